Context: an optimization exercise on an open-source flow, tuned for small area and a short achievable clock period. The choices shown serve that exercise and are no tape-out recipe.
The runs stand in the order in which they began. Some may have run side by side, so a run need not build on the results above it, and the first need not be the original design.
The series may have gaps, and a smaller design here may also do less where the tests do not look.
Function was not checked in any run shown here: the RTL went through the layout flow alone.
Power figures rest on the tool's default switching activity, not on a simulated workload.

===== flow/config.mk =====
export PLATFORM = sky130hd
export DESIGN_NAME = VKSA_256_top
export DESIGN_NICKNAME = VKSA_256_top
export VERILOG_FILES = /design/flow/design.v
export SDC_FILE = /design/flow/constraint.sdc
export NUM_CORES = 4
export LEC_CHECK = 0
export CAP_MARGIN = 20
export CORE_AREA = 17 17 227 227
export CTS_CLUSTER_DIAMETER = 120
export CTS_CLUSTER_SIZE = 24
export DIE_AREA = 0 0 244 244
export PLACE_DENSITY = 0.5
export SETUP_SLACK_MARGIN = 3.2
export SLEW_MARGIN = 20
export SYNTH_HIERARCHICAL = 1
export TNS_END_PERCENT = 5

===== flow/constraint.sdc =====
create_clock -name core_clock -period 5.5 [get_ports {in_clk}]
set_input_delay 1.1000 -clock core_clock [delete_from_list [all_inputs] [get_ports {in_clk}]]
set_output_delay 1.1000 -clock core_clock [all_outputs]
set_load 0.01 [all_outputs]

===== flow/design.v =====
module ksa_inv (a, y);
  input a;
  output y;
  assign y = ~a;
endmodule
module ksa_nand2 (a, b, y);
  input a, b;
  output y;
  assign y = ~(a & b);
endmodule
module ksa_nor2 (a, b, y);
  input a, b;
  output y;
  assign y = ~(a | b);
endmodule
module ksa_nand3 (a, b, c, y);
  input a, b, c;
  output y;
  assign y = ~(a & b & c);
endmodule
module ksa_nand4 (a, b, c, d, y);
  input a, b, c, d;
  output y;
  assign y = ~(a & b & c & d);
endmodule
module ksa_and2 (a, b, y);
  input a, b;
  output y;
  assign y = a & b;
endmodule
module ksa_and3 (a, b, c, y);
  input a, b, c;
  output y;
  assign y = a & b & c;
endmodule
module ksa_and4 (a, b, c, d, y);
  input a, b, c, d;
  output y;
  assign y = a & b & c & d;
endmodule
module ksa_xor2 (a, b, y);
  input a, b;
  output y;
  assign y = a ^ b;
endmodule
module ksa_xnor2 (a, b, y);
  input a, b;
  output y;
  assign y = ~(a ^ b);
endmodule
module ksa_aoi21 (p, c, g, y);
  input p, c, g;
  output y;
  assign y = ~((p & c) | g);
endmodule
module ksa_a21boi (p, c, ng, y);
  input p, c, ng;
  output y;
  assign y = ~((p & c) | ~ng);
endmodule
module ksa_oai21 (np, nc, ng, y);
  input np, nc, ng;
  output y;
  assign y = ~((np | nc) & ng);
endmodule
module ksa_fa (a, b, ci, s, co);
  input a, b, ci;
  output s, co;
  wire na = ~a, nb = ~b, nc = ~ci;
  assign s = ~(na ^ nb ^ nc);
  assign co = ~((na & nb) | (na & nc) | (nb & nc));
endmodule
module ksa_ha (a, b, s, co);
  input a, b;
  output s, co;
  assign s = a ^ b;
  assign co = a & b;
endmodule
module VKSA_blocks (in_A, in_B, in_CI, out_BS, out_BG);
  input [255:0] in_A, in_B;
  input in_CI;
  output [255:0] out_BS;
  output [64:0] out_BG;
  wire [256:0] c;
  ksa_fa u_0 (.a(in_A[0]), .b(in_B[0]), .ci(in_CI), .s(out_BS[0]), .co(c[1]));
  ksa_fa u_1 (.a(in_A[1]), .b(in_B[1]), .ci(c[1]), .s(out_BS[1]), .co(c[2]));
  ksa_fa u_2 (.a(in_A[2]), .b(in_B[2]), .ci(c[2]), .s(out_BS[2]), .co(out_BG[0]));
  ksa_ha u_3 (.a(in_A[3]), .b(in_B[3]), .s(out_BS[3]), .co(c[4]));
  ksa_fa u_4 (.a(in_A[4]), .b(in_B[4]), .ci(c[4]), .s(out_BS[4]), .co(c[5]));
  ksa_fa u_5 (.a(in_A[5]), .b(in_B[5]), .ci(c[5]), .s(out_BS[5]), .co(c[6]));
  ksa_fa u_6 (.a(in_A[6]), .b(in_B[6]), .ci(c[6]), .s(out_BS[6]), .co(out_BG[1]));
  ksa_ha u_7 (.a(in_A[7]), .b(in_B[7]), .s(out_BS[7]), .co(c[8]));
  ksa_fa u_8 (.a(in_A[8]), .b(in_B[8]), .ci(c[8]), .s(out_BS[8]), .co(c[9]));
  ksa_fa u_9 (.a(in_A[9]), .b(in_B[9]), .ci(c[9]), .s(out_BS[9]), .co(c[10]));
  ksa_fa u_10 (.a(in_A[10]), .b(in_B[10]), .ci(c[10]), .s(out_BS[10]), .co(out_BG[2]));
  ksa_ha u_11 (.a(in_A[11]), .b(in_B[11]), .s(out_BS[11]), .co(c[12]));
  ksa_fa u_12 (.a(in_A[12]), .b(in_B[12]), .ci(c[12]), .s(out_BS[12]), .co(c[13]));
  ksa_fa u_13 (.a(in_A[13]), .b(in_B[13]), .ci(c[13]), .s(out_BS[13]), .co(c[14]));
  ksa_fa u_14 (.a(in_A[14]), .b(in_B[14]), .ci(c[14]), .s(out_BS[14]), .co(out_BG[3]));
  ksa_ha u_15 (.a(in_A[15]), .b(in_B[15]), .s(out_BS[15]), .co(c[16]));
  ksa_fa u_16 (.a(in_A[16]), .b(in_B[16]), .ci(c[16]), .s(out_BS[16]), .co(c[17]));
  ksa_fa u_17 (.a(in_A[17]), .b(in_B[17]), .ci(c[17]), .s(out_BS[17]), .co(c[18]));
  ksa_fa u_18 (.a(in_A[18]), .b(in_B[18]), .ci(c[18]), .s(out_BS[18]), .co(out_BG[4]));
  ksa_ha u_19 (.a(in_A[19]), .b(in_B[19]), .s(out_BS[19]), .co(c[20]));
  ksa_fa u_20 (.a(in_A[20]), .b(in_B[20]), .ci(c[20]), .s(out_BS[20]), .co(c[21]));
  ksa_fa u_21 (.a(in_A[21]), .b(in_B[21]), .ci(c[21]), .s(out_BS[21]), .co(c[22]));
  ksa_fa u_22 (.a(in_A[22]), .b(in_B[22]), .ci(c[22]), .s(out_BS[22]), .co(out_BG[5]));
  ksa_ha u_23 (.a(in_A[23]), .b(in_B[23]), .s(out_BS[23]), .co(c[24]));
  ksa_fa u_24 (.a(in_A[24]), .b(in_B[24]), .ci(c[24]), .s(out_BS[24]), .co(c[25]));
  ksa_fa u_25 (.a(in_A[25]), .b(in_B[25]), .ci(c[25]), .s(out_BS[25]), .co(c[26]));
  ksa_fa u_26 (.a(in_A[26]), .b(in_B[26]), .ci(c[26]), .s(out_BS[26]), .co(out_BG[6]));
  ksa_ha u_27 (.a(in_A[27]), .b(in_B[27]), .s(out_BS[27]), .co(c[28]));
  ksa_fa u_28 (.a(in_A[28]), .b(in_B[28]), .ci(c[28]), .s(out_BS[28]), .co(c[29]));
  ksa_fa u_29 (.a(in_A[29]), .b(in_B[29]), .ci(c[29]), .s(out_BS[29]), .co(c[30]));
  ksa_fa u_30 (.a(in_A[30]), .b(in_B[30]), .ci(c[30]), .s(out_BS[30]), .co(out_BG[7]));
  ksa_ha u_31 (.a(in_A[31]), .b(in_B[31]), .s(out_BS[31]), .co(c[32]));
  ksa_fa u_32 (.a(in_A[32]), .b(in_B[32]), .ci(c[32]), .s(out_BS[32]), .co(c[33]));
  ksa_fa u_33 (.a(in_A[33]), .b(in_B[33]), .ci(c[33]), .s(out_BS[33]), .co(c[34]));
  ksa_fa u_34 (.a(in_A[34]), .b(in_B[34]), .ci(c[34]), .s(out_BS[34]), .co(out_BG[8]));
  ksa_ha u_35 (.a(in_A[35]), .b(in_B[35]), .s(out_BS[35]), .co(c[36]));
  ksa_fa u_36 (.a(in_A[36]), .b(in_B[36]), .ci(c[36]), .s(out_BS[36]), .co(c[37]));
  ksa_fa u_37 (.a(in_A[37]), .b(in_B[37]), .ci(c[37]), .s(out_BS[37]), .co(c[38]));
  ksa_fa u_38 (.a(in_A[38]), .b(in_B[38]), .ci(c[38]), .s(out_BS[38]), .co(out_BG[9]));
  ksa_ha u_39 (.a(in_A[39]), .b(in_B[39]), .s(out_BS[39]), .co(c[40]));
  ksa_fa u_40 (.a(in_A[40]), .b(in_B[40]), .ci(c[40]), .s(out_BS[40]), .co(c[41]));
  ksa_fa u_41 (.a(in_A[41]), .b(in_B[41]), .ci(c[41]), .s(out_BS[41]), .co(c[42]));
  ksa_fa u_42 (.a(in_A[42]), .b(in_B[42]), .ci(c[42]), .s(out_BS[42]), .co(out_BG[10]));
  ksa_ha u_43 (.a(in_A[43]), .b(in_B[43]), .s(out_BS[43]), .co(c[44]));
  ksa_fa u_44 (.a(in_A[44]), .b(in_B[44]), .ci(c[44]), .s(out_BS[44]), .co(c[45]));
  ksa_fa u_45 (.a(in_A[45]), .b(in_B[45]), .ci(c[45]), .s(out_BS[45]), .co(c[46]));
  ksa_fa u_46 (.a(in_A[46]), .b(in_B[46]), .ci(c[46]), .s(out_BS[46]), .co(out_BG[11]));
  ksa_ha u_47 (.a(in_A[47]), .b(in_B[47]), .s(out_BS[47]), .co(c[48]));
  ksa_fa u_48 (.a(in_A[48]), .b(in_B[48]), .ci(c[48]), .s(out_BS[48]), .co(c[49]));
  ksa_fa u_49 (.a(in_A[49]), .b(in_B[49]), .ci(c[49]), .s(out_BS[49]), .co(c[50]));
  ksa_fa u_50 (.a(in_A[50]), .b(in_B[50]), .ci(c[50]), .s(out_BS[50]), .co(out_BG[12]));
  ksa_ha u_51 (.a(in_A[51]), .b(in_B[51]), .s(out_BS[51]), .co(c[52]));
  ksa_fa u_52 (.a(in_A[52]), .b(in_B[52]), .ci(c[52]), .s(out_BS[52]), .co(c[53]));
  ksa_fa u_53 (.a(in_A[53]), .b(in_B[53]), .ci(c[53]), .s(out_BS[53]), .co(c[54]));
  ksa_fa u_54 (.a(in_A[54]), .b(in_B[54]), .ci(c[54]), .s(out_BS[54]), .co(out_BG[13]));
  ksa_ha u_55 (.a(in_A[55]), .b(in_B[55]), .s(out_BS[55]), .co(c[56]));
  ksa_fa u_56 (.a(in_A[56]), .b(in_B[56]), .ci(c[56]), .s(out_BS[56]), .co(c[57]));
  ksa_fa u_57 (.a(in_A[57]), .b(in_B[57]), .ci(c[57]), .s(out_BS[57]), .co(c[58]));
  ksa_fa u_58 (.a(in_A[58]), .b(in_B[58]), .ci(c[58]), .s(out_BS[58]), .co(out_BG[14]));
  ksa_ha u_59 (.a(in_A[59]), .b(in_B[59]), .s(out_BS[59]), .co(c[60]));
  ksa_fa u_60 (.a(in_A[60]), .b(in_B[60]), .ci(c[60]), .s(out_BS[60]), .co(c[61]));
  ksa_fa u_61 (.a(in_A[61]), .b(in_B[61]), .ci(c[61]), .s(out_BS[61]), .co(c[62]));
  ksa_fa u_62 (.a(in_A[62]), .b(in_B[62]), .ci(c[62]), .s(out_BS[62]), .co(out_BG[15]));
  ksa_ha u_63 (.a(in_A[63]), .b(in_B[63]), .s(out_BS[63]), .co(c[64]));
  ksa_fa u_64 (.a(in_A[64]), .b(in_B[64]), .ci(c[64]), .s(out_BS[64]), .co(c[65]));
  ksa_fa u_65 (.a(in_A[65]), .b(in_B[65]), .ci(c[65]), .s(out_BS[65]), .co(c[66]));
  ksa_fa u_66 (.a(in_A[66]), .b(in_B[66]), .ci(c[66]), .s(out_BS[66]), .co(out_BG[16]));
  ksa_ha u_67 (.a(in_A[67]), .b(in_B[67]), .s(out_BS[67]), .co(c[68]));
  ksa_fa u_68 (.a(in_A[68]), .b(in_B[68]), .ci(c[68]), .s(out_BS[68]), .co(c[69]));
  ksa_fa u_69 (.a(in_A[69]), .b(in_B[69]), .ci(c[69]), .s(out_BS[69]), .co(c[70]));
  ksa_fa u_70 (.a(in_A[70]), .b(in_B[70]), .ci(c[70]), .s(out_BS[70]), .co(out_BG[17]));
  ksa_ha u_71 (.a(in_A[71]), .b(in_B[71]), .s(out_BS[71]), .co(c[72]));
  ksa_fa u_72 (.a(in_A[72]), .b(in_B[72]), .ci(c[72]), .s(out_BS[72]), .co(c[73]));
  ksa_fa u_73 (.a(in_A[73]), .b(in_B[73]), .ci(c[73]), .s(out_BS[73]), .co(c[74]));
  ksa_fa u_74 (.a(in_A[74]), .b(in_B[74]), .ci(c[74]), .s(out_BS[74]), .co(out_BG[18]));
  ksa_ha u_75 (.a(in_A[75]), .b(in_B[75]), .s(out_BS[75]), .co(c[76]));
  ksa_fa u_76 (.a(in_A[76]), .b(in_B[76]), .ci(c[76]), .s(out_BS[76]), .co(c[77]));
  ksa_fa u_77 (.a(in_A[77]), .b(in_B[77]), .ci(c[77]), .s(out_BS[77]), .co(c[78]));
  ksa_fa u_78 (.a(in_A[78]), .b(in_B[78]), .ci(c[78]), .s(out_BS[78]), .co(out_BG[19]));
  ksa_ha u_79 (.a(in_A[79]), .b(in_B[79]), .s(out_BS[79]), .co(c[80]));
  ksa_fa u_80 (.a(in_A[80]), .b(in_B[80]), .ci(c[80]), .s(out_BS[80]), .co(c[81]));
  ksa_fa u_81 (.a(in_A[81]), .b(in_B[81]), .ci(c[81]), .s(out_BS[81]), .co(c[82]));
  ksa_fa u_82 (.a(in_A[82]), .b(in_B[82]), .ci(c[82]), .s(out_BS[82]), .co(out_BG[20]));
  ksa_ha u_83 (.a(in_A[83]), .b(in_B[83]), .s(out_BS[83]), .co(c[84]));
  ksa_fa u_84 (.a(in_A[84]), .b(in_B[84]), .ci(c[84]), .s(out_BS[84]), .co(c[85]));
  ksa_fa u_85 (.a(in_A[85]), .b(in_B[85]), .ci(c[85]), .s(out_BS[85]), .co(c[86]));
  ksa_fa u_86 (.a(in_A[86]), .b(in_B[86]), .ci(c[86]), .s(out_BS[86]), .co(out_BG[21]));
  ksa_ha u_87 (.a(in_A[87]), .b(in_B[87]), .s(out_BS[87]), .co(c[88]));
  ksa_fa u_88 (.a(in_A[88]), .b(in_B[88]), .ci(c[88]), .s(out_BS[88]), .co(c[89]));
  ksa_fa u_89 (.a(in_A[89]), .b(in_B[89]), .ci(c[89]), .s(out_BS[89]), .co(c[90]));
  ksa_fa u_90 (.a(in_A[90]), .b(in_B[90]), .ci(c[90]), .s(out_BS[90]), .co(out_BG[22]));
  ksa_ha u_91 (.a(in_A[91]), .b(in_B[91]), .s(out_BS[91]), .co(c[92]));
  ksa_fa u_92 (.a(in_A[92]), .b(in_B[92]), .ci(c[92]), .s(out_BS[92]), .co(c[93]));
  ksa_fa u_93 (.a(in_A[93]), .b(in_B[93]), .ci(c[93]), .s(out_BS[93]), .co(c[94]));
  ksa_fa u_94 (.a(in_A[94]), .b(in_B[94]), .ci(c[94]), .s(out_BS[94]), .co(out_BG[23]));
  ksa_ha u_95 (.a(in_A[95]), .b(in_B[95]), .s(out_BS[95]), .co(c[96]));
  ksa_fa u_96 (.a(in_A[96]), .b(in_B[96]), .ci(c[96]), .s(out_BS[96]), .co(c[97]));
  ksa_fa u_97 (.a(in_A[97]), .b(in_B[97]), .ci(c[97]), .s(out_BS[97]), .co(c[98]));
  ksa_fa u_98 (.a(in_A[98]), .b(in_B[98]), .ci(c[98]), .s(out_BS[98]), .co(out_BG[24]));
  ksa_ha u_99 (.a(in_A[99]), .b(in_B[99]), .s(out_BS[99]), .co(c[100]));
  ksa_fa u_100 (.a(in_A[100]), .b(in_B[100]), .ci(c[100]), .s(out_BS[100]), .co(c[101]));
  ksa_fa u_101 (.a(in_A[101]), .b(in_B[101]), .ci(c[101]), .s(out_BS[101]), .co(c[102]));
  ksa_fa u_102 (.a(in_A[102]), .b(in_B[102]), .ci(c[102]), .s(out_BS[102]), .co(out_BG[25]));
  ksa_ha u_103 (.a(in_A[103]), .b(in_B[103]), .s(out_BS[103]), .co(c[104]));
  ksa_fa u_104 (.a(in_A[104]), .b(in_B[104]), .ci(c[104]), .s(out_BS[104]), .co(c[105]));
  ksa_fa u_105 (.a(in_A[105]), .b(in_B[105]), .ci(c[105]), .s(out_BS[105]), .co(c[106]));
  ksa_fa u_106 (.a(in_A[106]), .b(in_B[106]), .ci(c[106]), .s(out_BS[106]), .co(out_BG[26]));
  ksa_ha u_107 (.a(in_A[107]), .b(in_B[107]), .s(out_BS[107]), .co(c[108]));
  ksa_fa u_108 (.a(in_A[108]), .b(in_B[108]), .ci(c[108]), .s(out_BS[108]), .co(c[109]));
  ksa_fa u_109 (.a(in_A[109]), .b(in_B[109]), .ci(c[109]), .s(out_BS[109]), .co(c[110]));
  ksa_fa u_110 (.a(in_A[110]), .b(in_B[110]), .ci(c[110]), .s(out_BS[110]), .co(out_BG[27]));
  ksa_ha u_111 (.a(in_A[111]), .b(in_B[111]), .s(out_BS[111]), .co(c[112]));
  ksa_fa u_112 (.a(in_A[112]), .b(in_B[112]), .ci(c[112]), .s(out_BS[112]), .co(c[113]));
  ksa_fa u_113 (.a(in_A[113]), .b(in_B[113]), .ci(c[113]), .s(out_BS[113]), .co(c[114]));
  ksa_fa u_114 (.a(in_A[114]), .b(in_B[114]), .ci(c[114]), .s(out_BS[114]), .co(out_BG[28]));
  ksa_ha u_115 (.a(in_A[115]), .b(in_B[115]), .s(out_BS[115]), .co(c[116]));
  ksa_fa u_116 (.a(in_A[116]), .b(in_B[116]), .ci(c[116]), .s(out_BS[116]), .co(c[117]));
  ksa_fa u_117 (.a(in_A[117]), .b(in_B[117]), .ci(c[117]), .s(out_BS[117]), .co(c[118]));
  ksa_fa u_118 (.a(in_A[118]), .b(in_B[118]), .ci(c[118]), .s(out_BS[118]), .co(out_BG[29]));
  ksa_ha u_119 (.a(in_A[119]), .b(in_B[119]), .s(out_BS[119]), .co(c[120]));
  ksa_fa u_120 (.a(in_A[120]), .b(in_B[120]), .ci(c[120]), .s(out_BS[120]), .co(c[121]));
  ksa_fa u_121 (.a(in_A[121]), .b(in_B[121]), .ci(c[121]), .s(out_BS[121]), .co(c[122]));
  ksa_fa u_122 (.a(in_A[122]), .b(in_B[122]), .ci(c[122]), .s(out_BS[122]), .co(out_BG[30]));
  ksa_ha u_123 (.a(in_A[123]), .b(in_B[123]), .s(out_BS[123]), .co(c[124]));
  ksa_fa u_124 (.a(in_A[124]), .b(in_B[124]), .ci(c[124]), .s(out_BS[124]), .co(c[125]));
  ksa_fa u_125 (.a(in_A[125]), .b(in_B[125]), .ci(c[125]), .s(out_BS[125]), .co(c[126]));
  ksa_fa u_126 (.a(in_A[126]), .b(in_B[126]), .ci(c[126]), .s(out_BS[126]), .co(out_BG[31]));
  ksa_ha u_127 (.a(in_A[127]), .b(in_B[127]), .s(out_BS[127]), .co(c[128]));
  ksa_fa u_128 (.a(in_A[128]), .b(in_B[128]), .ci(c[128]), .s(out_BS[128]), .co(c[129]));
  ksa_fa u_129 (.a(in_A[129]), .b(in_B[129]), .ci(c[129]), .s(out_BS[129]), .co(c[130]));
  ksa_fa u_130 (.a(in_A[130]), .b(in_B[130]), .ci(c[130]), .s(out_BS[130]), .co(out_BG[32]));
  ksa_ha u_131 (.a(in_A[131]), .b(in_B[131]), .s(out_BS[131]), .co(c[132]));
  ksa_fa u_132 (.a(in_A[132]), .b(in_B[132]), .ci(c[132]), .s(out_BS[132]), .co(c[133]));
  ksa_fa u_133 (.a(in_A[133]), .b(in_B[133]), .ci(c[133]), .s(out_BS[133]), .co(c[134]));
  ksa_fa u_134 (.a(in_A[134]), .b(in_B[134]), .ci(c[134]), .s(out_BS[134]), .co(out_BG[33]));
  ksa_ha u_135 (.a(in_A[135]), .b(in_B[135]), .s(out_BS[135]), .co(c[136]));
  ksa_fa u_136 (.a(in_A[136]), .b(in_B[136]), .ci(c[136]), .s(out_BS[136]), .co(c[137]));
  ksa_fa u_137 (.a(in_A[137]), .b(in_B[137]), .ci(c[137]), .s(out_BS[137]), .co(c[138]));
  ksa_fa u_138 (.a(in_A[138]), .b(in_B[138]), .ci(c[138]), .s(out_BS[138]), .co(out_BG[34]));
  ksa_ha u_139 (.a(in_A[139]), .b(in_B[139]), .s(out_BS[139]), .co(c[140]));
  ksa_fa u_140 (.a(in_A[140]), .b(in_B[140]), .ci(c[140]), .s(out_BS[140]), .co(c[141]));
  ksa_fa u_141 (.a(in_A[141]), .b(in_B[141]), .ci(c[141]), .s(out_BS[141]), .co(c[142]));
  ksa_fa u_142 (.a(in_A[142]), .b(in_B[142]), .ci(c[142]), .s(out_BS[142]), .co(out_BG[35]));
  ksa_ha u_143 (.a(in_A[143]), .b(in_B[143]), .s(out_BS[143]), .co(c[144]));
  ksa_fa u_144 (.a(in_A[144]), .b(in_B[144]), .ci(c[144]), .s(out_BS[144]), .co(c[145]));
  ksa_fa u_145 (.a(in_A[145]), .b(in_B[145]), .ci(c[145]), .s(out_BS[145]), .co(c[146]));
  ksa_fa u_146 (.a(in_A[146]), .b(in_B[146]), .ci(c[146]), .s(out_BS[146]), .co(out_BG[36]));
  ksa_ha u_147 (.a(in_A[147]), .b(in_B[147]), .s(out_BS[147]), .co(c[148]));
  ksa_fa u_148 (.a(in_A[148]), .b(in_B[148]), .ci(c[148]), .s(out_BS[148]), .co(c[149]));
  ksa_fa u_149 (.a(in_A[149]), .b(in_B[149]), .ci(c[149]), .s(out_BS[149]), .co(c[150]));
  ksa_fa u_150 (.a(in_A[150]), .b(in_B[150]), .ci(c[150]), .s(out_BS[150]), .co(out_BG[37]));
  ksa_ha u_151 (.a(in_A[151]), .b(in_B[151]), .s(out_BS[151]), .co(c[152]));
  ksa_fa u_152 (.a(in_A[152]), .b(in_B[152]), .ci(c[152]), .s(out_BS[152]), .co(c[153]));
  ksa_fa u_153 (.a(in_A[153]), .b(in_B[153]), .ci(c[153]), .s(out_BS[153]), .co(c[154]));
  ksa_fa u_154 (.a(in_A[154]), .b(in_B[154]), .ci(c[154]), .s(out_BS[154]), .co(out_BG[38]));
  ksa_ha u_155 (.a(in_A[155]), .b(in_B[155]), .s(out_BS[155]), .co(c[156]));
  ksa_fa u_156 (.a(in_A[156]), .b(in_B[156]), .ci(c[156]), .s(out_BS[156]), .co(c[157]));
  ksa_fa u_157 (.a(in_A[157]), .b(in_B[157]), .ci(c[157]), .s(out_BS[157]), .co(c[158]));
  ksa_fa u_158 (.a(in_A[158]), .b(in_B[158]), .ci(c[158]), .s(out_BS[158]), .co(out_BG[39]));
  ksa_ha u_159 (.a(in_A[159]), .b(in_B[159]), .s(out_BS[159]), .co(c[160]));
  ksa_fa u_160 (.a(in_A[160]), .b(in_B[160]), .ci(c[160]), .s(out_BS[160]), .co(c[161]));
  ksa_fa u_161 (.a(in_A[161]), .b(in_B[161]), .ci(c[161]), .s(out_BS[161]), .co(c[162]));
  ksa_fa u_162 (.a(in_A[162]), .b(in_B[162]), .ci(c[162]), .s(out_BS[162]), .co(out_BG[40]));
  ksa_ha u_163 (.a(in_A[163]), .b(in_B[163]), .s(out_BS[163]), .co(c[164]));
  ksa_fa u_164 (.a(in_A[164]), .b(in_B[164]), .ci(c[164]), .s(out_BS[164]), .co(c[165]));
  ksa_fa u_165 (.a(in_A[165]), .b(in_B[165]), .ci(c[165]), .s(out_BS[165]), .co(c[166]));
  ksa_fa u_166 (.a(in_A[166]), .b(in_B[166]), .ci(c[166]), .s(out_BS[166]), .co(out_BG[41]));
  ksa_ha u_167 (.a(in_A[167]), .b(in_B[167]), .s(out_BS[167]), .co(c[168]));
  ksa_fa u_168 (.a(in_A[168]), .b(in_B[168]), .ci(c[168]), .s(out_BS[168]), .co(c[169]));
  ksa_fa u_169 (.a(in_A[169]), .b(in_B[169]), .ci(c[169]), .s(out_BS[169]), .co(c[170]));
  ksa_fa u_170 (.a(in_A[170]), .b(in_B[170]), .ci(c[170]), .s(out_BS[170]), .co(out_BG[42]));
  ksa_ha u_171 (.a(in_A[171]), .b(in_B[171]), .s(out_BS[171]), .co(c[172]));
  ksa_fa u_172 (.a(in_A[172]), .b(in_B[172]), .ci(c[172]), .s(out_BS[172]), .co(c[173]));
  ksa_fa u_173 (.a(in_A[173]), .b(in_B[173]), .ci(c[173]), .s(out_BS[173]), .co(c[174]));
  ksa_fa u_174 (.a(in_A[174]), .b(in_B[174]), .ci(c[174]), .s(out_BS[174]), .co(out_BG[43]));
  ksa_ha u_175 (.a(in_A[175]), .b(in_B[175]), .s(out_BS[175]), .co(c[176]));
  ksa_fa u_176 (.a(in_A[176]), .b(in_B[176]), .ci(c[176]), .s(out_BS[176]), .co(c[177]));
  ksa_fa u_177 (.a(in_A[177]), .b(in_B[177]), .ci(c[177]), .s(out_BS[177]), .co(c[178]));
  ksa_fa u_178 (.a(in_A[178]), .b(in_B[178]), .ci(c[178]), .s(out_BS[178]), .co(out_BG[44]));
  ksa_ha u_179 (.a(in_A[179]), .b(in_B[179]), .s(out_BS[179]), .co(c[180]));
  ksa_fa u_180 (.a(in_A[180]), .b(in_B[180]), .ci(c[180]), .s(out_BS[180]), .co(c[181]));
  ksa_fa u_181 (.a(in_A[181]), .b(in_B[181]), .ci(c[181]), .s(out_BS[181]), .co(c[182]));
  ksa_fa u_182 (.a(in_A[182]), .b(in_B[182]), .ci(c[182]), .s(out_BS[182]), .co(out_BG[45]));
  ksa_ha u_183 (.a(in_A[183]), .b(in_B[183]), .s(out_BS[183]), .co(c[184]));
  ksa_fa u_184 (.a(in_A[184]), .b(in_B[184]), .ci(c[184]), .s(out_BS[184]), .co(c[185]));
  ksa_fa u_185 (.a(in_A[185]), .b(in_B[185]), .ci(c[185]), .s(out_BS[185]), .co(c[186]));
  ksa_fa u_186 (.a(in_A[186]), .b(in_B[186]), .ci(c[186]), .s(out_BS[186]), .co(out_BG[46]));
  ksa_ha u_187 (.a(in_A[187]), .b(in_B[187]), .s(out_BS[187]), .co(c[188]));
  ksa_fa u_188 (.a(in_A[188]), .b(in_B[188]), .ci(c[188]), .s(out_BS[188]), .co(c[189]));
  ksa_fa u_189 (.a(in_A[189]), .b(in_B[189]), .ci(c[189]), .s(out_BS[189]), .co(c[190]));
  ksa_fa u_190 (.a(in_A[190]), .b(in_B[190]), .ci(c[190]), .s(out_BS[190]), .co(out_BG[47]));
  ksa_ha u_191 (.a(in_A[191]), .b(in_B[191]), .s(out_BS[191]), .co(c[192]));
  ksa_fa u_192 (.a(in_A[192]), .b(in_B[192]), .ci(c[192]), .s(out_BS[192]), .co(c[193]));
  ksa_fa u_193 (.a(in_A[193]), .b(in_B[193]), .ci(c[193]), .s(out_BS[193]), .co(c[194]));
  ksa_fa u_194 (.a(in_A[194]), .b(in_B[194]), .ci(c[194]), .s(out_BS[194]), .co(out_BG[48]));
  ksa_ha u_195 (.a(in_A[195]), .b(in_B[195]), .s(out_BS[195]), .co(c[196]));
  ksa_fa u_196 (.a(in_A[196]), .b(in_B[196]), .ci(c[196]), .s(out_BS[196]), .co(c[197]));
  ksa_fa u_197 (.a(in_A[197]), .b(in_B[197]), .ci(c[197]), .s(out_BS[197]), .co(c[198]));
  ksa_fa u_198 (.a(in_A[198]), .b(in_B[198]), .ci(c[198]), .s(out_BS[198]), .co(out_BG[49]));
  ksa_ha u_199 (.a(in_A[199]), .b(in_B[199]), .s(out_BS[199]), .co(c[200]));
  ksa_fa u_200 (.a(in_A[200]), .b(in_B[200]), .ci(c[200]), .s(out_BS[200]), .co(c[201]));
  ksa_fa u_201 (.a(in_A[201]), .b(in_B[201]), .ci(c[201]), .s(out_BS[201]), .co(c[202]));
  ksa_fa u_202 (.a(in_A[202]), .b(in_B[202]), .ci(c[202]), .s(out_BS[202]), .co(out_BG[50]));
  ksa_ha u_203 (.a(in_A[203]), .b(in_B[203]), .s(out_BS[203]), .co(c[204]));
  ksa_fa u_204 (.a(in_A[204]), .b(in_B[204]), .ci(c[204]), .s(out_BS[204]), .co(c[205]));
  ksa_fa u_205 (.a(in_A[205]), .b(in_B[205]), .ci(c[205]), .s(out_BS[205]), .co(c[206]));
  ksa_fa u_206 (.a(in_A[206]), .b(in_B[206]), .ci(c[206]), .s(out_BS[206]), .co(out_BG[51]));
  ksa_ha u_207 (.a(in_A[207]), .b(in_B[207]), .s(out_BS[207]), .co(c[208]));
  ksa_fa u_208 (.a(in_A[208]), .b(in_B[208]), .ci(c[208]), .s(out_BS[208]), .co(c[209]));
  ksa_fa u_209 (.a(in_A[209]), .b(in_B[209]), .ci(c[209]), .s(out_BS[209]), .co(c[210]));
  ksa_fa u_210 (.a(in_A[210]), .b(in_B[210]), .ci(c[210]), .s(out_BS[210]), .co(out_BG[52]));
  ksa_ha u_211 (.a(in_A[211]), .b(in_B[211]), .s(out_BS[211]), .co(c[212]));
  ksa_fa u_212 (.a(in_A[212]), .b(in_B[212]), .ci(c[212]), .s(out_BS[212]), .co(c[213]));
  ksa_fa u_213 (.a(in_A[213]), .b(in_B[213]), .ci(c[213]), .s(out_BS[213]), .co(c[214]));
  ksa_fa u_214 (.a(in_A[214]), .b(in_B[214]), .ci(c[214]), .s(out_BS[214]), .co(out_BG[53]));
  ksa_ha u_215 (.a(in_A[215]), .b(in_B[215]), .s(out_BS[215]), .co(c[216]));
  ksa_fa u_216 (.a(in_A[216]), .b(in_B[216]), .ci(c[216]), .s(out_BS[216]), .co(c[217]));
  ksa_fa u_217 (.a(in_A[217]), .b(in_B[217]), .ci(c[217]), .s(out_BS[217]), .co(c[218]));
  ksa_fa u_218 (.a(in_A[218]), .b(in_B[218]), .ci(c[218]), .s(out_BS[218]), .co(out_BG[54]));
  ksa_ha u_219 (.a(in_A[219]), .b(in_B[219]), .s(out_BS[219]), .co(c[220]));
  ksa_fa u_220 (.a(in_A[220]), .b(in_B[220]), .ci(c[220]), .s(out_BS[220]), .co(c[221]));
  ksa_fa u_221 (.a(in_A[221]), .b(in_B[221]), .ci(c[221]), .s(out_BS[221]), .co(c[222]));
  ksa_fa u_222 (.a(in_A[222]), .b(in_B[222]), .ci(c[222]), .s(out_BS[222]), .co(out_BG[55]));
  ksa_ha u_223 (.a(in_A[223]), .b(in_B[223]), .s(out_BS[223]), .co(c[224]));
  ksa_fa u_224 (.a(in_A[224]), .b(in_B[224]), .ci(c[224]), .s(out_BS[224]), .co(c[225]));
  ksa_fa u_225 (.a(in_A[225]), .b(in_B[225]), .ci(c[225]), .s(out_BS[225]), .co(c[226]));
  ksa_fa u_226 (.a(in_A[226]), .b(in_B[226]), .ci(c[226]), .s(out_BS[226]), .co(out_BG[56]));
  ksa_ha u_227 (.a(in_A[227]), .b(in_B[227]), .s(out_BS[227]), .co(c[228]));
  ksa_fa u_228 (.a(in_A[228]), .b(in_B[228]), .ci(c[228]), .s(out_BS[228]), .co(c[229]));
  ksa_fa u_229 (.a(in_A[229]), .b(in_B[229]), .ci(c[229]), .s(out_BS[229]), .co(c[230]));
  ksa_fa u_230 (.a(in_A[230]), .b(in_B[230]), .ci(c[230]), .s(out_BS[230]), .co(out_BG[57]));
  ksa_ha u_231 (.a(in_A[231]), .b(in_B[231]), .s(out_BS[231]), .co(c[232]));
  ksa_fa u_232 (.a(in_A[232]), .b(in_B[232]), .ci(c[232]), .s(out_BS[232]), .co(c[233]));
  ksa_fa u_233 (.a(in_A[233]), .b(in_B[233]), .ci(c[233]), .s(out_BS[233]), .co(c[234]));
  ksa_fa u_234 (.a(in_A[234]), .b(in_B[234]), .ci(c[234]), .s(out_BS[234]), .co(out_BG[58]));
  ksa_ha u_235 (.a(in_A[235]), .b(in_B[235]), .s(out_BS[235]), .co(c[236]));
  ksa_fa u_236 (.a(in_A[236]), .b(in_B[236]), .ci(c[236]), .s(out_BS[236]), .co(c[237]));
  ksa_fa u_237 (.a(in_A[237]), .b(in_B[237]), .ci(c[237]), .s(out_BS[237]), .co(c[238]));
  ksa_fa u_238 (.a(in_A[238]), .b(in_B[238]), .ci(c[238]), .s(out_BS[238]), .co(out_BG[59]));
  ksa_ha u_239 (.a(in_A[239]), .b(in_B[239]), .s(out_BS[239]), .co(c[240]));
  ksa_fa u_240 (.a(in_A[240]), .b(in_B[240]), .ci(c[240]), .s(out_BS[240]), .co(c[241]));
  ksa_fa u_241 (.a(in_A[241]), .b(in_B[241]), .ci(c[241]), .s(out_BS[241]), .co(c[242]));
  ksa_fa u_242 (.a(in_A[242]), .b(in_B[242]), .ci(c[242]), .s(out_BS[242]), .co(out_BG[60]));
  ksa_ha u_243 (.a(in_A[243]), .b(in_B[243]), .s(out_BS[243]), .co(c[244]));
  ksa_fa u_244 (.a(in_A[244]), .b(in_B[244]), .ci(c[244]), .s(out_BS[244]), .co(c[245]));
  ksa_fa u_245 (.a(in_A[245]), .b(in_B[245]), .ci(c[245]), .s(out_BS[245]), .co(c[246]));
  ksa_fa u_246 (.a(in_A[246]), .b(in_B[246]), .ci(c[246]), .s(out_BS[246]), .co(out_BG[61]));
  ksa_ha u_247 (.a(in_A[247]), .b(in_B[247]), .s(out_BS[247]), .co(c[248]));
  ksa_fa u_248 (.a(in_A[248]), .b(in_B[248]), .ci(c[248]), .s(out_BS[248]), .co(c[249]));
  ksa_fa u_249 (.a(in_A[249]), .b(in_B[249]), .ci(c[249]), .s(out_BS[249]), .co(c[250]));
  ksa_fa u_250 (.a(in_A[250]), .b(in_B[250]), .ci(c[250]), .s(out_BS[250]), .co(out_BG[62]));
  ksa_ha u_251 (.a(in_A[251]), .b(in_B[251]), .s(out_BS[251]), .co(c[252]));
  ksa_fa u_252 (.a(in_A[252]), .b(in_B[252]), .ci(c[252]), .s(out_BS[252]), .co(c[253]));
  ksa_fa u_253 (.a(in_A[253]), .b(in_B[253]), .ci(c[253]), .s(out_BS[253]), .co(c[254]));
  ksa_fa u_254 (.a(in_A[254]), .b(in_B[254]), .ci(c[254]), .s(out_BS[254]), .co(out_BG[63]));
  ksa_ha u_255 (.a(in_A[255]), .b(in_B[255]), .s(out_BS[255]), .co(out_BG[64]));
endmodule
module VKSA_256 (in_BS, in_BG, out_S, out_CO);
  input [255:0] in_BS;
  input [64:0] in_BG;
  output [255:0] out_S;
  output out_CO;
  wire bp1;
  ksa_nand3 i2 (.a(in_BS[0]), .b(in_BS[1]), .c(in_BS[2]), .y(bp1));
  wire bp3;
  ksa_nand4 i4 (.a(in_BS[3]), .b(in_BS[4]), .c(in_BS[5]), .d(in_BS[6]), .y(bp3));
  wire bp5;
  ksa_nand4 i6 (.a(in_BS[7]), .b(in_BS[8]), .c(in_BS[9]), .d(in_BS[10]), .y(bp5));
  wire bp7;
  ksa_nand4 i8 (.a(in_BS[11]), .b(in_BS[12]), .c(in_BS[13]), .d(in_BS[14]), .y(bp7));
  wire bp9;
  ksa_nand4 i10 (.a(in_BS[15]), .b(in_BS[16]), .c(in_BS[17]), .d(in_BS[18]), .y(bp9));
  wire bp11;
  ksa_nand4 i12 (.a(in_BS[19]), .b(in_BS[20]), .c(in_BS[21]), .d(in_BS[22]), .y(bp11));
  wire bp13;
  ksa_nand4 i14 (.a(in_BS[23]), .b(in_BS[24]), .c(in_BS[25]), .d(in_BS[26]), .y(bp13));
  wire bp15;
  ksa_nand4 i16 (.a(in_BS[27]), .b(in_BS[28]), .c(in_BS[29]), .d(in_BS[30]), .y(bp15));
  wire bp17;
  ksa_nand4 i18 (.a(in_BS[31]), .b(in_BS[32]), .c(in_BS[33]), .d(in_BS[34]), .y(bp17));
  wire bp19;
  ksa_nand4 i20 (.a(in_BS[35]), .b(in_BS[36]), .c(in_BS[37]), .d(in_BS[38]), .y(bp19));
  wire bp21;
  ksa_nand4 i22 (.a(in_BS[39]), .b(in_BS[40]), .c(in_BS[41]), .d(in_BS[42]), .y(bp21));
  wire bp23;
  ksa_nand4 i24 (.a(in_BS[43]), .b(in_BS[44]), .c(in_BS[45]), .d(in_BS[46]), .y(bp23));
  wire bp25;
  ksa_nand4 i26 (.a(in_BS[47]), .b(in_BS[48]), .c(in_BS[49]), .d(in_BS[50]), .y(bp25));
  wire bp27;
  ksa_nand4 i28 (.a(in_BS[51]), .b(in_BS[52]), .c(in_BS[53]), .d(in_BS[54]), .y(bp27));
  wire bp29;
  ksa_nand4 i30 (.a(in_BS[55]), .b(in_BS[56]), .c(in_BS[57]), .d(in_BS[58]), .y(bp29));
  wire bp31;
  ksa_nand4 i32 (.a(in_BS[59]), .b(in_BS[60]), .c(in_BS[61]), .d(in_BS[62]), .y(bp31));
  wire bp33;
  ksa_nand4 i34 (.a(in_BS[63]), .b(in_BS[64]), .c(in_BS[65]), .d(in_BS[66]), .y(bp33));
  wire bp35;
  ksa_nand4 i36 (.a(in_BS[67]), .b(in_BS[68]), .c(in_BS[69]), .d(in_BS[70]), .y(bp35));
  wire bp37;
  ksa_nand4 i38 (.a(in_BS[71]), .b(in_BS[72]), .c(in_BS[73]), .d(in_BS[74]), .y(bp37));
  wire bp39;
  ksa_nand4 i40 (.a(in_BS[75]), .b(in_BS[76]), .c(in_BS[77]), .d(in_BS[78]), .y(bp39));
  wire bp41;
  ksa_nand4 i42 (.a(in_BS[79]), .b(in_BS[80]), .c(in_BS[81]), .d(in_BS[82]), .y(bp41));
  wire bp43;
  ksa_nand4 i44 (.a(in_BS[83]), .b(in_BS[84]), .c(in_BS[85]), .d(in_BS[86]), .y(bp43));
  wire bp45;
  ksa_nand4 i46 (.a(in_BS[87]), .b(in_BS[88]), .c(in_BS[89]), .d(in_BS[90]), .y(bp45));
  wire bp47;
  ksa_nand4 i48 (.a(in_BS[91]), .b(in_BS[92]), .c(in_BS[93]), .d(in_BS[94]), .y(bp47));
  wire bp49;
  ksa_nand4 i50 (.a(in_BS[95]), .b(in_BS[96]), .c(in_BS[97]), .d(in_BS[98]), .y(bp49));
  wire bp51;
  ksa_nand4 i52 (.a(in_BS[99]), .b(in_BS[100]), .c(in_BS[101]), .d(in_BS[102]), .y(bp51));
  wire bp53;
  ksa_nand4 i54 (.a(in_BS[103]), .b(in_BS[104]), .c(in_BS[105]), .d(in_BS[106]), .y(bp53));
  wire bp55;
  ksa_nand4 i56 (.a(in_BS[107]), .b(in_BS[108]), .c(in_BS[109]), .d(in_BS[110]), .y(bp55));
  wire bp57;
  ksa_nand4 i58 (.a(in_BS[111]), .b(in_BS[112]), .c(in_BS[113]), .d(in_BS[114]), .y(bp57));
  wire bp59;
  ksa_nand4 i60 (.a(in_BS[115]), .b(in_BS[116]), .c(in_BS[117]), .d(in_BS[118]), .y(bp59));
  wire bp61;
  ksa_nand4 i62 (.a(in_BS[119]), .b(in_BS[120]), .c(in_BS[121]), .d(in_BS[122]), .y(bp61));
  wire bp63;
  ksa_nand4 i64 (.a(in_BS[123]), .b(in_BS[124]), .c(in_BS[125]), .d(in_BS[126]), .y(bp63));
  wire bp65;
  ksa_nand4 i66 (.a(in_BS[127]), .b(in_BS[128]), .c(in_BS[129]), .d(in_BS[130]), .y(bp65));
  wire bp67;
  ksa_nand4 i68 (.a(in_BS[131]), .b(in_BS[132]), .c(in_BS[133]), .d(in_BS[134]), .y(bp67));
  wire bp69;
  ksa_nand4 i70 (.a(in_BS[135]), .b(in_BS[136]), .c(in_BS[137]), .d(in_BS[138]), .y(bp69));
  wire bp71;
  ksa_nand4 i72 (.a(in_BS[139]), .b(in_BS[140]), .c(in_BS[141]), .d(in_BS[142]), .y(bp71));
  wire bp73;
  ksa_nand4 i74 (.a(in_BS[143]), .b(in_BS[144]), .c(in_BS[145]), .d(in_BS[146]), .y(bp73));
  wire bp75;
  ksa_nand4 i76 (.a(in_BS[147]), .b(in_BS[148]), .c(in_BS[149]), .d(in_BS[150]), .y(bp75));
  wire bp77;
  ksa_nand4 i78 (.a(in_BS[151]), .b(in_BS[152]), .c(in_BS[153]), .d(in_BS[154]), .y(bp77));
  wire bp79;
  ksa_nand4 i80 (.a(in_BS[155]), .b(in_BS[156]), .c(in_BS[157]), .d(in_BS[158]), .y(bp79));
  wire bp81;
  ksa_nand4 i82 (.a(in_BS[159]), .b(in_BS[160]), .c(in_BS[161]), .d(in_BS[162]), .y(bp81));
  wire bp83;
  ksa_nand4 i84 (.a(in_BS[163]), .b(in_BS[164]), .c(in_BS[165]), .d(in_BS[166]), .y(bp83));
  wire bp85;
  ksa_nand4 i86 (.a(in_BS[167]), .b(in_BS[168]), .c(in_BS[169]), .d(in_BS[170]), .y(bp85));
  wire bp87;
  ksa_nand4 i88 (.a(in_BS[171]), .b(in_BS[172]), .c(in_BS[173]), .d(in_BS[174]), .y(bp87));
  wire bp89;
  ksa_nand4 i90 (.a(in_BS[175]), .b(in_BS[176]), .c(in_BS[177]), .d(in_BS[178]), .y(bp89));
  wire bp91;
  ksa_nand4 i92 (.a(in_BS[179]), .b(in_BS[180]), .c(in_BS[181]), .d(in_BS[182]), .y(bp91));
  wire bp93;
  ksa_nand4 i94 (.a(in_BS[183]), .b(in_BS[184]), .c(in_BS[185]), .d(in_BS[186]), .y(bp93));
  wire bp95;
  ksa_nand4 i96 (.a(in_BS[187]), .b(in_BS[188]), .c(in_BS[189]), .d(in_BS[190]), .y(bp95));
  wire bp97;
  ksa_nand4 i98 (.a(in_BS[191]), .b(in_BS[192]), .c(in_BS[193]), .d(in_BS[194]), .y(bp97));
  wire bp99;
  ksa_nand4 i100 (.a(in_BS[195]), .b(in_BS[196]), .c(in_BS[197]), .d(in_BS[198]), .y(bp99));
  wire bp101;
  ksa_nand4 i102 (.a(in_BS[199]), .b(in_BS[200]), .c(in_BS[201]), .d(in_BS[202]), .y(bp101));
  wire bp103;
  ksa_nand4 i104 (.a(in_BS[203]), .b(in_BS[204]), .c(in_BS[205]), .d(in_BS[206]), .y(bp103));
  wire bp105;
  ksa_nand4 i106 (.a(in_BS[207]), .b(in_BS[208]), .c(in_BS[209]), .d(in_BS[210]), .y(bp105));
  wire bp107;
  ksa_nand4 i108 (.a(in_BS[211]), .b(in_BS[212]), .c(in_BS[213]), .d(in_BS[214]), .y(bp107));
  wire bp109;
  ksa_nand4 i110 (.a(in_BS[215]), .b(in_BS[216]), .c(in_BS[217]), .d(in_BS[218]), .y(bp109));
  wire bp111;
  ksa_nand4 i112 (.a(in_BS[219]), .b(in_BS[220]), .c(in_BS[221]), .d(in_BS[222]), .y(bp111));
  wire bp113;
  ksa_nand4 i114 (.a(in_BS[223]), .b(in_BS[224]), .c(in_BS[225]), .d(in_BS[226]), .y(bp113));
  wire bp115;
  ksa_nand4 i116 (.a(in_BS[227]), .b(in_BS[228]), .c(in_BS[229]), .d(in_BS[230]), .y(bp115));
  wire bp117;
  ksa_nand4 i118 (.a(in_BS[231]), .b(in_BS[232]), .c(in_BS[233]), .d(in_BS[234]), .y(bp117));
  wire bp119;
  ksa_nand4 i120 (.a(in_BS[235]), .b(in_BS[236]), .c(in_BS[237]), .d(in_BS[238]), .y(bp119));
  wire bp121;
  ksa_nand4 i122 (.a(in_BS[239]), .b(in_BS[240]), .c(in_BS[241]), .d(in_BS[242]), .y(bp121));
  wire bp123;
  ksa_nand4 i124 (.a(in_BS[243]), .b(in_BS[244]), .c(in_BS[245]), .d(in_BS[246]), .y(bp123));
  wire bp125;
  ksa_nand4 i126 (.a(in_BS[247]), .b(in_BS[248]), .c(in_BS[249]), .d(in_BS[250]), .y(bp125));
  wire bp127;
  ksa_nand4 i128 (.a(in_BS[251]), .b(in_BS[252]), .c(in_BS[253]), .d(in_BS[254]), .y(bp127));
  wire bp129;
  ksa_inv i130 (.a(in_BS[255]), .y(bp129));
  wire g131;
  wire iv132;
  ksa_inv i133 (.a(bp3), .y(iv132));
  ksa_aoi21 i134 (.p(iv132), .c(in_BG[0]), .g(in_BG[1]), .y(g131));
  wire g135;
  wire iv136;
  ksa_inv i137 (.a(bp7), .y(iv136));
  ksa_aoi21 i138 (.p(iv136), .c(in_BG[2]), .g(in_BG[3]), .y(g135));
  wire p139;
  wire iv140;
  ksa_inv i141 (.a(bp5), .y(iv140));
  ksa_nand2 i142 (.a(iv136), .b(iv140), .y(p139));
  wire g143;
  wire iv144;
  ksa_inv i145 (.a(bp11), .y(iv144));
  ksa_aoi21 i146 (.p(iv144), .c(in_BG[4]), .g(in_BG[5]), .y(g143));
  wire p147;
  wire iv148;
  ksa_inv i149 (.a(bp9), .y(iv148));
  ksa_nand2 i150 (.a(iv144), .b(iv148), .y(p147));
  wire g151;
  wire iv152;
  ksa_inv i153 (.a(bp15), .y(iv152));
  ksa_aoi21 i154 (.p(iv152), .c(in_BG[6]), .g(in_BG[7]), .y(g151));
  wire p155;
  wire iv156;
  ksa_inv i157 (.a(bp13), .y(iv156));
  ksa_nand2 i158 (.a(iv152), .b(iv156), .y(p155));
  wire g159;
  wire iv160;
  ksa_inv i161 (.a(bp19), .y(iv160));
  ksa_aoi21 i162 (.p(iv160), .c(in_BG[8]), .g(in_BG[9]), .y(g159));
  wire p163;
  wire iv164;
  ksa_inv i165 (.a(bp17), .y(iv164));
  ksa_nand2 i166 (.a(iv160), .b(iv164), .y(p163));
  wire g167;
  wire iv168;
  ksa_inv i169 (.a(bp23), .y(iv168));
  ksa_aoi21 i170 (.p(iv168), .c(in_BG[10]), .g(in_BG[11]), .y(g167));
  wire p171;
  wire iv172;
  ksa_inv i173 (.a(bp21), .y(iv172));
  ksa_nand2 i174 (.a(iv168), .b(iv172), .y(p171));
  wire g175;
  wire iv176;
  ksa_inv i177 (.a(bp27), .y(iv176));
  ksa_aoi21 i178 (.p(iv176), .c(in_BG[12]), .g(in_BG[13]), .y(g175));
  wire p179;
  wire iv180;
  ksa_inv i181 (.a(bp25), .y(iv180));
  ksa_nand2 i182 (.a(iv176), .b(iv180), .y(p179));
  wire g183;
  wire iv184;
  ksa_inv i185 (.a(bp31), .y(iv184));
  ksa_aoi21 i186 (.p(iv184), .c(in_BG[14]), .g(in_BG[15]), .y(g183));
  wire p187;
  wire iv188;
  ksa_inv i189 (.a(bp29), .y(iv188));
  ksa_nand2 i190 (.a(iv184), .b(iv188), .y(p187));
  wire g191;
  wire iv192;
  ksa_inv i193 (.a(bp35), .y(iv192));
  ksa_aoi21 i194 (.p(iv192), .c(in_BG[16]), .g(in_BG[17]), .y(g191));
  wire p195;
  wire iv196;
  ksa_inv i197 (.a(bp33), .y(iv196));
  ksa_nand2 i198 (.a(iv192), .b(iv196), .y(p195));
  wire g199;
  wire iv200;
  ksa_inv i201 (.a(bp39), .y(iv200));
  ksa_aoi21 i202 (.p(iv200), .c(in_BG[18]), .g(in_BG[19]), .y(g199));
  wire p203;
  wire iv204;
  ksa_inv i205 (.a(bp37), .y(iv204));
  ksa_nand2 i206 (.a(iv200), .b(iv204), .y(p203));
  wire g207;
  wire iv208;
  ksa_inv i209 (.a(bp43), .y(iv208));
  ksa_aoi21 i210 (.p(iv208), .c(in_BG[20]), .g(in_BG[21]), .y(g207));
  wire p211;
  wire iv212;
  ksa_inv i213 (.a(bp41), .y(iv212));
  ksa_nand2 i214 (.a(iv208), .b(iv212), .y(p211));
  wire g215;
  wire iv216;
  ksa_inv i217 (.a(bp47), .y(iv216));
  ksa_aoi21 i218 (.p(iv216), .c(in_BG[22]), .g(in_BG[23]), .y(g215));
  wire p219;
  wire iv220;
  ksa_inv i221 (.a(bp45), .y(iv220));
  ksa_nand2 i222 (.a(iv216), .b(iv220), .y(p219));
  wire g223;
  wire iv224;
  ksa_inv i225 (.a(bp51), .y(iv224));
  ksa_aoi21 i226 (.p(iv224), .c(in_BG[24]), .g(in_BG[25]), .y(g223));
  wire p227;
  wire iv228;
  ksa_inv i229 (.a(bp49), .y(iv228));
  ksa_nand2 i230 (.a(iv224), .b(iv228), .y(p227));
  wire g231;
  wire iv232;
  ksa_inv i233 (.a(bp55), .y(iv232));
  ksa_aoi21 i234 (.p(iv232), .c(in_BG[26]), .g(in_BG[27]), .y(g231));
  wire p235;
  wire iv236;
  ksa_inv i237 (.a(bp53), .y(iv236));
  ksa_nand2 i238 (.a(iv232), .b(iv236), .y(p235));
  wire g239;
  wire iv240;
  ksa_inv i241 (.a(bp59), .y(iv240));
  ksa_aoi21 i242 (.p(iv240), .c(in_BG[28]), .g(in_BG[29]), .y(g239));
  wire p243;
  wire iv244;
  ksa_inv i245 (.a(bp57), .y(iv244));
  ksa_nand2 i246 (.a(iv240), .b(iv244), .y(p243));
  wire g247;
  wire iv248;
  ksa_inv i249 (.a(bp63), .y(iv248));
  ksa_aoi21 i250 (.p(iv248), .c(in_BG[30]), .g(in_BG[31]), .y(g247));
  wire p251;
  wire iv252;
  ksa_inv i253 (.a(bp61), .y(iv252));
  ksa_nand2 i254 (.a(iv248), .b(iv252), .y(p251));
  wire g255;
  wire iv256;
  ksa_inv i257 (.a(bp67), .y(iv256));
  ksa_aoi21 i258 (.p(iv256), .c(in_BG[32]), .g(in_BG[33]), .y(g255));
  wire p259;
  wire iv260;
  ksa_inv i261 (.a(bp65), .y(iv260));
  ksa_nand2 i262 (.a(iv256), .b(iv260), .y(p259));
  wire g263;
  wire iv264;
  ksa_inv i265 (.a(bp71), .y(iv264));
  ksa_aoi21 i266 (.p(iv264), .c(in_BG[34]), .g(in_BG[35]), .y(g263));
  wire p267;
  wire iv268;
  ksa_inv i269 (.a(bp69), .y(iv268));
  ksa_nand2 i270 (.a(iv264), .b(iv268), .y(p267));
  wire g271;
  wire iv272;
  ksa_inv i273 (.a(bp75), .y(iv272));
  ksa_aoi21 i274 (.p(iv272), .c(in_BG[36]), .g(in_BG[37]), .y(g271));
  wire p275;
  wire iv276;
  ksa_inv i277 (.a(bp73), .y(iv276));
  ksa_nand2 i278 (.a(iv272), .b(iv276), .y(p275));
  wire g279;
  wire iv280;
  ksa_inv i281 (.a(bp79), .y(iv280));
  ksa_aoi21 i282 (.p(iv280), .c(in_BG[38]), .g(in_BG[39]), .y(g279));
  wire p283;
  wire iv284;
  ksa_inv i285 (.a(bp77), .y(iv284));
  ksa_nand2 i286 (.a(iv280), .b(iv284), .y(p283));
  wire g287;
  wire iv288;
  ksa_inv i289 (.a(bp83), .y(iv288));
  ksa_aoi21 i290 (.p(iv288), .c(in_BG[40]), .g(in_BG[41]), .y(g287));
  wire p291;
  wire iv292;
  ksa_inv i293 (.a(bp81), .y(iv292));
  ksa_nand2 i294 (.a(iv288), .b(iv292), .y(p291));
  wire g295;
  wire iv296;
  ksa_inv i297 (.a(bp87), .y(iv296));
  ksa_aoi21 i298 (.p(iv296), .c(in_BG[42]), .g(in_BG[43]), .y(g295));
  wire p299;
  wire iv300;
  ksa_inv i301 (.a(bp85), .y(iv300));
  ksa_nand2 i302 (.a(iv296), .b(iv300), .y(p299));
  wire g303;
  wire iv304;
  ksa_inv i305 (.a(bp91), .y(iv304));
  ksa_aoi21 i306 (.p(iv304), .c(in_BG[44]), .g(in_BG[45]), .y(g303));
  wire p307;
  wire iv308;
  ksa_inv i309 (.a(bp89), .y(iv308));
  ksa_nand2 i310 (.a(iv304), .b(iv308), .y(p307));
  wire g311;
  wire iv312;
  ksa_inv i313 (.a(bp95), .y(iv312));
  ksa_aoi21 i314 (.p(iv312), .c(in_BG[46]), .g(in_BG[47]), .y(g311));
  wire p315;
  wire iv316;
  ksa_inv i317 (.a(bp93), .y(iv316));
  ksa_nand2 i318 (.a(iv312), .b(iv316), .y(p315));
  wire g319;
  wire iv320;
  ksa_inv i321 (.a(bp99), .y(iv320));
  ksa_aoi21 i322 (.p(iv320), .c(in_BG[48]), .g(in_BG[49]), .y(g319));
  wire p323;
  wire iv324;
  ksa_inv i325 (.a(bp97), .y(iv324));
  ksa_nand2 i326 (.a(iv320), .b(iv324), .y(p323));
  wire g327;
  wire iv328;
  ksa_inv i329 (.a(bp103), .y(iv328));
  ksa_aoi21 i330 (.p(iv328), .c(in_BG[50]), .g(in_BG[51]), .y(g327));
  wire p331;
  wire iv332;
  ksa_inv i333 (.a(bp101), .y(iv332));
  ksa_nand2 i334 (.a(iv328), .b(iv332), .y(p331));
  wire g335;
  wire iv336;
  ksa_inv i337 (.a(bp107), .y(iv336));
  ksa_aoi21 i338 (.p(iv336), .c(in_BG[52]), .g(in_BG[53]), .y(g335));
  wire p339;
  wire iv340;
  ksa_inv i341 (.a(bp105), .y(iv340));
  ksa_nand2 i342 (.a(iv336), .b(iv340), .y(p339));
  wire g343;
  wire iv344;
  ksa_inv i345 (.a(bp111), .y(iv344));
  ksa_aoi21 i346 (.p(iv344), .c(in_BG[54]), .g(in_BG[55]), .y(g343));
  wire p347;
  wire iv348;
  ksa_inv i349 (.a(bp109), .y(iv348));
  ksa_nand2 i350 (.a(iv344), .b(iv348), .y(p347));
  wire g351;
  wire iv352;
  ksa_inv i353 (.a(bp115), .y(iv352));
  ksa_aoi21 i354 (.p(iv352), .c(in_BG[56]), .g(in_BG[57]), .y(g351));
  wire p355;
  wire iv356;
  ksa_inv i357 (.a(bp113), .y(iv356));
  ksa_nand2 i358 (.a(iv352), .b(iv356), .y(p355));
  wire g359;
  wire iv360;
  ksa_inv i361 (.a(bp119), .y(iv360));
  ksa_aoi21 i362 (.p(iv360), .c(in_BG[58]), .g(in_BG[59]), .y(g359));
  wire p363;
  wire iv364;
  ksa_inv i365 (.a(bp117), .y(iv364));
  ksa_nand2 i366 (.a(iv360), .b(iv364), .y(p363));
  wire g367;
  wire iv368;
  ksa_inv i369 (.a(bp123), .y(iv368));
  ksa_aoi21 i370 (.p(iv368), .c(in_BG[60]), .g(in_BG[61]), .y(g367));
  wire p371;
  wire iv372;
  ksa_inv i373 (.a(bp121), .y(iv372));
  ksa_nand2 i374 (.a(iv368), .b(iv372), .y(p371));
  wire g375;
  wire iv376;
  ksa_inv i377 (.a(bp127), .y(iv376));
  ksa_aoi21 i378 (.p(iv376), .c(in_BG[62]), .g(in_BG[63]), .y(g375));
  wire p379;
  wire iv380;
  ksa_inv i381 (.a(bp125), .y(iv380));
  ksa_nand2 i382 (.a(iv376), .b(iv380), .y(p379));
  wire g383;
  ksa_oai21 i384 (.np(p139), .nc(g131), .ng(g135), .y(g383));
  wire g385;
  ksa_oai21 i386 (.np(p155), .nc(g143), .ng(g151), .y(g385));
  wire p387;
  ksa_nor2 i388 (.a(p155), .b(p147), .y(p387));
  wire g389;
  ksa_oai21 i390 (.np(p171), .nc(g159), .ng(g167), .y(g389));
  wire p391;
  ksa_nor2 i392 (.a(p171), .b(p163), .y(p391));
  wire g393;
  ksa_oai21 i394 (.np(p187), .nc(g175), .ng(g183), .y(g393));
  wire p395;
  ksa_nor2 i396 (.a(p187), .b(p179), .y(p395));
  wire g397;
  ksa_oai21 i398 (.np(p203), .nc(g191), .ng(g199), .y(g397));
  wire p399;
  ksa_nor2 i400 (.a(p203), .b(p195), .y(p399));
  wire g401;
  ksa_oai21 i402 (.np(p219), .nc(g207), .ng(g215), .y(g401));
  wire p403;
  ksa_nor2 i404 (.a(p219), .b(p211), .y(p403));
  wire g405;
  ksa_oai21 i406 (.np(p235), .nc(g223), .ng(g231), .y(g405));
  wire p407;
  ksa_nor2 i408 (.a(p235), .b(p227), .y(p407));
  wire g409;
  ksa_oai21 i410 (.np(p251), .nc(g239), .ng(g247), .y(g409));
  wire p411;
  ksa_nor2 i412 (.a(p251), .b(p243), .y(p411));
  wire g413;
  ksa_oai21 i414 (.np(p267), .nc(g255), .ng(g263), .y(g413));
  wire p415;
  ksa_nor2 i416 (.a(p267), .b(p259), .y(p415));
  wire g417;
  ksa_oai21 i418 (.np(p283), .nc(g271), .ng(g279), .y(g417));
  wire p419;
  ksa_nor2 i420 (.a(p283), .b(p275), .y(p419));
  wire g421;
  ksa_oai21 i422 (.np(p299), .nc(g287), .ng(g295), .y(g421));
  wire p423;
  ksa_nor2 i424 (.a(p299), .b(p291), .y(p423));
  wire g425;
  ksa_oai21 i426 (.np(p315), .nc(g303), .ng(g311), .y(g425));
  wire p427;
  ksa_nor2 i428 (.a(p315), .b(p307), .y(p427));
  wire g429;
  ksa_oai21 i430 (.np(p331), .nc(g319), .ng(g327), .y(g429));
  wire p431;
  ksa_nor2 i432 (.a(p331), .b(p323), .y(p431));
  wire g433;
  ksa_oai21 i434 (.np(p347), .nc(g335), .ng(g343), .y(g433));
  wire p435;
  ksa_nor2 i436 (.a(p347), .b(p339), .y(p435));
  wire g437;
  ksa_oai21 i438 (.np(p363), .nc(g351), .ng(g359), .y(g437));
  wire p439;
  ksa_nor2 i440 (.a(p363), .b(p355), .y(p439));
  wire g441;
  ksa_oai21 i442 (.np(p379), .nc(g367), .ng(g375), .y(g441));
  wire p443;
  ksa_nor2 i444 (.a(p379), .b(p371), .y(p443));
  wire g445;
  wire iv446;
  ksa_inv i447 (.a(g383), .y(iv446));
  ksa_oai21 i448 (.np(p147), .nc(iv446), .ng(g143), .y(g445));
  wire g449;
  ksa_aoi21 i450 (.p(p387), .c(g383), .g(g385), .y(g449));
  wire g451;
  wire iv452;
  ksa_inv i453 (.a(g389), .y(iv452));
  ksa_oai21 i454 (.np(p179), .nc(iv452), .ng(g175), .y(g451));
  wire p455;
  wire iv456;
  ksa_inv i457 (.a(p391), .y(iv456));
  ksa_nor2 i458 (.a(p179), .b(iv456), .y(p455));
  wire g459;
  ksa_aoi21 i460 (.p(p395), .c(g389), .g(g393), .y(g459));
  wire p461;
  ksa_nand2 i462 (.a(p395), .b(p391), .y(p461));
  wire g463;
  wire iv464;
  ksa_inv i465 (.a(g397), .y(iv464));
  ksa_oai21 i466 (.np(p211), .nc(iv464), .ng(g207), .y(g463));
  wire p467;
  wire iv468;
  ksa_inv i469 (.a(p399), .y(iv468));
  ksa_nor2 i470 (.a(p211), .b(iv468), .y(p467));
  wire g471;
  ksa_aoi21 i472 (.p(p403), .c(g397), .g(g401), .y(g471));
  wire p473;
  ksa_nand2 i474 (.a(p403), .b(p399), .y(p473));
  wire g475;
  wire iv476;
  ksa_inv i477 (.a(g405), .y(iv476));
  ksa_oai21 i478 (.np(p243), .nc(iv476), .ng(g239), .y(g475));
  wire p479;
  wire iv480;
  ksa_inv i481 (.a(p407), .y(iv480));
  ksa_nor2 i482 (.a(p243), .b(iv480), .y(p479));
  wire g483;
  ksa_aoi21 i484 (.p(p411), .c(g405), .g(g409), .y(g483));
  wire p485;
  ksa_nand2 i486 (.a(p411), .b(p407), .y(p485));
  wire g487;
  wire iv488;
  ksa_inv i489 (.a(g413), .y(iv488));
  ksa_oai21 i490 (.np(p275), .nc(iv488), .ng(g271), .y(g487));
  wire p491;
  wire iv492;
  ksa_inv i493 (.a(p415), .y(iv492));
  ksa_nor2 i494 (.a(p275), .b(iv492), .y(p491));
  wire g495;
  ksa_aoi21 i496 (.p(p419), .c(g413), .g(g417), .y(g495));
  wire p497;
  ksa_nand2 i498 (.a(p419), .b(p415), .y(p497));
  wire g499;
  wire iv500;
  ksa_inv i501 (.a(g421), .y(iv500));
  ksa_oai21 i502 (.np(p307), .nc(iv500), .ng(g303), .y(g499));
  wire p503;
  wire iv504;
  ksa_inv i505 (.a(p423), .y(iv504));
  ksa_nor2 i506 (.a(p307), .b(iv504), .y(p503));
  wire g507;
  ksa_aoi21 i508 (.p(p427), .c(g421), .g(g425), .y(g507));
  wire p509;
  ksa_nand2 i510 (.a(p427), .b(p423), .y(p509));
  wire g511;
  wire iv512;
  ksa_inv i513 (.a(g429), .y(iv512));
  ksa_oai21 i514 (.np(p339), .nc(iv512), .ng(g335), .y(g511));
  wire p515;
  wire iv516;
  ksa_inv i517 (.a(p431), .y(iv516));
  ksa_nor2 i518 (.a(p339), .b(iv516), .y(p515));
  wire g519;
  ksa_aoi21 i520 (.p(p435), .c(g429), .g(g433), .y(g519));
  wire p521;
  ksa_nand2 i522 (.a(p435), .b(p431), .y(p521));
  wire g523;
  wire iv524;
  ksa_inv i525 (.a(g437), .y(iv524));
  ksa_oai21 i526 (.np(p371), .nc(iv524), .ng(g367), .y(g523));
  wire p527;
  wire iv528;
  ksa_inv i529 (.a(p439), .y(iv528));
  ksa_nor2 i530 (.a(p371), .b(iv528), .y(p527));
  wire g531;
  ksa_aoi21 i532 (.p(p443), .c(g437), .g(g441), .y(g531));
  wire p533;
  ksa_nand2 i534 (.a(p443), .b(p439), .y(p533));
  wire g535;
  ksa_oai21 i536 (.np(p163), .nc(g449), .ng(g159), .y(g535));
  wire g537;
  wire iv538;
  ksa_inv i539 (.a(g449), .y(iv538));
  ksa_aoi21 i540 (.p(p391), .c(iv538), .g(g389), .y(g537));
  wire g541;
  ksa_aoi21 i542 (.p(p455), .c(iv538), .g(g451), .y(g541));
  wire g543;
  ksa_oai21 i544 (.np(p461), .nc(g449), .ng(g459), .y(g543));
  wire g545;
  ksa_oai21 i546 (.np(p227), .nc(g471), .ng(g223), .y(g545));
  wire p547;
  ksa_nor2 i548 (.a(p227), .b(p473), .y(p547));
  wire g549;
  wire iv550;
  ksa_inv i551 (.a(g471), .y(iv550));
  ksa_aoi21 i552 (.p(p407), .c(iv550), .g(g405), .y(g549));
  wire p553;
  wire iv554;
  ksa_inv i555 (.a(p473), .y(iv554));
  ksa_nand2 i556 (.a(p407), .b(iv554), .y(p553));
  wire g557;
  ksa_aoi21 i558 (.p(p479), .c(iv550), .g(g475), .y(g557));
  wire p559;
  ksa_nand2 i560 (.a(p479), .b(iv554), .y(p559));
  wire g561;
  ksa_oai21 i562 (.np(p485), .nc(g471), .ng(g483), .y(g561));
  wire p563;
  ksa_nor2 i564 (.a(p485), .b(p473), .y(p563));
  wire g565;
  ksa_oai21 i566 (.np(p291), .nc(g495), .ng(g287), .y(g565));
  wire p567;
  ksa_nor2 i568 (.a(p291), .b(p497), .y(p567));
  wire g569;
  wire iv570;
  ksa_inv i571 (.a(g495), .y(iv570));
  ksa_aoi21 i572 (.p(p423), .c(iv570), .g(g421), .y(g569));
  wire p573;
  wire iv574;
  ksa_inv i575 (.a(p497), .y(iv574));
  ksa_nand2 i576 (.a(p423), .b(iv574), .y(p573));
  wire g577;
  ksa_aoi21 i578 (.p(p503), .c(iv570), .g(g499), .y(g577));
  wire p579;
  ksa_nand2 i580 (.a(p503), .b(iv574), .y(p579));
  wire g581;
  ksa_oai21 i582 (.np(p509), .nc(g495), .ng(g507), .y(g581));
  wire p583;
  ksa_nor2 i584 (.a(p509), .b(p497), .y(p583));
  wire g585;
  ksa_oai21 i586 (.np(p355), .nc(g519), .ng(g351), .y(g585));
  wire p587;
  ksa_nor2 i588 (.a(p355), .b(p521), .y(p587));
  wire g589;
  wire iv590;
  ksa_inv i591 (.a(g519), .y(iv590));
  ksa_aoi21 i592 (.p(p439), .c(iv590), .g(g437), .y(g589));
  wire p593;
  wire iv594;
  ksa_inv i595 (.a(p521), .y(iv594));
  ksa_nand2 i596 (.a(p439), .b(iv594), .y(p593));
  wire g597;
  ksa_aoi21 i598 (.p(p527), .c(iv590), .g(g523), .y(g597));
  wire p599;
  ksa_nand2 i600 (.a(p527), .b(iv594), .y(p599));
  wire g601;
  ksa_oai21 i602 (.np(p533), .nc(g519), .ng(g531), .y(g601));
  wire p603;
  ksa_nor2 i604 (.a(p533), .b(p521), .y(p603));
  wire g605;
  wire iv606;
  ksa_inv i607 (.a(g543), .y(iv606));
  ksa_oai21 i608 (.np(p195), .nc(iv606), .ng(g191), .y(g605));
  wire g609;
  ksa_aoi21 i610 (.p(p399), .c(g543), .g(g397), .y(g609));
  wire g611;
  ksa_aoi21 i612 (.p(p467), .c(g543), .g(g463), .y(g611));
  wire g613;
  ksa_oai21 i614 (.np(p473), .nc(iv606), .ng(g471), .y(g613));
  wire g615;
  ksa_aoi21 i616 (.p(p547), .c(g543), .g(g545), .y(g615));
  wire g617;
  ksa_oai21 i618 (.np(p553), .nc(iv606), .ng(g549), .y(g617));
  wire g619;
  ksa_oai21 i620 (.np(p559), .nc(iv606), .ng(g557), .y(g619));
  wire g621;
  ksa_aoi21 i622 (.p(p563), .c(g543), .g(g561), .y(g621));
  wire g623;
  wire iv624;
  ksa_inv i625 (.a(g581), .y(iv624));
  ksa_oai21 i626 (.np(p323), .nc(iv624), .ng(g319), .y(g623));
  wire p627;
  wire iv628;
  ksa_inv i629 (.a(p583), .y(iv628));
  ksa_nor2 i630 (.a(p323), .b(iv628), .y(p627));
  wire g631;
  ksa_aoi21 i632 (.p(p431), .c(g581), .g(g429), .y(g631));
  wire p633;
  ksa_nand2 i634 (.a(p431), .b(p583), .y(p633));
  wire g635;
  ksa_aoi21 i636 (.p(p515), .c(g581), .g(g511), .y(g635));
  wire p637;
  ksa_nand2 i638 (.a(p515), .b(p583), .y(p637));
  wire g639;
  ksa_oai21 i640 (.np(p521), .nc(iv624), .ng(g519), .y(g639));
  wire p641;
  ksa_nor2 i642 (.a(p521), .b(iv628), .y(p641));
  wire g643;
  ksa_aoi21 i644 (.p(p587), .c(g581), .g(g585), .y(g643));
  wire p645;
  ksa_nand2 i646 (.a(p587), .b(p583), .y(p645));
  wire g647;
  ksa_oai21 i648 (.np(p593), .nc(iv624), .ng(g589), .y(g647));
  wire p649;
  ksa_nor2 i650 (.a(p593), .b(iv628), .y(p649));
  wire g651;
  ksa_oai21 i652 (.np(p599), .nc(iv624), .ng(g597), .y(g651));
  wire p653;
  ksa_nor2 i654 (.a(p599), .b(iv628), .y(p653));
  wire g655;
  ksa_aoi21 i656 (.p(p603), .c(g581), .g(g601), .y(g655));
  wire p657;
  ksa_nand2 i658 (.a(p603), .b(p583), .y(p657));
  wire g659;
  ksa_oai21 i660 (.np(p259), .nc(g621), .ng(g255), .y(g659));
  wire g661;
  wire iv662;
  ksa_inv i663 (.a(g621), .y(iv662));
  ksa_aoi21 i664 (.p(p415), .c(iv662), .g(g413), .y(g661));
  wire g665;
  ksa_aoi21 i666 (.p(p491), .c(iv662), .g(g487), .y(g665));
  wire g667;
  ksa_oai21 i668 (.np(p497), .nc(g621), .ng(g495), .y(g667));
  wire g669;
  ksa_aoi21 i670 (.p(p567), .c(iv662), .g(g565), .y(g669));
  wire g671;
  ksa_oai21 i672 (.np(p573), .nc(g621), .ng(g569), .y(g671));
  wire g673;
  ksa_oai21 i674 (.np(p579), .nc(g621), .ng(g577), .y(g673));
  wire g675;
  ksa_aoi21 i676 (.p(p583), .c(iv662), .g(g581), .y(g675));
  wire g677;
  ksa_aoi21 i678 (.p(p627), .c(iv662), .g(g623), .y(g677));
  wire g679;
  ksa_oai21 i680 (.np(p633), .nc(g621), .ng(g631), .y(g679));
  wire g681;
  ksa_oai21 i682 (.np(p637), .nc(g621), .ng(g635), .y(g681));
  wire g683;
  ksa_aoi21 i684 (.p(p641), .c(iv662), .g(g639), .y(g683));
  wire g685;
  ksa_oai21 i686 (.np(p645), .nc(g621), .ng(g643), .y(g685));
  wire g687;
  ksa_aoi21 i688 (.p(p649), .c(iv662), .g(g647), .y(g687));
  wire g689;
  ksa_aoi21 i690 (.p(p653), .c(iv662), .g(g651), .y(g689));
  wire g691;
  ksa_oai21 i692 (.np(p657), .nc(g621), .ng(g655), .y(g691));
  wire g693;
  wire iv694;
  ksa_inv i695 (.a(g131), .y(iv694));
  ksa_aoi21 i696 (.p(iv140), .c(iv694), .g(in_BG[2]), .y(g693));
  wire g697;
  ksa_aoi21 i698 (.p(iv148), .c(g383), .g(in_BG[4]), .y(g697));
  wire g699;
  ksa_aoi21 i700 (.p(iv156), .c(g445), .g(in_BG[6]), .y(g699));
  wire g701;
  ksa_aoi21 i702 (.p(iv164), .c(iv538), .g(in_BG[8]), .y(g701));
  wire g703;
  ksa_aoi21 i704 (.p(iv172), .c(g535), .g(in_BG[10]), .y(g703));
  wire g705;
  wire iv706;
  ksa_inv i707 (.a(g537), .y(iv706));
  ksa_aoi21 i708 (.p(iv180), .c(iv706), .g(in_BG[12]), .y(g705));
  wire g709;
  wire iv710;
  ksa_inv i711 (.a(g541), .y(iv710));
  ksa_aoi21 i712 (.p(iv188), .c(iv710), .g(in_BG[14]), .y(g709));
  wire g713;
  ksa_aoi21 i714 (.p(iv196), .c(g543), .g(in_BG[16]), .y(g713));
  wire g715;
  ksa_aoi21 i716 (.p(iv204), .c(g605), .g(in_BG[18]), .y(g715));
  wire g717;
  wire iv718;
  ksa_inv i719 (.a(g609), .y(iv718));
  ksa_aoi21 i720 (.p(iv212), .c(iv718), .g(in_BG[20]), .y(g717));
  wire g721;
  wire iv722;
  ksa_inv i723 (.a(g611), .y(iv722));
  ksa_aoi21 i724 (.p(iv220), .c(iv722), .g(in_BG[22]), .y(g721));
  wire g725;
  ksa_aoi21 i726 (.p(iv228), .c(g613), .g(in_BG[24]), .y(g725));
  wire g727;
  wire iv728;
  ksa_inv i729 (.a(g615), .y(iv728));
  ksa_aoi21 i730 (.p(iv236), .c(iv728), .g(in_BG[26]), .y(g727));
  wire g731;
  ksa_aoi21 i732 (.p(iv244), .c(g617), .g(in_BG[28]), .y(g731));
  wire g733;
  ksa_aoi21 i734 (.p(iv252), .c(g619), .g(in_BG[30]), .y(g733));
  wire g735;
  ksa_aoi21 i736 (.p(iv260), .c(iv662), .g(in_BG[32]), .y(g735));
  wire g737;
  ksa_aoi21 i738 (.p(iv268), .c(g659), .g(in_BG[34]), .y(g737));
  wire g739;
  wire iv740;
  ksa_inv i741 (.a(g661), .y(iv740));
  ksa_aoi21 i742 (.p(iv276), .c(iv740), .g(in_BG[36]), .y(g739));
  wire g743;
  wire iv744;
  ksa_inv i745 (.a(g665), .y(iv744));
  ksa_aoi21 i746 (.p(iv284), .c(iv744), .g(in_BG[38]), .y(g743));
  wire g747;
  ksa_aoi21 i748 (.p(iv292), .c(g667), .g(in_BG[40]), .y(g747));
  wire g749;
  wire iv750;
  ksa_inv i751 (.a(g669), .y(iv750));
  ksa_aoi21 i752 (.p(iv300), .c(iv750), .g(in_BG[42]), .y(g749));
  wire g753;
  ksa_aoi21 i754 (.p(iv308), .c(g671), .g(in_BG[44]), .y(g753));
  wire g755;
  ksa_aoi21 i756 (.p(iv316), .c(g673), .g(in_BG[46]), .y(g755));
  wire g757;
  wire iv758;
  ksa_inv i759 (.a(g675), .y(iv758));
  ksa_aoi21 i760 (.p(iv324), .c(iv758), .g(in_BG[48]), .y(g757));
  wire g761;
  wire iv762;
  ksa_inv i763 (.a(g677), .y(iv762));
  ksa_aoi21 i764 (.p(iv332), .c(iv762), .g(in_BG[50]), .y(g761));
  wire g765;
  ksa_aoi21 i766 (.p(iv340), .c(g679), .g(in_BG[52]), .y(g765));
  wire g767;
  ksa_aoi21 i768 (.p(iv348), .c(g681), .g(in_BG[54]), .y(g767));
  wire g769;
  wire iv770;
  ksa_inv i771 (.a(g683), .y(iv770));
  ksa_aoi21 i772 (.p(iv356), .c(iv770), .g(in_BG[56]), .y(g769));
  wire g773;
  ksa_aoi21 i774 (.p(iv364), .c(g685), .g(in_BG[58]), .y(g773));
  wire g775;
  wire iv776;
  ksa_inv i777 (.a(g687), .y(iv776));
  ksa_aoi21 i778 (.p(iv372), .c(iv776), .g(in_BG[60]), .y(g775));
  wire g779;
  wire iv780;
  ksa_inv i781 (.a(g689), .y(iv780));
  ksa_aoi21 i782 (.p(iv380), .c(iv780), .g(in_BG[62]), .y(g779));
  wire g783;
  wire iv784;
  ksa_inv i785 (.a(bp129), .y(iv784));
  ksa_aoi21 i786 (.p(iv784), .c(g691), .g(in_BG[64]), .y(g783));
  assign out_S[0] = in_BS[0];
  assign out_S[1] = in_BS[1];
  assign out_S[2] = in_BS[2];
  ksa_xor2 i787 (.a(in_BS[3]), .b(in_BG[0]), .y(out_S[3]));
  wire t788;
  ksa_nand2 i789 (.a(in_BG[0]), .b(in_BS[3]), .y(t788));
  ksa_xnor2 i790 (.a(in_BS[4]), .b(t788), .y(out_S[4]));
  wire t791;
  ksa_nand3 i792 (.a(in_BG[0]), .b(in_BS[3]), .c(in_BS[4]), .y(t791));
  ksa_xnor2 i793 (.a(in_BS[5]), .b(t791), .y(out_S[5]));
  wire t794;
  ksa_nand4 i795 (.a(in_BG[0]), .b(in_BS[3]), .c(in_BS[4]), .d(in_BS[5]), .y(t794));
  ksa_xnor2 i796 (.a(in_BS[6]), .b(t794), .y(out_S[6]));
  ksa_xnor2 i797 (.a(in_BS[7]), .b(g131), .y(out_S[7]));
  wire nq798;
  ksa_inv i799 (.a(in_BS[7]), .y(nq798));
  wire t800;
  ksa_nor2 i801 (.a(g131), .b(nq798), .y(t800));
  ksa_xor2 i802 (.a(in_BS[8]), .b(t800), .y(out_S[8]));
  wire nq803;
  ksa_nand2 i804 (.a(in_BS[7]), .b(in_BS[8]), .y(nq803));
  wire t805;
  ksa_nor2 i806 (.a(g131), .b(nq803), .y(t805));
  ksa_xor2 i807 (.a(in_BS[9]), .b(t805), .y(out_S[9]));
  wire nq808;
  ksa_nand3 i809 (.a(in_BS[7]), .b(in_BS[8]), .c(in_BS[9]), .y(nq808));
  wire t810;
  ksa_nor2 i811 (.a(g131), .b(nq808), .y(t810));
  ksa_xor2 i812 (.a(in_BS[10]), .b(t810), .y(out_S[10]));
  ksa_xnor2 i813 (.a(in_BS[11]), .b(g693), .y(out_S[11]));
  wire nq814;
  ksa_inv i815 (.a(in_BS[11]), .y(nq814));
  wire t816;
  ksa_nor2 i817 (.a(g693), .b(nq814), .y(t816));
  ksa_xor2 i818 (.a(in_BS[12]), .b(t816), .y(out_S[12]));
  wire nq819;
  ksa_nand2 i820 (.a(in_BS[11]), .b(in_BS[12]), .y(nq819));
  wire t821;
  ksa_nor2 i822 (.a(g693), .b(nq819), .y(t821));
  ksa_xor2 i823 (.a(in_BS[13]), .b(t821), .y(out_S[13]));
  wire nq824;
  ksa_nand3 i825 (.a(in_BS[11]), .b(in_BS[12]), .c(in_BS[13]), .y(nq824));
  wire t826;
  ksa_nor2 i827 (.a(g693), .b(nq824), .y(t826));
  ksa_xor2 i828 (.a(in_BS[14]), .b(t826), .y(out_S[14]));
  ksa_xor2 i829 (.a(in_BS[15]), .b(g383), .y(out_S[15]));
  wire t830;
  ksa_nand2 i831 (.a(g383), .b(in_BS[15]), .y(t830));
  ksa_xnor2 i832 (.a(in_BS[16]), .b(t830), .y(out_S[16]));
  wire t833;
  ksa_nand3 i834 (.a(g383), .b(in_BS[15]), .c(in_BS[16]), .y(t833));
  ksa_xnor2 i835 (.a(in_BS[17]), .b(t833), .y(out_S[17]));
  wire t836;
  ksa_nand4 i837 (.a(g383), .b(in_BS[15]), .c(in_BS[16]), .d(in_BS[17]), .y(t836));
  ksa_xnor2 i838 (.a(in_BS[18]), .b(t836), .y(out_S[18]));
  ksa_xnor2 i839 (.a(in_BS[19]), .b(g697), .y(out_S[19]));
  wire nq840;
  ksa_inv i841 (.a(in_BS[19]), .y(nq840));
  wire t842;
  ksa_nor2 i843 (.a(g697), .b(nq840), .y(t842));
  ksa_xor2 i844 (.a(in_BS[20]), .b(t842), .y(out_S[20]));
  wire nq845;
  ksa_nand2 i846 (.a(in_BS[19]), .b(in_BS[20]), .y(nq845));
  wire t847;
  ksa_nor2 i848 (.a(g697), .b(nq845), .y(t847));
  ksa_xor2 i849 (.a(in_BS[21]), .b(t847), .y(out_S[21]));
  wire nq850;
  ksa_nand3 i851 (.a(in_BS[19]), .b(in_BS[20]), .c(in_BS[21]), .y(nq850));
  wire t852;
  ksa_nor2 i853 (.a(g697), .b(nq850), .y(t852));
  ksa_xor2 i854 (.a(in_BS[22]), .b(t852), .y(out_S[22]));
  ksa_xor2 i855 (.a(in_BS[23]), .b(g445), .y(out_S[23]));
  wire t856;
  ksa_nand2 i857 (.a(g445), .b(in_BS[23]), .y(t856));
  ksa_xnor2 i858 (.a(in_BS[24]), .b(t856), .y(out_S[24]));
  wire t859;
  ksa_nand3 i860 (.a(g445), .b(in_BS[23]), .c(in_BS[24]), .y(t859));
  ksa_xnor2 i861 (.a(in_BS[25]), .b(t859), .y(out_S[25]));
  wire t862;
  ksa_nand4 i863 (.a(g445), .b(in_BS[23]), .c(in_BS[24]), .d(in_BS[25]), .y(t862));
  ksa_xnor2 i864 (.a(in_BS[26]), .b(t862), .y(out_S[26]));
  ksa_xnor2 i865 (.a(in_BS[27]), .b(g699), .y(out_S[27]));
  wire nq866;
  ksa_inv i867 (.a(in_BS[27]), .y(nq866));
  wire t868;
  ksa_nor2 i869 (.a(g699), .b(nq866), .y(t868));
  ksa_xor2 i870 (.a(in_BS[28]), .b(t868), .y(out_S[28]));
  wire nq871;
  ksa_nand2 i872 (.a(in_BS[27]), .b(in_BS[28]), .y(nq871));
  wire t873;
  ksa_nor2 i874 (.a(g699), .b(nq871), .y(t873));
  ksa_xor2 i875 (.a(in_BS[29]), .b(t873), .y(out_S[29]));
  wire nq876;
  ksa_nand3 i877 (.a(in_BS[27]), .b(in_BS[28]), .c(in_BS[29]), .y(nq876));
  wire t878;
  ksa_nor2 i879 (.a(g699), .b(nq876), .y(t878));
  ksa_xor2 i880 (.a(in_BS[30]), .b(t878), .y(out_S[30]));
  ksa_xnor2 i881 (.a(in_BS[31]), .b(g449), .y(out_S[31]));
  wire nq882;
  ksa_inv i883 (.a(in_BS[31]), .y(nq882));
  wire t884;
  ksa_nor2 i885 (.a(g449), .b(nq882), .y(t884));
  ksa_xor2 i886 (.a(in_BS[32]), .b(t884), .y(out_S[32]));
  wire nq887;
  ksa_nand2 i888 (.a(in_BS[31]), .b(in_BS[32]), .y(nq887));
  wire t889;
  ksa_nor2 i890 (.a(g449), .b(nq887), .y(t889));
  ksa_xor2 i891 (.a(in_BS[33]), .b(t889), .y(out_S[33]));
  wire nq892;
  ksa_nand3 i893 (.a(in_BS[31]), .b(in_BS[32]), .c(in_BS[33]), .y(nq892));
  wire t894;
  ksa_nor2 i895 (.a(g449), .b(nq892), .y(t894));
  ksa_xor2 i896 (.a(in_BS[34]), .b(t894), .y(out_S[34]));
  ksa_xnor2 i897 (.a(in_BS[35]), .b(g701), .y(out_S[35]));
  wire nq898;
  ksa_inv i899 (.a(in_BS[35]), .y(nq898));
  wire t900;
  ksa_nor2 i901 (.a(g701), .b(nq898), .y(t900));
  ksa_xor2 i902 (.a(in_BS[36]), .b(t900), .y(out_S[36]));
  wire nq903;
  ksa_nand2 i904 (.a(in_BS[35]), .b(in_BS[36]), .y(nq903));
  wire t905;
  ksa_nor2 i906 (.a(g701), .b(nq903), .y(t905));
  ksa_xor2 i907 (.a(in_BS[37]), .b(t905), .y(out_S[37]));
  wire nq908;
  ksa_nand3 i909 (.a(in_BS[35]), .b(in_BS[36]), .c(in_BS[37]), .y(nq908));
  wire t910;
  ksa_nor2 i911 (.a(g701), .b(nq908), .y(t910));
  ksa_xor2 i912 (.a(in_BS[38]), .b(t910), .y(out_S[38]));
  ksa_xor2 i913 (.a(in_BS[39]), .b(g535), .y(out_S[39]));
  wire t914;
  ksa_nand2 i915 (.a(g535), .b(in_BS[39]), .y(t914));
  ksa_xnor2 i916 (.a(in_BS[40]), .b(t914), .y(out_S[40]));
  wire t917;
  ksa_nand3 i918 (.a(g535), .b(in_BS[39]), .c(in_BS[40]), .y(t917));
  ksa_xnor2 i919 (.a(in_BS[41]), .b(t917), .y(out_S[41]));
  wire t920;
  ksa_nand4 i921 (.a(g535), .b(in_BS[39]), .c(in_BS[40]), .d(in_BS[41]), .y(t920));
  ksa_xnor2 i922 (.a(in_BS[42]), .b(t920), .y(out_S[42]));
  ksa_xnor2 i923 (.a(in_BS[43]), .b(g703), .y(out_S[43]));
  wire nq924;
  ksa_inv i925 (.a(in_BS[43]), .y(nq924));
  wire t926;
  ksa_nor2 i927 (.a(g703), .b(nq924), .y(t926));
  ksa_xor2 i928 (.a(in_BS[44]), .b(t926), .y(out_S[44]));
  wire nq929;
  ksa_nand2 i930 (.a(in_BS[43]), .b(in_BS[44]), .y(nq929));
  wire t931;
  ksa_nor2 i932 (.a(g703), .b(nq929), .y(t931));
  ksa_xor2 i933 (.a(in_BS[45]), .b(t931), .y(out_S[45]));
  wire nq934;
  ksa_nand3 i935 (.a(in_BS[43]), .b(in_BS[44]), .c(in_BS[45]), .y(nq934));
  wire t936;
  ksa_nor2 i937 (.a(g703), .b(nq934), .y(t936));
  ksa_xor2 i938 (.a(in_BS[46]), .b(t936), .y(out_S[46]));
  ksa_xnor2 i939 (.a(in_BS[47]), .b(g537), .y(out_S[47]));
  wire nq940;
  ksa_inv i941 (.a(in_BS[47]), .y(nq940));
  wire t942;
  ksa_nor2 i943 (.a(g537), .b(nq940), .y(t942));
  ksa_xor2 i944 (.a(in_BS[48]), .b(t942), .y(out_S[48]));
  wire nq945;
  ksa_nand2 i946 (.a(in_BS[47]), .b(in_BS[48]), .y(nq945));
  wire t947;
  ksa_nor2 i948 (.a(g537), .b(nq945), .y(t947));
  ksa_xor2 i949 (.a(in_BS[49]), .b(t947), .y(out_S[49]));
  wire nq950;
  ksa_nand3 i951 (.a(in_BS[47]), .b(in_BS[48]), .c(in_BS[49]), .y(nq950));
  wire t952;
  ksa_nor2 i953 (.a(g537), .b(nq950), .y(t952));
  ksa_xor2 i954 (.a(in_BS[50]), .b(t952), .y(out_S[50]));
  ksa_xnor2 i955 (.a(in_BS[51]), .b(g705), .y(out_S[51]));
  wire nq956;
  ksa_inv i957 (.a(in_BS[51]), .y(nq956));
  wire t958;
  ksa_nor2 i959 (.a(g705), .b(nq956), .y(t958));
  ksa_xor2 i960 (.a(in_BS[52]), .b(t958), .y(out_S[52]));
  wire nq961;
  ksa_nand2 i962 (.a(in_BS[51]), .b(in_BS[52]), .y(nq961));
  wire t963;
  ksa_nor2 i964 (.a(g705), .b(nq961), .y(t963));
  ksa_xor2 i965 (.a(in_BS[53]), .b(t963), .y(out_S[53]));
  wire nq966;
  ksa_nand3 i967 (.a(in_BS[51]), .b(in_BS[52]), .c(in_BS[53]), .y(nq966));
  wire t968;
  ksa_nor2 i969 (.a(g705), .b(nq966), .y(t968));
  ksa_xor2 i970 (.a(in_BS[54]), .b(t968), .y(out_S[54]));
  ksa_xnor2 i971 (.a(in_BS[55]), .b(g541), .y(out_S[55]));
  wire nq972;
  ksa_inv i973 (.a(in_BS[55]), .y(nq972));
  wire t974;
  ksa_nor2 i975 (.a(g541), .b(nq972), .y(t974));
  ksa_xor2 i976 (.a(in_BS[56]), .b(t974), .y(out_S[56]));
  wire nq977;
  ksa_nand2 i978 (.a(in_BS[55]), .b(in_BS[56]), .y(nq977));
  wire t979;
  ksa_nor2 i980 (.a(g541), .b(nq977), .y(t979));
  ksa_xor2 i981 (.a(in_BS[57]), .b(t979), .y(out_S[57]));
  wire nq982;
  ksa_nand3 i983 (.a(in_BS[55]), .b(in_BS[56]), .c(in_BS[57]), .y(nq982));
  wire t984;
  ksa_nor2 i985 (.a(g541), .b(nq982), .y(t984));
  ksa_xor2 i986 (.a(in_BS[58]), .b(t984), .y(out_S[58]));
  ksa_xnor2 i987 (.a(in_BS[59]), .b(g709), .y(out_S[59]));
  wire nq988;
  ksa_inv i989 (.a(in_BS[59]), .y(nq988));
  wire t990;
  ksa_nor2 i991 (.a(g709), .b(nq988), .y(t990));
  ksa_xor2 i992 (.a(in_BS[60]), .b(t990), .y(out_S[60]));
  wire nq993;
  ksa_nand2 i994 (.a(in_BS[59]), .b(in_BS[60]), .y(nq993));
  wire t995;
  ksa_nor2 i996 (.a(g709), .b(nq993), .y(t995));
  ksa_xor2 i997 (.a(in_BS[61]), .b(t995), .y(out_S[61]));
  wire nq998;
  ksa_nand3 i999 (.a(in_BS[59]), .b(in_BS[60]), .c(in_BS[61]), .y(nq998));
  wire t1000;
  ksa_nor2 i1001 (.a(g709), .b(nq998), .y(t1000));
  ksa_xor2 i1002 (.a(in_BS[62]), .b(t1000), .y(out_S[62]));
  ksa_xor2 i1003 (.a(in_BS[63]), .b(g543), .y(out_S[63]));
  wire t1004;
  ksa_nand2 i1005 (.a(g543), .b(in_BS[63]), .y(t1004));
  ksa_xnor2 i1006 (.a(in_BS[64]), .b(t1004), .y(out_S[64]));
  wire t1007;
  ksa_nand3 i1008 (.a(g543), .b(in_BS[63]), .c(in_BS[64]), .y(t1007));
  ksa_xnor2 i1009 (.a(in_BS[65]), .b(t1007), .y(out_S[65]));
  wire t1010;
  ksa_nand4 i1011 (.a(g543), .b(in_BS[63]), .c(in_BS[64]), .d(in_BS[65]), .y(t1010));
  ksa_xnor2 i1012 (.a(in_BS[66]), .b(t1010), .y(out_S[66]));
  ksa_xnor2 i1013 (.a(in_BS[67]), .b(g713), .y(out_S[67]));
  wire nq1014;
  ksa_inv i1015 (.a(in_BS[67]), .y(nq1014));
  wire t1016;
  ksa_nor2 i1017 (.a(g713), .b(nq1014), .y(t1016));
  ksa_xor2 i1018 (.a(in_BS[68]), .b(t1016), .y(out_S[68]));
  wire nq1019;
  ksa_nand2 i1020 (.a(in_BS[67]), .b(in_BS[68]), .y(nq1019));
  wire t1021;
  ksa_nor2 i1022 (.a(g713), .b(nq1019), .y(t1021));
  ksa_xor2 i1023 (.a(in_BS[69]), .b(t1021), .y(out_S[69]));
  wire nq1024;
  ksa_nand3 i1025 (.a(in_BS[67]), .b(in_BS[68]), .c(in_BS[69]), .y(nq1024));
  wire t1026;
  ksa_nor2 i1027 (.a(g713), .b(nq1024), .y(t1026));
  ksa_xor2 i1028 (.a(in_BS[70]), .b(t1026), .y(out_S[70]));
  ksa_xor2 i1029 (.a(in_BS[71]), .b(g605), .y(out_S[71]));
  wire t1030;
  ksa_nand2 i1031 (.a(g605), .b(in_BS[71]), .y(t1030));
  ksa_xnor2 i1032 (.a(in_BS[72]), .b(t1030), .y(out_S[72]));
  wire t1033;
  ksa_nand3 i1034 (.a(g605), .b(in_BS[71]), .c(in_BS[72]), .y(t1033));
  ksa_xnor2 i1035 (.a(in_BS[73]), .b(t1033), .y(out_S[73]));
  wire t1036;
  ksa_nand4 i1037 (.a(g605), .b(in_BS[71]), .c(in_BS[72]), .d(in_BS[73]), .y(t1036));
  ksa_xnor2 i1038 (.a(in_BS[74]), .b(t1036), .y(out_S[74]));
  ksa_xnor2 i1039 (.a(in_BS[75]), .b(g715), .y(out_S[75]));
  wire nq1040;
  ksa_inv i1041 (.a(in_BS[75]), .y(nq1040));
  wire t1042;
  ksa_nor2 i1043 (.a(g715), .b(nq1040), .y(t1042));
  ksa_xor2 i1044 (.a(in_BS[76]), .b(t1042), .y(out_S[76]));
  wire nq1045;
  ksa_nand2 i1046 (.a(in_BS[75]), .b(in_BS[76]), .y(nq1045));
  wire t1047;
  ksa_nor2 i1048 (.a(g715), .b(nq1045), .y(t1047));
  ksa_xor2 i1049 (.a(in_BS[77]), .b(t1047), .y(out_S[77]));
  wire nq1050;
  ksa_nand3 i1051 (.a(in_BS[75]), .b(in_BS[76]), .c(in_BS[77]), .y(nq1050));
  wire t1052;
  ksa_nor2 i1053 (.a(g715), .b(nq1050), .y(t1052));
  ksa_xor2 i1054 (.a(in_BS[78]), .b(t1052), .y(out_S[78]));
  ksa_xnor2 i1055 (.a(in_BS[79]), .b(g609), .y(out_S[79]));
  wire nq1056;
  ksa_inv i1057 (.a(in_BS[79]), .y(nq1056));
  wire t1058;
  ksa_nor2 i1059 (.a(g609), .b(nq1056), .y(t1058));
  ksa_xor2 i1060 (.a(in_BS[80]), .b(t1058), .y(out_S[80]));
  wire nq1061;
  ksa_nand2 i1062 (.a(in_BS[79]), .b(in_BS[80]), .y(nq1061));
  wire t1063;
  ksa_nor2 i1064 (.a(g609), .b(nq1061), .y(t1063));
  ksa_xor2 i1065 (.a(in_BS[81]), .b(t1063), .y(out_S[81]));
  wire nq1066;
  ksa_nand3 i1067 (.a(in_BS[79]), .b(in_BS[80]), .c(in_BS[81]), .y(nq1066));
  wire t1068;
  ksa_nor2 i1069 (.a(g609), .b(nq1066), .y(t1068));
  ksa_xor2 i1070 (.a(in_BS[82]), .b(t1068), .y(out_S[82]));
  ksa_xnor2 i1071 (.a(in_BS[83]), .b(g717), .y(out_S[83]));
  wire nq1072;
  ksa_inv i1073 (.a(in_BS[83]), .y(nq1072));
  wire t1074;
  ksa_nor2 i1075 (.a(g717), .b(nq1072), .y(t1074));
  ksa_xor2 i1076 (.a(in_BS[84]), .b(t1074), .y(out_S[84]));
  wire nq1077;
  ksa_nand2 i1078 (.a(in_BS[83]), .b(in_BS[84]), .y(nq1077));
  wire t1079;
  ksa_nor2 i1080 (.a(g717), .b(nq1077), .y(t1079));
  ksa_xor2 i1081 (.a(in_BS[85]), .b(t1079), .y(out_S[85]));
  wire nq1082;
  ksa_nand3 i1083 (.a(in_BS[83]), .b(in_BS[84]), .c(in_BS[85]), .y(nq1082));
  wire t1084;
  ksa_nor2 i1085 (.a(g717), .b(nq1082), .y(t1084));
  ksa_xor2 i1086 (.a(in_BS[86]), .b(t1084), .y(out_S[86]));
  ksa_xnor2 i1087 (.a(in_BS[87]), .b(g611), .y(out_S[87]));
  wire nq1088;
  ksa_inv i1089 (.a(in_BS[87]), .y(nq1088));
  wire t1090;
  ksa_nor2 i1091 (.a(g611), .b(nq1088), .y(t1090));
  ksa_xor2 i1092 (.a(in_BS[88]), .b(t1090), .y(out_S[88]));
  wire nq1093;
  ksa_nand2 i1094 (.a(in_BS[87]), .b(in_BS[88]), .y(nq1093));
  wire t1095;
  ksa_nor2 i1096 (.a(g611), .b(nq1093), .y(t1095));
  ksa_xor2 i1097 (.a(in_BS[89]), .b(t1095), .y(out_S[89]));
  wire nq1098;
  ksa_nand3 i1099 (.a(in_BS[87]), .b(in_BS[88]), .c(in_BS[89]), .y(nq1098));
  wire t1100;
  ksa_nor2 i1101 (.a(g611), .b(nq1098), .y(t1100));
  ksa_xor2 i1102 (.a(in_BS[90]), .b(t1100), .y(out_S[90]));
  ksa_xnor2 i1103 (.a(in_BS[91]), .b(g721), .y(out_S[91]));
  wire nq1104;
  ksa_inv i1105 (.a(in_BS[91]), .y(nq1104));
  wire t1106;
  ksa_nor2 i1107 (.a(g721), .b(nq1104), .y(t1106));
  ksa_xor2 i1108 (.a(in_BS[92]), .b(t1106), .y(out_S[92]));
  wire nq1109;
  ksa_nand2 i1110 (.a(in_BS[91]), .b(in_BS[92]), .y(nq1109));
  wire t1111;
  ksa_nor2 i1112 (.a(g721), .b(nq1109), .y(t1111));
  ksa_xor2 i1113 (.a(in_BS[93]), .b(t1111), .y(out_S[93]));
  wire nq1114;
  ksa_nand3 i1115 (.a(in_BS[91]), .b(in_BS[92]), .c(in_BS[93]), .y(nq1114));
  wire t1116;
  ksa_nor2 i1117 (.a(g721), .b(nq1114), .y(t1116));
  ksa_xor2 i1118 (.a(in_BS[94]), .b(t1116), .y(out_S[94]));
  ksa_xor2 i1119 (.a(in_BS[95]), .b(g613), .y(out_S[95]));
  wire t1120;
  ksa_nand2 i1121 (.a(g613), .b(in_BS[95]), .y(t1120));
  ksa_xnor2 i1122 (.a(in_BS[96]), .b(t1120), .y(out_S[96]));
  wire t1123;
  ksa_nand3 i1124 (.a(g613), .b(in_BS[95]), .c(in_BS[96]), .y(t1123));
  ksa_xnor2 i1125 (.a(in_BS[97]), .b(t1123), .y(out_S[97]));
  wire t1126;
  ksa_nand4 i1127 (.a(g613), .b(in_BS[95]), .c(in_BS[96]), .d(in_BS[97]), .y(t1126));
  ksa_xnor2 i1128 (.a(in_BS[98]), .b(t1126), .y(out_S[98]));
  ksa_xnor2 i1129 (.a(in_BS[99]), .b(g725), .y(out_S[99]));
  wire nq1130;
  ksa_inv i1131 (.a(in_BS[99]), .y(nq1130));
  wire t1132;
  ksa_nor2 i1133 (.a(g725), .b(nq1130), .y(t1132));
  ksa_xor2 i1134 (.a(in_BS[100]), .b(t1132), .y(out_S[100]));
  wire nq1135;
  ksa_nand2 i1136 (.a(in_BS[99]), .b(in_BS[100]), .y(nq1135));
  wire t1137;
  ksa_nor2 i1138 (.a(g725), .b(nq1135), .y(t1137));
  ksa_xor2 i1139 (.a(in_BS[101]), .b(t1137), .y(out_S[101]));
  wire nq1140;
  ksa_nand3 i1141 (.a(in_BS[99]), .b(in_BS[100]), .c(in_BS[101]), .y(nq1140));
  wire t1142;
  ksa_nor2 i1143 (.a(g725), .b(nq1140), .y(t1142));
  ksa_xor2 i1144 (.a(in_BS[102]), .b(t1142), .y(out_S[102]));
  ksa_xnor2 i1145 (.a(in_BS[103]), .b(g615), .y(out_S[103]));
  wire nq1146;
  ksa_inv i1147 (.a(in_BS[103]), .y(nq1146));
  wire t1148;
  ksa_nor2 i1149 (.a(g615), .b(nq1146), .y(t1148));
  ksa_xor2 i1150 (.a(in_BS[104]), .b(t1148), .y(out_S[104]));
  wire nq1151;
  ksa_nand2 i1152 (.a(in_BS[103]), .b(in_BS[104]), .y(nq1151));
  wire t1153;
  ksa_nor2 i1154 (.a(g615), .b(nq1151), .y(t1153));
  ksa_xor2 i1155 (.a(in_BS[105]), .b(t1153), .y(out_S[105]));
  wire nq1156;
  ksa_nand3 i1157 (.a(in_BS[103]), .b(in_BS[104]), .c(in_BS[105]), .y(nq1156));
  wire t1158;
  ksa_nor2 i1159 (.a(g615), .b(nq1156), .y(t1158));
  ksa_xor2 i1160 (.a(in_BS[106]), .b(t1158), .y(out_S[106]));
  ksa_xnor2 i1161 (.a(in_BS[107]), .b(g727), .y(out_S[107]));
  wire nq1162;
  ksa_inv i1163 (.a(in_BS[107]), .y(nq1162));
  wire t1164;
  ksa_nor2 i1165 (.a(g727), .b(nq1162), .y(t1164));
  ksa_xor2 i1166 (.a(in_BS[108]), .b(t1164), .y(out_S[108]));
  wire nq1167;
  ksa_nand2 i1168 (.a(in_BS[107]), .b(in_BS[108]), .y(nq1167));
  wire t1169;
  ksa_nor2 i1170 (.a(g727), .b(nq1167), .y(t1169));
  ksa_xor2 i1171 (.a(in_BS[109]), .b(t1169), .y(out_S[109]));
  wire nq1172;
  ksa_nand3 i1173 (.a(in_BS[107]), .b(in_BS[108]), .c(in_BS[109]), .y(nq1172));
  wire t1174;
  ksa_nor2 i1175 (.a(g727), .b(nq1172), .y(t1174));
  ksa_xor2 i1176 (.a(in_BS[110]), .b(t1174), .y(out_S[110]));
  ksa_xor2 i1177 (.a(in_BS[111]), .b(g617), .y(out_S[111]));
  wire t1178;
  ksa_nand2 i1179 (.a(g617), .b(in_BS[111]), .y(t1178));
  ksa_xnor2 i1180 (.a(in_BS[112]), .b(t1178), .y(out_S[112]));
  wire t1181;
  ksa_nand3 i1182 (.a(g617), .b(in_BS[111]), .c(in_BS[112]), .y(t1181));
  ksa_xnor2 i1183 (.a(in_BS[113]), .b(t1181), .y(out_S[113]));
  wire t1184;
  ksa_nand4 i1185 (.a(g617), .b(in_BS[111]), .c(in_BS[112]), .d(in_BS[113]), .y(t1184));
  ksa_xnor2 i1186 (.a(in_BS[114]), .b(t1184), .y(out_S[114]));
  ksa_xnor2 i1187 (.a(in_BS[115]), .b(g731), .y(out_S[115]));
  wire nq1188;
  ksa_inv i1189 (.a(in_BS[115]), .y(nq1188));
  wire t1190;
  ksa_nor2 i1191 (.a(g731), .b(nq1188), .y(t1190));
  ksa_xor2 i1192 (.a(in_BS[116]), .b(t1190), .y(out_S[116]));
  wire nq1193;
  ksa_nand2 i1194 (.a(in_BS[115]), .b(in_BS[116]), .y(nq1193));
  wire t1195;
  ksa_nor2 i1196 (.a(g731), .b(nq1193), .y(t1195));
  ksa_xor2 i1197 (.a(in_BS[117]), .b(t1195), .y(out_S[117]));
  wire nq1198;
  ksa_nand3 i1199 (.a(in_BS[115]), .b(in_BS[116]), .c(in_BS[117]), .y(nq1198));
  wire t1200;
  ksa_nor2 i1201 (.a(g731), .b(nq1198), .y(t1200));
  ksa_xor2 i1202 (.a(in_BS[118]), .b(t1200), .y(out_S[118]));
  ksa_xor2 i1203 (.a(in_BS[119]), .b(g619), .y(out_S[119]));
  wire t1204;
  ksa_nand2 i1205 (.a(g619), .b(in_BS[119]), .y(t1204));
  ksa_xnor2 i1206 (.a(in_BS[120]), .b(t1204), .y(out_S[120]));
  wire t1207;
  ksa_nand3 i1208 (.a(g619), .b(in_BS[119]), .c(in_BS[120]), .y(t1207));
  ksa_xnor2 i1209 (.a(in_BS[121]), .b(t1207), .y(out_S[121]));
  wire t1210;
  ksa_nand4 i1211 (.a(g619), .b(in_BS[119]), .c(in_BS[120]), .d(in_BS[121]), .y(t1210));
  ksa_xnor2 i1212 (.a(in_BS[122]), .b(t1210), .y(out_S[122]));
  ksa_xnor2 i1213 (.a(in_BS[123]), .b(g733), .y(out_S[123]));
  wire nq1214;
  ksa_inv i1215 (.a(in_BS[123]), .y(nq1214));
  wire t1216;
  ksa_nor2 i1217 (.a(g733), .b(nq1214), .y(t1216));
  ksa_xor2 i1218 (.a(in_BS[124]), .b(t1216), .y(out_S[124]));
  wire nq1219;
  ksa_nand2 i1220 (.a(in_BS[123]), .b(in_BS[124]), .y(nq1219));
  wire t1221;
  ksa_nor2 i1222 (.a(g733), .b(nq1219), .y(t1221));
  ksa_xor2 i1223 (.a(in_BS[125]), .b(t1221), .y(out_S[125]));
  wire nq1224;
  ksa_nand3 i1225 (.a(in_BS[123]), .b(in_BS[124]), .c(in_BS[125]), .y(nq1224));
  wire t1226;
  ksa_nor2 i1227 (.a(g733), .b(nq1224), .y(t1226));
  ksa_xor2 i1228 (.a(in_BS[126]), .b(t1226), .y(out_S[126]));
  ksa_xnor2 i1229 (.a(in_BS[127]), .b(g621), .y(out_S[127]));
  wire nq1230;
  ksa_inv i1231 (.a(in_BS[127]), .y(nq1230));
  wire t1232;
  ksa_nor2 i1233 (.a(g621), .b(nq1230), .y(t1232));
  ksa_xor2 i1234 (.a(in_BS[128]), .b(t1232), .y(out_S[128]));
  wire nq1235;
  ksa_nand2 i1236 (.a(in_BS[127]), .b(in_BS[128]), .y(nq1235));
  wire t1237;
  ksa_nor2 i1238 (.a(g621), .b(nq1235), .y(t1237));
  ksa_xor2 i1239 (.a(in_BS[129]), .b(t1237), .y(out_S[129]));
  wire nq1240;
  ksa_nand3 i1241 (.a(in_BS[127]), .b(in_BS[128]), .c(in_BS[129]), .y(nq1240));
  wire t1242;
  ksa_nor2 i1243 (.a(g621), .b(nq1240), .y(t1242));
  ksa_xor2 i1244 (.a(in_BS[130]), .b(t1242), .y(out_S[130]));
  ksa_xnor2 i1245 (.a(in_BS[131]), .b(g735), .y(out_S[131]));
  wire nq1246;
  ksa_inv i1247 (.a(in_BS[131]), .y(nq1246));
  wire t1248;
  ksa_nor2 i1249 (.a(g735), .b(nq1246), .y(t1248));
  ksa_xor2 i1250 (.a(in_BS[132]), .b(t1248), .y(out_S[132]));
  wire nq1251;
  ksa_nand2 i1252 (.a(in_BS[131]), .b(in_BS[132]), .y(nq1251));
  wire t1253;
  ksa_nor2 i1254 (.a(g735), .b(nq1251), .y(t1253));
  ksa_xor2 i1255 (.a(in_BS[133]), .b(t1253), .y(out_S[133]));
  wire nq1256;
  ksa_nand3 i1257 (.a(in_BS[131]), .b(in_BS[132]), .c(in_BS[133]), .y(nq1256));
  wire t1258;
  ksa_nor2 i1259 (.a(g735), .b(nq1256), .y(t1258));
  ksa_xor2 i1260 (.a(in_BS[134]), .b(t1258), .y(out_S[134]));
  ksa_xor2 i1261 (.a(in_BS[135]), .b(g659), .y(out_S[135]));
  wire t1262;
  ksa_nand2 i1263 (.a(g659), .b(in_BS[135]), .y(t1262));
  ksa_xnor2 i1264 (.a(in_BS[136]), .b(t1262), .y(out_S[136]));
  wire t1265;
  ksa_nand3 i1266 (.a(g659), .b(in_BS[135]), .c(in_BS[136]), .y(t1265));
  ksa_xnor2 i1267 (.a(in_BS[137]), .b(t1265), .y(out_S[137]));
  wire t1268;
  ksa_nand4 i1269 (.a(g659), .b(in_BS[135]), .c(in_BS[136]), .d(in_BS[137]), .y(t1268));
  ksa_xnor2 i1270 (.a(in_BS[138]), .b(t1268), .y(out_S[138]));
  ksa_xnor2 i1271 (.a(in_BS[139]), .b(g737), .y(out_S[139]));
  wire nq1272;
  ksa_inv i1273 (.a(in_BS[139]), .y(nq1272));
  wire t1274;
  ksa_nor2 i1275 (.a(g737), .b(nq1272), .y(t1274));
  ksa_xor2 i1276 (.a(in_BS[140]), .b(t1274), .y(out_S[140]));
  wire nq1277;
  ksa_nand2 i1278 (.a(in_BS[139]), .b(in_BS[140]), .y(nq1277));
  wire t1279;
  ksa_nor2 i1280 (.a(g737), .b(nq1277), .y(t1279));
  ksa_xor2 i1281 (.a(in_BS[141]), .b(t1279), .y(out_S[141]));
  wire nq1282;
  ksa_nand3 i1283 (.a(in_BS[139]), .b(in_BS[140]), .c(in_BS[141]), .y(nq1282));
  wire t1284;
  ksa_nor2 i1285 (.a(g737), .b(nq1282), .y(t1284));
  ksa_xor2 i1286 (.a(in_BS[142]), .b(t1284), .y(out_S[142]));
  ksa_xnor2 i1287 (.a(in_BS[143]), .b(g661), .y(out_S[143]));
  wire nq1288;
  ksa_inv i1289 (.a(in_BS[143]), .y(nq1288));
  wire t1290;
  ksa_nor2 i1291 (.a(g661), .b(nq1288), .y(t1290));
  ksa_xor2 i1292 (.a(in_BS[144]), .b(t1290), .y(out_S[144]));
  wire nq1293;
  ksa_nand2 i1294 (.a(in_BS[143]), .b(in_BS[144]), .y(nq1293));
  wire t1295;
  ksa_nor2 i1296 (.a(g661), .b(nq1293), .y(t1295));
  ksa_xor2 i1297 (.a(in_BS[145]), .b(t1295), .y(out_S[145]));
  wire nq1298;
  ksa_nand3 i1299 (.a(in_BS[143]), .b(in_BS[144]), .c(in_BS[145]), .y(nq1298));
  wire t1300;
  ksa_nor2 i1301 (.a(g661), .b(nq1298), .y(t1300));
  ksa_xor2 i1302 (.a(in_BS[146]), .b(t1300), .y(out_S[146]));
  ksa_xnor2 i1303 (.a(in_BS[147]), .b(g739), .y(out_S[147]));
  wire nq1304;
  ksa_inv i1305 (.a(in_BS[147]), .y(nq1304));
  wire t1306;
  ksa_nor2 i1307 (.a(g739), .b(nq1304), .y(t1306));
  ksa_xor2 i1308 (.a(in_BS[148]), .b(t1306), .y(out_S[148]));
  wire nq1309;
  ksa_nand2 i1310 (.a(in_BS[147]), .b(in_BS[148]), .y(nq1309));
  wire t1311;
  ksa_nor2 i1312 (.a(g739), .b(nq1309), .y(t1311));
  ksa_xor2 i1313 (.a(in_BS[149]), .b(t1311), .y(out_S[149]));
  wire nq1314;
  ksa_nand3 i1315 (.a(in_BS[147]), .b(in_BS[148]), .c(in_BS[149]), .y(nq1314));
  wire t1316;
  ksa_nor2 i1317 (.a(g739), .b(nq1314), .y(t1316));
  ksa_xor2 i1318 (.a(in_BS[150]), .b(t1316), .y(out_S[150]));
  ksa_xnor2 i1319 (.a(in_BS[151]), .b(g665), .y(out_S[151]));
  wire nq1320;
  ksa_inv i1321 (.a(in_BS[151]), .y(nq1320));
  wire t1322;
  ksa_nor2 i1323 (.a(g665), .b(nq1320), .y(t1322));
  ksa_xor2 i1324 (.a(in_BS[152]), .b(t1322), .y(out_S[152]));
  wire nq1325;
  ksa_nand2 i1326 (.a(in_BS[151]), .b(in_BS[152]), .y(nq1325));
  wire t1327;
  ksa_nor2 i1328 (.a(g665), .b(nq1325), .y(t1327));
  ksa_xor2 i1329 (.a(in_BS[153]), .b(t1327), .y(out_S[153]));
  wire nq1330;
  ksa_nand3 i1331 (.a(in_BS[151]), .b(in_BS[152]), .c(in_BS[153]), .y(nq1330));
  wire t1332;
  ksa_nor2 i1333 (.a(g665), .b(nq1330), .y(t1332));
  ksa_xor2 i1334 (.a(in_BS[154]), .b(t1332), .y(out_S[154]));
  ksa_xnor2 i1335 (.a(in_BS[155]), .b(g743), .y(out_S[155]));
  wire nq1336;
  ksa_inv i1337 (.a(in_BS[155]), .y(nq1336));
  wire t1338;
  ksa_nor2 i1339 (.a(g743), .b(nq1336), .y(t1338));
  ksa_xor2 i1340 (.a(in_BS[156]), .b(t1338), .y(out_S[156]));
  wire nq1341;
  ksa_nand2 i1342 (.a(in_BS[155]), .b(in_BS[156]), .y(nq1341));
  wire t1343;
  ksa_nor2 i1344 (.a(g743), .b(nq1341), .y(t1343));
  ksa_xor2 i1345 (.a(in_BS[157]), .b(t1343), .y(out_S[157]));
  wire nq1346;
  ksa_nand3 i1347 (.a(in_BS[155]), .b(in_BS[156]), .c(in_BS[157]), .y(nq1346));
  wire t1348;
  ksa_nor2 i1349 (.a(g743), .b(nq1346), .y(t1348));
  ksa_xor2 i1350 (.a(in_BS[158]), .b(t1348), .y(out_S[158]));
  ksa_xor2 i1351 (.a(in_BS[159]), .b(g667), .y(out_S[159]));
  wire t1352;
  ksa_nand2 i1353 (.a(g667), .b(in_BS[159]), .y(t1352));
  ksa_xnor2 i1354 (.a(in_BS[160]), .b(t1352), .y(out_S[160]));
  wire t1355;
  ksa_nand3 i1356 (.a(g667), .b(in_BS[159]), .c(in_BS[160]), .y(t1355));
  ksa_xnor2 i1357 (.a(in_BS[161]), .b(t1355), .y(out_S[161]));
  wire t1358;
  ksa_nand4 i1359 (.a(g667), .b(in_BS[159]), .c(in_BS[160]), .d(in_BS[161]), .y(t1358));
  ksa_xnor2 i1360 (.a(in_BS[162]), .b(t1358), .y(out_S[162]));
  ksa_xnor2 i1361 (.a(in_BS[163]), .b(g747), .y(out_S[163]));
  wire nq1362;
  ksa_inv i1363 (.a(in_BS[163]), .y(nq1362));
  wire t1364;
  ksa_nor2 i1365 (.a(g747), .b(nq1362), .y(t1364));
  ksa_xor2 i1366 (.a(in_BS[164]), .b(t1364), .y(out_S[164]));
  wire nq1367;
  ksa_nand2 i1368 (.a(in_BS[163]), .b(in_BS[164]), .y(nq1367));
  wire t1369;
  ksa_nor2 i1370 (.a(g747), .b(nq1367), .y(t1369));
  ksa_xor2 i1371 (.a(in_BS[165]), .b(t1369), .y(out_S[165]));
  wire nq1372;
  ksa_nand3 i1373 (.a(in_BS[163]), .b(in_BS[164]), .c(in_BS[165]), .y(nq1372));
  wire t1374;
  ksa_nor2 i1375 (.a(g747), .b(nq1372), .y(t1374));
  ksa_xor2 i1376 (.a(in_BS[166]), .b(t1374), .y(out_S[166]));
  ksa_xnor2 i1377 (.a(in_BS[167]), .b(g669), .y(out_S[167]));
  wire nq1378;
  ksa_inv i1379 (.a(in_BS[167]), .y(nq1378));
  wire t1380;
  ksa_nor2 i1381 (.a(g669), .b(nq1378), .y(t1380));
  ksa_xor2 i1382 (.a(in_BS[168]), .b(t1380), .y(out_S[168]));
  wire nq1383;
  ksa_nand2 i1384 (.a(in_BS[167]), .b(in_BS[168]), .y(nq1383));
  wire t1385;
  ksa_nor2 i1386 (.a(g669), .b(nq1383), .y(t1385));
  ksa_xor2 i1387 (.a(in_BS[169]), .b(t1385), .y(out_S[169]));
  wire nq1388;
  ksa_nand3 i1389 (.a(in_BS[167]), .b(in_BS[168]), .c(in_BS[169]), .y(nq1388));
  wire t1390;
  ksa_nor2 i1391 (.a(g669), .b(nq1388), .y(t1390));
  ksa_xor2 i1392 (.a(in_BS[170]), .b(t1390), .y(out_S[170]));
  ksa_xnor2 i1393 (.a(in_BS[171]), .b(g749), .y(out_S[171]));
  wire nq1394;
  ksa_inv i1395 (.a(in_BS[171]), .y(nq1394));
  wire t1396;
  ksa_nor2 i1397 (.a(g749), .b(nq1394), .y(t1396));
  ksa_xor2 i1398 (.a(in_BS[172]), .b(t1396), .y(out_S[172]));
  wire nq1399;
  ksa_nand2 i1400 (.a(in_BS[171]), .b(in_BS[172]), .y(nq1399));
  wire t1401;
  ksa_nor2 i1402 (.a(g749), .b(nq1399), .y(t1401));
  ksa_xor2 i1403 (.a(in_BS[173]), .b(t1401), .y(out_S[173]));
  wire nq1404;
  ksa_nand3 i1405 (.a(in_BS[171]), .b(in_BS[172]), .c(in_BS[173]), .y(nq1404));
  wire t1406;
  ksa_nor2 i1407 (.a(g749), .b(nq1404), .y(t1406));
  ksa_xor2 i1408 (.a(in_BS[174]), .b(t1406), .y(out_S[174]));
  ksa_xor2 i1409 (.a(in_BS[175]), .b(g671), .y(out_S[175]));
  wire t1410;
  ksa_nand2 i1411 (.a(g671), .b(in_BS[175]), .y(t1410));
  ksa_xnor2 i1412 (.a(in_BS[176]), .b(t1410), .y(out_S[176]));
  wire t1413;
  ksa_nand3 i1414 (.a(g671), .b(in_BS[175]), .c(in_BS[176]), .y(t1413));
  ksa_xnor2 i1415 (.a(in_BS[177]), .b(t1413), .y(out_S[177]));
  wire t1416;
  ksa_nand4 i1417 (.a(g671), .b(in_BS[175]), .c(in_BS[176]), .d(in_BS[177]), .y(t1416));
  ksa_xnor2 i1418 (.a(in_BS[178]), .b(t1416), .y(out_S[178]));
  ksa_xnor2 i1419 (.a(in_BS[179]), .b(g753), .y(out_S[179]));
  wire nq1420;
  ksa_inv i1421 (.a(in_BS[179]), .y(nq1420));
  wire t1422;
  ksa_nor2 i1423 (.a(g753), .b(nq1420), .y(t1422));
  ksa_xor2 i1424 (.a(in_BS[180]), .b(t1422), .y(out_S[180]));
  wire nq1425;
  ksa_nand2 i1426 (.a(in_BS[179]), .b(in_BS[180]), .y(nq1425));
  wire t1427;
  ksa_nor2 i1428 (.a(g753), .b(nq1425), .y(t1427));
  ksa_xor2 i1429 (.a(in_BS[181]), .b(t1427), .y(out_S[181]));
  wire nq1430;
  ksa_nand3 i1431 (.a(in_BS[179]), .b(in_BS[180]), .c(in_BS[181]), .y(nq1430));
  wire t1432;
  ksa_nor2 i1433 (.a(g753), .b(nq1430), .y(t1432));
  ksa_xor2 i1434 (.a(in_BS[182]), .b(t1432), .y(out_S[182]));
  ksa_xor2 i1435 (.a(in_BS[183]), .b(g673), .y(out_S[183]));
  wire t1436;
  ksa_nand2 i1437 (.a(g673), .b(in_BS[183]), .y(t1436));
  ksa_xnor2 i1438 (.a(in_BS[184]), .b(t1436), .y(out_S[184]));
  wire t1439;
  ksa_nand3 i1440 (.a(g673), .b(in_BS[183]), .c(in_BS[184]), .y(t1439));
  ksa_xnor2 i1441 (.a(in_BS[185]), .b(t1439), .y(out_S[185]));
  wire t1442;
  ksa_nand4 i1443 (.a(g673), .b(in_BS[183]), .c(in_BS[184]), .d(in_BS[185]), .y(t1442));
  ksa_xnor2 i1444 (.a(in_BS[186]), .b(t1442), .y(out_S[186]));
  ksa_xnor2 i1445 (.a(in_BS[187]), .b(g755), .y(out_S[187]));
  wire nq1446;
  ksa_inv i1447 (.a(in_BS[187]), .y(nq1446));
  wire t1448;
  ksa_nor2 i1449 (.a(g755), .b(nq1446), .y(t1448));
  ksa_xor2 i1450 (.a(in_BS[188]), .b(t1448), .y(out_S[188]));
  wire nq1451;
  ksa_nand2 i1452 (.a(in_BS[187]), .b(in_BS[188]), .y(nq1451));
  wire t1453;
  ksa_nor2 i1454 (.a(g755), .b(nq1451), .y(t1453));
  ksa_xor2 i1455 (.a(in_BS[189]), .b(t1453), .y(out_S[189]));
  wire nq1456;
  ksa_nand3 i1457 (.a(in_BS[187]), .b(in_BS[188]), .c(in_BS[189]), .y(nq1456));
  wire t1458;
  ksa_nor2 i1459 (.a(g755), .b(nq1456), .y(t1458));
  ksa_xor2 i1460 (.a(in_BS[190]), .b(t1458), .y(out_S[190]));
  ksa_xnor2 i1461 (.a(in_BS[191]), .b(g675), .y(out_S[191]));
  wire nq1462;
  ksa_inv i1463 (.a(in_BS[191]), .y(nq1462));
  wire t1464;
  ksa_nor2 i1465 (.a(g675), .b(nq1462), .y(t1464));
  ksa_xor2 i1466 (.a(in_BS[192]), .b(t1464), .y(out_S[192]));
  wire nq1467;
  ksa_nand2 i1468 (.a(in_BS[191]), .b(in_BS[192]), .y(nq1467));
  wire t1469;
  ksa_nor2 i1470 (.a(g675), .b(nq1467), .y(t1469));
  ksa_xor2 i1471 (.a(in_BS[193]), .b(t1469), .y(out_S[193]));
  wire nq1472;
  ksa_nand3 i1473 (.a(in_BS[191]), .b(in_BS[192]), .c(in_BS[193]), .y(nq1472));
  wire t1474;
  ksa_nor2 i1475 (.a(g675), .b(nq1472), .y(t1474));
  ksa_xor2 i1476 (.a(in_BS[194]), .b(t1474), .y(out_S[194]));
  ksa_xnor2 i1477 (.a(in_BS[195]), .b(g757), .y(out_S[195]));
  wire nq1478;
  ksa_inv i1479 (.a(in_BS[195]), .y(nq1478));
  wire t1480;
  ksa_nor2 i1481 (.a(g757), .b(nq1478), .y(t1480));
  ksa_xor2 i1482 (.a(in_BS[196]), .b(t1480), .y(out_S[196]));
  wire nq1483;
  ksa_nand2 i1484 (.a(in_BS[195]), .b(in_BS[196]), .y(nq1483));
  wire t1485;
  ksa_nor2 i1486 (.a(g757), .b(nq1483), .y(t1485));
  ksa_xor2 i1487 (.a(in_BS[197]), .b(t1485), .y(out_S[197]));
  wire nq1488;
  ksa_nand3 i1489 (.a(in_BS[195]), .b(in_BS[196]), .c(in_BS[197]), .y(nq1488));
  wire t1490;
  ksa_nor2 i1491 (.a(g757), .b(nq1488), .y(t1490));
  ksa_xor2 i1492 (.a(in_BS[198]), .b(t1490), .y(out_S[198]));
  ksa_xnor2 i1493 (.a(in_BS[199]), .b(g677), .y(out_S[199]));
  wire nq1494;
  ksa_inv i1495 (.a(in_BS[199]), .y(nq1494));
  wire t1496;
  ksa_nor2 i1497 (.a(g677), .b(nq1494), .y(t1496));
  ksa_xor2 i1498 (.a(in_BS[200]), .b(t1496), .y(out_S[200]));
  wire nq1499;
  ksa_nand2 i1500 (.a(in_BS[199]), .b(in_BS[200]), .y(nq1499));
  wire t1501;
  ksa_nor2 i1502 (.a(g677), .b(nq1499), .y(t1501));
  ksa_xor2 i1503 (.a(in_BS[201]), .b(t1501), .y(out_S[201]));
  wire nq1504;
  ksa_nand3 i1505 (.a(in_BS[199]), .b(in_BS[200]), .c(in_BS[201]), .y(nq1504));
  wire t1506;
  ksa_nor2 i1507 (.a(g677), .b(nq1504), .y(t1506));
  ksa_xor2 i1508 (.a(in_BS[202]), .b(t1506), .y(out_S[202]));
  ksa_xnor2 i1509 (.a(in_BS[203]), .b(g761), .y(out_S[203]));
  wire nq1510;
  ksa_inv i1511 (.a(in_BS[203]), .y(nq1510));
  wire t1512;
  ksa_nor2 i1513 (.a(g761), .b(nq1510), .y(t1512));
  ksa_xor2 i1514 (.a(in_BS[204]), .b(t1512), .y(out_S[204]));
  wire nq1515;
  ksa_nand2 i1516 (.a(in_BS[203]), .b(in_BS[204]), .y(nq1515));
  wire t1517;
  ksa_nor2 i1518 (.a(g761), .b(nq1515), .y(t1517));
  ksa_xor2 i1519 (.a(in_BS[205]), .b(t1517), .y(out_S[205]));
  wire nq1520;
  ksa_nand3 i1521 (.a(in_BS[203]), .b(in_BS[204]), .c(in_BS[205]), .y(nq1520));
  wire t1522;
  ksa_nor2 i1523 (.a(g761), .b(nq1520), .y(t1522));
  ksa_xor2 i1524 (.a(in_BS[206]), .b(t1522), .y(out_S[206]));
  ksa_xor2 i1525 (.a(in_BS[207]), .b(g679), .y(out_S[207]));
  wire t1526;
  ksa_nand2 i1527 (.a(g679), .b(in_BS[207]), .y(t1526));
  ksa_xnor2 i1528 (.a(in_BS[208]), .b(t1526), .y(out_S[208]));
  wire t1529;
  ksa_nand3 i1530 (.a(g679), .b(in_BS[207]), .c(in_BS[208]), .y(t1529));
  ksa_xnor2 i1531 (.a(in_BS[209]), .b(t1529), .y(out_S[209]));
  wire t1532;
  ksa_nand4 i1533 (.a(g679), .b(in_BS[207]), .c(in_BS[208]), .d(in_BS[209]), .y(t1532));
  ksa_xnor2 i1534 (.a(in_BS[210]), .b(t1532), .y(out_S[210]));
  ksa_xnor2 i1535 (.a(in_BS[211]), .b(g765), .y(out_S[211]));
  wire nq1536;
  ksa_inv i1537 (.a(in_BS[211]), .y(nq1536));
  wire t1538;
  ksa_nor2 i1539 (.a(g765), .b(nq1536), .y(t1538));
  ksa_xor2 i1540 (.a(in_BS[212]), .b(t1538), .y(out_S[212]));
  wire nq1541;
  ksa_nand2 i1542 (.a(in_BS[211]), .b(in_BS[212]), .y(nq1541));
  wire t1543;
  ksa_nor2 i1544 (.a(g765), .b(nq1541), .y(t1543));
  ksa_xor2 i1545 (.a(in_BS[213]), .b(t1543), .y(out_S[213]));
  wire nq1546;
  ksa_nand3 i1547 (.a(in_BS[211]), .b(in_BS[212]), .c(in_BS[213]), .y(nq1546));
  wire t1548;
  ksa_nor2 i1549 (.a(g765), .b(nq1546), .y(t1548));
  ksa_xor2 i1550 (.a(in_BS[214]), .b(t1548), .y(out_S[214]));
  ksa_xor2 i1551 (.a(in_BS[215]), .b(g681), .y(out_S[215]));
  wire t1552;
  ksa_nand2 i1553 (.a(g681), .b(in_BS[215]), .y(t1552));
  ksa_xnor2 i1554 (.a(in_BS[216]), .b(t1552), .y(out_S[216]));
  wire t1555;
  ksa_nand3 i1556 (.a(g681), .b(in_BS[215]), .c(in_BS[216]), .y(t1555));
  ksa_xnor2 i1557 (.a(in_BS[217]), .b(t1555), .y(out_S[217]));
  wire t1558;
  ksa_nand4 i1559 (.a(g681), .b(in_BS[215]), .c(in_BS[216]), .d(in_BS[217]), .y(t1558));
  ksa_xnor2 i1560 (.a(in_BS[218]), .b(t1558), .y(out_S[218]));
  ksa_xnor2 i1561 (.a(in_BS[219]), .b(g767), .y(out_S[219]));
  wire nq1562;
  ksa_inv i1563 (.a(in_BS[219]), .y(nq1562));
  wire t1564;
  ksa_nor2 i1565 (.a(g767), .b(nq1562), .y(t1564));
  ksa_xor2 i1566 (.a(in_BS[220]), .b(t1564), .y(out_S[220]));
  wire nq1567;
  ksa_nand2 i1568 (.a(in_BS[219]), .b(in_BS[220]), .y(nq1567));
  wire t1569;
  ksa_nor2 i1570 (.a(g767), .b(nq1567), .y(t1569));
  ksa_xor2 i1571 (.a(in_BS[221]), .b(t1569), .y(out_S[221]));
  wire nq1572;
  ksa_nand3 i1573 (.a(in_BS[219]), .b(in_BS[220]), .c(in_BS[221]), .y(nq1572));
  wire t1574;
  ksa_nor2 i1575 (.a(g767), .b(nq1572), .y(t1574));
  ksa_xor2 i1576 (.a(in_BS[222]), .b(t1574), .y(out_S[222]));
  ksa_xnor2 i1577 (.a(in_BS[223]), .b(g683), .y(out_S[223]));
  wire nq1578;
  ksa_inv i1579 (.a(in_BS[223]), .y(nq1578));
  wire t1580;
  ksa_nor2 i1581 (.a(g683), .b(nq1578), .y(t1580));
  ksa_xor2 i1582 (.a(in_BS[224]), .b(t1580), .y(out_S[224]));
  wire nq1583;
  ksa_nand2 i1584 (.a(in_BS[223]), .b(in_BS[224]), .y(nq1583));
  wire t1585;
  ksa_nor2 i1586 (.a(g683), .b(nq1583), .y(t1585));
  ksa_xor2 i1587 (.a(in_BS[225]), .b(t1585), .y(out_S[225]));
  wire nq1588;
  ksa_nand3 i1589 (.a(in_BS[223]), .b(in_BS[224]), .c(in_BS[225]), .y(nq1588));
  wire t1590;
  ksa_nor2 i1591 (.a(g683), .b(nq1588), .y(t1590));
  ksa_xor2 i1592 (.a(in_BS[226]), .b(t1590), .y(out_S[226]));
  ksa_xnor2 i1593 (.a(in_BS[227]), .b(g769), .y(out_S[227]));
  wire nq1594;
  ksa_inv i1595 (.a(in_BS[227]), .y(nq1594));
  wire t1596;
  ksa_nor2 i1597 (.a(g769), .b(nq1594), .y(t1596));
  ksa_xor2 i1598 (.a(in_BS[228]), .b(t1596), .y(out_S[228]));
  wire nq1599;
  ksa_nand2 i1600 (.a(in_BS[227]), .b(in_BS[228]), .y(nq1599));
  wire t1601;
  ksa_nor2 i1602 (.a(g769), .b(nq1599), .y(t1601));
  ksa_xor2 i1603 (.a(in_BS[229]), .b(t1601), .y(out_S[229]));
  wire nq1604;
  ksa_nand3 i1605 (.a(in_BS[227]), .b(in_BS[228]), .c(in_BS[229]), .y(nq1604));
  wire t1606;
  ksa_nor2 i1607 (.a(g769), .b(nq1604), .y(t1606));
  ksa_xor2 i1608 (.a(in_BS[230]), .b(t1606), .y(out_S[230]));
  ksa_xor2 i1609 (.a(in_BS[231]), .b(g685), .y(out_S[231]));
  wire t1610;
  ksa_nand2 i1611 (.a(g685), .b(in_BS[231]), .y(t1610));
  ksa_xnor2 i1612 (.a(in_BS[232]), .b(t1610), .y(out_S[232]));
  wire t1613;
  ksa_nand3 i1614 (.a(g685), .b(in_BS[231]), .c(in_BS[232]), .y(t1613));
  ksa_xnor2 i1615 (.a(in_BS[233]), .b(t1613), .y(out_S[233]));
  wire t1616;
  ksa_nand4 i1617 (.a(g685), .b(in_BS[231]), .c(in_BS[232]), .d(in_BS[233]), .y(t1616));
  ksa_xnor2 i1618 (.a(in_BS[234]), .b(t1616), .y(out_S[234]));
  ksa_xnor2 i1619 (.a(in_BS[235]), .b(g773), .y(out_S[235]));
  wire nq1620;
  ksa_inv i1621 (.a(in_BS[235]), .y(nq1620));
  wire t1622;
  ksa_nor2 i1623 (.a(g773), .b(nq1620), .y(t1622));
  ksa_xor2 i1624 (.a(in_BS[236]), .b(t1622), .y(out_S[236]));
  wire nq1625;
  ksa_nand2 i1626 (.a(in_BS[235]), .b(in_BS[236]), .y(nq1625));
  wire t1627;
  ksa_nor2 i1628 (.a(g773), .b(nq1625), .y(t1627));
  ksa_xor2 i1629 (.a(in_BS[237]), .b(t1627), .y(out_S[237]));
  wire nq1630;
  ksa_nand3 i1631 (.a(in_BS[235]), .b(in_BS[236]), .c(in_BS[237]), .y(nq1630));
  wire t1632;
  ksa_nor2 i1633 (.a(g773), .b(nq1630), .y(t1632));
  ksa_xor2 i1634 (.a(in_BS[238]), .b(t1632), .y(out_S[238]));
  ksa_xnor2 i1635 (.a(in_BS[239]), .b(g687), .y(out_S[239]));
  wire nq1636;
  ksa_inv i1637 (.a(in_BS[239]), .y(nq1636));
  wire t1638;
  ksa_nor2 i1639 (.a(g687), .b(nq1636), .y(t1638));
  ksa_xor2 i1640 (.a(in_BS[240]), .b(t1638), .y(out_S[240]));
  wire nq1641;
  ksa_nand2 i1642 (.a(in_BS[239]), .b(in_BS[240]), .y(nq1641));
  wire t1643;
  ksa_nor2 i1644 (.a(g687), .b(nq1641), .y(t1643));
  ksa_xor2 i1645 (.a(in_BS[241]), .b(t1643), .y(out_S[241]));
  wire nq1646;
  ksa_nand3 i1647 (.a(in_BS[239]), .b(in_BS[240]), .c(in_BS[241]), .y(nq1646));
  wire t1648;
  ksa_nor2 i1649 (.a(g687), .b(nq1646), .y(t1648));
  ksa_xor2 i1650 (.a(in_BS[242]), .b(t1648), .y(out_S[242]));
  ksa_xnor2 i1651 (.a(in_BS[243]), .b(g775), .y(out_S[243]));
  wire nq1652;
  ksa_inv i1653 (.a(in_BS[243]), .y(nq1652));
  wire t1654;
  ksa_nor2 i1655 (.a(g775), .b(nq1652), .y(t1654));
  ksa_xor2 i1656 (.a(in_BS[244]), .b(t1654), .y(out_S[244]));
  wire nq1657;
  ksa_nand2 i1658 (.a(in_BS[243]), .b(in_BS[244]), .y(nq1657));
  wire t1659;
  ksa_nor2 i1660 (.a(g775), .b(nq1657), .y(t1659));
  ksa_xor2 i1661 (.a(in_BS[245]), .b(t1659), .y(out_S[245]));
  wire nq1662;
  ksa_nand3 i1663 (.a(in_BS[243]), .b(in_BS[244]), .c(in_BS[245]), .y(nq1662));
  wire t1664;
  ksa_nor2 i1665 (.a(g775), .b(nq1662), .y(t1664));
  ksa_xor2 i1666 (.a(in_BS[246]), .b(t1664), .y(out_S[246]));
  ksa_xnor2 i1667 (.a(in_BS[247]), .b(g689), .y(out_S[247]));
  wire nq1668;
  ksa_inv i1669 (.a(in_BS[247]), .y(nq1668));
  wire t1670;
  ksa_nor2 i1671 (.a(g689), .b(nq1668), .y(t1670));
  ksa_xor2 i1672 (.a(in_BS[248]), .b(t1670), .y(out_S[248]));
  wire nq1673;
  ksa_nand2 i1674 (.a(in_BS[247]), .b(in_BS[248]), .y(nq1673));
  wire t1675;
  ksa_nor2 i1676 (.a(g689), .b(nq1673), .y(t1675));
  ksa_xor2 i1677 (.a(in_BS[249]), .b(t1675), .y(out_S[249]));
  wire nq1678;
  ksa_nand3 i1679 (.a(in_BS[247]), .b(in_BS[248]), .c(in_BS[249]), .y(nq1678));
  wire t1680;
  ksa_nor2 i1681 (.a(g689), .b(nq1678), .y(t1680));
  ksa_xor2 i1682 (.a(in_BS[250]), .b(t1680), .y(out_S[250]));
  ksa_xnor2 i1683 (.a(in_BS[251]), .b(g779), .y(out_S[251]));
  wire nq1684;
  ksa_inv i1685 (.a(in_BS[251]), .y(nq1684));
  wire t1686;
  ksa_nor2 i1687 (.a(g779), .b(nq1684), .y(t1686));
  ksa_xor2 i1688 (.a(in_BS[252]), .b(t1686), .y(out_S[252]));
  wire nq1689;
  ksa_nand2 i1690 (.a(in_BS[251]), .b(in_BS[252]), .y(nq1689));
  wire t1691;
  ksa_nor2 i1692 (.a(g779), .b(nq1689), .y(t1691));
  ksa_xor2 i1693 (.a(in_BS[253]), .b(t1691), .y(out_S[253]));
  wire nq1694;
  ksa_nand3 i1695 (.a(in_BS[251]), .b(in_BS[252]), .c(in_BS[253]), .y(nq1694));
  wire t1696;
  ksa_nor2 i1697 (.a(g779), .b(nq1694), .y(t1696));
  ksa_xor2 i1698 (.a(in_BS[254]), .b(t1696), .y(out_S[254]));
  ksa_xor2 i1699 (.a(in_BS[255]), .b(g691), .y(out_S[255]));
  ksa_inv i1700 (.a(g783), .y(out_CO));
endmodule
module VKSA_256_top (in_clk, in_A, in_B, in_CI, out_S, out_CO);
  input in_clk;
  input [255:0] in_A, in_B;
  input in_CI;
  output reg [255:0] out_S;
  output reg out_CO;
  wire [255:0] w_bs;
  wire [64:0] w_bg;
  reg [255:0] r_bs;
  reg [64:0] r_bg;
  wire [255:0] w_S;
  wire w_CO;
  VKSA_blocks U0 (.in_A(in_A), .in_B(in_B), .in_CI(in_CI), .out_BS(w_bs), .out_BG(w_bg));
  always @(posedge in_clk) begin
    r_bs <= w_bs;
    r_bg <= w_bg;
    out_S <= w_S;
    out_CO <= w_CO;
  end
  VKSA_256 U1 (.in_BS(r_bs), .in_BG(r_bg), .out_S(w_S), .out_CO(w_CO));
endmodule

===== flow/flow/run.sh =====
#!/bin/bash
# Standard synthesis and layout, with plain minimum-size buffers on the ports
# (buffer_ports would otherwise pick clkdlybuf4s50_1, a slow delay cell), and
# with every gate reset to its smallest drive strength after global placement
# (flow/downsize.tcl), so that timing repair upsizes only what it needs.
set -euo pipefail
bash standard.sh synth > synth.log 2>&1
bash standard.sh "BUFFER_PORTS_ARGS=-buffer_cell sky130_fd_sc_hd__buf_1" \
  "POST_GLOBAL_PLACE_TCL=$PWD/flow/downsize.tcl" finish > layout.log 2>&1

===== flow/flow/downsize.tcl =====
# Start timing repair from minimum-size gates: every combinational cell that
# synthesis mapped to a larger drive strength is swapped for the smallest cell
# of the same function (same name but for the drive-strength suffix). The
# resizer then upsizes only the gates that timing needs.
set n 0
set saved 0.0
foreach inst [get_cells *] {
  set lc [get_lib_cells -of_objects $inst]
  if {$lc eq "" || $lc eq "NULL"} { continue }
  set name [get_name $lc]
  if {![regexp {^(sky130_fd_sc_hd__[a-z0-9]+)_([0-9]+)$} $name -> base drive]} { continue }
  if {[string match "*df*" $base] || [string match "*clk*" $base] || [string match "*tap*" $base]} { continue }
  set best $name
  set best_area [get_property $lc area]
  foreach cand [get_lib_cells ${base}_*] {
    set cname [get_name $cand]
    if {![regexp "^${base}_\[0-9\]+\$" $cname]} { continue }
    if {[get_property $cand dont_use]} { continue }
    set a [get_property $cand area]
    if {$a < $best_area} { set best $cname; set best_area $a }
  }
  if {$best ne $name} {
    set saved [expr {$saved + [get_property $lc area] - $best_area}]
    replace_cell $inst [get_lib_cells $best]
    incr n
  }
}
puts "downsize.tcl: downsized $n cells, [format %.1f $saved] um2"

===== flow/standard.sh =====
#!/bin/bash
# synth_recipe.tcl (not shown) runs the flow's synth.tcl, then flattens the netlist and writes it again
# the make line also repeats each setting of config.mk as NAME=value (left out here)
make -C /OpenROAD-flow-scripts/flow DESIGN_CONFIG=/design/flow/config.mk WORK_HOME=/design/flow/orfs CLKGATE_MAP_FILE= SYNTH_SCRIPT=/design/flow/synth_recipe.tcl "${@:-finish}"

==> results.yml, run 1 <==
logic_synthesis:
  synth_top_family_by_area: "adder cells"
  ys.warnings.count: 7
  synth_top_cell_by_area: "dfxtp_1"
  syn-cell-area_um2: 22000
  synth-seq-area-share_pct: 52.6
  synth_area_per_cell_um2: 12.1
  syn_nets: 2583
  yosys.cell_types.count: 13
  yosys-top-cells-area: "dfxtp_1, fa_1, xor2_1, a21oi_2, xnor2_1"
  yosys.area_share.simple_pct: 8.53
  synth_fa_ha_area_share_pct: 21.1
  synth_compound_area_share_pct: 4.92
  synthMuxAreaShare_pct: 0
  synth_top_area_share_pct: 52.6
  ys_seq_elements: 578
  syn_inst: 1813
  synth_xor_area_share_pct: 10.1
global_routing:
  grt_usage_pct: 24.7
  grt_max_degree: 25
  grt_pass1_vias: 16400
  gr-total-overflow: 0
  antenna_found_initial: 8
  grt_pass1_wl_um: 111000
floorplanning:
  die_h_um: 244
  fp-row-count: 76
  io-pin-count: 771
  dieArea_um2: 59500
  core_area_um2: 43400
  die-width_um: 244
  start_util_pct: 50.7
clock_tree:
  clkLatencyLatePin_ns: 0.59
  clk_pin_slew_ns: 0.10
  clk_path_buf_depth: 3
  clock-sinks: 578
  ctsHoldBuffers: 0
  tritoncts: "yes"
  htreeDepth: 1
  root_buffer: "clkbuf_16"
  cts_inserted_buffers: 28
timing:
  setup_viol: 0
  fmax_mhz: 405
  maxSlewViolCount: 0
  finClkSkew_ns: 0.0274
  final_hold_viol_count: 0
  slew_headroom_pct: 69.4
  tns_ns: 0
  post-route-period-util_pct: 44.9
  tightest_slew_ns: 0.461
  period_needed_ns: 2.47
  rsz0062_at_grt: "true"
cells_and_area:
  layout_common_cells: "buf_1, dfxtp_1, fa_1, xor2_1, nor2_1"
  regArea_um2: 11700
  fillers: 3706
  design_area_um2: 27400
  multiInputGateArea_um2: 10200
  final_common_cell: "buf_1"
  fin_nets: 3449
  area_growth_syn_to_layout_pct: 24.7
  drive_gt1_share_pct: 10.8
route:
  wl_per_cell_um: 24.0
  postRouteAntennaNets: 0
  drc: 0
  vias: 15600
  drtPass1Iterations: 7
  drtIter0Drc: 719
  totalWireLength_um: 78400
  vias_per_cell: 4.78
power:
  switching_share_pct: 32.0
  p_int_mw: 6.89
  p_seq_share_pct: 55.5
  p_switching_mw: 3.24
  clockPowerShare_pct: 21.6
  p_leak_nw: 11.5
  ir_drop_mv: 0.208
  cellPowerDensity_nw_per_um2: 370
  power_frac_comb_pct: 22.9
flow_run:
  maxCapViolCount: 0
setup_path:
  cp-start-kind: "flop"
  cp_num_cells: 14
  end_kind: "flop"
  rr_endpoint: "out_S[162]"
  rrSetupSlack_ns: 3.03
  crit_path_start: "r_bs[3]"
  critPathMaxFanout: 6
  worstPathArrival_ns: 2.95
  ff2ff_path_depth: 14
  cp_slowest_cell: "dfxtp_2"
  cp_data_required_time_ns: 5.99
  path_buf_inv: 5
  crit_chain: "nand4_1 -> inv_2 -> a21oi_4 -> o21ai_4 -> a21oi_4 -> o21ai_4 -> a21oi_4 -> buf_4 -> buf_12 -> buf_4 -> o21ai_4 -> buf_4 -> nand4_1 -> xnor2_1"
  crit_path_end: "out_S[162]"
  slowest_delay_ns: 0.35
  critPathTopFamily: "compound AO/OA/AOI/OAI gates"
  reg2reg_from: "r_bs[3]"
  crit_type: "reg2reg"
min_path:
  hp-start: "r_bs[1]"
  hold_path.class: "reg2reg"
placed_design:
  post_dp_cell_area_um2: 25200
  io_buffers: 770
  dp_hpwl_um: 68800
outcome:
  status: "no timing/DRC/antenna violations"
[state kept, by name, indices dropped and copies added, names as in the netlist]
register and cells:
r_bg 65, r_bs 256, out_S 256, out_CO 1
[cells in the mapped netlist (all sizes together)]
| library cell | count |
|---|---|
| o21ai | 48 |
| nand2 | 111 |
| inv | 153 |
| xnor2 | 95 |
| fa | 192 |
| nor2 | 173 |
| nand4 | 79 |
| ha | 64 |
| nand3 | 63 |
| buf | 3 |
| dfxtp | 578 |
| a21oi | 96 |
| xor2 | 158 |
[power by group through the flow]
stage / combinational (mW) / clock (mW) / sequential, mW
after floorplan: 0.807 / 0 / 5.78
after global placement: 2.21 / 0 / 5.70
after detailed placement: 2.16 / 0 / 5.69
after CTS: 2.29 / 2.24 / 5.60
after global routing: 2.54 / 2.39 / 5.71
final: 2.32 / 2.19 / 5.62
[worst min-delay path by stage]
stage | endpoint | slack (ns) | cells past startpoint
global placement | out_S[1] | 0.31 | 0
global route | out_S[1] | 0.33 | 0
floorplan | out_CO | 0.39 | 2
detailed placement | out_S[1] | 0.31 | 0
finish | out_S[1] | 0.33 | 0
CTS | out_S[1] | 0.33 | 0
[cell type report]
class | instances | area share (%)
multi-input cells | 1079 | 37.2
diodes | 5 | 0.0457
well taps | 585 | 2.67
clock inverters | 2 | 0.169
inverters | 153 | 2.12
clock buffers | 28 | 2.56
flip-flops and latches | 578 | 42.7
repair buffers | 839 | 12.6
[per-module statistics from Yosys, one instance, submodules excluded, a selection]
module        cells inside  area, µm²  times used
ksa_xnor2                1       8.76          95
ksa_nand2                1       3.75         111
VKSA_256_top           578      11600           1
ksa_ha                   1       12.5          64
ksa_aoi21                1       8.76          96
ksa_fa                   1       20.0         192
ksa_nor2                 1       3.75         173
ksa_oai21                1       5.00          48
ksa_nand3                1       5.00          63
[per-layer routing]
layer | GRT usage [%] | up-vias | share of wire, %
met1 | 27.0 | 7551 | 37
li1 | - | 7487 | -
met4 | 4.94 | 4 | 2.3
met5 | 0 | - | 0.034
met2 | 46.7 | 503 | 53
met3 | 7.50 | 78 | 7.7
[timing repair]
item | 4_1_cts | 5_1_grt
setup endpoints to repair | 286 | 268
cloned | 0 | 1
gates resized for setup | 135 | 125
pin swaps | 41 | 34
buffers inserted | 28 | 40
[worst register-to-register path, cell delays in order (launching register included)]
cell	delay, ns
dfxtp_2	0.35
nand4_1	0.11
inv_2	0.09
a21oi_4	0.06
o21ai_4	0.21
a21oi_4	0.11
o21ai_4	0.27
a21oi_4	0.12
buf_4	0.17
buf_12	0.15
buf_4	0.14
o21ai_4	0.18
buf_4	0.17
nand4_1	0.11
xnor2_1	0.14
[per-stage QoR]
stage	hold slack, ns	cells	total power, mW	worst slack (ns)	util (%)
finish	0.331	3269	10.1	3.03	63.2
global route	0.333	3267	10.6	2.89	63.2
CTS	0.332	3223	10.1	3.04	61.7
detailed placement	0.314	3165	7.85	0.378	58.2
global placement	0.310	3165	7.91	2.01	59.3
floorplan	0.392	1813	6.59	2.71	-
[logic make-up after synthesis]
| family | Yosys count |
|---|---|
| AO/OA/AOI/OAI | 144 |
| XOR/XNOR | 253 |
| adder cells (fa/ha/maj) | 256 |
| buffers and inverters | 156 |
| flip-flops | 578 |
| AND/OR/NAND/NOR | 426 |
==> run 2, diff against run 1 <==
--- a/flow/config.mk
+++ b/flow/config.mk
@@ -13,3 +13,3 @@
 export PLACE_DENSITY = 0.5
-export SETUP_SLACK_MARGIN = 3.2
+export SETUP_SLACK_MARGIN = 3.25
 export SLEW_MARGIN = 20
==> results.yml, run 2 <==
outcome:
  status: "no timing/DRC/antenna violations"
power:
  cellPowerDensity_nw_per_um2: 370
  p_leak_nw: 11.5
  ir_drop_mv: 0.208
  p_total_mw: 10.1
cells_and_area:
  fin_cells: 3269
  final_common_cell: "buf_1"
  layout_common_cells: "buf_1, dfxtp_1, fa_1, xor2_1, nor2_1"
  drive_gt1_share_pct: 11.2
  largestRegisters: "out_S x256, r_bs x256, r_bg x65"
  fin_nets: 3449
  area_growth_syn_to_layout_pct: 24.8
timing:
  tightest_slew_ns: 0.481
  finClkSkew_ns: 0.0257
  holdWs_ns: 0.330
  period_needed_ns: 2.46
  timing.final.ws_setup_ns: 3.04
  fmax_mhz: 407
  maxSlewViolCount: 0
  post-route-period-util_pct: 44.7
  final_hold_viol_count: 0
  slew_headroom_pct: 68.1
  rsz0062_at_grt: "true"
  setup_viol: 0
  tns_ns: 0
min_path:
  hold_path.class: "reg2reg"
route:
  drc: 0
  postRouteAntennaNets: 0
  vias: 15700
  totalWireLength_um: 78400
  drtPass1Iterations: 5
  vias_per_cell: 4.80
  drtIter0Drc: 781
  wl_per_cell_um: 24.0
logic_synthesis:
  synthFlopType: "dfxtp_1"
  async_flop_share_pct: 0
  yosys.cell_types.count: 13
  synth.most_common_cell: "dfxtp_1"
  syn_nets: 2583
  yosys-top-cells-area: "dfxtp_1, fa_1, xor2_1, a21oi_2, xnor2_1"
  synth_commonest_cells: "dfxtp_1, fa_1, nor2_1, xor2_1, inv_1"
  synth_edf_count: 0
  synth-seq-area-share_pct: 52.6
  synth_top_cell_by_area: "dfxtp_1"
  synth_top_area_share_pct: 52.6
  syn_inst: 1813
  synth_area_per_cell_um2: 12.1
  syn-cell-area_um2: 22000
  ys_seq_elements: 578
  ys.warnings.count: 7
floorplanning:
  fp-row-count: 76
  core_area_um2: 43400
  die_h_um: 244
  start_util_pct: 50.7
  dieArea_um2: 59500
  die-width_um: 244
  io-pin-count: 771
clock_tree:
  cts_inserted_buffers: 28
  clock-sinks: 578
  tritoncts: "yes"
  clk_pin_slew_ns: 0.09
  htreeDepth: 1
  clk_path_buf_depth: 3
  clkLatencyLatePin_ns: 0.59
  root_buffer: "clkbuf_16"
setup_path:
  cp_slowest_cell: "dfxtp_4"
  end_kind: "flop"
  crit_type: "reg2reg"
  cp_data_required_time_ns: 5.97
  slowest_delay_ns: 0.37
  cp-start-kind: "flop"
  crit_chain: "nand4_1 -> inv_2 -> a21oi_2 -> o21ai_4 -> a21oi_4 -> o21ai_4 -> a21oi_4 -> clkinvlp_4 -> buf_6 -> a21oi_4 -> inv_2 -> a21oi_4 -> nor2_1 -> xor2_1"
  cp_common_cell: "a21oi_4"
  worstPathArrival_ns: 2.92
  critPathMaxFanout: 4
global_routing:
  grt_max_degree: 25
  grt_pass1_vias: 16400
  antenna_found_initial: 9
  gr-total-overflow: 0
  grt_usage_pct: 24.7
  grt_pass1_wl_um: 111000
placed_design:
  place_ws_ns: 0.378
  dp_hpwl_um: 68800
  io_buffers: 770
  placed_cells: 3165
flow_run:
  maxCapViolCount: 0
run 2: cell counts after synthesis:
Identical to the previous run, type by type.
run 2: report_power, final:
part	internal [mW]	switching (mW)
clock network	0.924	1.26
logic	0.912	1.42
registers	5.06	0.563
run 2: critical path, delay by kind of cell (launching register included):
family	cells	cell delay [ns]
AOI/OAI and AO/OA	7	1.22
buffers and inverters	4	0.43
DFF	1	0.37
and+or+nand+nor	2	0.15
xor gates and xnor gates	1	0.15
run 2: stage by stage:
stage                     utilization [%]  area, µm²
after global placement               59.3      25700
after floorplan                         -      22100
after CTS                            61.7      26800
final                                63.3      27400
after detailed placement             58.2      25200
after global routing                 63.3      27400
run 2: cells by family (layout without fill, tap and decap cells):
| kind of cell | after synthesis | in the layout | share of synthesized area (%) |
|---|---|---|---|
| fa+ha+maj | 256 | 256 | 21.1 |
| flops | 578 | 578 | 52.6 |
| compound gates | 144 | 144 | 4.92 |
| other cells | 0 | 5 | 0 |
| buf+inv | 156 | 1022 | 2.71 |
| simple gates | 426 | 426 | 8.53 |
| xor+xnor | 253 | 253 | 10.1 |
run 2: timing repair:
action	4_1_cts	5_1_grt
hold buffers	0	0
pin swaps	44	38
endpoints found under the setup margin	367	367
buffers inserted	29	40
resized for setup	136	138
run 2: routing by layer:
layer / global-route usage, % / part of all wire, % / vias to the layer above
met4: 4.94 / 2.2 / 4
met3: 7.51 / 7.9 / 74
met2: 46.7 / 54 / 521
met1: 27.0 / 36 / 7587
met5: 0 / 0.034 / -
li1: - / - / 7489
run 2: per-module statistics from Yosys, one instance, submodules excluded, excerpt:
module	copies in the design	flops+latches
VKSA_256	1	0
VKSA_256_top	1	578
ksa_aoi21	96	0
ksa_fa	192	0
ksa_ha	64	0
ksa_inv	153	0
ksa_nand2	111	0
ksa_nand3	63	0
ksa_nand4	79	0
ksa_nor2	173	0
ksa_oai21	48	0
ksa_xnor2	95	0
ksa_xor2	158	0
run 2: final cells by class:
type,count,area (µm²)
timing repair buffer,839,3460
clock buffer,28,701
antenna,5,12.5
fill,3696,15900
multi-input combinational,1079,10200
inverter,153,582
tap,585,732
clock inverter,2,46.3
sequential,578,11700
run 2: final timing paths:
kind,to,start,cells past startpoint,slack [ns]
setup reg to reg,out_S[228],r_bs[12],14,3.04
hold reg to reg,out_S[1],r_bs[1],0,0.33
setup / recovery,out_S[228],r_bs[12],14,3.04
hold / removal,out_S[1],r_bs[1],0,0.33

## what the ideal ports hide
The results above use ideal ports. As a check the final layouts listed here were re-extracted and re-timed, cells and wires unchanged. Step 1 sets driving cells, clkbuf_16 on the clock port and buf_2 on the other inputs (assumed; they add their load-dependent delay and slew). Step 2 moves the port delays by t, midway between the first and last clock arrival at a register: inputs arrive t later, outputs are due t later. That takes back most of the time a late clock gives input paths. Three values: no drivers, after step 1, after step 2; two values: the first two.
run	t, ns	slack for setup (ns)	worst setup path at the end	latest minus earliest clock arrival (ns)
run 1	0.637	3.033 / 3.029 / 2.607	input to register	0.029 / 0.029
run 2	0.635	3.043 / 3.034 / 2.609	input to register	0.025 / 0.026
After both steps every run listed still meets setup and hold. For run 2, which loses most, drivers alone change the setup slack by -0.009 ns; drivers and shift together by -0.434 ns.
